What follows belongs to an exercise in optimizing a design on an open flow for small area; a production flow would make more cautious choices.
The RTL was checked by simulation tests, not by an equivalence proof against the original design.
The runs stand in the order in which they began. Some may have run side by side, so a run need not build on the results above it, and the first need not be the original design.
Not every run is shown, and edits may drop behaviour that the tests do not exercise.
The clock port is modelled as an ideal driver; clocking choices that lean on that would not hold on a real chip.
Power and IR drop assume default switching activity.

[design.v]
module uart_fifo #(
    parameter WIDTH = 32,            
    parameter DEPTH = 4,             
    parameter AWIDTH = $clog2(DEPTH)
) (
    input                       rst,
    input                       clk,
    input                       push,
    input                       pop,
    input [WIDTH-1:0]           din,
    output logic [WIDTH-1:0]    dout,
    output                      full,
    output                      empty,
    output [AWIDTH:0]           entry
);
    reg [WIDTH-1:0]     mem[2**AWIDTH-1:0];      
    reg [AWIDTH:0]      rdptr;
    reg [AWIDTH:0]      wtptr;
    logic               ren;
    logic               wen;
    logic [AWIDTH:0]    wrptr_minus_rdptr;
    always @(posedge clk) begin
        if (rst) begin
            rdptr <= 'b0;
            wtptr <= 'b0;
        end
        else begin
            if (ren) begin
                rdptr <= rdptr + 1'b1;
            end
            if (wen) begin
                wtptr <= wtptr + 1'b1;
            end
        end
    end
    assign wen = ~full & push;
    assign ren = ~empty & pop;
    assign wrptr_minus_rdptr = wtptr - rdptr;
    assign full  = wrptr_minus_rdptr == DEPTH;
    assign empty = wrptr_minus_rdptr == 0;
    assign entry = wrptr_minus_rdptr;
    always @(posedge clk) begin
        if (wen)
        begin
            mem[wtptr[AWIDTH-1:0]] <= din;
        end
    end
    always @* begin
        dout = mem[rdptr[AWIDTH-1:0]];
    end
endmodule
module uart_baud #(
    parameter SAMPLE = 1
) (
    input           clk,
    input           rst,
    input [15:0]    cfg_div,
    input           baud_clear,
    output reg      baud_tick,
    output reg      baud_sample
);
    reg [15:0]      baud_cnt;
    logic           baud_cnt_fire;
    logic [15:0]    div;
    assign baud_cnt_fire = baud_cnt == 0;
    assign div = cfg_div + 1'b1;
    always @(posedge clk) begin
        if (rst) baud_cnt <= 0;
        else begin
            if (baud_cnt_fire || baud_clear) baud_cnt <= div;
            else baud_cnt <= baud_cnt - 1'b1;
        end
    end
    always @(posedge clk) begin
        if (rst) baud_tick <= 0;
        else baud_tick <= baud_cnt_fire;
    end
    generate
        if (SAMPLE) begin: sample_logic
            reg [11:0]  sample_cnt;
            logic       sample_cnt_fire;
            assign sample_cnt_fire = sample_cnt == 0;
            always @(posedge clk) begin
                if (rst) sample_cnt <= 0;
                else begin
                    if (sample_cnt_fire || baud_clear) sample_cnt <= div[15:4];
                    else sample_cnt <= sample_cnt - 1'b1;
                end
            end
            always @(posedge clk) begin
                if (rst) baud_sample <= 0;
                else baud_sample <= sample_cnt_fire;
            end
        end
        else begin: no_sample_logic
            always baud_sample = 0;
        end
    endgenerate
endmodule
module uart_rx (
    input           clk,
    input           rst,
    input [15:0]    cfg_div,
    input           cfg_rxen,
    input           cfg_nstop,
    output reg       rx_valid,
    output reg [7:0] rx_data,
    input           uart_rxd
);
    logic           baud_tick;
    logic           baud_sample;
    logic           cycle_cnt_fire;
    logic           cycle_cnt_cmpl;
    logic           sample_cnt_fire;
    logic           uart_rxd_synced;
    reg [1:0]       uart_rxd_sync;
    reg             baud_clear;
    reg [2:0]       cycle_cnt;
    reg [3:0]       sample_cnt;
    localparam IDLE  = 0;
    localparam START = 1;
    localparam DATA  = 2;
    localparam STOP  = 3;
    reg [1:0]       state;
    logic [1:0]     state_next;
    assign cycle_cnt_fire = (cycle_cnt == 0);
    assign cycle_cnt_cmpl = cycle_cnt_fire & baud_tick;
    assign sample_cnt_fire = (sample_cnt == 0);
    always @(posedge clk) begin
        if (rst) uart_rxd_sync <= 2'b11;
        else begin
            uart_rxd_sync[0] <= uart_rxd;
            uart_rxd_sync[1] <= uart_rxd_sync[0];
        end
    end
    assign uart_rxd_synced = uart_rxd_sync[1];
    always @(*) begin
        state_next = state;
        case(state)
            IDLE:  if (!uart_rxd_synced & cfg_rxen) state_next = START;
            START: if (sample_cnt_fire) state_next = DATA;  
            DATA:  if (cycle_cnt_cmpl) state_next = STOP;
            STOP:  if (cycle_cnt_cmpl) state_next = IDLE;
        endcase
    end
    always @(posedge clk) begin
        if (rst) state <= IDLE;
        else state <= state_next;
    end
    always @(posedge clk) begin
        baud_clear <= 1'b0;
        rx_valid <= 1'b0;
        if (baud_sample) sample_cnt <= sample_cnt - 1'b1;
        if (baud_tick) cycle_cnt <= cycle_cnt - 1'b1;
        case(state)
            IDLE: begin
                baud_clear <= 1'b1;
                sample_cnt <= 7;
            end
            START: begin
                if (sample_cnt_fire) baud_clear <= 1'b1;
                cycle_cnt <= 7;
            end
            DATA: begin
                if (baud_tick) rx_data <= {uart_rxd_synced, rx_data[7:1]};
                if (cycle_cnt_cmpl) cycle_cnt <= {2'b0, cfg_nstop};
            end
            STOP: begin
                rx_valid <= cycle_cnt_cmpl;
            end
        endcase
    end
    uart_baud u_uart_baud(
        .clk            (clk),
        .rst            (rst),
        .cfg_div        (cfg_div),
        .baud_clear     (baud_clear),
        .baud_tick      (baud_tick),
        .baud_sample    (baud_sample)
    );
endmodule
module uart_tx (
    input           clk,
    input           rst,
    input [15:0]    cfg_div,
    input           cfg_txen,
    input           cfg_nstop,
    input           tx_valid,
    input [7:0]     tx_data,
    output reg      tx_ready,
    output reg      uart_txd
);
    logic           req;
    logic           baud_tick;
    logic           cycle_cnt_cmpl;
    logic           cycle_cnt_fire;
    reg             baud_clear;
    reg [7:0]       buffer;
    reg [2:0]       cycle_cnt;
    localparam IDLE  = 0;
    localparam START = 1;
    localparam DATA  = 2;
    localparam STOP  = 3;
    reg [1:0]       state;
    logic [1:0]     state_next;
    assign          req = tx_valid & tx_ready & cfg_txen;
    assign          cycle_cnt_fire = (cycle_cnt == 0);
    assign          cycle_cnt_cmpl = cycle_cnt_fire & baud_tick;
    always @(*) begin
        state_next = state;
        case(state)
            IDLE:  if (req) state_next = START;
            START: if (baud_tick) state_next = DATA;
            DATA:  if (cycle_cnt_cmpl) state_next = STOP;
            STOP:  if (cycle_cnt_cmpl) state_next = IDLE;
        endcase
    end
    always @(posedge clk) begin
        if (rst) state <= IDLE;
        else state <= state_next;
    end
    always @(posedge clk) begin
        baud_clear <= 1'b0;
        tx_ready <= 1'b0;
        if (baud_tick) cycle_cnt <= cycle_cnt - 1'b1;
        case(state)
            IDLE: begin
                buffer <= tx_data;
                tx_ready <= ~req;
                uart_txd <= 1'b1;
                baud_clear <= 1'b1;
            end
            START: begin
                uart_txd <= 1'b0;
                cycle_cnt <= 7;
            end
            DATA: begin
                uart_txd <= buffer[0];
                if (baud_tick) buffer <= (buffer >> 1);
                if (cycle_cnt_cmpl) cycle_cnt <= {2'b0, cfg_nstop};
            end
            STOP: begin
                uart_txd <= 1'b1;
            end
        endcase
    end
    uart_baud u_uart_baud(
        .clk            (clk),
        .rst            (rst),
        .cfg_div        (cfg_div),
        .baud_clear     (baud_clear),
        .baud_tick      (baud_tick),
        .baud_sample    ()
    );
endmodule
module avalon_uart (
    input               clk,
    input               rst,
    input               avn_read,
    input               avn_write,
    input [4:0]         avn_address,
    input [31:0]        avn_writedata,
    output reg [31:0]   avn_readdata,
    output              avn_waitrequest,
    output              int_txwm,
    output              int_rxwm,
    output              uart_txd,
    input               uart_rxd
);
    logic [15:0]    cfg_div;
    logic           cfg_txen;
    logic           cfg_rxen;
    logic           cfg_nstop;
    logic           tx_valid;
    logic [7:0]     tx_data;
    logic           tx_ready;
    logic           rx_valid;
    logic [7:0]     rx_data;
    logic           txfifo_push;
    logic           txfifo_pop;
    logic [7:0]     txfifo_din;
    logic [7:0]     txfifo_dout;
    logic           txfifo_full;
    logic           txfifo_empty;
    logic [3:0]     txfifo_entry;
    logic           rxfifo_push;
    logic           rxfifo_pop;
    logic [7:0]     rxfifo_din;
    logic [7:0]     rxfifo_dout;
    logic           rxfifo_full;
    logic           rxfifo_empty;
    logic [3:0]     rxfifo_entry;
    logic           txwm;
    logic           rxwm;
    reg             txdata_valid;
    logic [31:0]    txdata;
    reg             txdata_full;
    reg [7:0]       txdata_data;
    logic           txdata_write;
    assign txdata = {txdata_full, 23'b0, txdata_data};
    logic [31:0]    rxdata;
    logic           rxdata_empty;
    logic [7:0]     rxdata_data;
    logic           rxdata_read;
    assign rxdata = {rxdata_empty, 23'b0, rxdata_data};
    logic [31:0]    txctrl;
    reg [2:0]       txctrl_txcnt;
    reg             txctrl_nstop;    
    reg             txctrl_txen;
    logic           txctrl_write;
    assign txctrl = {13'b0, txctrl_txcnt, 14'b0, txctrl_nstop, txctrl_txen};
    logic [31:0]    rxctrl;
    reg [2:0]       rxctrl_rxcnt;
    reg             rxctrl_rxen;
    logic           rxctrl_write;
    assign rxctrl = {13'b0, rxctrl_rxcnt, 15'b0, rxctrl_rxen};
    logic [31:0]    ie;
    reg             ie_rxwm;
    reg             ie_txwm;
    logic           ie_write;
    assign ie = {30'b0, ie_rxwm, ie_txwm};
    logic [31:0]    ip;
    reg             ip_rxwm;
    reg             ip_txwm;
    assign ip = {30'b0, ip_rxwm, ip_txwm};
    logic [31:0]    div;
    reg [15:0]      div_div;     
    logic           div_write;
    assign div = {16'b0, div_div};
    always @(posedge clk) begin
        case(avn_address)
        5'h00: avn_readdata <= txdata;
        5'h04: avn_readdata <= rxdata;
        5'h08: avn_readdata <= txctrl;
        5'h0C: avn_readdata <= rxctrl;
        5'h10: avn_readdata <= ie;
        5'h14: avn_readdata <= ip;
        5'h18: avn_readdata <= div;
        default: avn_readdata <= txdata;
        endcase
    end
    always @* begin
        txdata_write = 1'b0;
        txctrl_write = 1'b0;
        rxctrl_write = 1'b0;
        ie_write = 1'b0;
        div_write = 1'b0;
        /*verilator lint_off CASEINCOMPLETE*/
        case(avn_address)
        /*verilator lint_on CASEINCOMPLETE*/
        5'h00: txdata_write = avn_write;
        5'h08: txctrl_write = avn_write;
        5'h0C: rxctrl_write = avn_write;
        5'h10: ie_write = avn_write;
        5'h18: div_write = avn_write;
        endcase
    end
    always @(posedge clk) begin
        if (rst) begin
            txdata_data <= 8'b0;
            txctrl_txcnt <= 3'b0;
            txctrl_nstop <= 1'b0;
            txctrl_txen <= 1'b0;
            rxctrl_rxcnt <= 3'b0;
            rxctrl_rxen <= 1'b0;
            ie_rxwm <= 1'b0;
            ie_txwm <= 1'b0;
            div_div <= 16'b0;
        end
        else begin
        if (txdata_write) begin
            txdata_data <= avn_writedata[7:0];
        end
        if (txctrl_write) begin
            txctrl_txcnt <= avn_writedata[18:16];
            txctrl_nstop <= avn_writedata[1];
            txctrl_txen <= avn_writedata[0];
        end
        if (rxctrl_write) begin
            rxctrl_rxcnt <= avn_writedata[18:16];
            rxctrl_rxen <= avn_writedata[0];
        end
        if (ie_write) begin
            ie_rxwm <= avn_writedata[1];
            ie_txwm <= avn_writedata[0];
        end
        if (div_write) begin
            div_div <= avn_writedata[15:0];
        end
        end
    end
    always @(posedge clk) begin
        txdata_full <= txfifo_full;
        ip_rxwm <= rxwm;
        ip_txwm <= txwm;
    end
    assign avn_waitrequest = 1'b0;
    assign rxdata_empty = rxfifo_empty;
    assign rxdata_data = rxfifo_dout;
    assign int_txwm = ip_txwm;
    assign int_rxwm = ip_rxwm;
    assign rxdata_read = (avn_address == 5'h04) & avn_read;
    assign cfg_div   = div_div;
    assign cfg_txen  = txctrl_txen;
    assign cfg_rxen  = rxctrl_rxen;
    assign cfg_nstop = txctrl_nstop;
    always @(posedge clk) begin
        if (rst) txdata_valid <= 1'b0;
        else txdata_valid <= txdata_write;
    end
    assign txfifo_push  = txdata_valid & ~txfifo_full;
    assign txfifo_pop   = ~txfifo_empty & tx_ready;
    assign txfifo_din   = txdata_data;
    assign tx_valid     = txfifo_pop;
    assign tx_data      = txfifo_dout;
    assign txwm         = (txfifo_entry < {1'b0, txctrl_txcnt}) & ie_txwm;
    assign rxfifo_push  = rx_valid & ~rxfifo_full;
    assign rxfifo_pop   = rxdata_read;
    assign rxfifo_din   = rx_data;
    assign rxwm         = (rxfifo_entry > {1'b0, rxctrl_rxcnt}) & ie_rxwm;
    uart_tx u_uart_tx(.*);
    uart_rx u_uart_rx(.*);
    uart_fifo #( .WIDTH (8), .DEPTH (8))
    u_tx_fifo (
        .rst    (rst),
        .clk    (clk),
        .push   (txfifo_push),
        .pop    (txfifo_pop),
        .din    (txfifo_din),
        .dout   (txfifo_dout),
        .full   (txfifo_full),
        .empty  (txfifo_empty),
        .entry  (txfifo_entry)
    );
    uart_fifo #( .WIDTH (8), .DEPTH (8))
    u_rx_fifo (
        .rst    (rst),
        .clk    (clk),
        .push   (rxfifo_push),
        .pop    (rxfifo_pop),
        .din    (rxfifo_din),
        .dout   (rxfifo_dout),
        .full   (rxfifo_full),
        .empty  (rxfifo_empty),
        .entry  (rxfifo_entry)
    );
endmodule
[config.mk]
export PLATFORM = sky130hd
export DESIGN_NAME = avalon_uart
export DESIGN_NICKNAME = avalon_uart
export VERILOG_FILES = /design/flow/design.v
export SDC_FILE = /design/flow/constraint.sdc
export NUM_CORES = 4
export LEC_CHECK = 0
export CAP_MARGIN = 20
export CORE_MARGIN = 2
export CORE_UTILIZATION = 40
export SLEW_MARGIN = 20
[run.sh]
#!/bin/bash
# synth_recipe.tcl (not shown) runs the flow's synth.tcl, then flattens the netlist and writes it again
# the make line also repeats each setting of config.mk as NAME=value (left out here)
make -C /OpenROAD-flow-scripts/flow DESIGN_CONFIG=/design/flow/config.mk WORK_HOME=/design/flow/orfs CLKGATE_MAP_FILE= SYNTH_SCRIPT=/design/flow/synth_recipe.tcl finish
[constraint.sdc]
create_clock -name core_clock -period 5.0 [get_ports {clk}]
set_input_delay 1.0000 -clock core_clock [delete_from_list [all_inputs] [get_ports {clk}]]
set_output_delay 1.0000 -clock core_clock [all_outputs]
set_load 0.01 [all_outputs]
==> results of run 1 <==
registers in the layout, indices dropped and copies added (netlist names), 12 cells and up, named ones only:
name and cells:
u_uart_tx.u_uart_baud.baud_cnt 16, div_div 16, avn_readdata 20, u_tx_fifo.mem 64, u_uart_rx.u_uart_baud.baud_cnt 16, u_rx_fifo.mem 64
u_uart_rx.u_uart_baud.sample_logic.sample_cnt 12
worst paths after layout:
check	from	to	slack, ns
setup / recovery	u_rx_fifo.wtptr[0]	u_rx_fifo.mem[5][7]	1.75
hold / removal	u_uart_rx.uart_rxd_sync[0]	u_uart_rx.uart_rxd_sync[1]	0.42
setup reg to reg	u_rx_fifo.wtptr[0]	u_rx_fifo.mem[5][7]	1.75
hold reg to reg	u_uart_rx.uart_rxd_sync[0]	u_uart_rx.uart_rxd_sync[1]	0.42
where the power goes:
group	switching (uW)	internal (uW)	total (uW)
registers	139	2670	2810
clock network	966	1600	2570
logic	617	499	1120
cells by family after synthesis:
kind of cell	after synthesis
flip-flops	293
adder cells (fa/ha/maj)	37
AND/OR/NAND/NOR	325
multiplexers	75
XOR/XNOR	63
other	1
AO/OA/AOI/OAI	161
buffers and inverters	101
through the flow:
step | power (uW) | utilization (%) | cells
floorplan | 3750 | - | 1068
detailed placement | 3980 | 43.2 | 1473
CTS | 6560 | 46.9 | 1531
global route | 6820 | 46.9 | 1531
finish | 6500 | 46.9 | 1531
global placement | 3960 | 43.2 | 1473
area by class of cell:
class,instances,area (um2)
Timing Repair Buffer,64,606
Clock buffer,33,783
Multi-Input combinational cell,674,5040
Fill cell,2831,16700
Sequential cell,293,7310
Tap cell,402,503
Inverter,40,150
Clock inverter,25,372
worst reg2reg max path, stage by stage, from the launching register on:
cell     delay [ns]
dfxtp_1        0.41
inv_1          0.15
ha_1           0.19
inv_1          0.06
fa_1           0.37
xor2_1         0.26
or3b_1         0.26
o31a_1         0.26
nand2_1        0.14
nor3b_2        0.78
metal layers:
layer	GRT usage, %	up-vias	routed length, um
li1	-	3922	-
met1	23.0	3948	12800
met2	27.5	132	12700
met3	2.18	40	843
met4	3.94	0	525
met5	0	-	0
cell usage after synthesis, drive strengths merged (26+ instances only):
library cell | count | area, um2
nor2 | 101 | 379
xor2 | 26 | 228
ha | 35 | 438
clkbuf | 32 | 121
a21oi | 39 | 195
a211oi | 40 | 350
nand3 | 36 | 180
xnor2 | 37 | 324
inv | 40 | 150
mux4 | 32 | 721
buf | 29 | 191
dfxtp | 149 | 2980
o21ai | 34 | 170
mux2i | 40 | 400
edfxtp | 144 | 4320
nand2 | 69 | 259
==> impl_metrics.py, run 1 <==
metrics = {
    "status": {
        "outcome": "finished clean",
    },
    "place": {
        "place_area_mm2": 0.0136,
        "place_ws_ns": 1.08,
        "hpwl_um": 18100,
        "port_buffers": 51,
        "gp_congestion": 0.774,
    },
    "grt": {
        "track_usage_pct": 16.5,
        "first_global_vias": 7895,
        "grt_antenna_before_repair": 0,
        "grt_max_degree": 66,
        "gr-total-overflow": 0,
        "grt_pass1_wl_um": 43400,
    },
    "floorplan": {
        "die_w_um": 182,
        "core_mm2": 0.0315,
        "dieArea_mm2": 0.0333,
        "fp.dieH_um": 182,
        "initial_core_util_pct": 40.5,
        "io_pins": 78,
        "fp-row-count": 65,
    },
    "worst_setup_path": {
        "setup.worst_path.class": "register to register",
        "cp.required_ns": 5.19,
        "reg2reg_depth": 9,
        "cp-end-kind": "register",
        "crit_buf_inv": 2,
        "worst-path-stages": 9,
        "crit_top_cell": "inv_1",
        "slowest_delay_ns": 0.78,
        "start_kind": "register",
        "cp_slowest_cell": "nor3b_2",
        "worstPathMaxFanout": 8,
        "path_cells": "inv_1 > ha_1 > inv_1 > fa_1 > xor2_1 > or3b_1 > o31a_1 > nand2_1 > nor3b_2",
        "crit_arrival_ns": 3.43,
        "crit_family": "simple AND/OR/NAND/NOR gates",
    },
    "sta": {
        "finalWorstSetupSlack_ns": 1.75,
        "fin_skew_ns": 0.0135,
        "tns_ns": 0,
        "slew_violations": 0,
        "final-hold-violation-count": 0,
        "rsz0062_at_grt": "false",
        "relSlewSlack_pct": 32.0,
        "finalCritPeriodShare_pct": 64.9,
        "fin_crit_ns": 3.25,
        "setup_viol": 0,
        "hold_ws_ns": 0.418,
        "fmax_ghz": 0.308,
        "tightest_slew_ns": 1.02,
    },
    "power": {
        "p_leak_uw": 0.00501,
        "p_per_area_mw_per_mm2": 440,
        "ir_drop_uv": 268,
    },
    "flow_run": {
        "cap_violations": 0,
    },
    "yosys": {
        "ys.flop_type": "dfxtp_1",
        "ys_warn_count": 5,
        "synth_compound_area_share_pct": 9.21,
        "synth_top_family_by_area": "simple AND/OR/NAND/NOR gates",
        "synth.distinct_cells": 70,
        "async_flop_share_pct": 0,
        "ys_ff_latch": 293,
        "synth_edf_count": 144,
        "yosys.area_share.simple_pct": 12.6,
        "synth-adder-area-share_pct": 3.75,
        "avgSynthCellArea_um2": 12.1,
        "syn-cell-area_mm2": 0.0127,
        "synthXorXnorAreaFrac_pct": 4.33,
        "synthMuxAreaShare_pct": 9.07,
        "yosysSeqAreaShare_pct": 57.4,
        "synthCells": 1056,
    },
    "final_layout": {
        "stdcell_area_mm2": 0.0148,
        "final_cell_mix": "dfxtp_1 (148), edfxtp_1 (144), nor2_1 (101)",
        "final_nets": 1183,
        "diodes": 0,
        "area_growth_syn_to_layout_pct": 15.9,
        "layout_commonest_cell": "dfxtp_1",
        "final_layout_size_suffix_gt1_share_pct": 12.3,
    },
    "clock_tree": {
        "cts_hold_buf": 0,
        "ctsResizeCount": 0,
        "max-clock-path-buffers": 3,
        "clk_pin_slew_ns": 0.06,
        "cts_num_sinks": 293,
        "postCtsSetupBuffers": 0,
        "cts_buffers": 31,
        "cts_tree": "done",
        "htree_levels": 1,
        "worstSkewPairLatency_ns": 0.56,
        "cts_root_buf": "clkbuf_16",
    },
    "detailed_routing": {
        "antenna_left": 0,
        "drtIter0Drc": 510,
        "vias": 8042,
        "post_drt_wl_per_cell_um": 17.6,
        "routed_wirelength_um": 26900,
        "vias_per_cell": 5.25,
        "drcViolationCount": 0,
        "first_pass_iters": 5,
    },
    "hold_path": {
        "hold_class": "register to register",
        "holdPathStages": 1,
    },
}
==> inputs of run 2 (changes only) <==
--- a/config.mk
+++ b/config.mk
@@ -8,4 +8,5 @@
 export CAP_MARGIN = 20
 export CORE_MARGIN = 2
-export CORE_UTILIZATION = 40
+export CORE_UTILIZATION = 60
+export CTS_BUF_LIST = sky130_fd_sc_hd__clkbuf_2 sky130_fd_sc_hd__clkbuf_4
 export SLEW_MARGIN = 20
==> impl_metrics.py, run 2 <==
metrics = {
    "clock_tree": {
        "cts_num_sinks": 293,
        "max-clock-path-buffers": 3,
        "clk_pin_slew_ns": 0.06,
        "cts_buffers": 75,
        "cts_hold_buf": 0,
        "ctsResizeCount": 0,
        "cts_root_buf": "clkbuf_4",
        "htree_levels": 3,
        "cts_tree": "done",
        "worstSkewPairLatency_ns": 0.70,
        "postCtsSetupBuffers": 0,
    },
    "worst_setup_path": {
        "path_cells": "inv_1 > ha_1 > inv_1 > fa_1 > or3b_1 > o311ai_1 > a21oi_1 > o221a_2",
        "r2r-end": "u_uart_tx.state[0]",
        "start_kind": "register",
        "reg2reg_depth": 8,
        "cp_slowest_cell": "o311ai_1",
        "cp.required_ns": 5.56,
        "crit_arrival_ns": 3.70,
        "slowest_delay_ns": 0.61,
        "ff2ff_setup_slack_ns": 1.86,
        "worstPathMaxFanout": 8,
        "rr_startpoint": "u_tx_fifo.wtptr[0]",
        "crit_top_cell": "inv_1",
        "setup.worst_path.class": "register to register",
        "cp-end-kind": "register",
    },
    "grt": {
        "grt_pass1_wl_um": 42900,
        "grt_max_degree": 68,
        "first_global_vias": 8243,
        "track_usage_pct": 25.0,
        "grt_antenna_before_repair": 2,
        "gr-total-overflow": 0,
    },
    "power": {
        "p_per_area_mw_per_mm2": 422,
        "p_leak_uw": 0.00509,
        "ir_drop_uv": 302,
    },
    "yosys": {
        "avgSynthCellArea_um2": 12.1,
        "synth_edf_count": 144,
        "ys_warn_count": 5,
        "async_flop_share_pct": 0,
        "synthTopCellsByArea": "edfxtp_1 (34%), dfxtp_1 (23%), mux4_2 (5.7%)",
        "yosysSeqAreaShare_pct": 57.4,
        "synth_top_cell_by_area": "edfxtp_1",
        "ys_ff_latch": 293,
        "synth.distinct_cells": 70,
        "yosys.area.top_type_share_pct": 34.0,
        "synthCells": 1056,
        "synth.most_common_cell": "dfxtp_1",
        "synth_common_cells": "dfxtp_1 (149), edfxtp_1 (144), nor2_1 (101)",
        "syn-cell-area_mm2": 0.0127,
        "ys.flop_type": "dfxtp_1",
    },
    "place": {
        "gp_congestion": 0.813,
        "place_ws_ns": 1.52,
        "hpwl_um": 17900,
        "port_buffers": 51,
    },
    "status": {
        "outcome": "finished clean",
    },
    "sta": {
        "rsz0062_at_grt": "false",
        "setup_viol": 0,
        "tns_ns": 0,
        "fmax_ghz": 0.319,
        "finalWorstSetupSlack_ns": 1.86,
        "relSlewSlack_pct": 29.9,
        "fin_crit_ns": 3.14,
        "slew_violations": 0,
        "final-hold-violation-count": 0,
        "tightest_slew_ns": 1.05,
        "finalCritPeriodShare_pct": 62.7,
        "fin_skew_ns": 0.0506,
    },
    "detailed_routing": {
        "vias": 8342,
        "drcViolationCount": 0,
        "wl_met3_um": 1450,
        "top_layer": "met5",
        "first_pass_iters": 5,
        "wl_met1_um": 12300,
        "dr_wl_met2_um": 12800,
        "routed_wirelength_um": 27200,
        "drtIter0Drc": 526,
        "vias_per_cell": 5.63,
        "antenna_left": 0,
        "post_drt_wl_per_cell_um": 18.3,
    },
    "final_layout": {
        "final_nets": 1228,
        "layout_commonest_cell": "dfxtp_1",
        "final_cell_mix": "dfxtp_1 (148), edfxtp_1 (144), clkbuf_4 (123)",
        "final_layout_size_suffix_gt1_share_pct": 18.0,
        "area_growth_syn_to_layout_pct": 14.0,
        "fill_cells": 1619,
    },
    "hold_path": {
        "holdPathStages": 1,
        "hold_path_end": "u_uart_rx.uart_rxd_sync[1]",
        "hold_class": "register to register",
        "worstHoldStart": "u_uart_rx.uart_rxd_sync[0]",
    },
    "floorplan": {
        "fp.dieH_um": 150,
        "die_w_um": 150,
        "fp-row-count": 53,
        "core_mm2": 0.0210,
        "dieArea_mm2": 0.0224,
        "initial_core_util_pct": 60.8,
        "io_pins": 78,
    },
    "flow_run": {
        "cap_violations": 0,
    },
}
-- run 2: cell counts after synthesis --
No cell type changed its count.
-- run 2: kinds of logic (layout without fill, tap and decap cells) --
group           count (synthesis)  count (layout)  synth area share, %
simple gates                  325             325                 12.6
flops                         293             293                 57.4
compound gates                161             161                 9.21
buf+inv                       101             239                 3.64
mux                            75              75                 9.07
xor+xnor                       63              63                 4.33
fa+ha+maj                      37              37                 3.75
other cells                     1              14               0.0294
-- run 2: power by group --
| group | internal (uW) | leakage [uW] | switching, uW |
|---|---|---|---|
| Sequential | 2670 | 0.00249 | 171 |
| Clock | 1260 | 0.000630 | 945 |
| Combinational | 496 | 0.00197 | 584 |
-- run 2: worst max-delay path by stage --
stage                       startpoint  slack, ns                  end  cells past startpoint
floorplan           u_rx_fifo.wtptr[0]       1.94  u_rx_fifo.mem[4][0]                      9
global placement        avn_address[2]       1.51   u_rx_fifo.rdptr[3]                      6
detailed placement      avn_address[2]       1.52   u_rx_fifo.rdptr[3]                      6
CTS                 u_rx_fifo.wtptr[0]       1.85  u_rx_fifo.mem[3][1]                      9
global route        u_tx_fifo.wtptr[0]       1.64   u_uart_tx.state[0]                      8
finish              u_tx_fifo.wtptr[0]       1.86   u_uart_tx.state[0]                      8
-- run 2: per-stage QoR --
| step | power, uW | cells | hold slack (ns) | area, um2 | utilization, % |
|---|---|---|---|---|---|
| 6_report | 6130 | 1482 | 0.418 | 14500 | 69.3 |
| 5_1_grt | 6460 | 1482 | 0.444 | 14500 | 69.3 |
| 4_1_cts | 6180 | 1481 | 0.429 | 14500 | 69.3 |
| 3_5_place_dp | 3970 | 1347 | 0.409 | 13500 | 64.2 |
| 3_3_place_gp | 3950 | 1347 | 0.405 | 13500 | 64.2 |
| 2_1_floorplan | 3750 | 1068 | 0.389 | 12800 | - |
-- run 2: layer usage --
metal,up-vias,GRT usage (%)
met5,-,0
met4,2,10.3
met3,56,5.09
met2,235,39.4
met1,3996,34.3
li1,4053,-
-- run 2: cell type report --
type | count | area, um2 | share of cell area [%]
diodes | 1 | 2.50 | 0.0172
clock buffers | 123 | 923 | 6.36
repair buffers | 65 | 613 | 4.22
flip-flops and latches | 293 | 7310 | 50.3
clock inverters | 11 | 130 | 0.896
inverters | 40 | 150 | 1.03
multi-input cells | 674 | 5050 | 34.8
well taps | 275 | 344 | 2.37
-- run 2: critical path, delay by kind of cell (launching register included) --
kind | cells | cell delay (ns)
AOI/OAI and AO/OA | 3 | 1.12
adders and majority gates | 2 | 0.68
and+or+nand+nor | 1 | 0.52
DFF | 1 | 0.49
buffers and inverters | 2 | 0.24
==> inputs of run 3 (changes only) <==
==> design.v (replaced) <==
module uart_fifo #(
    parameter HEAD_AT_COUNT = 0      
) (
    input               rst,
    input               clk,
    input               push,
    input               pop,
    input [7:0]         din,
    output [7:0]        dout,
    output              full,
    output              empty,
    output [3:0]        entry
);
    reg [7:0]   mem [7:0];
    reg [3:0]   count;
    logic       wen;
    logic       ren;
    logic [2:0] ridx;
    assign full  = count[3];
    assign empty = (count == 4'd0);
    assign entry = count;
    assign wen = ~full & push;
    assign ren = ~empty & pop;
    always @(posedge clk) begin
        if (rst) count <= 4'd0;
        else if (wen & ~ren) count <= count + 1'b1;
        else if (ren & ~wen) count <= count - 1'b1;
    end
    integer i;
    always @(posedge clk) begin
        if (wen) begin
            mem[0] <= din;
            for (i = 1; i < 8; i = i + 1) mem[i] <= mem[i-1];
        end
    end
    assign ridx = HEAD_AT_COUNT ? count[2:0] : count[2:0] - 1'b1;
    assign dout = mem[ridx];
endmodule
module uart_baud #(
    parameter SAMPLE = 1
) (
    input           clk,
    input [15:0]    cfg_div,
    input           baud_clear,
    output reg      baud_tick,
    output reg      baud_sample
);
    reg [15:0]      baud_cnt;
    logic           baud_cnt_fire;
    assign baud_cnt_fire = &baud_cnt;
    always @(posedge clk) begin
        if (baud_cnt_fire || baud_clear) baud_cnt <= cfg_div;
        else baud_cnt <= baud_cnt - 1'b1;
        baud_tick <= baud_cnt_fire;
    end
    generate
        if (SAMPLE) begin: sample_logic
            reg [11:0]  sample_cnt;
            reg         sample_ext;
            logic       sample_cnt_fire;
            logic       sample_load;
            assign sample_cnt_fire = sample_ext ? (&sample_cnt) : (sample_cnt == 12'd0);
            assign sample_load = sample_cnt_fire || baud_clear;
            always @(posedge clk) begin
                if (sample_load) sample_cnt <= cfg_div[15:4];
                else if (!sample_ext) sample_cnt <= sample_cnt - 1'b1;
                sample_ext <= sample_load & (&cfg_div[3:0]);
                baud_sample <= sample_cnt_fire;
            end
        end
        else begin: no_sample_logic
            always @* baud_sample = 1'b0;
        end
    endgenerate
endmodule
module uart_rx (
    input           clk,
    input           rst,
    input [15:0]    cfg_div,
    input           cfg_rxen,
    input           cfg_nstop,
    output reg       rx_valid,
    output reg [7:0] rx_data,
    input           uart_rxd
);
    logic           baud_tick;
    logic           baud_sample;
    logic           cnt_zero;
    logic           cycle_cnt_cmpl;
    logic           uart_rxd_synced;
    reg [1:0]       uart_rxd_sync;
    reg             baud_clear;
    reg [2:0]       cnt;
    localparam IDLE  = 0;
    localparam START = 1;
    localparam DATA  = 2;
    localparam STOP  = 3;
    reg [1:0]       state;
    logic [1:0]     state_next;
    assign cnt_zero = (cnt == 3'd0);
    assign cycle_cnt_cmpl = cnt_zero & baud_tick;
    always @(posedge clk) begin
        if (rst) uart_rxd_sync <= 2'b11;
        else begin
            uart_rxd_sync[0] <= uart_rxd;
            uart_rxd_sync[1] <= uart_rxd_sync[0];
        end
    end
    assign uart_rxd_synced = uart_rxd_sync[1];
    always @(*) begin
        state_next = state;
        case(state)
            IDLE:  if (!uart_rxd_synced & cfg_rxen) state_next = START;
            START: if (cnt_zero) state_next = DATA;
            DATA:  if (cycle_cnt_cmpl) state_next = STOP;
            STOP:  if (cycle_cnt_cmpl) state_next = IDLE;
        endcase
    end
    always @(posedge clk) begin
        if (rst) state <= IDLE;
        else state <= state_next;
    end
    always @(posedge clk) begin
        baud_clear <= (state == IDLE) | ((state == START) & cnt_zero);
        rx_valid <= (state == STOP) & cycle_cnt_cmpl;
        case(state)
            IDLE: begin
                cnt <= 3'd7;
            end
            START: begin
                if (cnt_zero) cnt <= 3'd7;
                else if (baud_sample) cnt <= cnt - 1'b1;
            end
            DATA: begin
                if (baud_tick) rx_data <= {uart_rxd_synced, rx_data[7:1]};
                if (cycle_cnt_cmpl) cnt <= {2'b0, cfg_nstop};
                else if (baud_tick) cnt <= cnt - 1'b1;
            end
            STOP: begin
                if (baud_tick) cnt <= cnt - 1'b1;
            end
        endcase
    end
    uart_baud #(.SAMPLE(1)) u_uart_baud(
        .clk            (clk),
        .cfg_div        (cfg_div),
        .baud_clear     (baud_clear),
        .baud_tick      (baud_tick),
        .baud_sample    (baud_sample)
    );
endmodule
module uart_tx (
    input           clk,
    input           rst,
    input [15:0]    cfg_div,
    input           cfg_txen,
    input           cfg_nstop,
    input           fifo_empty,
    input [7:0]     fifo_head,
    output          fifo_pop,
    output reg      uart_txd
);
    logic           req;
    logic           baud_tick;
    logic           cycle_cnt_cmpl;
    reg             tx_ready;
    reg             baud_clear;
    reg [7:0]       buffer;
    reg [2:0]       cycle_cnt;
    localparam IDLE  = 0;
    localparam START = 1;
    localparam DATA  = 2;
    localparam STOP  = 3;
    reg [1:0]       state;
    logic [1:0]     state_next;
    assign fifo_pop = ~fifo_empty & tx_ready;
    assign req = fifo_pop & cfg_txen;
    assign cycle_cnt_cmpl = (cycle_cnt == 3'd0) & baud_tick;
    always @(*) begin
        state_next = state;
        case(state)
            IDLE:  if (req) state_next = START;
            START: if (baud_tick) state_next = DATA;
            DATA:  if (cycle_cnt_cmpl) state_next = STOP;
            STOP:  if (cycle_cnt_cmpl) state_next = IDLE;
        endcase
    end
    always @(posedge clk) begin
        if (rst) state <= IDLE;
        else state <= state_next;
    end
    always @(posedge clk) begin
        baud_clear <= (state == IDLE);
        tx_ready <= (state == IDLE) & ~req;
        if (baud_tick) cycle_cnt <= cycle_cnt - 1'b1;
        case(state)
            IDLE: begin
                buffer <= fifo_head;
                uart_txd <= 1'b1;
            end
            START: begin
                uart_txd <= 1'b0;
                cycle_cnt <= 3'd7;
            end
            DATA: begin
                uart_txd <= buffer[0];
                if (baud_tick) buffer <= (buffer >> 1);
                if (cycle_cnt_cmpl) cycle_cnt <= {2'b0, cfg_nstop};
            end
            STOP: begin
                uart_txd <= 1'b1;
            end
        endcase
    end
    uart_baud #(.SAMPLE(0)) u_uart_baud(
        .clk            (clk),
        .cfg_div        (cfg_div),
        .baud_clear     (baud_clear),
        .baud_tick      (baud_tick),
        .baud_sample    ()
    );
endmodule
module avalon_uart (
    input               clk,
    input               rst,
    input               avn_read,
    input               avn_write,
    input [4:0]         avn_address,
    input [31:0]        avn_writedata,
    output reg [31:0]   avn_readdata,
    output              avn_waitrequest,
    output              int_txwm,
    output              int_rxwm,
    output              uart_txd,
    input               uart_rxd
);
    logic           rx_valid;
    logic [7:0]     rx_data;
    logic           txfifo_push;
    logic           txfifo_pop;
    logic [7:0]     txfifo_dout;
    logic           txfifo_full;
    logic           txfifo_empty;
    logic [3:0]     txfifo_entry;
    logic           rxfifo_pop;
    logic [7:0]     rxfifo_dout;
    logic           rxfifo_full;
    logic           rxfifo_empty;
    logic [3:0]     rxfifo_entry;
    reg             txdata_valid;
    reg             txdata_full;
    reg [7:0]       txdata_data;
    reg [2:0]       txctrl_txcnt;
    reg             txctrl_nstop;
    reg             txctrl_txen;
    reg [2:0]       rxctrl_rxcnt;
    reg             rxctrl_rxen;
    reg             ie_rxwm;
    reg             ie_txwm;
    reg             ip_rxwm;
    reg             ip_txwm;
    reg [15:0]      div_div;
    reg [2:0]       rd_sel;
    reg             rd_flag;
    reg [1:0]       rd_ip;
    logic           addr_ok;
    logic           txdata_write;
    logic           txctrl_write;
    logic           rxctrl_write;
    logic           ie_write;
    logic           div_write;
    assign addr_ok = (avn_address[1:0] == 2'b00) & (avn_address[4:2] != 3'd7);
    assign txdata_write = avn_write & (avn_address == 5'h00);
    assign txctrl_write = avn_write & (avn_address == 5'h08);
    assign rxctrl_write = avn_write & (avn_address == 5'h0C);
    assign ie_write     = avn_write & (avn_address == 5'h10);
    assign div_write    = avn_write & (avn_address == 5'h18);
    always @(posedge clk) begin
        if (rst) begin
            txdata_data <= 8'b0;
            txctrl_txcnt <= 3'b0;
            txctrl_nstop <= 1'b0;
            txctrl_txen <= 1'b0;
            rxctrl_rxcnt <= 3'b0;
            rxctrl_rxen <= 1'b0;
            ie_rxwm <= 1'b0;
            ie_txwm <= 1'b0;
            div_div <= 16'b0;
        end
        else begin
        if (txdata_write) begin
            txdata_data <= avn_writedata[7:0];
        end
        if (txctrl_write) begin
            txctrl_txcnt <= avn_writedata[18:16];
            txctrl_nstop <= avn_writedata[1];
            txctrl_txen <= avn_writedata[0];
        end
        if (rxctrl_write) begin
            rxctrl_rxcnt <= avn_writedata[18:16];
            rxctrl_rxen <= avn_writedata[0];
        end
        if (ie_write) begin
            ie_rxwm <= avn_writedata[1];
            ie_txwm <= avn_writedata[0];
        end
        if (div_write) begin
            div_div <= avn_writedata[15:0];
        end
        end
    end
    always @(posedge clk) begin
        txdata_full <= txfifo_full;
        ip_rxwm <= (rxfifo_entry > {1'b0, rxctrl_rxcnt}) & ie_rxwm;
        ip_txwm <= (txfifo_entry < {1'b0, txctrl_txcnt}) & ie_txwm;
    end
    always @(posedge clk) begin
        if (rst) txdata_valid <= 1'b0;
        else txdata_valid <= txdata_write;
    end
    always @(posedge clk) begin
        rd_sel  <= addr_ok ? avn_address[4:2] : 3'd0;
        rd_flag <= (avn_address == 5'h04) ? rxfifo_empty :
                   (addr_ok & (avn_address[4:2] != 3'd0)) ? 1'b0 : txdata_full;
        rd_ip   <= {ip_rxwm, ip_txwm};
    end
    always @* begin
        avn_readdata = 32'b0;
        avn_readdata[31] = rd_flag;
        case (rd_sel)
        3'd0: avn_readdata[7:0] = txdata_data;
        3'd1: avn_readdata[7:0] = rxfifo_dout;
        3'd2: begin
            avn_readdata[18:16] = txctrl_txcnt;
            avn_readdata[1:0] = {txctrl_nstop, txctrl_txen};
        end
        3'd3: begin
            avn_readdata[18:16] = rxctrl_rxcnt;
            avn_readdata[0] = rxctrl_rxen;
        end
        3'd4: avn_readdata[1:0] = {ie_rxwm, ie_txwm};
        3'd5: avn_readdata[1:0] = rd_ip;
        default: avn_readdata[15:0] = div_div;
        endcase
    end
    assign avn_waitrequest = 1'b0;
    assign int_txwm = ip_txwm;
    assign int_rxwm = ip_rxwm;
    assign txfifo_push = txdata_valid;
    assign rxfifo_pop  = (avn_address == 5'h04) & avn_read;
    uart_tx u_uart_tx (
        .clk        (clk),
        .rst        (rst),
        .cfg_div    (div_div),
        .cfg_txen   (txctrl_txen),
        .cfg_nstop  (txctrl_nstop),
        .fifo_empty (txfifo_empty),
        .fifo_head  (txfifo_dout),
        .fifo_pop   (txfifo_pop),
        .uart_txd   (uart_txd)
    );
    uart_rx u_uart_rx (
        .clk        (clk),
        .rst        (rst),
        .cfg_div    (div_div),
        .cfg_rxen   (rxctrl_rxen),
        .cfg_nstop  (txctrl_nstop),
        .rx_valid   (rx_valid),
        .rx_data    (rx_data),
        .uart_rxd   (uart_rxd)
    );
    uart_fifo #(.HEAD_AT_COUNT(0)) u_tx_fifo (
        .rst    (rst),
        .clk    (clk),
        .push   (txfifo_push),
        .pop    (txfifo_pop),
        .din    (txdata_data),
        .dout   (txfifo_dout),
        .full   (txfifo_full),
        .empty  (txfifo_empty),
        .entry  (txfifo_entry)
    );
    uart_fifo #(.HEAD_AT_COUNT(1)) u_rx_fifo (
        .rst    (rst),
        .clk    (clk),
        .push   (rx_valid),
        .pop    (rxfifo_pop),
        .din    (rx_data),
        .dout   (rxfifo_dout),
        .full   (rxfifo_full),
        .empty  (rxfifo_empty),
        .entry  (rxfifo_entry)
    );
endmodule
--- a/config.mk
+++ b/config.mk
@@ -8,5 +8,4 @@
 export CAP_MARGIN = 20
 export CORE_MARGIN = 2
-export CORE_UTILIZATION = 60
-export CTS_BUF_LIST = sky130_fd_sc_hd__clkbuf_2 sky130_fd_sc_hd__clkbuf_4
+export CORE_UTILIZATION = 40
 export SLEW_MARGIN = 20
==> impl_metrics.py, run 3 <==
metrics = {
    "status": {
        "outcome": "finished clean",
    },
    "yosys": {
        "syn-cell-area_mm2": 0.0114,
        "synth.most_common_cell": "edfxtp_1",
        "synth-adder-area-share_pct": 3.65,
        "synthXorXnorAreaFrac_pct": 3.23,
        "ys.flop_type": "edfxtp_1",
        "synth_common_cells": "edfxtp_1 (159), dfxtp_1 (103), nor2_1 (97)",
        "synthTopCellsByArea": "edfxtp_1 (42%), dfxtp_1 (18%), mux2i_1 (5.2%)",
        "yosys.area.top_type_share_pct": 41.9,
        "ys_warn_count": 9,
        "synth_compound_area_share_pct": 10.0,
        "yosys.area_share.simple_pct": 11.7,
        "synthCells": 967,
        "synth_edf_count": 159,
        "ys_ff_latch": 262,
        "yosysSeqAreaShare_pct": 60.0,
        "async_flop_share_pct": 0,
        "synth_top_family_by_area": "simple AND/OR/NAND/NOR gates",
        "avgSynthCellArea_um2": 11.8,
        "synthMuxAreaShare_pct": 7.66,
        "synth.distinct_cells": 68,
        "synth_top_cell_by_area": "edfxtp_1",
    },
    "clock_tree": {
        "cts_num_sinks": 262,
        "max-clock-path-buffers": 3,
        "cts_root_buf": "clkbuf_16",
        "cts_tree": "done",
        "clk_pin_slew_ns": 0.06,
        "htree_levels": 1,
        "ctsResizeCount": 0,
        "cts_hold_buf": 0,
        "postCtsSetupBuffers": 0,
        "cts_buffers": 29,
        "worstSkewPairLatency_ns": 0.55,
    },
    "worst_setup_path": {
        "reg2reg_depth": 10,
        "worstPathMaxFanout": 21,
        "cp-end-kind": "output port",
        "cp.required_ns": 4.00,
        "rr_startpoint": "u_rx_fifo.count[0]",
        "start_kind": "register",
        "crit_start": "u_rx_fifo.count[0]",
        "crit_arrival_ns": 2.98,
        "setup.worst_path.class": "register to output port",
        "r2r-end": "u_rx_fifo.count[3]",
        "ff2ff_setup_slack_ns": 1.95,
    },
    "grt": {
        "grt_antenna_before_repair": 0,
        "grt_max_degree": 66,
        "grt_pass1_wl_um": 38800,
        "track_usage_pct": 16.0,
        "first_global_vias": 6981,
        "gr-total-overflow": 0,
    },
    "detailed_routing": {
        "top_layer": "met4",
        "wl_met3_um": 919,
        "routed_wirelength_um": 24000,
        "post_drt_wl_per_cell_um": 17.0,
        "drtIter0Drc": 437,
        "vias_per_cell": 5.08,
        "drcViolationCount": 0,
        "vias": 7177,
        "antenna_left": 0,
        "first_pass_iters": 6,
        "wl_met1_um": 11800,
        "dr_wl_met2_um": 10600,
    },
    "place": {
        "port_buffers": 51,
        "hpwl_um": 15900,
        "place_ws_ns": 1.48,
        "gp_congestion": 0.823,
    },
    "sta": {
        "fin_skew_ns": 0.0130,
        "slew_violations": 0,
        "fmax_ghz": 0.251,
        "tightest_slew_ns": 0.995,
        "rsz0062_at_grt": "false",
        "relSlewSlack_pct": 33.7,
        "finalCritPeriodShare_pct": 79.6,
        "setup_viol": 0,
        "fin_crit_ns": 3.98,
        "finalWorstSetupSlack_ns": 1.02,
        "tns_ns": 0,
        "final-hold-violation-count": 0,
        "hold_ws_ns": 0.401,
    },
    "final_layout": {
        "final_nets": 1086,
        "final_layout_size_suffix_gt1_share_pct": 8.79,
        "area_growth_syn_to_layout_pct": 15.3,
        "layout_commonest_cell": "edfxtp_1",
        "diodes": 0,
        "final_cell_mix": "edfxtp_1 (159), dfxtp_1 (103), nor2_1 (97)",
    },
    "floorplan": {
        "core_mm2": 0.0279,
        "io_pins": 78,
        "initial_core_util_pct": 40.8,
        "die_w_um": 173,
        "fp-row-count": 61,
        "dieArea_mm2": 0.0298,
        "fp.dieH_um": 173,
    },
    "power": {
        "p_leak_uw": 0.00470,
        "ir_drop_uv": 263,
        "p_per_area_mw_per_mm2": 493,
        "power_uw": 6480,
    },
    "flow_run": {
        "cap_violations": 0,
    },
    "hold_path": {
        "holdPathStages": 0,
        "hold_class": "register to register",
        "hold_path_end": "rd_ip[1]",
        "worstHoldStart": "ip_rxwm",
    },
}
-- run 3: changes by cell type after synthesis, moves of 10 or more --
cell / delta
xor2_1: -10
o21ai_1: +18
mux4_2: -23
a211oi_1: -22
mux2i_1: +19
edfxtp_1: +15
xnor2_1: -11
dfxtp_1: -46
nand3_1: -27
o21ai_0: +18
-- run 3: worst max-delay path by stage --
stage / to / slack [ns] / cells after the start
2_1_floorplan: u_rx_fifo.count[3] / 1.29 / 9
3_3_place_gp: u_rx_fifo.count[3] / 1.49 / 11
3_5_place_dp: u_rx_fifo.count[3] / 1.48 / 11
4_1_cts: avn_readdata[1] / 0.94 / 6
5_1_grt: avn_readdata[1] / 0.79 / 6
6_report: avn_readdata[1] / 1.02 / 6
-- run 3: final cells by class --
| type | instances | area, um2 |
|---|---|---|
| Multi-Input combinational cell | 625 | 4190 |
| Timing Repair Buffer | 60 | 573 |
| Clock buffer | 45 | 856 |
| Tap cell | 378 | 473 |
| Inverter | 34 | 128 |
| Fill cell | 2588 | 14800 |
| Sequential cell | 262 | 6840 |
| Clock inverter | 9 | 77.6 |
-- run 3: critical path: stages, from the launching register on --
cell and delay (ns):
dfxtp_1 0.86, inv_1 0.26, nor3_1 0.24, a221oi_1 0.07, o21ai_0 0.26, o21a_1 0.19
clkdlybuf4s50_1 0.55
-- run 3: cell families (layout without fill, tap and decap cells) --
group | count (synthesis) | in the layout
other cells | 1 | 13
mux | 75 | 75
fa+ha+maj | 32 | 32
simple gates | 278 | 278
buf+inv | 92 | 148
flops | 262 | 262
compound gates | 185 | 185
xor+xnor | 42 | 42
-- run 3: report_power, final --
group | leakage, uW | internal [uW] | total (uW) | switching, uW
combinational | 0.00191 | 827 | 1770 | 944
sequential | 0.00233 | 2490 | 2640 | 155
clock | 0.000465 | 1220 | 2070 | 842
-- run 3: stage by stage --
step                      util (%)  cell area, um2  instances
after floorplan                  -           11400        979
after global placement        43.7           12200       1359
after detailed placement      43.7           12200       1359
after CTS                     47.0           13100       1413
after global routing          47.0           13100       1413
final                         47.0           13100       1413
-- run 3: per-layer routing --
metal	vias up	GRT usage (%)
met4	0	4.91
met1	3441	23.1
met2	116	24.8
li1	3576	-
met3	44	2.51
met5	-	0
==> inputs of run 4 (changes only) <==
==> flow/run.sh (new file) <==
#!/bin/bash
# Standard ORFS layout, with clock tree synthesis told not to add dummy
# loads and to build clusters of clkbuf_8.
set -euo pipefail
export CTS_ARGS="-sink_clustering_enable -repair_clock_nets -dont_use_dummy_load -buf_list sky130_fd_sc_hd__clkbuf_8 -sink_clustering_size 16 -sink_clustering_max_diameter 60"
bash standard.sh > standard.log 2>&1
==> standard.sh (new file) <==
#!/bin/bash
# synth_recipe.tcl (not shown) runs the flow's synth.tcl, then flattens the netlist and writes it again
# the make line also repeats each setting of config.mk as NAME=value (left out here)
make -C /OpenROAD-flow-scripts/flow DESIGN_CONFIG=/design/flow/config.mk WORK_HOME=/design/flow/orfs CLKGATE_MAP_FILE= SYNTH_SCRIPT=/design/flow/synth_recipe.tcl "${@:-finish}"
removed: run.sh
==> impl_metrics.py, run 4 <==
metrics = {
    "grt": {
        "grt_pass1_wl_um": 38400,
        "grt_max_degree": 66,
        "track_usage_pct": 15.8,
        "gr-total-overflow": 0,
        "grt_antenna_before_repair": 0,
        "first_global_vias": 6953,
    },
    "detailed_routing": {
        "vias": 7086,
        "vias_per_cell": 5.12,
        "drcViolationCount": 0,
        "post_drt_wl_per_cell_um": 17.2,
        "antenna_left": 0,
        "routed_wirelength_um": 23800,
        "drtIter0Drc": 397,
        "first_pass_iters": 5,
    },
    "final_layout": {
        "fill_cells": 2658,
        "final_layout_size_suffix_gt1_share_pct": 7.15,
        "final_cell_mix": "edfxtp_1 (159), dfxtp_1 (103), nor2_1 (97)",
        "final_nets": 1083,
        "area_growth_syn_to_layout_pct": 10.3,
        "diodes": 0,
        "layout_commonest_cell": "edfxtp_1",
        "stdcell_area_mm2": 0.0126,
    },
    "floorplan": {
        "fp-row-count": 61,
        "dieArea_mm2": 0.0298,
        "die_w_um": 173,
        "core_mm2": 0.0279,
        "fp.dieH_um": 173,
        "io_pins": 78,
        "initial_core_util_pct": 40.8,
    },
    "sta": {
        "slew_violations": 0,
        "final-hold-violation-count": 0,
        "relSlewSlack_pct": 35.5,
        "finalCritPeriodShare_pct": 80.0,
        "fin_crit_ns": 4.00,
        "setup_viol": 0,
        "tightest_slew_ns": 0.968,
        "rsz0062_at_grt": "false",
        "fin_skew_ns": 0.0752,
        "fmax_ghz": 0.250,
        "tns_ns": 0,
    },
    "status": {
        "outcome": "finished clean",
    },
    "yosys": {
        "ys_warn_count": 9,
        "synth_edf_count": 159,
        "synth_common_cells": "edfxtp_1 (159), dfxtp_1 (103), nor2_1 (97)",
        "synth.most_common_cell": "edfxtp_1",
        "synth.distinct_cells": 68,
        "syn-cell-area_mm2": 0.0114,
        "async_flop_share_pct": 0,
        "avgSynthCellArea_um2": 11.8,
        "yosysSeqAreaShare_pct": 60.0,
        "synthCells": 967,
        "synth_top_cell_by_area": "edfxtp_1",
        "synthTopCellsByArea": "edfxtp_1 (42%), dfxtp_1 (18%), mux2i_1 (5.2%)",
        "ys_ff_latch": 262,
        "ys.flop_type": "edfxtp_1",
        "yosys.area.top_type_share_pct": 41.9,
    },
    "worst_setup_path": {
        "cp-end-kind": "output port",
        "start_kind": "register",
        "setup.worst_path.class": "register to output port",
        "crit_arrival_ns": 3.00,
        "worstPathMaxFanout": 21,
        "cp.required_ns": 4.00,
    },
    "power": {
        "p_leak_uw": 0.00442,
        "ir_drop_uv": 222,
        "p_per_area_mw_per_mm2": 441,
    },
    "hold_path": {
        "hold_class": "register to register",
    },
    "clock_tree": {
        "postCtsSetupBuffers": 0,
        "cts_tree": "done",
        "clk_pin_slew_ns": 0.10,
        "worstSkewPairLatency_ns": 0.59,
        "cts_num_sinks": 262,
        "ctsResizeCount": 0,
        "max-clock-path-buffers": 3,
        "cts_hold_buf": 0,
        "cts_buffers": 26,
        "htree_levels": 1,
        "cts_root_buf": "clkbuf_8",
    },
    "place": {
        "gp_congestion": 0.823,
        "hpwl_um": 15900,
        "port_buffers": 51,
        "place_area_mm2": 0.0122,
    },
    "flow_run": {
        "cap_violations": 0,
    },
}
[run 4: cell type report]
| type | instances | area [um2] | share of cell area, % |
|---|---|---|---|
| clock buffer | 26 | 358 | 2.85 |
| multi-input combinational | 625 | 4190 | 33.4 |
| timing repair buffer | 60 | 573 | 4.56 |
| sequential | 262 | 6840 | 54.4 |
| inverter | 34 | 128 | 1.02 |
| tap | 378 | 473 | 3.77 |
[run 4: critical path, cell delays in order, from the launching register on]
cell	delay [ns]
dfxtp_1	0.86
inv_1	0.26
nor3_1	0.24
a221oi_1	0.07
o21ai_0	0.26
o21a_1	0.19
clkdlybuf4s50_1	0.55
[run 4: power by group]
| part | switching [uW] | internal (uW) | leakage, uW |
|---|---|---|---|
| registers | 154 | 2480 | 0.00233 |
| logic | 941 | 827 | 0.00191 |
| clock network | 675 | 462 | 0.000187 |
[run 4: cell families (layout without fill, tap and decap cells)]
family | count (synthesis) | count (layout) | share of synthesized area [%]
and+or+nand+nor | 278 | 278 | 11.7
muxes | 75 | 75 | 7.66
other | 1 | 13 | 0.0329
buffers and inverters | 92 | 120 | 3.70
adders and majority gates | 32 | 32 | 3.65
xor gates and xnor gates | 42 | 42 | 3.23
AOI/OAI and AO/OA | 185 | 185 | 10.0
DFF | 262 | 262 | 60.0
[run 4: stage by stage]
| step | total power, uW | setup slack, ns | instances | util [%] | hold WS, ns |
|---|---|---|---|---|---|
| 5_1_grt | 5920 | 0.744 | 1385 | 45.0 | 0.375 |
| 6_report | 5540 | 0.998 | 1385 | 45.0 | 0.374 |
| 3_3_place_gp | 4450 | 1.49 | 1359 | 43.7 | 0.393 |
| 2_1_floorplan | 4120 | 1.29 | 979 | - | 0.382 |
| 4_1_cts | 5610 | 0.889 | 1385 | 45.0 | 0.369 |
| 3_5_place_dp | 4450 | 1.48 | 1359 | 43.7 | 0.389 |
[run 4: final timing paths]
check                     startpoint                 end  slack [ns]  cells past startpoint
setup reg to reg  u_rx_fifo.count[0]  u_rx_fifo.count[3]        1.94                     10
hold / removal               ip_rxwm            rd_ip[1]        0.37                      0
hold reg to reg              ip_rxwm            rd_ip[1]        0.37                      0
setup / recovery  u_rx_fifo.count[0]     avn_readdata[1]         1.0                      6
[run 4: layer usage]
metal,GRT usage (%),share of wire (%),up-vias
met5,0,0,-
met4,4.41,2.7,0
met3,2.48,3.8,39
met2,24.7,44,113
met1,23.0,49,3396
li1,-,-,3538
==> inputs of run 5 (changes only) <==
==> flow/run.sh (replaced) <==
#!/bin/bash
# Standard ORFS layout, with clock tree synthesis told not to add dummy
# loads and to build clusters of clkbuf_8, and ports buffered with buf_1.
set -euo pipefail
export CTS_ARGS="-sink_clustering_enable -repair_clock_nets -dont_use_dummy_load -buf_list sky130_fd_sc_hd__clkbuf_8 -sink_clustering_size 16 -sink_clustering_max_diameter 60"
export BUFFER_PORTS_ARGS="-buffer_cell sky130_fd_sc_hd__buf_1"
bash standard.sh > standard.log 2>&1
==> impl_metrics.py, run 5 <==
metrics = {
    "worst_setup_path": {
        "path_cells": "buf_4 > nand2b_1 > a2bb2oi_1 > a221oi_1 > o21ai_0 > o21a_1 > buf_1",
        "crit_arrival_ns": 2.79,
        "crit_family": "compound AO/OA/AOI/OAI gates",
        "cp_slowest_cell": "dfxtp_1",
        "crit_buf_inv": 2,
        "start_kind": "register",
        "crit_start": "u_rx_fifo.count[1]",
        "rr_startpoint": "u_rx_fifo.count[0]",
        "cp.required_ns": 4.00,
        "cp-end-kind": "output port",
        "setup.worst_path.class": "register to output port",
        "slowest_delay_ns": 0.62,
        "ff2ff_setup_slack_ns": 1.94,
        "worstPathMaxFanout": 13,
    },
    "power": {
        "ir_drop_uv": 286,
        "p_per_area_mw_per_mm2": 449,
        "switching_share_pct": 32.3,
        "clockPowerShare_pct": 20.0,
        "p_seq_share_pct": 48.0,
        "comb_power_share_pct": 32.0,
        "p_int_uw": 3720,
        "p_switching_uw": 1770,
        "p_leak_uw": 0.00429,
    },
    "clock_tree": {
        "postCtsSetupBuffers": 0,
        "cts_buffers": 24,
        "cts_tree": "done",
        "max-clock-path-buffers": 3,
        "htree_levels": 1,
        "cts_root_buf": "clkbuf_8",
        "clk_pin_slew_ns": 0.09,
        "cts_num_sinks": 262,
        "worstSkewPairLatency_ns": 0.56,
        "ctsResizeCount": 0,
        "cts_hold_buf": 0,
    },
    "yosys": {
        "async_flop_share_pct": 0,
        "synthCells": 967,
        "synthTopCellsByArea": "edfxtp_1 (42%), dfxtp_1 (18%), mux2i_1 (5.2%)",
        "ys.flop_type": "edfxtp_1",
        "avgSynthCellArea_um2": 11.8,
        "synth_common_cells": "edfxtp_1 (159), dfxtp_1 (103), nor2_1 (97)",
        "synth.most_common_cell": "edfxtp_1",
        "yosys.area.top_type_share_pct": 41.9,
        "ys_warn_count": 9,
        "synth_edf_count": 159,
        "syn-cell-area_mm2": 0.0114,
        "synth.distinct_cells": 68,
        "synth_top_cell_by_area": "edfxtp_1",
        "yosysSeqAreaShare_pct": 60.0,
        "ys_ff_latch": 262,
    },
    "final_layout": {
        "final_nets": 1082,
        "final_layout_size_suffix_gt1_share_pct": 7.06,
        "final_cell_mix": "edfxtp_1 (159), dfxtp_1 (103), nor2_1 (97)",
        "diodes": 0,
        "layout_commonest_cell": "edfxtp_1",
        "fill_cells": 2690,
        "final_cells": 1384,
        "area_growth_syn_to_layout_pct": 7.35,
    },
    "sta": {
        "finalWorstSetupSlack_ns": 1.21,
        "relSlewSlack_pct": 34.8,
        "fin_skew_ns": 0.0428,
        "fin_crit_ns": 3.79,
        "rsz0062_at_grt": "false",
        "final-hold-violation-count": 0,
        "setup_viol": 0,
        "slew_violations": 0,
        "hold_ws_ns": 0.387,
        "tightest_slew_ns": 0.978,
        "fmax_ghz": 0.264,
        "tns_ns": 0,
        "finalCritPeriodShare_pct": 75.8,
    },
    "place": {
        "gp_congestion": 0.800,
        "port_buffers": 51,
        "dp.cells": 1360,
        "hpwl_um": 16000,
        "place_ws_ns": 1.73,
    },
    "grt": {
        "grt_max_degree": 66,
        "track_usage_pct": 15.8,
        "grt_pass1_wl_um": 38400,
        "first_global_vias": 6955,
        "grt_antenna_before_repair": 0,
        "gr-total-overflow": 0,
    },
    "floorplan": {
        "fp-row-count": 61,
        "dieArea_mm2": 0.0298,
        "core_mm2": 0.0279,
        "die_w_um": 173,
        "fp.dieH_um": 173,
        "io_pins": 78,
        "initial_core_util_pct": 40.8,
    },
    "flow_run": {
        "cap_violations": 0,
    },
    "detailed_routing": {
        "routed_wirelength_um": 23800,
        "drtIter0Drc": 518,
        "first_pass_iters": 5,
        "antenna_left": 0,
        "drcViolationCount": 0,
        "post_drt_wl_per_cell_um": 17.2,
        "vias": 7174,
        "vias_per_cell": 5.18,
    },
    "status": {
        "outcome": "finished clean",
    },
    "hold_path": {
        "worstHoldStart": "ip_rxwm",
        "hold_class": "register to register",
    },
}
==> run 5: layout make-up <==
class | count | area [um2] | share of cell area [%]
inverter | 34 | 128 | 1.04
timing repair buffer | 61 | 268 | 2.19
tap | 378 | 473 | 3.87
multi-input combinational | 625 | 4190 | 34.3
sequential | 262 | 6840 | 55.9
clock buffer | 24 | 330 | 2.70
==> run 5: kinds of logic after synthesis <==
logic type / synth area share [%]
other: 0.0329
muxes: 7.66
adders and majority gates: 3.65
DFF: 60.0
AOI/OAI and AO/OA: 10.0
buffers and inverters: 3.70
and+or+nand+nor: 11.7
xor gates and xnor gates: 3.23
==> run 5: power by group through the flow <==
stage	Combinational, uW	Sequential [uW]	Clock, uW
2_1_floorplan	1470	2650	0
3_3_place_gp	1740	2680	0
3_5_place_dp	1760	2680	0
4_1_cts	1770	2630	1140
5_1_grt	1990	2660	1220
6_report	1760	2630	1100
==> run 5: layer usage <==
layer | wire [um] | vias to the layer above | GRT usage (%)
met1 | 11700 | 3470 | 22.9
met4 | 497 | 0 | 3.92
li1 | - | 3546 | -
met3 | 858 | 35 | 2.13
met2 | 10700 | 123 | 25.2
met5 | 0 | - | 0
==> run 5: metrics by stage <==
stage / instance area [um2] / utilization (%) / power [uW]
floorplan: 11400 / - / 4120
global route: 12200 / 43.8 / 5870
finish: 12200 / 43.8 / 5490
global placement: 11900 / 42.6 / 4420
detailed placement: 11900 / 42.6 / 4440
CTS: 12200 / 43.8 / 5550
==> run 5: worst paths after layout <==
path	to	depth (start not counted)
hold reg to reg	rd_ip[1]	0
setup / recovery	avn_readdata[1]	7
setup reg to reg	u_rx_fifo.count[3]	10
hold / removal	rd_ip[1]	0
==> inputs of run 6 (changes only) <==
==> flow/run.sh (replaced) <==
#!/bin/bash
# The standard ORFS layout with three changes:
# - ABC maps the logic for area (flow/abc_area_map.script: dch + amap)
#   instead of ORFS's speed script; registers are mapped before ABC, so
#   they are the standard synthesis's.
# - clock tree synthesis adds no dummy loads and builds clusters of
#   clkbuf_8.
# - ports are buffered with buf_1.
set -euo pipefail
here=$(pwd)
rm -rf "$here/scripts"
cp -r "$FLOW_HOME/scripts" "$here/scripts"
cp "$here/flow/abc_area_map.script" "$here/scripts/abc_area_map.script"
sed -i 's#/abc_speed.script#/abc_area_map.script#' "$here/scripts/synth_preamble.tcl"
grep -q abc_area_map.script "$here/scripts/synth_preamble.tcl"
export SCRIPTS_DIR="$here/scripts"
export CTS_ARGS="-sink_clustering_enable -repair_clock_nets -dont_use_dummy_load -buf_list sky130_fd_sc_hd__clkbuf_8 -sink_clustering_size 16 -sink_clustering_max_diameter 60"
export BUFFER_PORTS_ARGS="-buffer_cell sky130_fd_sc_hd__buf_1"
bash standard.sh > standard.log 2>&1
==> flow/abc_area_map.script (new file) <==
strash
dch -f
amap
topo
==> impl_metrics.py, run 6 <==
metrics = {
    "floorplan": {
        "dieArea_mm2": 0.0280,
        "core_mm2": 0.0261,
        "fp-row-count": 59,
        "initial_core_util_pct": 40.8,
        "fp.dieH_um": 167,
        "die_w_um": 167,
        "io_pins": 78,
    },
    "detailed_routing": {
        "vias": 7274,
        "routed_wirelength_um": 23100,
        "antenna_left": 0,
        "vias_per_cell": 5.34,
        "drcViolationCount": 0,
        "first_pass_iters": 16,
        "post_drt_wl_per_cell_um": 17.0,
        "drtIter0Drc": 736,
    },
    "final_layout": {
        "final_layout_size_suffix_gt1_share_pct": 4.19,
        "final_nets": 1102,
        "area_growth_syn_to_layout_pct": 9.44,
        "regArea_mm2": 0.00684,
        "diodes": 0,
        "final_cell_mix": "edfxtp_1 (159), clkinv_1 (103), dfxtp_1 (103)",
        "layout_commonest_cell": "edfxtp_1",
        "multiInputGateArea_mm2": 0.00342,
        "fill_cells": 2482,
        "stdcell_area_mm2": 0.0117,
    },
    "clock_tree": {
        "htree_levels": 1,
        "worstSkewPairLatency_ns": 0.55,
        "ctsResizeCount": 0,
        "cts_hold_buf": 0,
        "cts_buffers": 24,
        "clk_pin_slew_ns": 0.09,
        "cts_root_buf": "clkbuf_8",
        "max-clock-path-buffers": 3,
        "cts_tree": "done",
        "postCtsSetupBuffers": 0,
        "cts_num_sinks": 262,
    },
    "worst_setup_path": {
        "slowest_delay_ns": 0.84,
        "setup.worst_path.class": "register to output port",
        "rr_startpoint": "u_rx_fifo.count[1]",
        "reg2reg_depth": 12,
        "crit_arrival_ns": 3.24,
        "r2r-end": "u_rx_fifo.count[3]",
        "cp.required_ns": 4.00,
        "cp-end-kind": "output port",
        "ff2ff_setup_slack_ns": 1.75,
        "cp_slowest_cell": "nor3_1",
        "start_kind": "register",
        "path_cells": "clkinv_1 > nor3_1 > a222oi_1 > a41oi_1 > a21oi_1 > o211ai_1 > buf_1",
        "worstPathMaxFanout": 8,
    },
    "yosys": {
        "ys_warn_count": 9,
        "synthMuxAreaShare_pct": 0,
        "yosysSeqAreaShare_pct": 64.1,
        "async_flop_share_pct": 0,
        "yosys.area.top_type_share_pct": 44.7,
        "synth_top_family_by_area": "compound AO/OA/AOI/OAI gates",
        "synthTopCellsByArea": "edfxtp_1 (45%), dfxtp_1 (19%), a21oi_1 (4.1%)",
        "yosys.area_share.simple_pct": 9.75,
        "synth_edf_count": 159,
        "synth_common_cells": "edfxtp_1 (159), clkinv_1 (103), dfxtp_1 (103)",
        "ys.flop_type": "edfxtp_1",
        "synth_top_cell_by_area": "edfxtp_1",
        "synth-adder-area-share_pct": 3.89,
        "synthXorXnorAreaFrac_pct": 0.0821,
        "avgSynthCellArea_um2": 11.4,
        "syn-cell-area_mm2": 0.0107,
        "synth.distinct_cells": 44,
        "synth_compound_area_share_pct": 17.6,
        "ys_ff_latch": 262,
        "synthCells": 939,
        "synth.most_common_cell": "edfxtp_1",
    },
    "sta": {
        "fin_crit_ns": 4.24,
        "fmax_ghz": 0.236,
        "setup_viol": 0,
        "tns_ns": 0,
        "slew_violations": 0,
        "relSlewSlack_pct": 27.6,
        "final-hold-violation-count": 0,
        "fin_skew_ns": 0.0357,
        "hold_ws_ns": 0.381,
        "finalCritPeriodShare_pct": 84.8,
        "rsz0062_at_grt": "false",
        "tightest_slew_ns": 1.08,
    },
    "grt": {
        "first_global_vias": 6802,
        "gr-total-overflow": 0,
        "grt_max_degree": 66,
        "grt_pass1_wl_um": 36700,
        "grt_antenna_before_repair": 0,
        "track_usage_pct": 16.3,
    },
    "place": {
        "port_buffers": 51,
        "hpwl_um": 16100,
        "gp_congestion": 0.793,
        "place_area_mm2": 0.0113,
    },
    "flow_run": {
        "cap_violations": 0,
    },
    "power": {
        "p_leak_uw": 0.00382,
        "p_per_area_mw_per_mm2": 478,
        "ir_drop_uv": 247,
        "power_uw": 5580,
    },
    "status": {
        "outcome": "finished clean",
    },
    "hold_path": {
        "hold_path_end": "rd_ip[0]",
        "hold_class": "register to register",
        "worstHoldStart": "ip_txwm",
        "holdPathStages": 0,
    },
}
==> run 6: cell types whose count changed in the layout (fill, tap and decap cells not counted), sizes merged, moves of 12 or more <==
cell / previous run / this run
clkinv: 0 / 103
mux2i: 59 / 0
a21oi: 41 / 87
inv: 34 / 0
o22ai: 5 / 35
nand2: 76 / 48
a22oi: 11 / 38
xnor2: 26 / 0
nor3: 18 / 41
xor2: 16 / 1
and3: 14 / 1
a222oi: 0 / 12
==> run 6: how the worst max path moves through the flow <==
stage | startpoint | end | slack (ns) | depth (start not counted)
2_1_floorplan | u_tx_fifo.count[3] | u_tx_fifo.count[3] | 1.25 | 10
3_3_place_gp | u_rx_fifo.count[0] | avn_readdata[0] | 1.33 | 7
3_5_place_dp | u_rx_fifo.count[0] | avn_readdata[0] | 1.35 | 7
4_1_cts | u_rx_fifo.count[0] | avn_readdata[0] | 0.75 | 7
5_1_grt | u_rx_fifo.count[0] | avn_readdata[0] | 0.50 | 7
6_report | u_rx_fifo.count[0] | avn_readdata[0] | 0.76 | 7
==> run 6: cell families after synthesis <==
kind of cell | count (synthesis)
other | 1
AND/OR/NAND/NOR | 231
buffers and inverters | 117
flip-flops | 262
XOR/XNOR | 1
AO/OA/AOI/OAI | 295
adder cells (fa/ha/maj) | 32
==> run 6: routing by layer <==
metal / GRT usage, % / vias up / share of wire (%)
li1: - / 3672 / -
met1: 22.9 / 3401 / 47
met2: 27.0 / 165 / 47
met3: 2.72 / 36 / 4.8
met4: 3.29 / 0 / 1.9
met5: 0 / - / 0
==> run 6: final cells by class <==
type,count,area share (%)
multi-input cells,572,29.2
inverters,103,3.31
well taps,335,3.59
flip-flops and latches,262,58.5
clock buffers,24,2.83
repair buffers,65,2.50
==> run 6: critical path, delay by kind of cell, from the launching register on <==
| family | cells | cell delay (ns) |
|---|---|---|
| simple gates | 1 | 0.84 |
| buf+inv | 2 | 0.48 |
| compound gates | 4 | 0.88 |
| flops | 1 | 0.51 |
==> run 6: through the flow <==
stage	setup WS [ns]	util [%]	instances
floorplan	1.25	-	951
global placement	1.33	43.3	1335
detailed placement	1.35	43.4	1335
CTS	0.746	44.6	1359
global route	0.504	44.7	1361
finish	0.759	44.7	1361
==> run 6: where the power goes <==
group          total (uW)  leakage [uW]  internal (uW)  switching [uW]
clock                1090      0.000173            429             664
combinational        1660       0.00134            637            1030
sequential           2830       0.00231           2600             223
total                5580       0.00382           3670            1910
==> inputs of run 7 (changes only) <==
--- a/design.v
+++ b/design.v
@@ -80,5 +80,5 @@
     input           cfg_rxen,
     input           cfg_nstop,
-    output reg       rx_valid,
+    output logic     rx_valid,
     output reg [7:0] rx_data,
     input           uart_rxd
@@ -108,4 +108,5 @@
     end
     assign uart_rxd_synced = uart_rxd_sync[1];
+    assign rx_valid = (state == IDLE) & ~baud_clear;
     always @(*) begin
         state_next = state;
@@ -123,5 +124,4 @@
     always @(posedge clk) begin
         baud_clear <= (state == IDLE) | ((state == START) & cnt_zero);
-        rx_valid <= (state == STOP) & cycle_cnt_cmpl;
         case(state)
             IDLE: begin
@@ -164,5 +164,5 @@
     logic           baud_tick;
     logic           cycle_cnt_cmpl;
-    reg             tx_ready;
+    logic           tx_ready;
     reg             baud_clear;
     reg [7:0]       buffer;
@@ -174,4 +174,5 @@
     reg [1:0]       state;
     logic [1:0]     state_next;
+    assign tx_ready = (state == IDLE) & baud_clear;
     assign fifo_pop = ~fifo_empty & tx_ready;
     assign req = fifo_pop & cfg_txen;
@@ -192,5 +193,4 @@
     always @(posedge clk) begin
         baud_clear <= (state == IDLE);
-        tx_ready <= (state == IDLE) & ~req;
         if (baud_tick) cycle_cnt <= cycle_cnt - 1'b1;
         case(state)
@@ -204,6 +204,5 @@
             end
             DATA: begin
-                uart_txd <= buffer[0];
-                if (baud_tick) buffer <= (buffer >> 1);
+                uart_txd <= buffer[~cycle_cnt];
                 if (cycle_cnt_cmpl) cycle_cnt <= {2'b0, cfg_nstop};
             end
@@ -263,5 +262,4 @@
     reg [2:0]       rd_sel;
     reg             rd_flag;
-    reg [1:0]       rd_ip;
     logic           addr_ok;
     logic           txdata_write;
@@ -316,19 +314,27 @@
     end
     always @(posedge clk) begin
-        if (rst) txdata_valid <= 1'b0;
-        else txdata_valid <= txdata_write;
+        txdata_valid <= txdata_write;
     end
     always @(posedge clk) begin
-        rd_sel  <= addr_ok ? avn_address[4:2] : 3'd0;
-        rd_flag <= (avn_address == 5'h04) ? rxfifo_empty :
-                   (addr_ok & (avn_address[4:2] != 3'd0)) ? 1'b0 : txdata_full;
-        rd_ip   <= {ip_rxwm, ip_txwm};
+        if (addr_ok & (avn_address[4:2] == 3'd5)) begin
+            rd_sel  <= {1'b1, ip_rxwm, 1'b1};
+            rd_flag <= ip_txwm;
+        end
+        else begin
+            rd_sel  <= addr_ok ? avn_address[4:2] : 3'd0;
+            rd_flag <= (avn_address == 5'h04) ? rxfifo_empty : txdata_full;
+        end
     end
     always @* begin
         avn_readdata = 32'b0;
-        avn_readdata[31] = rd_flag;
         case (rd_sel)
-        3'd0: avn_readdata[7:0] = txdata_data;
-        3'd1: avn_readdata[7:0] = rxfifo_dout;
+        3'd0: begin
+            avn_readdata[31] = rd_flag;
+            avn_readdata[7:0] = txdata_data;
+        end
+        3'd1: begin
+            avn_readdata[31] = rd_flag;
+            avn_readdata[7:0] = rxfifo_dout;
+        end
         3'd2: begin
             avn_readdata[18:16] = txctrl_txcnt;
@@ -340,6 +346,6 @@
         end
         3'd4: avn_readdata[1:0] = {ie_rxwm, ie_txwm};
-        3'd5: avn_readdata[1:0] = rd_ip;
-        default: avn_readdata[15:0] = div_div;
+        3'd6: avn_readdata[15:0] = div_div;
+        default: avn_readdata[1:0] = {rd_sel[1], rd_flag};
         endcase
     end
--- a/flow/run.sh
+++ b/flow/run.sh
@@ -1,5 +1,5 @@
 #!/bin/bash
 # The standard ORFS layout with three changes:
-# - ABC maps the logic for area (flow/abc_area_map.script: dch + amap)
+# - ABC maps the logic for area (flow/abc_area_map.script: dc2, dch, amap)
 #   instead of ORFS's speed script; registers are mapped before ABC, so
 #   they are the standard synthesis's.
==> flow/abc_area_map.script (replaced) <==
strash
dc2
dch -f
amap -F 4 -A 8
topo
==> impl_metrics.py, run 7 <==
metrics = {
    "clock_tree": {
        "cts_tree": "done",
        "postCtsSetupBuffers": 0,
        "htree_levels": 1,
        "max-clock-path-buffers": 3,
        "ctsResizeCount": 0,
        "cts_hold_buf": 0,
        "worstSkewPairLatency_ns": 0.55,
        "clk_pin_slew_ns": 0.09,
        "cts_root_buf": "clkbuf_8",
        "cts_num_sinks": 258,
        "cts_buffers": 23,
    },
    "yosys": {
        "yosys.area.top_type_share_pct": 45.2,
        "synthMuxAreaShare_pct": 0,
        "ys_ff_latch": 258,
        "synth_compound_area_share_pct": 17.5,
        "synth_edf_count": 159,
        "ys_warn_count": 9,
        "async_flop_share_pct": 0,
        "synthTopCellsByArea": "edfxtp_1 (45%), dfxtp_1 (19%), clkinv_1 (4.4%)",
        "yosysSeqAreaShare_pct": 63.9,
        "ys.flop_type": "edfxtp_1",
        "synth_common_cells": "edfxtp_1 (159), clkinv_1 (124), dfxtp_1 (99)",
        "syn-cell-area_mm2": 0.0106,
        "yosys.area_share.simple_pct": 9.07,
        "synth_top_family_by_area": "compound AO/OA/AOI/OAI gates",
        "synth.most_common_cell": "edfxtp_1",
        "synth-adder-area-share_pct": 4.17,
        "synthCells": 922,
        "synthXorXnorAreaFrac_pct": 0,
        "avgSynthCellArea_um2": 11.5,
        "synth.distinct_cells": 36,
        "synth_top_cell_by_area": "edfxtp_1",
    },
    "grt": {
        "first_global_vias": 7197,
        "track_usage_pct": 17.2,
        "gr-total-overflow": 0,
        "grt_max_degree": 65,
        "grt_antenna_before_repair": 1,
        "grt_pass1_wl_um": 38500,
    },
    "final_layout": {
        "area_growth_syn_to_layout_pct": 9.80,
        "final_layout_size_suffix_gt1_share_pct": 4.34,
        "stdcell_area_mm2": 0.0116,
        "final_core_util_pct": 44.7,
        "final_nets": 1091,
        "final_cell_mix": "edfxtp_1 (159), clkinv_1 (124), dfxtp_1 (99)",
        "layout_commonest_cell": "edfxtp_1",
        "fill_cells": 2407,
    },
    "worst_setup_path": {
        "ff2ff_setup_slack_ns": 1.42,
        "setup.worst_path.class": "register to output port",
        "start_kind": "register",
        "cp-end-kind": "output port",
        "crit_arrival_ns": 3.38,
        "worstPathMaxFanout": 12,
        "cp.required_ns": 4.00,
    },
    "detailed_routing": {
        "drcViolationCount": 0,
        "first_pass_iters": 6,
        "antenna_left": 0,
        "vias_per_cell": 5.50,
        "routed_wirelength_um": 24000,
        "vias": 7424,
        "drtIter0Drc": 690,
        "post_drt_wl_per_cell_um": 17.8,
    },
    "sta": {
        "tns_ns": 0,
        "final-hold-violation-count": 0,
        "rsz0062_at_grt": "false",
        "fin_crit_ns": 4.38,
        "tightest_slew_ns": 1.04,
        "fin_skew_ns": 0.0663,
        "setup_viol": 0,
        "fmax_ghz": 0.229,
        "finalCritPeriodShare_pct": 87.5,
        "slew_violations": 0,
        "relSlewSlack_pct": 30.9,
    },
    "hold_path": {
        "hold_class": "register to register",
    },
    "power": {
        "ir_drop_uv": 286,
        "p_leak_uw": 0.00379,
        "p_per_area_mw_per_mm2": 543,
    },
    "flow_run": {
        "cap_violations": 0,
    },
    "floorplan": {
        "initial_core_util_pct": 40.7,
        "io_pins": 78,
        "dieArea_mm2": 0.0277,
        "die_w_um": 167,
        "fp-row-count": 59,
        "core_mm2": 0.0260,
        "fp.dieH_um": 167,
    },
    "place": {
        "hpwl_um": 16800,
        "gp_congestion": 0.801,
        "port_buffers": 51,
        "place_area_mm2": 0.0113,
    },
    "status": {
        "outcome": "finished clean",
    },
}
==> run 7: logic make-up after synthesis <==
family	count (synthesis)
AND/OR/NAND/NOR	210
other	1
flip-flops	258
AO/OA/AOI/OAI	282
adder cells (fa/ha/maj)	34
buffers and inverters	137
==> run 7: area by class of cell <==
type	instances	area, um2	share of cell area, %
tap	335	419	3.61
inverter	124	465	4.01
antenna	1	2.50	0.0216
clock buffer	23	317	2.73
multi-input combinational	539	3320	28.6
sequential	258	6760	58.2
timing repair buffer	69	327	2.81
==> run 7: report_power, final <==
| group | switching, uW | leakage [uW] | internal, uW |
|---|---|---|---|
| Clock | 640 | 0.000165 | 411 |
| Combinational | 1320 | 0.00132 | 797 |
| Sequential | 328 | 0.00230 | 2800 |
==> run 7: per-layer routing <==
layer,track usage [%],wire [um],up-vias
li1,-,-,3656
met1,24.6,11400,3572
met2,27.5,10900,161
met3,2.64,1100,35
met4,4.46,527,0
met5,0,0,-
==> run 7: critical path: stages, from the launching register on <==
cell and delay (ns):
dfxtp_1 0.45, clkinv_1 0.14, nor3_1 0.78, clkinv_1 0.65
o22ai_1 0.33, a221oi_1 0.12, o221ai_1 0.16, buf_1 0.18
==> run 7: worst paths after layout <==
path,start,endpoint,depth (start not counted)
setup / recovery,rd_sel[1],avn_readdata[1],7
setup reg to reg,u_rx_fifo.count[1],u_rx_fifo.count[3],16
hold reg to reg,u_uart_rx.uart_rxd_sync[0],u_uart_rx.uart_rxd_sync[1],1
hold / removal,u_uart_rx.uart_rxd_sync[0],u_uart_rx.uart_rxd_sync[1],1
==> run 7: metrics by stage <==
step           hold slack [ns]  total power (uW)  setup slack (ns)  instances
3_3_place_gp             0.393              5240              1.34       1325
6_report                 0.420              6300             0.624       1349
4_1_cts                  0.423              6350             0.658       1348
5_1_grt                  0.438              6800             0.458       1348
2_1_floorplan            0.391              4700            0.0379        934
3_5_place_dp             0.400              5300              1.28       1325
==> inputs of run 8 (changes only) <==
--- a/config.mk
+++ b/config.mk
@@ -9,3 +9,4 @@
 export CORE_MARGIN = 2
 export CORE_UTILIZATION = 40
+export GPL_TIMING_DRIVEN = 0
 export SLEW_MARGIN = 20
==> impl_metrics.py, run 8 <==
metrics = {
    "yosys": {
        "synth_edf_count": 159,
        "ys.flop_type": "edfxtp_1",
        "synthCells": 922,
        "syn-cell-area_mm2": 0.0106,
        "async_flop_share_pct": 0,
        "synth.distinct_cells": 36,
        "ys_warn_count": 9,
        "yosysSeqAreaShare_pct": 63.9,
        "ys_ff_latch": 258,
        "synth.most_common_cell": "edfxtp_1",
        "synth_common_cells": "edfxtp_1 (159), clkinv_1 (124), dfxtp_1 (99)",
        "synth_top_cell_by_area": "edfxtp_1",
        "yosys.area.top_type_share_pct": 45.2,
        "avgSynthCellArea_um2": 11.5,
        "synthTopCellsByArea": "edfxtp_1 (45%), dfxtp_1 (19%), clkinv_1 (4.4%)",
    },
    "clock_tree": {
        "worstSkewPairLatency_ns": 0.56,
        "max-clock-path-buffers": 3,
        "cts_root_buf": "clkbuf_8",
        "clk_pin_slew_ns": 0.08,
        "cts_hold_buf": 0,
        "cts_num_sinks": 258,
        "htree_levels": 1,
        "cts_tree": "done",
        "cts_buffers": 24,
    },
    "floorplan": {
        "die_w_um": 167,
        "initial_core_util_pct": 40.7,
        "fp.dieH_um": 167,
        "fp-row-count": 59,
        "dieArea_mm2": 0.0277,
        "io_pins": 78,
        "core_mm2": 0.0260,
    },
    "grt": {
        "track_usage_pct": 16.9,
        "grt_antenna_before_repair": 1,
        "gr-total-overflow": 0,
        "grt_max_degree": 33,
        "first_global_vias": 6931,
        "grt_pass1_wl_um": 37700,
    },
    "sta": {
        "rsz0062_at_grt": "false",
        "fin_crit_ns": 4.71,
        "fmax_ghz": 0.212,
        "tightest_slew_ns": 1.13,
        "hold_ws_ns": 0.423,
        "finalWorstSetupSlack_ns": 0.291,
        "final-hold-violation-count": 0,
        "relSlewSlack_pct": 24.0,
        "slew_violations": 0,
        "fin_skew_ns": 0.0590,
        "setup_viol": 0,
        "finalCritPeriodShare_pct": 94.2,
    },
    "worst_setup_path": {
        "setup.worst_path.class": "register to output port",
        "crit_arrival_ns": 3.71,
        "cp-end-kind": "output port",
        "start_kind": "register",
        "worstPathMaxFanout": 10,
        "cp.required_ns": 4.00,
        "reg2reg_depth": 15,
    },
    "detailed_routing": {
        "routed_wirelength_um": 23900,
        "vias_per_cell": 5.46,
        "drtIter0Drc": 567,
        "drcViolationCount": 0,
        "post_drt_wl_per_cell_um": 17.6,
        "vias": 7388,
        "first_pass_iters": 5,
        "antenna_left": 0,
    },
    "power": {
        "p_per_area_mw_per_mm2": 540,
        "ir_drop_uv": 262,
        "power_uw": 6350,
        "p_leak_uw": 0.00384,
    },
    "final_layout": {
        "area_growth_syn_to_layout_pct": 11.2,
        "final_cells": 1352,
        "stdcell_area_mm2": 0.0118,
        "final_cell_mix": "edfxtp_1 (159), clkinv_1 (124), dfxtp_1 (99)",
        "final_layout_size_suffix_gt1_share_pct": 5.71,
        "layout_commonest_cell": "edfxtp_1",
        "final_nets": 1094,
    },
    "place": {
        "port_buffers": 51,
        "place_ws_ns": 0.634,
        "place_area_mm2": 0.0114,
        "gp_congestion": 0.819,
        "hpwl_um": 16700,
        "dp.cells": 1326,
    },
    "status": {
        "outcome": "finished clean",
    },
    "flow_run": {
        "cap_violations": 0,
    },
    "hold_path": {
        "holdPathStages": 1,
        "hold_class": "register to register",
    },
}
## run 8: report_power, final
group | internal (uW) | switching (uW)
Sequential | 2800 | 337
Clock | 428 | 650
Combinational | 808 | 1320
## run 8: cell families (layout without fill, tap and decap cells)
group	Yosys count	in the layout	share of synthesized area (%)
compound gates	282	282	17.5
fa+ha+maj	34	34	4.17
buf+inv	137	219	5.33
flops	258	258	63.9
other cells	1	14	0.0355
simple gates	210	210	9.07
## run 8: metal layers
layer | up-vias | GRT usage (%) | share of wire, %
li1 | 3671 | - | -
met3 | 25 | 2.90 | 5.1
met5 | - | 0 | 0
met1 | 3511 | 24.3 | 47
met2 | 181 | 27.2 | 46
met4 | 0 | 3.64 | 1.8
## run 8: through the flow
stage / TNS (ns) / utilization [%]
final: 0 / 45.2
after global routing: 0 / 45.2
after CTS: 0 / 45.1
after detailed placement: 0 / 43.9
after global placement: -3.07 / 43.2
after floorplan: 0 / -
## run 8: repair_timing
item / 4_1_cts / 5_1_grt
resized for setup: 0 / 1
setup endpoints to repair: 0 / 4
endpoints found under the hold margin: 0 / 0
setup buffers: 0 / 0
## run 8: area by class of cell
type,count,area [um2]
inverters,124,465
clock buffers,24,330
well taps,335,419
repair buffers,58,312
fillers,2476,14200
flip-flops and latches,258,6760
diodes,1,2.50
multi-input cells,539,3370
plain buffers,13,97.6
## run 8: worst max-delay path: stages, from the launching register on
cell and delay [ns]:
dfxtp_1 0.42, nor2_1 0.58, clkinv_1 0.22, nor2_2 0.45, clkinv_1 0.44, nor2_1 0.18
nor2_1 0.08, a222oi_1 0.50, clkinv_1 0.13, buf_1 0.16
## run 8: path summary, 6_finish.rpt
| check | slack, ns | startpoint | endpoint |
|---|---|---|---|
| min reg2reg | 0.42 | u_uart_rx.uart_rxd_sync[0] | u_uart_rx.uart_rxd_sync[1] |
| max | 0.29 | u_rx_fifo.count[1] | avn_readdata[7] |
| min | 0.42 | u_uart_rx.uart_rxd_sync[0] | u_uart_rx.uart_rxd_sync[1] |
| max reg2reg | 1.01 | u_rx_fifo.count[1] | u_rx_fifo.count[3] |
==> inputs of run 9 (changes only) <==
--- a/config.mk
+++ b/config.mk
@@ -6,7 +6,6 @@
 export NUM_CORES = 4
 export LEC_CHECK = 0
-export CAP_MARGIN = 20
+export CAP_MARGIN = 0
 export CORE_MARGIN = 2
 export CORE_UTILIZATION = 40
-export GPL_TIMING_DRIVEN = 0
-export SLEW_MARGIN = 20
+export SLEW_MARGIN = 0
==> impl_metrics.py, run 9 <==
metrics = {
    "yosys": {
        "avgSynthCellArea_um2": 11.5,
        "ys_warn_count": 9,
        "async_flop_share_pct": 0,
        "ys_ff_latch": 258,
        "synth-adder-area-share_pct": 4.17,
        "ys.flop_type": "edfxtp_1",
        "synthXorXnorAreaFrac_pct": 0,
        "synthCells": 922,
        "syn-cell-area_mm2": 0.0106,
        "yosys.area_share.simple_pct": 9.07,
        "synth_compound_area_share_pct": 17.5,
        "synth_top_family_by_area": "compound AO/OA/AOI/OAI gates",
        "synthTopCellsByArea": "edfxtp_1 (45%), dfxtp_1 (19%), clkinv_1 (4.4%)",
        "synth_edf_count": 159,
        "yosysSeqAreaShare_pct": 63.9,
        "synth.most_common_cell": "edfxtp_1",
        "synth.distinct_cells": 36,
        "synth_common_cells": "edfxtp_1 (159), clkinv_1 (124), dfxtp_1 (99)",
        "yosys.area.top_type_share_pct": 45.2,
        "synth_top_cell_by_area": "edfxtp_1",
        "synthMuxAreaShare_pct": 0,
    },
    "clock_tree": {
        "max-clock-path-buffers": 3,
        "cts_tree": "done",
        "ctsResizeCount": 0,
        "worstSkewPairLatency_ns": 0.56,
        "cts_hold_buf": 0,
        "htree_levels": 1,
        "cts_buffers": 23,
        "cts_num_sinks": 258,
        "postCtsSetupBuffers": 0,
        "cts_root_buf": "clkbuf_8",
        "clk_pin_slew_ns": 0.09,
    },
    "place": {
        "port_buffers": 51,
        "hpwl_um": 16800,
        "gp_congestion": 0.801,
        "place_area_mm2": 0.0113,
    },
    "sta": {
        "fin_crit_ns": 4.36,
        "finalCritPeriodShare_pct": 87.3,
        "relSlewSlack_pct": 21.3,
        "tns_ns": 0,
        "rsz0062_at_grt": "false",
        "tightest_slew_ns": 1.17,
        "setup_viol": 0,
        "slew_violations": 0,
        "fin_skew_ns": 0.0440,
        "final-hold-violation-count": 0,
        "fmax_ghz": 0.229,
    },
    "detailed_routing": {
        "drtIter0Drc": 728,
        "antenna_left": 0,
        "drcViolationCount": 0,
        "routed_wirelength_um": 24100,
        "vias": 7503,
        "first_pass_iters": 8,
        "post_drt_wl_per_cell_um": 17.9,
        "vias_per_cell": 5.56,
    },
    "hold_path": {
        "hold_class": "register to register",
        "worstHoldStart": "u_uart_rx.uart_rxd_sync[0]",
    },
    "worst_setup_path": {
        "cp-end-kind": "output port",
        "path_cells": "clkinv_1 > nor3_1 > clkinv_1 > o22ai_1 > a221oi_1 > o221ai_1 > buf_1",
        "start_kind": "register",
        "crit_start": "rd_sel[1]",
        "crit_family": "buffers and inverters",
        "cp_slowest_cell": "nor3_1",
        "rr_startpoint": "u_rx_fifo.count[1]",
        "slowest_delay_ns": 0.79,
        "worstPathMaxFanout": 12,
        "setup.worst_path.class": "register to output port",
        "crit_buf_inv": 3,
        "cp.required_ns": 4.00,
        "crit_top_cell": "clkinv_1",
        "crit_arrival_ns": 3.36,
    },
    "final_layout": {
        "stdcell_area_mm2": 0.0116,
        "final_nets": 1091,
        "final_layout_size_suffix_gt1_share_pct": 4.24,
        "final_cell_mix": "edfxtp_1 (159), clkinv_1 (124), dfxtp_1 (99)",
        "area_growth_syn_to_layout_pct": 9.75,
        "layout_commonest_cell": "edfxtp_1",
        "fill_cells": 2401,
        "regArea_mm2": 0.00676,
        "multiInputGateArea_mm2": 0.00332,
    },
    "floorplan": {
        "die_w_um": 167,
        "core_mm2": 0.0260,
        "initial_core_util_pct": 40.7,
        "io_pins": 78,
        "dieArea_mm2": 0.0277,
        "fp-row-count": 59,
        "fp.dieH_um": 167,
    },
    "grt": {
        "grt_pass1_wl_um": 38500,
        "track_usage_pct": 17.2,
        "gr-total-overflow": 0,
        "grt_antenna_before_repair": 1,
        "first_global_vias": 7072,
        "grt_max_degree": 65,
    },
    "power": {
        "p_switching_uw": 2290,
        "p_int_uw": 4010,
        "clockPowerShare_pct": 16.8,
        "p_seq_share_pct": 49.7,
        "switching_share_pct": 36.4,
        "p_leak_uw": 0.00379,
        "ir_drop_uv": 272,
        "p_per_area_mw_per_mm2": 543,
        "comb_power_share_pct": 33.5,
    },
    "status": {
        "outcome": "finished clean",
    },
    "flow_run": {
        "cap_violations": 0,
    },
}
run 9: cell types whose count changed in the layout (fill, tap and decap cells not counted), sizes merged:
cell,delta
buf,-2
clkbuf,-1
run 9: kinds of logic after synthesis:
family	Yosys count
AOI/OAI and AO/OA	282
and+or+nand+nor	210
DFF	258
buffers and inverters	137
other	1
adders and majority gates	34
run 9: metrics by stage:
step / total power [uW] / setup slack, ns / util (%) / std cells / hold WS, ns
2_1_floorplan: 4700 / 0.0379 / - / 934 / 0.391
3_3_place_gp: 5240 / 1.34 / 43.4 / 1325 / 0.393
3_5_place_dp: 5290 / 1.29 / 43.4 / 1325 / 0.400
4_1_cts: 6350 / 0.677 / 44.6 / 1348 / 0.422
5_1_grt: 6800 / 0.443 / 44.6 / 1348 / 0.438
6_report: 6300 / 0.636 / 44.7 / 1349 / 0.419
run 9: path summary, 6_finish.rpt:
| check | to | slack [ns] | cells past startpoint |
|---|---|---|---|
| max | avn_readdata[1] | 0.64 | 7 |
| min | u_uart_rx.uart_rxd_sync[1] | 0.42 | 1 |
| max reg2reg | u_rx_fifo.count[3] | 1.42 | 16 |
| min reg2reg | u_uart_rx.uart_rxd_sync[1] | 0.42 | 1 |
run 9: layout make-up:
| cell class | count | share of cell area (%) |
|---|---|---|
| well taps | 335 | 3.61 |
| multi-input cells | 539 | 28.6 |
| flip-flops and latches | 258 | 58.2 |
| repair buffers | 69 | 2.81 |
| clock buffers | 23 | 2.73 |
| diodes | 1 | 0.0216 |
| inverters | 124 | 4.01 |
run 9: routing by layer:
metal / vias to the layer above / track usage [%] / part of all wire (%)
met5: - / 0 / 0
met2: 202 / 27.4 / 45
met1: 3606 / 24.8 / 47
met3: 28 / 2.88 / 6.3
li1: 3667 / - / -
met4: 0 / 3.97 / 1.8
run 9: power groups by stage:
stage	sequential [uW]	combinational, uW	clock, uW
floorplan	3080	1620	0
global placement	3160	2080	0
detailed placement	3170	2120	0
CTS	3130	2120	1100
global route	3190	2440	1170
finish	3130	2110	1060
==> inputs of run 10 (changes only) <==
--- a/flow/run.sh
+++ b/flow/run.sh
@@ -1,9 +1,11 @@
 #!/bin/bash
-# The standard ORFS layout with three changes:
-# - ABC maps the logic for area (flow/abc_area_map.script: dc2, dch, amap)
+# The standard ORFS layout with four changes:
+# - no hard adder cells before ABC (ADDER_MAP_FILE empty), so ABC maps
+#   the counters and comparators with the rest of the logic;
+# - ABC maps the logic for area (flow/abc_area_map.script: dch, amap)
 #   instead of ORFS's speed script; registers are mapped before ABC, so
-#   they are the standard synthesis's.
+#   they are the standard synthesis's;
 # - clock tree synthesis adds no dummy loads and builds clusters of
-#   clkbuf_8.
+#   clkbuf_8;
 # - ports are buffered with buf_1.
 set -euo pipefail
@@ -15,4 +17,5 @@
 grep -q abc_area_map.script "$here/scripts/synth_preamble.tcl"
 export SCRIPTS_DIR="$here/scripts"
+export ADDER_MAP_FILE=
 export CTS_ARGS="-sink_clustering_enable -repair_clock_nets -dont_use_dummy_load -buf_list sky130_fd_sc_hd__clkbuf_8 -sink_clustering_size 16 -sink_clustering_max_diameter 60"
 export BUFFER_PORTS_ARGS="-buffer_cell sky130_fd_sc_hd__buf_1"
==> flow/abc_area_map.script (replaced) <==
strash
dch -f
amap -F 4 -A 8
topo
--- a/config.mk
+++ b/config.mk
@@ -6,6 +6,6 @@
 export NUM_CORES = 4
 export LEC_CHECK = 0
-export CAP_MARGIN = 0
+export CAP_MARGIN = 20
 export CORE_MARGIN = 2
 export CORE_UTILIZATION = 40
-export SLEW_MARGIN = 0
+export SLEW_MARGIN = 20
==> impl_metrics.py, run 10 <==
metrics = {
    "yosys": {
        "synth_edf_count": 159,
        "synth_compound_area_share_pct": 18.0,
        "synthMuxAreaShare_pct": 0,
        "synth-adder-area-share_pct": 0,
        "synth_common_cells": "edfxtp_1 (159), dfxtp_1 (99), clkinv_1 (95)",
        "synth_top_family_by_area": "compound AO/OA/AOI/OAI gates",
        "async_flop_share_pct": 0,
        "avgSynthCellArea_um2": 11.7,
        "ys_warn_count": 9,
        "yosys.area_share.simple_pct": 9.53,
        "synth_top_cell_by_area": "edfxtp_1",
        "ys_ff_latch": 258,
        "synth.distinct_cells": 35,
        "yosysSeqAreaShare_pct": 67.9,
        "synthTopCellsByArea": "edfxtp_1 (48%), dfxtp_1 (20%), clkinv_1 (3.6%)",
        "synth.most_common_cell": "edfxtp_1",
        "yosys.area.top_type_share_pct": 48.0,
        "ys.flop_type": "edfxtp_1",
        "synthCells": 849,
        "synthXorXnorAreaFrac_pct": 0,
        "syn-cell-area_mm2": 0.00995,
    },
    "sta": {
        "tns_ns": 0,
        "slew_violations": 0,
        "tightest_slew_ns": 1.08,
        "fmax_ghz": 0.249,
        "finalCritPeriodShare_pct": 80.3,
        "final-hold-violation-count": 0,
        "fin_skew_ns": 0.0831,
        "relSlewSlack_pct": 27.5,
        "fin_crit_ns": 4.01,
        "rsz0062_at_grt": "false",
        "setup_viol": 0,
    },
    "flow_run": {
        "cap_violations": 0,
    },
    "hold_path": {
        "hold_path_end": "txdata_full",
        "holdPathStages": 0,
        "hold_class": "register to register",
        "worstHoldStart": "u_tx_fifo.count[3]",
    },
    "worst_setup_path": {
        "reg2reg_depth": 24,
        "ff2ff_setup_slack_ns": 1.12,
        "r2r-end": "u_uart_tx.u_uart_baud.baud_cnt[15]",
        "cp.required_ns": 4.00,
        "start_kind": "register",
        "crit_arrival_ns": 3.01,
        "cp-end-kind": "output port",
        "worstPathMaxFanout": 9,
        "rr_startpoint": "u_uart_tx.u_uart_baud.baud_cnt[0]",
        "setup.worst_path.class": "register to output port",
    },
    "clock_tree": {
        "cts_num_sinks": 258,
        "worstSkewPairLatency_ns": 0.57,
        "cts_root_buf": "clkbuf_8",
        "postCtsSetupBuffers": 0,
        "clk_pin_slew_ns": 0.09,
        "cts_tree": "done",
        "ctsResizeCount": 0,
        "cts_hold_buf": 0,
        "htree_levels": 1,
        "max-clock-path-buffers": 3,
        "cts_buffers": 22,
    },
    "place": {
        "port_buffers": 51,
        "place_area_mm2": 0.0106,
        "gp_congestion": 0.859,
        "hpwl_um": 15100,
    },
    "detailed_routing": {
        "drcViolationCount": 0,
        "first_pass_iters": 7,
        "vias_per_cell": 5.42,
        "post_drt_wl_per_cell_um": 17.7,
        "drtIter0Drc": 709,
        "vias": 6839,
        "routed_wirelength_um": 22300,
        "antenna_left": 0,
    },
    "grt": {
        "gr-total-overflow": 0,
        "track_usage_pct": 16.9,
        "grt_pass1_wl_um": 35100,
        "grt_max_degree": 67,
        "grt_antenna_before_repair": 0,
        "first_global_vias": 6344,
    },
    "status": {
        "outcome": "finished clean",
    },
    "floorplan": {
        "fp.dieH_um": 162,
        "die_w_um": 162,
        "dieArea_mm2": 0.0262,
        "core_mm2": 0.0244,
        "io_pins": 78,
        "initial_core_util_pct": 40.8,
        "fp-row-count": 57,
    },
    "final_layout": {
        "final_layout_size_suffix_gt1_share_pct": 4.48,
        "stdcell_area_mm2": 0.0109,
        "final_nets": 982,
        "final_cell_mix": "edfxtp_1 (159), dfxtp_1 (99), clkinv_1 (94)",
        "layout_commonest_cell": "edfxtp_1",
        "area_growth_syn_to_layout_pct": 9.93,
        "diodes": 0,
    },
    "power": {
        "p_leak_uw": 0.00352,
        "p_per_area_mw_per_mm2": 513,
        "ir_drop_uv": 281,
    },
}
[run 10: cell count changes after synthesis, moves of 5 or more]
cell,change
nor3_1,-11
nand3_1,-5
a22o_1,+5
nand2_1,+27
o22ai_1,-21
ha_1,-32
a32oi_1,+8
a21oi_1,-5
o21a_1,-8
or2_0,+7
clkinv_1,-29
[run 10: critical path, stage by stage, from the launching register on]
cell and delay (ns):
dfxtp_1 0.37, clkinv_1 0.18, nor3_1 0.08, buf_4 0.18, a22o_1 0.23, a221oi_1 0.31
nand3_1 0.26, a222oi_1 0.56, clkinv_1 0.13, buf_1 0.15
[run 10: layout make-up]
cell class              count  area (um2)
repair buffers             68         317
flip-flops and latches    258        6760
clock buffers              22         303
well taps                 324         405
multi-input cells         495        2810
fillers                  2294       13400
inverters                  95         357
[run 10: worst max-delay path by stage]
stage          slack, ns  cells after the start                                  to                               from
2_1_floorplan       0.48                     10                  u_rx_fifo.count[2]                 u_uart_rx.state[1]
3_3_place_gp        1.21                     24  u_uart_tx.u_uart_baud.baud_cnt[15]  u_uart_tx.u_uart_baud.baud_cnt[1]
3_5_place_dp        1.18                     24  u_uart_tx.u_uart_baud.baud_cnt[15]  u_uart_tx.u_uart_baud.baud_cnt[1]
4_1_cts             0.76                      7                     avn_readdata[0]                 u_rx_fifo.count[0]
5_1_grt             0.39                     24  u_uart_tx.u_uart_baud.baud_cnt[15]  u_uart_tx.u_uart_baud.baud_cnt[0]
6_report            0.99                      9                     avn_readdata[3]                 u_rx_fifo.count[0]
[run 10: cells by family after synthesis]
family,Yosys count
DFF,258
AOI/OAI and AO/OA,267
buffers and inverters,108
and+or+nand+nor,215
other,1
[run 10: metrics by stage]
stage | total power (uW) | cells | setup slack, ns | utilization (%) | hold slack [ns]
CTS | 5640 | 1261 | 0.758 | 44.8 | 0.367
floorplan | 4120 | 861 | 0.478 | - | 0.338
global placement | 4580 | 1239 | 1.21 | 43.6 | 0.357
detailed placement | 4610 | 1239 | 1.18 | 43.6 | 0.352
finish | 5610 | 1262 | 0.987 | 44.9 | 0.363
global route | 6000 | 1262 | 0.387 | 44.9 | 0.380
[run 10: layer usage]
metal | share of wire [%] | global-route usage, % | vias up
met4 | 2.3 | 4.34 | 0
met5 | 0 | 0 | -
met3 | 5.9 | 2.37 | 28
met1 | 46 | 24.5 | 3210
met2 | 45 | 27.0 | 197
li1 | - | - | 3404
[run 10: power by group]
group	switching [uW]	internal [uW]	total [uW]
Sequential	240	2700	2940
Combinational	1070	560	1630
Clock	644	394	1040
Total	1960	3650	5610
==> inputs of run 11 (changes only) <==
--- a/design.v
+++ b/design.v
@@ -48,7 +48,9 @@
     reg [15:0]      baud_cnt;
     logic           baud_cnt_fire;
-    assign baud_cnt_fire = &baud_cnt;
+    logic [15:0]    div;
+    assign div = cfg_div + 1'b1;
+    assign baud_cnt_fire = baud_cnt == 16'd0;
     always @(posedge clk) begin
-        if (baud_cnt_fire || baud_clear) baud_cnt <= cfg_div;
+        if (baud_cnt_fire || baud_clear) baud_cnt <= div;
         else baud_cnt <= baud_cnt - 1'b1;
         baud_tick <= baud_cnt_fire;
@@ -57,13 +59,9 @@
         if (SAMPLE) begin: sample_logic
             reg [11:0]  sample_cnt;
-            reg         sample_ext;
             logic       sample_cnt_fire;
-            logic       sample_load;
-            assign sample_cnt_fire = sample_ext ? (&sample_cnt) : (sample_cnt == 12'd0);
-            assign sample_load = sample_cnt_fire || baud_clear;
+            assign sample_cnt_fire = sample_cnt == 12'd0;
             always @(posedge clk) begin
-                if (sample_load) sample_cnt <= cfg_div[15:4];
-                else if (!sample_ext) sample_cnt <= sample_cnt - 1'b1;
-                sample_ext <= sample_load & (&cfg_div[3:0]);
+                if (sample_cnt_fire || baud_clear) sample_cnt <= div[15:4];
+                else sample_cnt <= sample_cnt - 1'b1;
                 baud_sample <= sample_cnt_fire;
             end
--- a/flow/run.sh
+++ b/flow/run.sh
@@ -3,5 +3,5 @@
 # - no hard adder cells before ABC (ADDER_MAP_FILE empty), so ABC maps
 #   the counters and comparators with the rest of the logic;
-# - ABC maps the logic for area (flow/abc_area_map.script: dch, amap)
+# - ABC maps the logic for area (flow/abc_area_map.script: dc2, dch, amap)
 #   instead of ORFS's speed script; registers are mapped before ABC, so
 #   they are the standard synthesis's;
==> flow/abc_area_map.script (replaced) <==
strash
dc2
dch -f
amap -F 4 -A 8
topo
==> impl_metrics.py, run 11 <==
metrics = {
    "worst_setup_path": {
        "cp_slowest_cell": "dfxtp_1",
        "crit_arrival_ns": 4.62,
        "cp.required_ns": 5.41,
        "slowest_delay_ns": 0.33,
        "start_kind": "register",
        "cp-end-kind": "register",
        "setup.worst_path.class": "register to register",
        "worstPathMaxFanout": 14,
    },
    "clock_tree": {
        "htree_levels": 1,
        "cts_hold_buf": 0,
        "clk_pin_slew_ns": 0.10,
        "max-clock-path-buffers": 3,
        "cts_num_sinks": 257,
        "cts_tree": "done",
        "cts_root_buf": "clkbuf_8",
        "cts_buffers": 20,
        "worstSkewPairLatency_ns": 0.54,
    },
    "yosys": {
        "yosys.area.top_type_share_pct": 44.7,
        "ys_warn_count": 9,
        "synth_common_cells": "edfxtp_1 (147), nor2_1 (117), clkinv_1 (112)",
        "avgSynthCellArea_um2": 11.2,
        "async_flop_share_pct": 0,
        "ys_ff_latch": 257,
        "synth_edf_count": 147,
        "synthCells": 878,
        "syn-cell-area_mm2": 0.00987,
        "ys.flop_type": "edfxtp_1",
        "synth.most_common_cell": "edfxtp_1",
        "yosysSeqAreaShare_pct": 67.1,
        "synth.distinct_cells": 34,
        "synthTopCellsByArea": "edfxtp_1 (45%), dfxtp_1 (22%), nor2_1 (4.5%)",
        "synth_top_cell_by_area": "edfxtp_1",
    },
    "place": {
        "place_area_mm2": 0.0106,
        "port_buffers": 51,
        "gp_congestion": 0.866,
        "hpwl_um": 15100,
        "place_ws_ns": 0.622,
    },
    "sta": {
        "tns_ns": 0,
        "relSlewSlack_pct": 47.0,
        "setup_viol": 0,
        "fin_skew_ns": 0.0581,
        "fin_crit_ns": 4.21,
        "tightest_slew_ns": 0.795,
        "slew_violations": 0,
        "fmax_ghz": 0.237,
        "finalCritPeriodShare_pct": 84.3,
        "finalWorstSetupSlack_ns": 0.787,
        "final-hold-violation-count": 0,
        "rsz0062_at_grt": "false",
    },
    "floorplan": {
        "dieArea_mm2": 0.0259,
        "initial_core_util_pct": 40.7,
        "fp-row-count": 57,
        "io_pins": 78,
        "fp.dieH_um": 161,
        "core_mm2": 0.0242,
        "die_w_um": 161,
    },
    "final_layout": {
        "final_layout_size_suffix_gt1_share_pct": 4.95,
        "layout_commonest_cell": "edfxtp_1",
        "final_nets": 1014,
        "stdcell_area_mm2": 0.0109,
        "diodes": 0,
        "final_cell_mix": "edfxtp_1 (147), nor2_1 (116), dfxtp_1 (110)",
        "area_growth_syn_to_layout_pct": 10.3,
    },
    "detailed_routing": {
        "first_pass_iters": 6,
        "drtIter0Drc": 548,
        "post_drt_wl_per_cell_um": 17.0,
        "antenna_left": 0,
        "drcViolationCount": 0,
        "vias_per_cell": 5.42,
        "routed_wirelength_um": 21900,
        "vias": 7014,
    },
    "grt": {
        "grt_max_degree": 66,
        "gr-total-overflow": 0,
        "first_global_vias": 6497,
        "grt_pass1_wl_um": 34700,
        "track_usage_pct": 16.7,
        "grt_antenna_before_repair": 0,
    },
    "power": {
        "ir_drop_uv": 162,
        "p_leak_uw": 0.00343,
        "p_per_area_mw_per_mm2": 369,
    },
    "hold_path": {
        "hold_class": "register to register",
    },
    "status": {
        "outcome": "finished clean",
    },
    "flow_run": {
        "cap_violations": 0,
    },
}
==> run 11: cell families after synthesis <==
kind of cell | share of synthesized area, %
compound gates | 18.9
buf+inv | 5.25
flops | 67.1
other cells | 0.0380
simple gates | 8.75
==> run 11: metrics by stage <==
| stage | hold slack, ns | util (%) | power (uW) | instances |
|---|---|---|---|---|
| after floorplan | 0.365 | - | 2900 | 890 |
| after global placement | 0.395 | 43.6 | 3070 | 1273 |
| after detailed placement | 0.407 | 43.6 | 3080 | 1273 |
| after CTS | 0.424 | 44.8 | 4050 | 1293 |
| after global routing | 0.444 | 44.9 | 4230 | 1294 |
| final | 0.423 | 44.9 | 4010 | 1294 |
==> run 11: per-layer routing <==
layer	share of wire, %	global-route usage [%]
met5	0	0
met4	2.8	5.44
met3	4.5	2.08
met2	45	26.6
met1	47	23.9
==> run 11: worst max-delay path, delay by kind of cell, from the launching register on <==
family / cells / cell delay, ns
DFF: 1 / 0.33
AOI/OAI and AO/OA: 1 / 0.13
and+or+nand+nor: 15 / 2.10
buffers and inverters: 14 / 1.50
==> run 11: layout make-up <==
| type | count | area [um2] |
|---|---|---|
| fillers | 2316 | 13400 |
| flip-flops and latches | 257 | 6620 |
| multi-input cells | 508 | 2800 |
| inverters | 112 | 424 |
| well taps | 324 | 405 |
| repair buffers | 72 | 349 |
| clock buffers | 20 | 275 |
| repair inverters | 1 | 7.51 |
==> run 11: what timing repair did <==
item	CTS	global route
gates resized for setup	0	6
endpoints found under the setup margin	0	16
setup buffers	0	0
==> run 11: worst paths after layout <==
check	from	cells after the start	to	slack, ns
min	u_uart_rx.uart_rxd_sync[0]	1	u_uart_rx.uart_rxd_sync[1]	0.42
min reg2reg	u_uart_rx.uart_rxd_sync[0]	1	u_uart_rx.uart_rxd_sync[1]	0.42
max	u_uart_tx.u_uart_baud.baud_cnt[0]	30	u_uart_tx.u_uart_baud.baud_cnt[3]	0.79
max reg2reg	u_uart_tx.u_uart_baud.baud_cnt[0]	30	u_uart_tx.u_uart_baud.baud_cnt[3]	0.79
==> run 11: power by group <==
group | switching [uW] | internal [uW]
Clock | 623 | 360
Sequential | 83.4 | 2350
Combinational | 382 | 213
==> inputs of run 12 (changes only) <==
--- a/flow/run.sh
+++ b/flow/run.sh
@@ -18,4 +18,5 @@
 export SCRIPTS_DIR="$here/scripts"
 export ADDER_MAP_FILE=
+export SKIP_REPAIR_TIE_FANOUT=1
 export CTS_ARGS="-sink_clustering_enable -repair_clock_nets -dont_use_dummy_load -buf_list sky130_fd_sc_hd__clkbuf_8 -sink_clustering_size 16 -sink_clustering_max_diameter 60"
 export BUFFER_PORTS_ARGS="-buffer_cell sky130_fd_sc_hd__buf_1"
==> impl_metrics.py, run 12 <==
metrics = {
    "yosys": {
        "synth_top_cell_by_area": "edfxtp_1",
        "synthCells": 878,
        "synth.distinct_cells": 34,
        "synth_edf_count": 147,
        "synthTopCellsByArea": "edfxtp_1 (45%), dfxtp_1 (22%), nor2_1 (4.5%)",
        "yosys.area.top_type_share_pct": 44.7,
        "yosysSeqAreaShare_pct": 67.1,
        "ys_warn_count": 9,
        "syn-cell-area_mm2": 0.00987,
        "ys.flop_type": "edfxtp_1",
        "ys_ff_latch": 257,
        "async_flop_share_pct": 0,
        "synth.most_common_cell": "edfxtp_1",
        "synth_common_cells": "edfxtp_1 (147), nor2_1 (117), clkinv_1 (112)",
        "avgSynthCellArea_um2": 11.2,
    },
    "worst_setup_path": {
        "rr_startpoint": "u_uart_tx.u_uart_baud.baud_cnt[0]",
        "worstPathMaxFanout": 16,
        "cp.required_ns": 5.42,
        "ff2ff_setup_slack_ns": 0.79,
        "reg2reg_depth": 31,
        "cp_slowest_cell": "dfxtp_1",
        "start_kind": "register",
        "slowest_delay_ns": 0.33,
        "crit_top_cell": "clkinv_1",
        "cp-end-kind": "register",
        "crit_start": "u_uart_tx.u_uart_baud.baud_cnt[0]",
        "r2r-end": "u_uart_tx.u_uart_baud.baud_cnt[14]",
        "crit_arrival_ns": 4.63,
        "setup.worst_path.class": "register to register",
    },
    "final_layout": {
        "layout_commonest_cell": "edfxtp_1",
        "final_nets": 1004,
        "final_layout_size_suffix_gt1_share_pct": 5.63,
        "diodes": 0,
        "area_growth_syn_to_layout_pct": 10.1,
        "final_cell_mix": "edfxtp_1 (147), nor2_1 (113), dfxtp_1 (110)",
        "final_cells": 1284,
    },
    "sta": {
        "final-hold-violation-count": 0,
        "relSlewSlack_pct": 44.7,
        "fin_crit_ns": 4.21,
        "setup_viol": 0,
        "tightest_slew_ns": 0.826,
        "hold_ws_ns": 0.420,
        "fmax_ghz": 0.238,
        "tns_ns": 0,
        "rsz0062_at_grt": "false",
        "slew_violations": 0,
        "finalCritPeriodShare_pct": 84.2,
        "fin_skew_ns": 0.0525,
    },
    "detailed_routing": {
        "drcViolationCount": 0,
        "drtIter0Drc": 690,
        "vias_per_cell": 5.37,
        "antenna_left": 0,
        "vias": 6893,
        "first_pass_iters": 6,
        "post_drt_wl_per_cell_um": 16.9,
        "routed_wirelength_um": 21700,
    },
    "place": {
        "hpwl_um": 14900,
        "gp_congestion": 0.860,
        "port_buffers": 51,
        "dp.cells": 1261,
    },
    "grt": {
        "grt_antenna_before_repair": 0,
        "grt_max_degree": 66,
        "grt_pass1_wl_um": 34200,
        "track_usage_pct": 16.4,
        "first_global_vias": 6444,
        "gr-total-overflow": 0,
    },
    "flow_run": {
        "cap_violations": 0,
    },
    "floorplan": {
        "fp.dieH_um": 161,
        "initial_core_util_pct": 40.7,
        "dieArea_mm2": 0.0259,
        "fp-row-count": 57,
        "die_w_um": 161,
        "core_mm2": 0.0242,
        "io_pins": 78,
    },
    "clock_tree": {
        "htree_levels": 1,
        "clk_pin_slew_ns": 0.10,
        "worstSkewPairLatency_ns": 0.54,
        "cts_buffers": 21,
        "cts_tree": "done",
        "cts_hold_buf": 0,
        "max-clock-path-buffers": 3,
        "cts_num_sinks": 257,
        "cts_root_buf": "clkbuf_8",
    },
    "power": {
        "ir_drop_uv": 178,
        "p_per_area_mw_per_mm2": 372,
        "p_leak_uw": 0.00341,
    },
    "status": {
        "outcome": "finished clean",
    },
    "hold_path": {
        "worstHoldStart": "u_uart_rx.uart_rxd_sync[0]",
        "hold_path_end": "u_uart_rx.uart_rxd_sync[1]",
        "hold_class": "register to register",
        "holdPathStages": 1,
    },
}
run 12: per-stage QoR:
| stage | cell area [um2] | utilization [%] | setup slack, ns | total power [uW] |
|---|---|---|---|---|
| detailed placement | 10500 | 43.4 | 0.704 | 3070 |
| global placement | 10500 | 43.4 | 0.757 | 3070 |
| finish | 10900 | 44.8 | 0.790 | 4040 |
| floorplan | 9870 | - | 0.265 | 2900 |
| CTS | 10800 | 44.6 | 0.675 | 4080 |
| global route | 10900 | 44.8 | 0.0115 | 4270 |
run 12: worst max-delay path by stage:
stage | end | slack [ns]
2_1_floorplan | u_rx_fifo.count[3] | 0.27
3_3_place_gp | u_uart_rx.u_uart_baud.baud_cnt[8] | 0.76
3_5_place_dp | u_uart_rx.u_uart_baud.baud_cnt[8] | 0.70
4_1_cts | u_uart_rx.u_uart_baud.baud_cnt[1] | 0.67
5_1_grt | u_uart_tx.u_uart_baud.baud_cnt[14] | 0.01
6_report | u_uart_tx.u_uart_baud.baud_cnt[14] | 0.79
run 12: layout make-up:
cell class / count / area (um2)
well taps: 324 / 405
fillers: 2295 / 13400
repair buffers: 72 / 349
flip-flops and latches: 257 / 6620
repair inverters: 2 / 10.0
clock buffers: 21 / 289
multi-input cells: 496 / 2760
inverters: 112 / 428
run 12: kinds of logic after synthesis:
family,synth area share (%)
compound gates,18.9
other cells,0.0380
flops,67.1
buf+inv,5.25
simple gates,8.75
run 12: layer usage:
layer | GRT usage [%] | wire (um) | vias to the layer above
met5 | 0 | 0 | -
met4 | 3.86 | 367 | 0
met3 | 3.16 | 1100 | 25
met2 | 26.1 | 9960 | 178
met1 | 23.3 | 10300 | 3243
li1 | - | - | 3447
run 12: critical path: cells and delay by family, from the launching register on:
family          cells  cell delay, ns
flops               1            0.33
simple gates       16            2.16
compound gates      1            0.05
buf+inv            14            1.52
run 12: timing repair:
item,4_1_cts,5_1_grt
gates resized for setup,0,8
buffers inserted,0,0
endpoints found under the setup margin,0,30
run 12: power breakdown:
group          total, uW  switching (uW)  internal (uW)  leakage (uW)
clock               1000             625            377      0.000151
combinational        604             387            217       0.00103
sequential          2440            84.2           2350       0.00222
==> inputs of run 13 (changes only) <==
--- a/flow/run.sh
+++ b/flow/run.sh
@@ -18,5 +18,5 @@
 export SCRIPTS_DIR="$here/scripts"
 export ADDER_MAP_FILE=
-export SKIP_REPAIR_TIE_FANOUT=1
+export REMOVE_ABC_BUFFERS=1
 export CTS_ARGS="-sink_clustering_enable -repair_clock_nets -dont_use_dummy_load -buf_list sky130_fd_sc_hd__clkbuf_8 -sink_clustering_size 16 -sink_clustering_max_diameter 60"
 export BUFFER_PORTS_ARGS="-buffer_cell sky130_fd_sc_hd__buf_1"
--- a/config.mk
+++ b/config.mk
@@ -9,3 +9,4 @@
 export CORE_MARGIN = 2
 export CORE_UTILIZATION = 40
+export GPL_TIMING_DRIVEN = 0
 export SLEW_MARGIN = 20
==> impl_metrics.py, run 13 <==
metrics = {
    "status": {
        "outcome": "finished clean",
    },
    "yosys": {
        "yosys.area.top_type_share_pct": 44.7,
        "synth_edf_count": 147,
        "synthMuxAreaShare_pct": 0,
        "async_flop_share_pct": 0,
        "synth_top_family_by_area": "compound AO/OA/AOI/OAI gates",
        "ys_ff_latch": 257,
        "synth.most_common_cell": "edfxtp_1",
        "avgSynthCellArea_um2": 11.2,
        "ys_warn_count": 9,
        "synth_compound_area_share_pct": 18.9,
        "synthXorXnorAreaFrac_pct": 0,
        "synth-adder-area-share_pct": 0,
        "yosys.area_share.simple_pct": 8.75,
        "syn-cell-area_mm2": 0.00987,
        "ys.flop_type": "edfxtp_1",
        "synthCells": 878,
        "yosysSeqAreaShare_pct": 67.1,
        "synth.distinct_cells": 34,
        "synth_top_cell_by_area": "edfxtp_1",
        "synth_common_cells": "edfxtp_1 (147), nor2_1 (117), clkinv_1 (112)",
        "synthTopCellsByArea": "edfxtp_1 (45%), dfxtp_1 (22%), nor2_1 (4.5%)",
    },
    "grt": {
        "track_usage_pct": 16.9,
        "first_global_vias": 6555,
        "grt_pass1_wl_um": 35100,
        "grt_max_degree": 35,
        "grt_antenna_before_repair": 0,
        "gr-total-overflow": 0,
    },
    "worst_setup_path": {
        "worstPathMaxFanout": 10,
        "crit_arrival_ns": 3.65,
        "rr_startpoint": "u_uart_tx.u_uart_baud.baud_cnt[0]",
        "crit_start": "u_rx_fifo.count[1]",
        "cp-end-kind": "output port",
        "cp.required_ns": 4.00,
        "setup.worst_path.class": "register to output port",
        "start_kind": "register",
    },
    "place": {
        "gp_congestion": 0.874,
        "port_buffers": 51,
        "hpwl_um": 15500,
        "place_ws_ns": 0.342,
        "place_area_mm2": 0.0106,
        "dp.cells": 1261,
    },
    "clock_tree": {
        "cts_hold_buf": 0,
        "cts_root_buf": "clkbuf_8",
        "cts_tree": "done",
        "cts_buffers": 22,
        "htree_levels": 1,
        "cts_num_sinks": 257,
        "worstSkewPairLatency_ns": 0.55,
        "clk_pin_slew_ns": 0.10,
        "max-clock-path-buffers": 3,
    },
    "sta": {
        "fmax_ghz": 0.215,
        "fin_crit_ns": 4.65,
        "final-hold-violation-count": 0,
        "slew_violations": 0,
        "setup_viol": 0,
        "tns_ns": 0,
        "finalCritPeriodShare_pct": 93.0,
        "relSlewSlack_pct": 36.0,
        "fin_skew_ns": 0.0712,
        "tightest_slew_ns": 0.957,
        "finalWorstSetupSlack_ns": 0.351,
    },
    "final_layout": {
        "diodes": 0,
        "final_nets": 1005,
        "final_core_util_pct": 45.0,
        "fill_cells": 2304,
        "final_layout_size_suffix_gt1_share_pct": 5.52,
        "area_growth_syn_to_layout_pct": 10.6,
        "final_cells": 1285,
        "layout_commonest_cell": "edfxtp_1",
        "final_cell_mix": "edfxtp_1 (147), nor2_1 (114), dfxtp_1 (110)",
        "stdcell_area_mm2": 0.0109,
    },
    "detailed_routing": {
        "antenna_left": 0,
        "first_pass_iters": 5,
        "drtIter0Drc": 566,
        "vias": 6959,
        "post_drt_wl_per_cell_um": 17.3,
        "vias_per_cell": 5.42,
        "routed_wirelength_um": 22200,
        "drcViolationCount": 0,
    },
    "power": {
        "ir_drop_uv": 230,
        "p_leak_uw": 0.00340,
        "p_per_area_mw_per_mm2": 373,
    },
    "hold_path": {
        "hold_class": "register to register",
        "worstHoldStart": "u_rx_fifo.mem[2][5]",
    },
    "floorplan": {
        "core_mm2": 0.0242,
        "die_w_um": 161,
        "io_pins": 78,
        "fp-row-count": 57,
        "fp.dieH_um": 161,
        "initial_core_util_pct": 40.7,
        "dieArea_mm2": 0.0259,
    },
    "flow_run": {
        "cap_violations": 0,
    },
}
## run 13: final timing paths
check	end	slack [ns]	depth (start not counted)
setup / recovery	avn_readdata[3]	0.35	7
setup reg to reg	u_uart_tx.u_uart_baud.baud_cnt[2]	0.60	30
hold / removal	u_rx_fifo.mem[3][5]	0.40	0
hold reg to reg	u_rx_fifo.mem[3][5]	0.40	0
## run 13: area by class of cell
cell class	instances	area [um2]	share of cell area, %
flip-flops and latches	257	6620	60.6
multi-input cells	508	2870	26.3
inverters	112	429	3.93
well taps	324	405	3.71
clock buffers	22	303	2.77
repair buffers	60	280	2.57
repair inverters	2	12.5	0.115
## run 13: where the power goes
part           leakage (uW)  internal [uW]  total (uW)  switching [uW]
clock network      0.000158            394        1030             632
logic               0.00102            202         599             397
registers           0.00222           2350        2440            89.4
## run 13: critical path, cell delays in order, from the launching register on
cell,delay (ns)
dfxtp_1,0.41
nor2_1,0.60
clkinv_1,0.22
nor2_2,0.45
clkinv_1,0.43
o21ai_0,0.58
o221ai_1,0.28
buf_1,0.18
## run 13: what timing repair did
action | CTS | global route
resized for setup | 0 | 9
setup endpoints to repair | 0 | 32
endpoints found under the hold margin | 0 | 0
setup buffers | 0 | 0
## run 13: kinds of logic after synthesis
group,after synthesis
and+or+nand+nor,208
AOI/OAI and AO/OA,287
buffers and inverters,125
other,1
DFF,257
## run 13: through the flow
step	total power [uW]	hold slack [ns]
after CTS	4100	0.405
final	4070	0.399
after floorplan	2890	0.365
after global routing	4270	0.411
after global placement	3050	0.396
after detailed placement	3080	0.403
## run 13: per-layer routing
metal | global-route usage [%] | routed length (um)
met1 | 23.7 | 10300
met2 | 27.7 | 10200
met3 | 2.36 | 1210
met4 | 4.83 | 475
met5 | 0 | 0
==> inputs of run 14 (changes only) <==
--- a/flow/run.sh
+++ b/flow/run.sh
@@ -18,5 +18,4 @@
 export SCRIPTS_DIR="$here/scripts"
 export ADDER_MAP_FILE=
-export REMOVE_ABC_BUFFERS=1
 export CTS_ARGS="-sink_clustering_enable -repair_clock_nets -dont_use_dummy_load -buf_list sky130_fd_sc_hd__clkbuf_8 -sink_clustering_size 16 -sink_clustering_max_diameter 60"
 export BUFFER_PORTS_ARGS="-buffer_cell sky130_fd_sc_hd__buf_1"
--- a/config.mk
+++ b/config.mk
@@ -8,5 +8,5 @@
 export CAP_MARGIN = 20
 export CORE_MARGIN = 2
-export CORE_UTILIZATION = 40
-export GPL_TIMING_DRIVEN = 0
+export CORE_UTILIZATION = 65
+export PLACE_DENSITY = 0.75
 export SLEW_MARGIN = 20
==> impl_metrics.py, run 14 <==
metrics = {
    "status": {
        "outcome": "finished clean",
    },
    "worst_setup_path": {
        "setup.worst_path.class": "register to register",
        "start_kind": "register",
        "slowest_delay_ns": 0.34,
        "cp.required_ns": 5.42,
        "reg2reg_depth": 30,
        "cp-end-kind": "register",
        "crit_arrival_ns": 4.74,
        "cp_slowest_cell": "dfxtp_1",
        "worstPathMaxFanout": 16,
        "crit_top_cell": "nor2_1",
    },
    "final_layout": {
        "final_cell_mix": "edfxtp_1 (147), nor2_1 (112), dfxtp_1 (110)",
        "final_layout_size_suffix_gt1_share_pct": 5.47,
        "fill_cells": 1053,
        "layout_commonest_cell": "edfxtp_1",
        "final_nets": 1013,
        "diodes": 0,
        "area_growth_syn_to_layout_pct": 8.70,
    },
    "clock_tree": {
        "cts_num_sinks": 257,
        "cts_buffers": 20,
        "max-clock-path-buffers": 3,
        "htree_levels": 1,
        "clk_pin_slew_ns": 0.10,
        "worstSkewPairLatency_ns": 0.55,
        "postCtsSetupBuffers": 0,
        "cts_tree": "done",
        "cts_root_buf": "clkbuf_8",
    },
    "yosys": {
        "synth_compound_area_share_pct": 18.9,
        "yosys.area_share.simple_pct": 8.75,
        "synthCells": 878,
        "synthMuxAreaShare_pct": 0,
        "synth_top_cell_by_area": "edfxtp_1",
        "synth.most_common_cell": "edfxtp_1",
        "avgSynthCellArea_um2": 11.2,
        "ys_warn_count": 9,
        "async_flop_share_pct": 0,
        "yosys.area.top_type_share_pct": 44.7,
        "synth_common_cells": "edfxtp_1 (147), nor2_1 (117), clkinv_1 (112)",
        "ys_ff_latch": 257,
        "yosysSeqAreaShare_pct": 67.1,
        "syn-cell-area_mm2": 0.00987,
        "synthXorXnorAreaFrac_pct": 0,
        "ys.flop_type": "edfxtp_1",
        "synth_edf_count": 147,
        "synth-adder-area-share_pct": 0,
        "synth.distinct_cells": 34,
        "synthTopCellsByArea": "edfxtp_1 (45%), dfxtp_1 (22%), nor2_1 (4.5%)",
        "synth_top_family_by_area": "compound AO/OA/AOI/OAI gates",
    },
    "grt": {
        "grtUsageMet1_pct": 37.6,
        "grt_use_met2_pct": 43.5,
        "first_global_vias": 6799,
        "grt_antenna_before_repair": 0,
        "met3_usage_pct": 4.86,
        "grt_pass1_wl_um": 34300,
        "grt_max_degree": 66,
        "grt-busiest-layer": "met2",
        "track_usage_pct": 26.7,
        "gr-total-overflow": 0,
    },
    "sta": {
        "hold_ws_ns": 0.403,
        "tightest_slew_ns": 0.815,
        "rsz0062_at_grt": "false",
        "slew_violations": 0,
        "tns_ns": 0,
        "fin_skew_ns": 0.0554,
        "fin_crit_ns": 4.32,
        "fmax_ghz": 0.232,
        "finalCritPeriodShare_pct": 86.3,
        "setup_viol": 0,
        "final-hold-violation-count": 0,
        "relSlewSlack_pct": 45.3,
    },
    "floorplan": {
        "die_w_um": 127,
        "fp-row-count": 45,
        "core_mm2": 0.0150,
        "dieArea_mm2": 0.0162,
        "io_pins": 78,
        "initial_core_util_pct": 65.6,
        "fp.dieH_um": 127,
    },
    "power": {
        "p_leak_uw": 0.00342,
        "ir_drop_uv": 227,
        "p_per_area_mw_per_mm2": 377,
    },
    "detailed_routing": {
        "vias": 7266,
        "vias_per_cell": 6.28,
        "routed_wirelength_um": 22000,
        "antenna_left": 0,
        "post_drt_wl_per_cell_um": 19.1,
        "first_pass_iters": 9,
        "drcViolationCount": 0,
        "drtIter0Drc": 760,
    },
    "place": {
        "hpwl_um": 15100,
        "gp_congestion": 0.853,
        "port_buffers": 51,
    },
    "hold_path": {
        "hold_class": "register to register",
        "holdPathStages": 0,
    },
    "flow_run": {
        "cap_violations": 0,
    },
}
==> run 14: cell counts after synthesis <==
Identical to the previous run, type by type.
==> run 14: critical path: cells and delay by family (launching register included) <==
family                 cells  cell delay (ns)
flip-flops                 1             0.34
AND/OR/NAND/NOR           15             2.14
AO/OA/AOI/OAI              1             0.17
buffers and inverters     14             1.54
==> run 14: final timing paths <==
kind,start,end,slack [ns]
hold / removal,u_uart_rx.rx_data[1],u_rx_fifo.mem[0][1],0.40
setup / recovery,u_uart_tx.u_uart_baud.baud_cnt[0],u_uart_tx.u_uart_baud.baud_cnt[6],0.68
setup reg to reg,u_uart_tx.u_uart_baud.baud_cnt[0],u_uart_tx.u_uart_baud.baud_cnt[6],0.68
hold reg to reg,u_uart_rx.rx_data[1],u_rx_fifo.mem[0][1],0.40
==> run 14: cells by family (layout without fill, tap and decap cells) <==
logic type             Yosys count  count (layout)
flip-flops                     257             257
AND/OR/NAND/NOR                208             208
other                            1              13
buffers and inverters          125             204
AO/OA/AOI/OAI                  287             287
==> run 14: power breakdown <==
| part | internal [uW] | total [uW] | switching [uW] |
|---|---|---|---|
| Sequential | 2350 | 2440 | 87.6 |
| Clock | 360 | 974 | 614 |
| Combinational | 217 | 633 | 416 |
==> run 14: layout make-up <==
cell class                 count  area [um2]  area share, %
clock buffer                  20         275           2.57
tap                          188         235           2.19
inverter                     112         428           3.99
sequential                   257        6620           61.7
timing repair buffer          70         338           3.15
multi-input combinational    508        2820           26.3
timing repair inverter         2        15.0          0.140
==> run 14: repair_timing <==
action / in CTS / in global routing
endpoints found under the setup margin: 0 / 32
resized for setup: 0 / 14
hold buffers: 0 / 0
hold endpoints to repair: 0 / 0
==> run 14: per-layer routing <==
metal	routed length, um	vias up
li1	-	3446
met1	9280	3447
met2	10400	328
met3	1890	45
met4	498	0
met5	0	-
==> run 14: per-stage QoR <==
stage / total power [uW] / utilization [%] / setup slack (ns) / area, um2 / cells
after global placement: 3050 / 69.1 / 0.667 / 10400 / 1135
after floorplan: 2900 / - / 0.265 / 9920 / 890
after global routing: 4220 / 71.3 / 0.0107 / 10700 / 1157
after detailed placement: 3090 / 69.1 / 0.552 / 10400 / 1135
after CTS: 4040 / 71.0 / 0.482 / 10700 / 1155
final: 4050 / 71.3 / 0.684 / 10700 / 1157
==> inputs of run 15 (changes only) <==
--- a/config.mk
+++ b/config.mk
@@ -8,5 +8,5 @@
 export CAP_MARGIN = 20
 export CORE_MARGIN = 2
-export CORE_UTILIZATION = 65
-export PLACE_DENSITY = 0.75
+export CORE_UTILIZATION = 75
+export PLACE_DENSITY = 0.85
 export SLEW_MARGIN = 20
==> impl_metrics.py, run 15 <==
metrics = {
    "yosys": {
        "synth_top_cell_by_area": "edfxtp_1",
        "synth_compound_area_share_pct": 18.9,
        "synth_common_cells": "edfxtp_1 (147), nor2_1 (117), clkinv_1 (112)",
        "synthCells": 878,
        "yosys.area_share.simple_pct": 8.75,
        "synth.distinct_cells": 34,
        "ys_ff_latch": 257,
        "syn-cell-area_mm2": 0.00987,
        "synth-adder-area-share_pct": 0,
        "yosysSeqAreaShare_pct": 67.1,
        "synthXorXnorAreaFrac_pct": 0,
        "synth_edf_count": 147,
        "ys.flop_type": "edfxtp_1",
        "async_flop_share_pct": 0,
        "synth_top_family_by_area": "compound AO/OA/AOI/OAI gates",
        "synthTopCellsByArea": "edfxtp_1 (45%), dfxtp_1 (22%), nor2_1 (4.5%)",
        "synthMuxAreaShare_pct": 0,
        "yosys.area.top_type_share_pct": 44.7,
        "avgSynthCellArea_um2": 11.2,
        "ys_warn_count": 9,
        "synth.most_common_cell": "edfxtp_1",
    },
    "worst_setup_path": {
        "setup.worst_path.class": "register to register",
        "crit_top_cell": "clkinv_1",
        "crit_arrival_ns": 4.71,
        "slowest_delay_ns": 0.33,
        "cp-endpoint": "u_uart_rx.u_uart_baud.baud_cnt[10]",
        "start_kind": "register",
        "cp_slowest_cell": "dfxtp_1",
        "ff2ff_setup_slack_ns": 0.66,
        "r2r-end": "u_uart_rx.u_uart_baud.baud_cnt[10]",
        "cp.required_ns": 5.37,
        "worstPathMaxFanout": 7,
        "cp-end-kind": "register",
        "rr_startpoint": "u_uart_rx.u_uart_baud.baud_cnt[0]",
        "crit_start": "u_uart_rx.u_uart_baud.baud_cnt[0]",
        "reg2reg_depth": 30,
    },
    "sta": {
        "fin_crit_ns": 4.34,
        "relSlewSlack_pct": 46.3,
        "fmax_ghz": 0.231,
        "hold_ws_ns": 0.390,
        "tns_ns": 0,
        "slew_violations": 0,
        "rsz0062_at_grt": "false",
        "finalCritPeriodShare_pct": 86.7,
        "final-hold-violation-count": 0,
        "finalWorstSetupSlack_ns": 0.665,
        "tightest_slew_ns": 0.802,
        "fin_skew_ns": 0.0661,
        "setup_viol": 0,
    },
    "floorplan": {
        "die_w_um": 119,
        "fp.dieH_um": 119,
        "dieArea_mm2": 0.0141,
        "core_mm2": 0.0127,
        "fp-row-count": 41,
        "initial_core_util_pct": 77.6,
        "io_pins": 78,
    },
    "clock_tree": {
        "cts_tree": "done",
        "clk_pin_slew_ns": 0.10,
        "cts_root_buf": "clkbuf_8",
        "worstSkewPairLatency_ns": 0.54,
        "cts_buffers": 20,
        "htree_levels": 1,
        "cts_hold_buf": 0,
        "max-clock-path-buffers": 3,
        "cts_num_sinks": 257,
    },
    "power": {
        "p_seq_share_pct": 60.3,
        "p_switching_uw": 1130,
        "switching_share_pct": 27.8,
        "p_per_area_mw_per_mm2": 379,
        "clockPowerShare_pct": 24.0,
        "p_int_uw": 2920,
        "comb_power_share_pct": 15.7,
        "ir_drop_uv": 270,
        "p_leak_uw": 0.00341,
        "power_uw": 4050,
    },
    "place": {
        "port_buffers": 51,
        "gp_congestion": 0.925,
        "hpwl_um": 15400,
        "place_ws_ns": 0.600,
    },
    "detailed_routing": {
        "drcViolationCount": 0,
        "drtIter0Drc": 1145,
        "post_drt_wl_per_cell_um": 19.8,
        "antenna_left": 0,
        "first_pass_iters": 8,
        "vias_per_cell": 6.57,
        "vias": 7472,
        "routed_wirelength_um": 22600,
    },
    "grt": {
        "first_global_vias": 7136,
        "grt_max_degree": 67,
        "grt_antenna_before_repair": 0,
        "gr-total-overflow": 0,
        "grt_pass1_wl_um": 36100,
        "track_usage_pct": 32.2,
    },
    "flow_run": {
        "cap_violations": 0,
    },
    "final_layout": {
        "final_nets": 1010,
        "area_growth_syn_to_layout_pct": 8.28,
        "final_cell_mix": "edfxtp_1 (147), nor2_1 (114), dfxtp_1 (110)",
        "final_core_util_pct": 84.0,
        "final_layout_size_suffix_gt1_share_pct": 5.28,
        "diodes": 0,
        "layout_commonest_cell": "edfxtp_1",
    },
    "hold_path": {
        "hold_class": "register to register",
        "worstHoldStart": "u_uart_rx.rx_data[3]",
    },
    "status": {
        "outcome": "finished clean",
    },
}
[run 15: cell counts after synthesis]
No cell type changed its count.
[run 15: final cells by class]
type	count	area, um2
multi-input cells	508	2830
clock buffers	20	275
repair inverters	2	10.0
repair buffers	67	312
well taps	172	215
flip-flops and latches	257	6620
inverters	112	428
fillers	714	2040
[run 15: cell families (layout without fill, tap and decap cells)]
family                 count (synthesis)  count (layout)
AOI/OAI and AO/OA                    287             287
buffers and inverters                125             201
DFF                                  257             257
other                                  1              13
and+or+nand+nor                      208             208
[run 15: stage by stage]
stage,cells,area (um2)
6_report,1138,10700
5_1_grt,1138,10700
4_1_cts,1136,10600
3_5_place_dp,1116,10400
2_1_floorplan,890,9920
3_3_place_gp,1116,10400
[run 15: power groups by stage]
stage                     combinational [uW]  sequential, uW  clock, uW
after floorplan                          443            2460          0
after global placement                   566            2470          0
after detailed placement                 605            2480          0
after CTS                                614            2440        971
after global routing                     708            2450       1050
final                                    636            2440        973
[run 15: routing by layer]
layer	part of all wire [%]	vias to the layer above	global-route usage (%)
li1	-	3450	-
met1	39	3442	45.1
met2	48	493	52.6
met3	9.3	87	3.47
met4	3.7	0	12.6
met5	0	-	0
[run 15: what timing repair did]
item	in CTS	in global routing
resized for setup	0	9
setup endpoints to repair	0	32
buffers inserted	0	0
[run 15: worst min-delay path by stage]
stage / cells after the start / endpoint / slack (ns)
after floorplan: 0 / txdata_full / 0.36
after global placement: 0 / u_rx_fifo.mem[0][0] / 0.40
after detailed placement: 0 / u_rx_fifo.mem[0][0] / 0.41
after CTS: 0 / u_uart_rx.rx_data[2] / 0.39
after global routing: 0 / u_rx_fifo.mem[0][3] / 0.40
final: 0 / u_rx_fifo.mem[0][3] / 0.39
[run 15: critical path, delay by kind of cell, from the launching register on]
family | cells | cell delay, ns
buf+inv | 14 | 1.61
compound gates | 1 | 0.13
flops | 1 | 0.33
simple gates | 15 | 2.11
==> inputs of run 16 (changes only) <==
==> flow/run.sh (replaced) <==
#!/bin/bash
# The standard ORFS layout with these changes:
# - no hard adder cells before ABC (ADDER_MAP_FILE empty), so ABC maps
#   the counters and comparators with the rest of the logic;
# - ABC maps the logic for area (flow/abc_area_map.script: fraig, dc2,
#   dch, amap) instead of ORFS's speed script; registers are mapped
#   before ABC, so they are the standard synthesis's;
# - clock tree synthesis adds no dummy loads and builds clusters of
#   clkbuf_8, then flow/clock_buffer_sizing.tcl downsizes clock buffers
#   that have slew to spare;
# - ports are buffered with buf_1.
# Each ORFS step keeps its own log under orfs/logs; standard.log has
# make's output.
set -euo pipefail
here=$(pwd)
rm -rf "$here/scripts"
cp -r "$FLOW_HOME/scripts" "$here/scripts"
cp "$here/flow/abc_area_map.script" "$here/scripts/abc_area_map.script"
sed -i 's#/abc_speed.script#/abc_area_map.script#' "$here/scripts/synth_preamble.tcl"
grep -q abc_area_map.script "$here/scripts/synth_preamble.tcl"
sed -i "s#^log_cmd clock_tree_synthesis {\*}\$cts_args\$#&\nsource $here/flow/clock_buffer_sizing.tcl#" "$here/scripts/cts.tcl"
grep -q clock_buffer_sizing.tcl "$here/scripts/cts.tcl"
export SCRIPTS_DIR="$here/scripts"
export ADDER_MAP_FILE=
export CTS_ARGS="-sink_clustering_enable -repair_clock_nets -dont_use_dummy_load -buf_list sky130_fd_sc_hd__clkbuf_8 -sink_clustering_size 16 -sink_clustering_max_diameter 60"
export CLK_BUF_MAX_SLEW=0.100
export BUFFER_PORTS_ARGS="-buffer_cell sky130_fd_sc_hd__buf_1"
bash standard.sh > standard.log 2>&1
==> flow/abc_area_map.script (replaced) <==
strash
&get -n
&fraig -x
&put
dc2
dch -f
amap -F 4 -A 8
topo
==> flow/clock_buffer_sizing.tcl (new file) <==
# Sourced by cts.tcl right after clock_tree_synthesis: give each clock
# buffer the smallest clkbuf size whose loads still see at most
# CLK_BUF_MAX_SLEW ns of slew (placement parasitics), leaf buffers first.
set_propagated_clock [all_clocks]
estimate_parasitics -placement

proc clk_worst_load_slew {net} {
  set w 0
  foreach p [get_pins -of_objects $net -filter "direction == input"] {
    set s [get_property $p slew_max]
    if {$s > $w} { set w $s }
  }
  return $w
}

proc downsize_clock_buffers {target} {
  set sizes {sky130_fd_sc_hd__clkbuf_1 sky130_fd_sc_hd__clkbuf_2 sky130_fd_sc_hd__clkbuf_4
             sky130_fd_sc_hd__clkbuf_8 sky130_fd_sc_hd__clkbuf_16}
  set leaves {}
  set upper {}
  foreach inst [get_cells *] {
    if {[lsearch $sizes [get_property $inst ref_name]] < 0} { continue }
    set out [get_nets -of_objects [get_pins -of_objects $inst -filter "direction == output"]]
    set drives_buf 0
    foreach p [get_pins -of_objects $out -filter "direction == input"] {
      if {[lsearch $sizes [get_property [get_cells -of_objects $p] ref_name]] >= 0} { set drives_buf 1 }
    }
    if {$drives_buf} { lappend upper $inst } else { lappend leaves $inst }
  }
  set n 0
  foreach inst [concat $leaves $upper] {
    set m [get_property $inst ref_name]
    set i [lsearch $sizes $m]
    set out [get_nets -of_objects [get_pins -of_objects $inst -filter "direction == output"]]
    set in [get_nets -of_objects [get_pins -of_objects $inst -filter "direction == input"]]
    for {set j 0} {$j < $i} {incr j} {
      replace_cell $inst [lindex $sizes $j]
      if {[clk_worst_load_slew $out] <= $target && [clk_worst_load_slew $in] <= $target} {
        incr n
        break
      }
      replace_cell $inst $m
    }
  }
  puts "clock_buffer_sizing: downsized $n clock buffers"
}

downsize_clock_buffers $::env(CLK_BUF_MAX_SLEW)
--- a/config.mk
+++ b/config.mk
@@ -8,5 +8,4 @@
 export CAP_MARGIN = 20
 export CORE_MARGIN = 2
-export CORE_UTILIZATION = 75
-export PLACE_DENSITY = 0.85
+export CORE_UTILIZATION = 40
 export SLEW_MARGIN = 20
==> impl_metrics.py, run 16 <==
metrics = {
    "worst_setup_path": {
        "slowest_delay_ns": 0.34,
        "crit_arrival_ns": 4.67,
        "setup.worst_path.class": "register to register",
        "cp.required_ns": 5.44,
        "worstPathMaxFanout": 14,
        "cp-end-kind": "register",
        "cp_slowest_cell": "dfxtp_1",
        "start_kind": "register",
    },
    "yosys": {
        "synth.distinct_cells": 38,
        "synth_top_cell_by_area": "edfxtp_1",
        "syn-cell-area_mm2": 0.00980,
        "synth_common_cells": "edfxtp_1 (147), dfxtp_1 (110), clkinv_1 (100), nor2_1 (100), a21oi_1 (75)",
        "ys_ff_latch": 257,
        "avgSynthCellArea_um2": 11.5,
        "yosys.area.top_type_share_pct": 45.0,
        "synth.most_common_cell": "edfxtp_1",
        "yosysSeqAreaShare_pct": 67.5,
        "synthTopCellsByArea": "edfxtp_1 (45%), dfxtp_1 (22%), a21oi_1 (3.8%)",
        "ys.flop_type": "edfxtp_1",
        "ys_warn_count": 9,
        "async_flop_share_pct": 0,
        "synth_edf_count": 147,
        "synthCells": 853,
    },
    "detailed_routing": {
        "vias_per_cell": 5.33,
        "first_pass_iters": 5,
        "drtIter0Drc": 679,
        "vias": 6788,
        "routed_wirelength_um": 21500,
        "drcViolationCount": 0,
        "post_drt_wl_per_cell_um": 16.9,
        "antenna_left": 0,
    },
    "grt": {
        "gr-total-overflow": 0,
        "grtUsageMet1_pct": 23.8,
        "grt-busiest-layer": "met2",
        "grt_max_degree": 67,
        "met3_usage_pct": 2.45,
        "grt_pass1_wl_um": 33800,
        "grt_antenna_before_repair": 1,
        "track_usage_pct": 16.4,
        "first_global_vias": 6186,
        "grt_use_met2_pct": 25.8,
    },
    "sta": {
        "slew_violations": 0,
        "setup_viol": 0,
        "rsz0062_at_grt": "false",
        "fmax_ghz": 0.236,
        "relSlewSlack_pct": 27.7,
        "fin_skew_ns": 0.0617,
        "fin_crit_ns": 4.23,
        "finalWorstSetupSlack_ns": 0.766,
        "tightest_slew_ns": 1.08,
        "tns_ns": 0,
        "final-hold-violation-count": 0,
        "finalCritPeriodShare_pct": 84.7,
    },
    "power": {
        "p_per_area_mw_per_mm2": 453,
        "ir_drop_uv": 234,
        "p_leak_uw": 0.00347,
    },
    "clock_tree": {
        "cts_tree": "done",
        "ctsResizeCount": 0,
        "clk_pin_slew_ns": 0.10,
        "worstSkewPairLatency_ns": 0.59,
        "cts_num_sinks": 257,
        "postCtsSetupBuffers": 0,
        "cts_buffers": 24,
        "cts_hold_buf": 0,
    },
    "floorplan": {
        "dieArea_mm2": 0.0258,
        "fp-row-count": 57,
        "fp.dieH_um": 161,
        "core_mm2": 0.0242,
        "die_w_um": 161,
        "initial_core_util_pct": 40.5,
        "io_pins": 78,
    },
    "final_layout": {
        "final_cell_mix": "edfxtp_1 (147), dfxtp_1 (110), nor2_1 (100)",
        "final_cells": 1273,
        "layout_commonest_cell": "edfxtp_1",
        "final_nets": 992,
        "final_layout_size_suffix_gt1_share_pct": 5.06,
        "fill_cells": 2255,
        "multiInputGateArea_mm2": 0.00278,
        "regArea_mm2": 0.00662,
        "area_growth_syn_to_layout_pct": 10.5,
    },
    "place": {
        "place_ws_ns": 0.743,
        "dp.cells": 1248,
        "gp_congestion": 0.815,
        "port_buffers": 51,
        "hpwl_um": 14600,
    },
    "hold_path": {
        "hold_class": "register to register",
    },
    "status": {
        "outcome": "finished clean",
    },
    "flow_run": {
        "cap_violations": 0,
    },
}
run 16: final cells by class:
class / count / area share, %
Antenna cell: 1 / 0.0231
Clock buffer: 24 / 2.88
Inverter: 100 / 3.46
Multi-Input combinational cell: 495 / 25.6
Sequential cell: 257 / 61.1
Tap cell: 324 / 3.74
Timing Repair Buffer: 72 / 3.20
run 16: per-layer routing:
metal  vias up  routed length, um
met2       193               9530
met1      3169              10300
met5         -                  0
met3        32               1190
met4         0                483
li1       3394                  -
run 16: cells by family (layout without fill, tap and decap cells):
| family | Yosys count | in the layout | synth area share, % |
|---|---|---|---|
| DFF | 257 | 257 | 67.5 |
| xor gates and xnor gates | 1 | 1 | 0.0894 |
| and+or+nand+nor | 199 | 199 | 8.78 |
| AOI/OAI and AO/OA | 282 | 282 | 18.8 |
| other | 1 | 14 | 0.0383 |
| buffers and inverters | 113 | 196 | 4.83 |
run 16: metrics by stage:
step	cell area (um2)	utilization (%)	hold slack [ns]	power, uW
after floorplan	9860	-	0.362	3540
after CTS	10800	44.8	0.407	4960
after global routing	10800	44.8	0.419	5210
final	10800	44.8	0.410	4910
after detailed placement	10500	43.5	0.382	3920
after global placement	10500	43.5	0.387	3890
run 16: critical path: cells and delay by family (launching register included):
kind / cells / cell delay (ns)
AND/OR/NAND/NOR: 15 / 2.08
buffers and inverters: 14 / 1.53
flip-flops: 1 / 0.34
AO/OA/AOI/OAI: 1 / 0.13
run 16: final timing paths:
path                                     start                           endpoint  slack [ns]  cells past startpoint
max reg2reg  u_uart_rx.u_uart_baud.baud_cnt[0]  u_uart_rx.u_uart_baud.baud_cnt[3]        0.77                     30
min                         u_tx_fifo.count[3]                        txdata_full        0.41                      0
max          u_uart_rx.u_uart_baud.baud_cnt[0]  u_uart_rx.u_uart_baud.baud_cnt[3]        0.77                     30
min reg2reg                 u_tx_fifo.count[3]                        txdata_full        0.41                      0
run 16: power breakdown:
group | internal [uW] | leakage (uW) | switching [uW]
logic | 414 | 0.00107 | 766
clock network | 403 | 0.000165 | 642
registers | 2520 | 0.00223 | 160
==> inputs of run 17 (changes only) <==
--- a/flow/run.sh
+++ b/flow/run.sh
@@ -24,5 +24,5 @@
 export ADDER_MAP_FILE=
 export CTS_ARGS="-sink_clustering_enable -repair_clock_nets -dont_use_dummy_load -buf_list sky130_fd_sc_hd__clkbuf_8 -sink_clustering_size 16 -sink_clustering_max_diameter 60"
-export CLK_BUF_MAX_SLEW=0.100
+export CLK_BUF_MAX_SLEW=0.0
 export BUFFER_PORTS_ARGS="-buffer_cell sky130_fd_sc_hd__buf_1"
 bash standard.sh > standard.log 2>&1
==> impl_metrics.py, run 17 <==
metrics = {
    "worst_setup_path": {
        "crit_family": "simple AND/OR/NAND/NOR gates",
        "start_kind": "register",
        "setup.worst_path.class": "register to register",
        "worstPathMaxFanout": 14,
        "cp-end-kind": "register",
        "crit_arrival_ns": 4.64,
        "crit_buf_inv": 14,
        "cp.required_ns": 5.41,
        "ff2ff_setup_slack_ns": 0.77,
        "slowest_delay_ns": 0.34,
        "cp_slowest_cell": "dfxtp_1",
    },
    "clock_tree": {
        "postCtsSetupBuffers": 0,
        "ctsResizeCount": 0,
        "worstSkewPairLatency_ns": 0.56,
        "cts_num_sinks": 257,
        "cts_buffers": 24,
        "cts_tree": "done",
        "clk_pin_slew_ns": 0.10,
        "cts_hold_buf": 0,
    },
    "sta": {
        "slew_violations": 0,
        "relSlewSlack_pct": 25.0,
        "rsz0062_at_grt": "false",
        "setup_viol": 0,
        "fin_skew_ns": 0.0621,
        "tns_ns": 0,
        "fin_crit_ns": 4.23,
        "finalCritPeriodShare_pct": 84.6,
        "tightest_slew_ns": 1.12,
        "finalWorstSetupSlack_ns": 0.770,
        "final-hold-violation-count": 0,
        "fmax_ghz": 0.236,
    },
    "status": {
        "outcome": "finished clean",
    },
    "yosys": {
        "ys.flop_type": "edfxtp_1",
        "synthCells": 853,
        "yosysSeqAreaShare_pct": 67.5,
        "avgSynthCellArea_um2": 11.5,
        "async_flop_share_pct": 0,
        "yosys.area.top_type_share_pct": 45.0,
        "synth.distinct_cells": 38,
        "synth_top_cell_by_area": "edfxtp_1",
        "synth.most_common_cell": "edfxtp_1",
        "ys_warn_count": 9,
        "synth_edf_count": 147,
        "ys_ff_latch": 257,
        "synthTopCellsByArea": "edfxtp_1 (45%), dfxtp_1 (22%), a21oi_1 (3.8%)",
        "synth_common_cells": "edfxtp_1 (147), dfxtp_1 (110), clkinv_1 (100), nor2_1 (100), a21oi_1 (75)",
        "syn-cell-area_mm2": 0.00980,
    },
    "power": {
        "p_leak_uw": 0.00347,
        "switching_share_pct": 31.8,
        "comb_power_share_pct": 23.9,
        "p_int_uw": 3370,
        "p_switching_uw": 1570,
        "clockPowerShare_pct": 21.7,
        "power_uw": 4940,
        "ir_drop_uv": 234,
        "p_seq_share_pct": 54.4,
        "p_per_area_mw_per_mm2": 455,
    },
    "detailed_routing": {
        "drtIter0Drc": 601,
        "drcViolationCount": 0,
        "wl_met1_um": 10300,
        "top_layer": "met4",
        "antenna_left": 0,
        "first_pass_iters": 7,
        "vias_per_cell": 5.34,
        "routed_wirelength_um": 21500,
        "vias": 6790,
        "post_drt_wl_per_cell_um": 16.9,
        "dr_wl_met2_um": 9520,
        "wl_met3_um": 1130,
    },
    "final_layout": {
        "multiInputGateArea_mm2": 0.00278,
        "final_layout_size_suffix_gt1_share_pct": 5.06,
        "final_core_util_pct": 44.9,
        "regArea_mm2": 0.00662,
        "layout_commonest_cell": "edfxtp_1",
        "diodes": 0,
        "final_nets": 992,
        "area_growth_syn_to_layout_pct": 10.7,
        "final_cell_mix": "edfxtp_1 (147), dfxtp_1 (110), nor2_1 (100)",
        "fill_cells": 2255,
    },
    "floorplan": {
        "initial_core_util_pct": 40.5,
        "fp-row-count": 57,
        "core_mm2": 0.0242,
        "dieArea_mm2": 0.0258,
        "fp.dieH_um": 161,
        "die_w_um": 161,
        "io_pins": 78,
    },
    "place": {
        "gp_congestion": 0.815,
        "port_buffers": 51,
        "place_ws_ns": 0.743,
        "hpwl_um": 14600,
    },
    "grt": {
        "first_global_vias": 6175,
        "grt_max_degree": 67,
        "grt_pass1_wl_um": 33800,
        "gr-total-overflow": 0,
        "grt_antenna_before_repair": 0,
        "track_usage_pct": 16.4,
    },
    "hold_path": {
        "hold_class": "register to register",
    },
    "flow_run": {
        "cap_violations": 0,
    },
}
## run 17: cell counts after synthesis
Identical to the previous run, type by type.
## run 17: layer usage
| metal | vias to the layer above | GRT usage (%) |
|---|---|---|
| met3 | 33 | 2.45 |
| met5 | - | 0 |
| met4 | 0 | 4.67 |
| met2 | 188 | 25.8 |
| li1 | 3385 | - |
| met1 | 3184 | 23.8 |
## run 17: cells by family after synthesis
| family | after synthesis | synth area share (%) |
|---|---|---|
| xor+xnor | 1 | 0.0894 |
| other cells | 1 | 0.0383 |
| compound gates | 282 | 18.8 |
| buf+inv | 113 | 4.83 |
| simple gates | 199 | 8.78 |
| flops | 257 | 67.5 |
## run 17: worst register-to-register path, delay by kind of cell, from the launching register on
| kind | cells | cell delay, ns |
|---|---|---|
| simple gates | 15 | 2.07 |
| buf+inv | 14 | 1.53 |
| flops | 1 | 0.34 |
| compound gates | 1 | 0.14 |
## run 17: final cells by class
cell class	count	area share, %
Multi-Input combinational cell	495	25.6
Sequential cell	257	61.0
Timing Repair Buffer	72	3.19
Clock buffer	24	3.04
Tap cell	324	3.74
Inverter	100	3.46
## run 17: path summary, 6_finish.rpt
kind / start / to / depth (start not counted)
setup / recovery: u_uart_rx.u_uart_baud.baud_cnt[0] / u_uart_rx.u_uart_baud.baud_cnt[3] / 30
hold / removal: u_tx_fifo.count[3] / txdata_full / 0
setup reg to reg: u_uart_rx.u_uart_baud.baud_cnt[0] / u_uart_rx.u_uart_baud.baud_cnt[3] / 30
hold reg to reg: u_tx_fifo.count[3] / txdata_full / 0
## run 17: power by group through the flow
stage / combinational (uW) / sequential [uW] / clock, uW
finish: 1180 / 2690 / 1070
global route: 1340 / 2720 / 1190
CTS: 1190 / 2680 / 1110
detailed placement: 1190 / 2730 / 0
global placement: 1170 / 2720 / 0
floorplan: 863 / 2680 / 0
## run 17: through the flow
stage                     area (um2)  instances  hold slack, ns
final                          10900       1272           0.408
after global routing           10900       1272           0.419
after CTS                      10800       1272           0.407
after detailed placement       10500       1248           0.382
after global placement         10500       1247           0.387
after floorplan                 9860        865           0.362
==> inputs of run 18 (changes only) <==
--- a/design.v
+++ b/design.v
@@ -46,22 +46,28 @@
     output reg      baud_sample
 );
-    reg [15:0]      baud_cnt;
+    localparam [15:0] MASK16 = 16'hAAAA;
+    localparam [11:0] MASK12 = 12'hAAA;
+    reg [15:0]      baud_cnt_q;
+    logic [15:0]    baud_cnt;
     logic           baud_cnt_fire;
     logic [15:0]    div;
+    assign baud_cnt = baud_cnt_q ^ MASK16;
     assign div = cfg_div + 1'b1;
     assign baud_cnt_fire = baud_cnt == 16'd0;
     always @(posedge clk) begin
-        if (baud_cnt_fire || baud_clear) baud_cnt <= div;
-        else baud_cnt <= baud_cnt - 1'b1;
+        if (baud_cnt_fire || baud_clear) baud_cnt_q <= div ^ MASK16;
+        else baud_cnt_q <= (baud_cnt - 1'b1) ^ MASK16;
         baud_tick <= baud_cnt_fire;
     end
     generate
         if (SAMPLE) begin: sample_logic
-            reg [11:0]  sample_cnt;
+            reg [11:0]  sample_cnt_q;
+            logic [11:0] sample_cnt;
             logic       sample_cnt_fire;
+            assign sample_cnt = sample_cnt_q ^ MASK12;
             assign sample_cnt_fire = sample_cnt == 12'd0;
             always @(posedge clk) begin
-                if (sample_cnt_fire || baud_clear) sample_cnt <= div[15:4];
-                else sample_cnt <= sample_cnt - 1'b1;
+                if (sample_cnt_fire || baud_clear) sample_cnt_q <= div[15:4] ^ MASK12;
+                else sample_cnt_q <= (sample_cnt - 1'b1) ^ MASK12;
                 baud_sample <= sample_cnt_fire;
             end
@@ -257,5 +263,6 @@
     reg             ip_rxwm;
     reg             ip_txwm;
-    reg [15:0]      div_div;
+    reg [15:0]      div_q;           
+    logic [15:0]    div_div;
     reg [2:0]       rd_sel;
     reg             rd_flag;
@@ -266,4 +273,6 @@
     logic           ie_write;
     logic           div_write;
+    localparam [15:0] DIV_MASK = 16'hFFFF;
+    assign div_div = div_q ^ DIV_MASK;
     assign addr_ok = (avn_address[1:0] == 2'b00) & (avn_address[4:2] != 3'd7);
     assign txdata_write = avn_write & (avn_address == 5'h00);
@@ -282,5 +291,5 @@
             ie_rxwm <= 1'b0;
             ie_txwm <= 1'b0;
-            div_div <= 16'b0;
+            div_q <= DIV_MASK;
         end
         else begin
@@ -302,5 +311,5 @@
         end
         if (div_write) begin
-            div_div <= avn_writedata[15:0];
+            div_q <= avn_writedata[15:0] ^ DIV_MASK;
         end
         end
--- a/flow/run.sh
+++ b/flow/run.sh
@@ -24,5 +24,5 @@
 export ADDER_MAP_FILE=
 export CTS_ARGS="-sink_clustering_enable -repair_clock_nets -dont_use_dummy_load -buf_list sky130_fd_sc_hd__clkbuf_8 -sink_clustering_size 16 -sink_clustering_max_diameter 60"
-export CLK_BUF_MAX_SLEW=0.0
+export CLK_BUF_MAX_SLEW=0.100
 export BUFFER_PORTS_ARGS="-buffer_cell sky130_fd_sc_hd__buf_1"
 bash standard.sh > standard.log 2>&1
==> impl_metrics.py, run 18 <==
metrics = {
    "final_layout": {
        "layout_commonest_cell": "edfxtp_1",
        "area_growth_syn_to_layout_pct": 10.4,
        "final_layout_size_suffix_gt1_share_pct": 5.26,
        "final_nets": 957,
        "final_cell_mix": "edfxtp_1 (147), dfxtp_1 (110), nor2_1 (88)",
        "fill_cells": 2313,
        "multiInputGateArea_mm2": 0.00278,
        "regArea_mm2": 0.00662,
    },
    "worst_setup_path": {
        "cp_slowest_cell": "a221oi_1",
        "crit_start": "u_rx_fifo.count[0]",
        "setup.worst_path.class": "register to output port",
        "worstPathMaxFanout": 10,
        "cp-endpoint": "avn_readdata[1]",
        "cp-end-kind": "output port",
        "crit_arrival_ns": 2.71,
        "slowest_delay_ns": 0.44,
        "rr_startpoint": "div_q[0]",
        "cp.required_ns": 4.00,
        "path_cells": "clkinv_1 > nor3_1 > buf_4 > a222oi_1 > nand2_1 > a221oi_1 > o221ai_1 > buf_1",
        "reg2reg_depth": 24,
        "start_kind": "register",
        "r2r-end": "u_uart_rx.u_uart_baud.sample_logic.sample_cnt_q[11]",
        "ff2ff_setup_slack_ns": 1.37,
    },
    "grt": {
        "track_usage_pct": 17.2,
        "grt_pass1_wl_um": 35100,
        "grtUsageMet1_pct": 25.4,
        "grt_antenna_before_repair": 2,
        "met3_usage_pct": 3.04,
        "grt_max_degree": 66,
        "grt_use_met2_pct": 26.4,
        "grt-busiest-layer": "met2",
        "first_global_vias": 6455,
        "gr-total-overflow": 0,
    },
    "floorplan": {
        "core_mm2": 0.0241,
        "initial_core_util_pct": 40.5,
        "fp-row-count": 57,
        "dieArea_mm2": 0.0256,
        "io_pins": 78,
        "die_w_um": 160,
        "fp.dieH_um": 160,
    },
    "sta": {
        "tns_ns": 0,
        "rsz0062_at_grt": "false",
        "slew_violations": 0,
        "final-hold-violation-count": 0,
        "fin_skew_ns": 0.0724,
        "fmax_ghz": 0.269,
        "tightest_slew_ns": 1.09,
        "finalCritPeriodShare_pct": 74.3,
        "relSlewSlack_pct": 27.1,
        "setup_viol": 0,
        "fin_crit_ns": 3.71,
    },
    "yosys": {
        "synth_common_cells": "edfxtp_1 (147), dfxtp_1 (110), nor2_1 (89)",
        "synthTopCellsByArea": "edfxtp_1 (45%), dfxtp_1 (23%), a22oi_1 (3.6%)",
        "ys.flop_type": "edfxtp_1",
        "ys_warn_count": 9,
        "syn-cell-area_mm2": 0.00975,
        "synthCells": 820,
        "avgSynthCellArea_um2": 11.9,
        "synth_top_cell_by_area": "edfxtp_1",
        "yosys.area.top_type_share_pct": 45.3,
        "yosysSeqAreaShare_pct": 67.8,
        "synth_edf_count": 147,
        "async_flop_share_pct": 0,
        "synth.most_common_cell": "edfxtp_1",
        "ys_ff_latch": 257,
        "synth.distinct_cells": 35,
    },
    "clock_tree": {
        "postCtsSetupBuffers": 0,
        "cts_num_sinks": 257,
        "cts_buffers": 22,
        "worstSkewPairLatency_ns": 0.58,
        "cts_tree": "done",
        "cts_hold_buf": 0,
        "clk_pin_slew_ns": 0.09,
        "ctsResizeCount": 0,
    },
    "detailed_routing": {
        "first_pass_iters": 7,
        "post_drt_wl_per_cell_um": 17.7,
        "vias_per_cell": 5.52,
        "drcViolationCount": 0,
        "drtIter0Drc": 701,
        "vias": 6835,
        "routed_wirelength_um": 22000,
        "antenna_left": 0,
    },
    "hold_path": {
        "hold_class": "register to register",
        "holdPathStages": 1,
    },
    "power": {
        "p_leak_uw": 0.00343,
        "p_per_area_mw_per_mm2": 435,
        "power_uw": 4680,
        "ir_drop_uv": 308,
    },
    "flow_run": {
        "cap_violations": 0,
    },
    "place": {
        "gp_congestion": 0.829,
        "port_buffers": 51,
        "hpwl_um": 15200,
    },
    "status": {
        "outcome": "finished clean",
    },
}
[run 18: routing by layer]
layer  vias to the layer above  part of all wire, %
li1                       3333                    -
met1                      3254                   47
met2                       221                   45
met3                        27                  6.7
met4                         0                  1.9
met5                         -                    0
[run 18: cells by family after synthesis]
kind of cell	Yosys count	synth area share (%)
AO/OA/AOI/OAI	263	19.0
XOR/XNOR	1	0.0898
buffers and inverters	100	4.35
flip-flops	257	67.8
other	1	0.0385
AND/OR/NAND/NOR	198	8.63
[run 18: power breakdown]
part	total (uW)	internal (uW)	switching, uW
clock	997	369	627
combinational	1040	366	678
sequential	2640	2500	142
[run 18: cell type report]
type | instances | area share [%]
flip-flops and latches | 257 | 61.5
well taps | 324 | 3.77
diodes | 2 | 0.0465
repair buffers | 72 | 3.22
multi-input cells | 475 | 25.8
inverters | 87 | 3.03
clock buffers | 22 | 2.64
[run 18: how the worst min path moves through the flow]
| stage | start | to | slack [ns] |
|---|---|---|---|
| 2_1_floorplan | u_tx_fifo.count[3] | txdata_full | 0.36 |
| 3_3_place_gp | u_uart_rx.uart_rxd_sync[0] | u_uart_rx.uart_rxd_sync[1] | 0.39 |
| 3_5_place_dp | u_uart_rx.uart_rxd_sync[0] | u_uart_rx.uart_rxd_sync[1] | 0.40 |
| 4_1_cts | u_uart_rx.uart_rxd_sync[0] | u_uart_rx.uart_rxd_sync[1] | 0.42 |
| 5_1_grt | u_rx_fifo.mem[6][2] | u_rx_fifo.mem[7][2] | 0.46 |
| 6_report | u_uart_rx.uart_rxd_sync[0] | u_uart_rx.uart_rxd_sync[1] | 0.42 |
[run 18: critical path, delay by kind of cell (launching register included)]
family          cells  cell delay (ns)
simple gates        2             0.17
buf+inv             3             0.54
compound gates      3             1.05
flops               1             0.42
[run 18: stage by stage]
step	util [%]	cell area (um2)	hold slack (ns)	cells	setup WS (ns)
after floorplan	-	9800	0.362	832	0.306
after global placement	43.4	10500	0.395	1214	1.13
after detailed placement	43.4	10500	0.397	1214	1.11
after CTS	44.6	10700	0.421	1236	1.06
after global routing	44.7	10800	0.456	1239	0.851
final	44.7	10800	0.418	1239	1.29
==> inputs of run 19 (changes only) <==
--- a/flow/run.sh
+++ b/flow/run.sh
@@ -23,4 +23,5 @@
 export SCRIPTS_DIR="$here/scripts"
 export ADDER_MAP_FILE=
+export GPL_KEEP_OVERFLOW=0
 export CTS_ARGS="-sink_clustering_enable -repair_clock_nets -dont_use_dummy_load -buf_list sky130_fd_sc_hd__clkbuf_8 -sink_clustering_size 16 -sink_clustering_max_diameter 60"
 export CLK_BUF_MAX_SLEW=0.100
==> impl_metrics.py, run 19 <==
metrics = {
    "status": {
        "outcome": "finished clean",
    },
    "yosys": {
        "synthCells": 820,
        "avgSynthCellArea_um2": 11.9,
        "synth.distinct_cells": 35,
        "ys.flop_type": "edfxtp_1",
        "yosys.area.top_type_share_pct": 45.3,
        "syn-cell-area_mm2": 0.00975,
        "ys_warn_count": 9,
        "synth_top_cell_by_area": "edfxtp_1",
        "ys_ff_latch": 257,
        "async_flop_share_pct": 0,
        "synthTopCellsByArea": "edfxtp_1 (45%), dfxtp_1 (23%), a22oi_1 (3.6%)",
        "yosysSeqAreaShare_pct": 67.8,
        "synth.most_common_cell": "edfxtp_1",
        "synth_edf_count": 147,
        "synth_common_cells": "edfxtp_1 (147), dfxtp_1 (110), nor2_1 (89)",
    },
    "clock_tree": {
        "cts_num_sinks": 257,
        "worstSkewPairLatency_ns": 0.58,
        "clk_pin_slew_ns": 0.10,
        "cts_hold_buf": 0,
        "cts_tree": "done",
        "postCtsSetupBuffers": 0,
        "cts_buffers": 22,
        "ctsResizeCount": 0,
    },
    "power": {
        "p_int_uw": 3210,
        "power_uw": 4670,
        "p_switching_uw": 1460,
        "p_leak_uw": 0.00338,
        "switching_share_pct": 31.3,
        "p_per_area_mw_per_mm2": 434,
        "comb_power_share_pct": 22.3,
        "ir_drop_uv": 239,
        "clockPowerShare_pct": 21.2,
        "p_seq_share_pct": 56.5,
    },
    "sta": {
        "rsz0062_at_grt": "false",
        "finalCritPeriodShare_pct": 84.2,
        "fin_skew_ns": 0.0487,
        "tightest_slew_ns": 1.09,
        "setup_viol": 0,
        "relSlewSlack_pct": 27.0,
        "fmax_ghz": 0.238,
        "finalWorstSetupSlack_ns": 0.792,
        "final-hold-violation-count": 0,
        "fin_crit_ns": 4.21,
        "slew_violations": 0,
    },
    "worst_setup_path": {
        "crit_arrival_ns": 3.21,
        "start_kind": "register",
        "setup.worst_path.class": "register to output port",
        "worstPathMaxFanout": 9,
        "cp.required_ns": 4.00,
        "cp-end-kind": "output port",
        "ff2ff_setup_slack_ns": 1.38,
    },
    "floorplan": {
        "io_pins": 78,
        "core_mm2": 0.0241,
        "initial_core_util_pct": 40.5,
        "fp-row-count": 57,
        "die_w_um": 160,
        "dieArea_mm2": 0.0256,
        "fp.dieH_um": 160,
    },
    "flow_run": {
        "cap_violations": 0,
    },
    "detailed_routing": {
        "post_drt_wl_per_cell_um": 18.0,
        "vias_per_cell": 5.60,
        "routed_wirelength_um": 22000,
        "drtIter0Drc": 706,
        "first_pass_iters": 7,
        "drcViolationCount": 0,
        "antenna_left": 0,
        "vias": 6858,
    },
    "final_layout": {
        "final_core_util_pct": 44.7,
        "final_nets": 943,
        "final_cell_mix": "edfxtp_1 (147), dfxtp_1 (110), nor2_1 (88)",
        "area_growth_syn_to_layout_pct": 10.5,
        "stdcell_area_mm2": 0.0108,
        "final_cells": 1224,
        "final_layout_size_suffix_gt1_share_pct": 5.45,
        "layout_commonest_cell": "edfxtp_1",
        "fill_cells": 2277,
    },
    "place": {
        "hpwl_um": 15400,
        "gp_congestion": 0.825,
        "port_buffers": 51,
        "dp.cells": 1201,
        "place_ws_ns": 1.10,
        "place_area_mm2": 0.0105,
    },
    "grt": {
        "grt_max_degree": 46,
        "track_usage_pct": 17.0,
        "first_global_vias": 6399,
        "gr-total-overflow": 0,
        "grt_pass1_wl_um": 34700,
        "grt_antenna_before_repair": 1,
    },
    "hold_path": {
        "hold_class": "register to register",
    },
}
-- run 19: cell counts after synthesis --
No cell type changed its count.
-- run 19: layer usage --
metal  part of all wire (%)  wire (um)  vias up  global-route usage (%)
met5                      0          0        -                       0
li1                       -          -     3301                       -
met3                    5.7       1250       28                    2.26
met1                     48      10600     3337                    25.2
met2                     45       9860      192                    26.5
met4                    1.7        370        0                    4.22
-- run 19: worst max-delay path, cell delays in order, from the launching register on --
cell and delay (ns):
dfxtp_1 0.59, clkinv_1 0.35, nor3_2 0.70, a222oi_1 0.24, nand2_1 0.12, a221oi_1 0.08, o221ai_1 0.36, buf_1 0.20
-- run 19: path summary, 6_finish.rpt --
kind / start / endpoint / depth (start not counted)
worst max-delay path: u_rx_fifo.count[1] / avn_readdata[1] / 7
worst min-delay path: u_uart_rx.uart_rxd_sync[0] / u_uart_rx.uart_rxd_sync[1] / 1
worst max register to register: div_q[0] / u_uart_rx.u_uart_baud.baud_cnt_q[15] / 24
worst min register to register: u_uart_rx.uart_rxd_sync[0] / u_uart_rx.uart_rxd_sync[1] / 1
-- run 19: kinds of logic after synthesis --
logic type             count (synthesis)  synth area share (%)
XOR/XNOR                               1                0.0898
other                                  1                0.0385
buffers and inverters                100                  4.35
AO/OA/AOI/OAI                        263                  19.0
AND/OR/NAND/NOR                      198                  8.63
flip-flops                           257                  67.8
-- run 19: layout make-up --
| class | instances | area [um2] | area share [%] |
|---|---|---|---|
| Antenna cell | 1 | 2.50 | 0.0232 |
| Multi-Input combinational cell | 475 | 2850 | 26.5 |
| Tap cell | 324 | 405 | 3.76 |
| Clock buffer | 22 | 275 | 2.56 |
| Timing Repair Buffer | 58 | 295 | 2.74 |
| Inverter | 87 | 328 | 3.04 |
| Sequential cell | 257 | 6620 | 61.4 |
-- run 19: power groups by stage --
stage          clock network (uW)  registers [uW]  logic, uW
6_report                      990            2640       1040
5_1_grt                      1100            2670       1170
4_1_cts                      1030            2640       1040
3_3_place_gp                    0            2680        978
2_1_floorplan                   0            2640        741
3_5_place_dp                    0            2680       1040
-- run 19: through the flow --
| stage | hold slack, ns | TNS, ns |
|---|---|---|
| global route | 0.445 | 0 |
| global placement | 0.394 | -4.20 |
| detailed placement | 0.399 | 0 |
| floorplan | 0.362 | 0 |
| CTS | 0.431 | 0 |
| finish | 0.427 | 0 |
==> inputs of run 20 (changes only) <==
--- a/flow/run.sh
+++ b/flow/run.sh
@@ -4,6 +4,7 @@
 #   the counters and comparators with the rest of the logic;
 # - ABC maps the logic for area (flow/abc_area_map.script: fraig, dc2,
-#   dch, amap) instead of ORFS's speed script; registers are mapped
-#   before ABC, so they are the standard synthesis's;
+#   dch, amap) instead of ORFS's speed script, without the weak _0 cells
+#   that have a _1 twin of the same area; registers are mapped before
+#   ABC, so they are the standard synthesis's;
 # - clock tree synthesis adds no dummy loads and builds clusters of
 #   clkbuf_8, then flow/clock_buffer_sizing.tcl downsizes clock buffers
@@ -19,9 +20,13 @@
 sed -i 's#/abc_speed.script#/abc_area_map.script#' "$here/scripts/synth_preamble.tcl"
 grep -q abc_area_map.script "$here/scripts/synth_preamble.tcl"
+# ABC also leaves out the _0 drive variants that have a _1 variant of the
+# same area, so that equal-area choices take the stronger cell
+sed -i 's#{\*}\$lib_dont_use_args -constr#{*}$lib_dont_use_args {*}$::env(ABC_EXTRA_DONT_USE) -constr#' "$here/scripts/synth_preamble.tcl"
+grep -q ABC_EXTRA_DONT_USE "$here/scripts/synth_preamble.tcl"
 sed -i "s#^log_cmd clock_tree_synthesis {\*}\$cts_args\$#&\nsource $here/flow/clock_buffer_sizing.tcl#" "$here/scripts/cts.tcl"
 grep -q clock_buffer_sizing.tcl "$here/scripts/cts.tcl"
 export SCRIPTS_DIR="$here/scripts"
 export ADDER_MAP_FILE=
-export GPL_KEEP_OVERFLOW=0
+export ABC_EXTRA_DONT_USE="-dont_use sky130_fd_sc_hd__o21ai_0 -dont_use sky130_fd_sc_hd__a21boi_0 -dont_use sky130_fd_sc_hd__and2_0 -dont_use sky130_fd_sc_hd__o311ai_0 -dont_use sky130_fd_sc_hd__or2_0"
 export CTS_ARGS="-sink_clustering_enable -repair_clock_nets -dont_use_dummy_load -buf_list sky130_fd_sc_hd__clkbuf_8 -sink_clustering_size 16 -sink_clustering_max_diameter 60"
 export CLK_BUF_MAX_SLEW=0.100
==> impl_metrics.py, run 20 <==
metrics = {
    "detailed_routing": {
        "drcViolationCount": 0,
        "antenna_left": 0,
        "routed_wirelength_um": 22100,
        "drtIter0Drc": 649,
        "post_drt_wl_per_cell_um": 17.9,
        "first_pass_iters": 9,
        "vias_per_cell": 5.53,
        "vias": 6835,
    },
    "final_layout": {
        "final_cell_mix": "edfxtp_1 (147), dfxtp_1 (110), nor2_1 (89)",
        "fill_cells": 2318,
        "regArea_mm2": 0.00662,
        "layout_commonest_cell": "edfxtp_1",
        "final_nets": 956,
        "stdcell_area_mm2": 0.0108,
        "area_growth_syn_to_layout_pct": 10.4,
        "final_layout_size_suffix_gt1_share_pct": 5.26,
        "multiInputGateArea_mm2": 0.00279,
    },
    "clock_tree": {
        "cts_num_sinks": 257,
        "ctsResizeCount": 0,
        "worstSkewPairLatency_ns": 0.60,
        "cts_buffers": 23,
        "clk_pin_slew_ns": 0.10,
        "cts_hold_buf": 0,
        "cts_tree": "done",
        "postCtsSetupBuffers": 0,
    },
    "grt": {
        "first_global_vias": 6258,
        "track_usage_pct": 17.0,
        "gr-total-overflow": 0,
        "grt_pass1_wl_um": 34600,
        "grt_max_degree": 66,
        "grt_antenna_before_repair": 1,
    },
    "yosys": {
        "yosys.area.top_type_share_pct": 45.3,
        "synth_common_cells": "edfxtp_1 (147), dfxtp_1 (110), nor2_1 (89)",
        "synth.most_common_cell": "edfxtp_1",
        "yosysSeqAreaShare_pct": 67.8,
        "ys.flop_type": "edfxtp_1",
        "synth_edf_count": 147,
        "ys_warn_count": 9,
        "synth_top_cell_by_area": "edfxtp_1",
        "synthCells": 820,
        "avgSynthCellArea_um2": 11.9,
        "async_flop_share_pct": 0,
        "synth.distinct_cells": 35,
        "ys_ff_latch": 257,
        "synthTopCellsByArea": "edfxtp_1 (45%), dfxtp_1 (23%), a22oi_1 (3.6%)",
        "syn-cell-area_mm2": 0.00975,
    },
    "worst_setup_path": {
        "cp.required_ns": 4.00,
        "cp-end-kind": "output port",
        "setup.worst_path.class": "register to output port",
        "worstPathMaxFanout": 9,
        "start_kind": "register",
        "crit_arrival_ns": 2.75,
    },
    "place": {
        "gp_congestion": 0.816,
        "port_buffers": 51,
        "place_area_mm2": 0.0105,
        "hpwl_um": 15100,
    },
    "sta": {
        "tns_ns": 0,
        "tightest_slew_ns": 1.06,
        "fmax_ghz": 0.266,
        "setup_viol": 0,
        "rsz0062_at_grt": "false",
        "final-hold-violation-count": 0,
        "fin_crit_ns": 3.75,
        "slew_violations": 0,
        "finalCritPeriodShare_pct": 75.1,
        "fin_skew_ns": 0.0801,
        "relSlewSlack_pct": 28.7,
    },
    "power": {
        "p_per_area_mw_per_mm2": 438,
        "p_leak_uw": 0.00343,
        "ir_drop_uv": 265,
    },
    "floorplan": {
        "die_w_um": 160,
        "fp.dieH_um": 160,
        "initial_core_util_pct": 40.5,
        "io_pins": 78,
        "fp-row-count": 57,
        "dieArea_mm2": 0.0256,
        "core_mm2": 0.0241,
    },
    "status": {
        "outcome": "finished clean",
    },
    "hold_path": {
        "hold_class": "register to register",
    },
    "flow_run": {
        "cap_violations": 0,
    },
}
## run 20: critical path: stages, from the launching register on
cell,delay (ns)
dfxtp_1,0.40
clkinv_1,0.17
nor3_1,0.07
buf_4,0.19
a222oi_1,0.34
nand2_1,0.10
a221oi_1,0.43
o221ai_1,0.28
buf_1,0.19
## run 20: final timing paths
kind                                                          to  cells past startpoint  slack [ns]           startpoint
max                                              avn_readdata[1]                      8        1.25   u_rx_fifo.count[1]
min                                          u_rx_fifo.mem[4][0]                      0        0.40  u_rx_fifo.mem[3][0]
max reg2reg  u_uart_rx.u_uart_baud.sample_logic.sample_cnt_q[11]                     24        1.35             div_q[0]
min reg2reg                                  u_rx_fifo.mem[4][0]                      0        0.40  u_rx_fifo.mem[3][0]
## run 20: final cells by class
| class | instances | share of cell area [%] |
|---|---|---|
| antenna | 1 | 0.0232 |
| clock buffer | 23 | 2.76 |
| inverter | 87 | 3.03 |
| multi-input combinational | 475 | 25.9 |
| sequential | 257 | 61.4 |
| tap | 324 | 3.76 |
| timing repair buffer | 70 | 3.10 |
## run 20: routing by layer
layer	up-vias	global-route usage (%)	wire length, um
met2	226	25.7	9700
li1	3325	-	-
met3	24	2.96	1500
met4	0	3.03	340
met5	-	0	0
met1	3260	25.9	10600
## run 20: through the flow
stage / power, uW / cells / setup slack [ns] / hold WS, ns / utilization (%)
floorplan: 3400 / 832 / 0.251 / 0.368 / -
global placement: 3720 / 1213 / 1.42 / 0.386 / 43.4
detailed placement: 3730 / 1213 / 1.39 / 0.393 / 43.4
CTS: 4750 / 1236 / 1.20 / 0.404 / 44.6
global route: 4990 / 1237 / 0.742 / 0.411 / 44.7
finish: 4720 / 1237 / 1.25 / 0.400 / 44.7
## run 20: kinds of logic after synthesis
group / after synthesis / synth area share (%)
compound gates: 263 / 19.0
xor+xnor: 1 / 0.0898
buf+inv: 100 / 4.35
flops: 257 / 67.8
other cells: 1 / 0.0385
simple gates: 198 / 8.63
## run 20: power by group
group / internal [uW] / switching [uW]
combinational: 369 / 686
clock: 386 / 642
sequential: 2500 / 141
==> inputs of run 21 (changes only) <==
--- a/flow/run.sh
+++ b/flow/run.sh
@@ -10,5 +10,7 @@
 #   clkbuf_8, then flow/clock_buffer_sizing.tcl downsizes clock buffers
 #   that have slew to spare;
-# - ports are buffered with buf_1.
+# - ports are buffered with buf_1, and flow/pre_gpl_repair.tcl repairs
+#   slew and capacitance right after that, before timing-driven global
+#   placement;
 # Each ORFS step keeps its own log under orfs/logs; standard.log has
 # make's output.
@@ -24,4 +26,7 @@
 sed -i 's#{\*}\$lib_dont_use_args -constr#{*}$lib_dont_use_args {*}$::env(ABC_EXTRA_DONT_USE) -constr#' "$here/scripts/synth_preamble.tcl"
 grep -q ABC_EXTRA_DONT_USE "$here/scripts/synth_preamble.tcl"
+awk -v f="$here/flow/pre_gpl_repair.tcl" '{print} /^    buffer_ports /{print "    source " f}' "$here/scripts/global_place.tcl" > "$here/scripts/global_place.tcl.new"
+mv "$here/scripts/global_place.tcl.new" "$here/scripts/global_place.tcl"
+grep -q pre_gpl_repair.tcl "$here/scripts/global_place.tcl"
 sed -i "s#^log_cmd clock_tree_synthesis {\*}\$cts_args\$#&\nsource $here/flow/clock_buffer_sizing.tcl#" "$here/scripts/cts.tcl"
 grep -q clock_buffer_sizing.tcl "$here/scripts/cts.tcl"
==> flow/pre_gpl_repair.tcl (new file) <==
# Sourced by global_place.tcl after port buffering: repair max slew and
# capacitance on the initial placement (the FIFO write enables drive 64
# flip-flops each), so that timing-driven global placement does not see
# those slow nets as timing violations and rebuffer elsewhere.
estimate_parasitics -placement
repair_design -verbose
==> impl_metrics.py, run 21 <==
metrics = {
    "worst_setup_path": {
        "worstPathMaxFanout": 9,
        "rr_startpoint": "div_q[0]",
        "cp.required_ns": 4.00,
        "start_kind": "register",
        "setup.worst_path.class": "register to output port",
        "crit_arrival_ns": 2.73,
        "cp-end-kind": "output port",
        "ff2ff_setup_slack_ns": 1.41,
        "r2r-end": "u_uart_rx.u_uart_baud.baud_cnt_q[15]",
        "reg2reg_depth": 24,
    },
    "clock_tree": {
        "ctsResizeCount": 0,
        "postCtsSetupBuffers": 0,
        "cts_hold_buf": 0,
        "worstSkewPairLatency_ns": 0.57,
        "cts_tree": "done",
        "cts_buffers": 22,
        "cts_num_sinks": 257,
        "clk_pin_slew_ns": 0.10,
    },
    "yosys": {
        "synth_top_cell_by_area": "edfxtp_1",
        "yosysSeqAreaShare_pct": 67.8,
        "synth.distinct_cells": 35,
        "async_flop_share_pct": 0,
        "ys.flop_type": "edfxtp_1",
        "synth_common_cells": "edfxtp_1 (147), dfxtp_1 (110), nor2_1 (89)",
        "synth.most_common_cell": "edfxtp_1",
        "synthCells": 820,
        "synthTopCellsByArea": "edfxtp_1 (45%), dfxtp_1 (23%), a22oi_1 (3.6%)",
        "syn-cell-area_mm2": 0.00975,
        "ys_ff_latch": 257,
        "avgSynthCellArea_um2": 11.9,
        "synth_edf_count": 147,
        "yosys.area.top_type_share_pct": 45.3,
        "ys_warn_count": 9,
    },
    "place": {
        "hpwl_um": 15100,
        "port_buffers": 51,
        "gp_congestion": 0.834,
    },
    "power": {
        "comb_power_share_pct": 22.6,
        "p_leak_uw": 0.00343,
        "p_per_area_mw_per_mm2": 435,
        "clockPowerShare_pct": 21.1,
        "p_seq_share_pct": 56.3,
        "ir_drop_uv": 254,
        "switching_share_pct": 31.0,
        "p_switching_uw": 1450,
        "p_int_uw": 3230,
    },
    "hold_path": {
        "worstHoldStart": "u_uart_rx.uart_rxd_sync[0]",
        "hold_class": "register to register",
        "holdPathStages": 1,
        "hold_path_end": "u_uart_rx.uart_rxd_sync[1]",
    },
    "detailed_routing": {
        "vias_per_cell": 5.50,
        "routed_wirelength_um": 21900,
        "post_drt_wl_per_cell_um": 17.6,
        "drcViolationCount": 0,
        "drtIter0Drc": 546,
        "first_pass_iters": 5,
        "antenna_left": 0,
        "vias": 6825,
    },
    "sta": {
        "tightest_slew_ns": 0.982,
        "tns_ns": 0,
        "rsz0062_at_grt": "false",
        "final-hold-violation-count": 0,
        "relSlewSlack_pct": 34.0,
        "setup_viol": 0,
        "fin_skew_ns": 0.0989,
        "finalCritPeriodShare_pct": 74.5,
        "fin_crit_ns": 3.73,
        "fmax_ghz": 0.268,
        "slew_violations": 0,
    },
    "final_layout": {
        "layout_commonest_cell": "edfxtp_1",
        "final_cell_mix": "edfxtp_1 (147), dfxtp_1 (110), nor2_1 (89)",
        "regArea_mm2": 0.00662,
        "fill_cells": 2271,
        "multiInputGateArea_mm2": 0.00278,
        "final_nets": 959,
        "final_layout_size_suffix_gt1_share_pct": 5.25,
        "area_growth_syn_to_layout_pct": 10.4,
        "final_core_util_pct": 44.7,
    },
    "grt": {
        "grt_max_degree": 66,
        "gr-total-overflow": 0,
        "grt_antenna_before_repair": 2,
        "first_global_vias": 6272,
        "track_usage_pct": 16.8,
        "grt_pass1_wl_um": 34200,
    },
    "floorplan": {
        "core_mm2": 0.0241,
        "die_w_um": 160,
        "fp.dieH_um": 160,
        "fp-row-count": 57,
        "dieArea_mm2": 0.0256,
        "io_pins": 78,
        "initial_core_util_pct": 40.5,
    },
    "flow_run": {
        "cap_violations": 0,
    },
    "status": {
        "outcome": "finished clean",
    },
}
run 21: power by group through the flow:
stage          clock (uW)  combinational [uW]  sequential (uW)
2_1_floorplan           0                 757             2640
3_3_place_gp            0                1050             2680
3_5_place_dp            0                1060             2680
4_1_cts              1030                1070             2640
5_1_grt              1090                1190             2660
6_report              986                1060             2640
run 21: metrics by stage:
step           instances  power (uW)  hold slack, ns  worst slack, ns  instance area (um2)
6_report            1241        4680           0.414             1.27                10800
4_1_cts             1238        4730           0.404             1.24                10800
3_3_place_gp        1216        3720           0.388             1.46                10500
2_1_floorplan        832        3400           0.368            0.251                 9800
3_5_place_dp        1216        3750           0.392             1.40                10500
5_1_grt             1240        4950           0.431            0.809                10800
run 21: logic make-up (layout without fill, tap and decap cells):
group	Yosys count	count (layout)	synth area share, %
AOI/OAI and AO/OA	263	263	19.0
DFF	257	257	67.8
and+or+nand+nor	198	198	8.63
buffers and inverters	100	183	4.35
other	1	15	0.0385
xor gates and xnor gates	1	1	0.0898
run 21: worst max path at each step:
stage / start / end / slack, ns / cells after the start
after floorplan: u_uart_rx.state[0] / u_rx_fifo.count[2] / 0.25 / 9
after global placement: div_q[0] / u_uart_rx.u_uart_baud.sample_logic.sample_cnt_q[11] / 1.46 / 24
after detailed placement: div_q[0] / u_uart_tx.u_uart_baud.baud_cnt_q[15] / 1.40 / 24
after CTS: u_rx_fifo.count[1] / avn_readdata[1] / 1.24 / 8
after global routing: div_q[0] / u_uart_tx.u_uart_baud.baud_cnt_q[15] / 0.81 / 24
final: u_rx_fifo.count[1] / avn_readdata[1] / 1.27 / 8
run 21: layout make-up:
type	count	area share (%)
clock buffer	22	2.55
antenna	2	0.0465
sequential	257	61.5
multi-input combinational	475	25.8
inverter	87	3.03
tap	324	3.77
timing repair buffer	74	3.36
run 21: critical path, cell delays in order, from the launching register on:
cell and delay, ns:
dfxtp_1 0.41, clkinv_1 0.17, nor3_1 0.07, buf_4 0.19
a222oi_1 0.36, nand2_1 0.10, a221oi_1 0.40, o221ai_1 0.28
buf_1 0.19
run 21: routing by layer:
| metal | share of wire [%] | wire, um | up-vias | global-route usage, % |
|---|---|---|---|---|
| li1 | - | - | 3327 | - |
| met3 | 6.8 | 1500 | 25 | 3.32 |
| met4 | 1.8 | 396 | 0 | 4.18 |
| met5 | 0 | 0 | - | 0 |
| met1 | 47 | 10300 | 3262 | 24.1 |
| met2 | 44 | 9740 | 211 | 26.3 |
==> inputs of run 22 (changes only) <==
--- a/flow/run.sh
+++ b/flow/run.sh
@@ -33,4 +33,5 @@
 export SCRIPTS_DIR="$here/scripts"
 export ADDER_MAP_FILE=
+export GPL_KEEP_OVERFLOW=0
 export ABC_EXTRA_DONT_USE="-dont_use sky130_fd_sc_hd__o21ai_0 -dont_use sky130_fd_sc_hd__a21boi_0 -dont_use sky130_fd_sc_hd__and2_0 -dont_use sky130_fd_sc_hd__o311ai_0 -dont_use sky130_fd_sc_hd__or2_0"
 export CTS_ARGS="-sink_clustering_enable -repair_clock_nets -dont_use_dummy_load -buf_list sky130_fd_sc_hd__clkbuf_8 -sink_clustering_size 16 -sink_clustering_max_diameter 60"
==> impl_metrics.py, run 22 <==
metrics = {
    "status": {
        "outcome": "finished clean",
    },
    "sta": {
        "tightest_slew_ns": 1.14,
        "fin_crit_ns": 4.17,
        "finalCritPeriodShare_pct": 83.4,
        "fmax_ghz": 0.240,
        "final-hold-violation-count": 0,
        "setup_viol": 0,
        "rsz0062_at_grt": "false",
        "slew_violations": 0,
        "fin_skew_ns": 0.0843,
        "relSlewSlack_pct": 23.2,
        "tns_ns": 0,
        "finalWorstSetupSlack_ns": 0.831,
    },
    "detailed_routing": {
        "vias": 6779,
        "vias_per_cell": 5.52,
        "routed_wirelength_um": 22000,
        "antenna_left": 0,
        "drtIter0Drc": 750,
        "post_drt_wl_per_cell_um": 17.9,
        "first_pass_iters": 7,
        "drcViolationCount": 0,
    },
    "worst_setup_path": {
        "ff2ff_setup_slack_ns": 1.25,
        "reg2reg_depth": 18,
        "cp-end-kind": "output port",
        "cp.required_ns": 4.00,
        "crit_start": "u_rx_fifo.count[0]",
        "r2r-end": "u_uart_rx.u_uart_baud.baud_cnt_q[15]",
        "start_kind": "register",
        "crit_arrival_ns": 3.17,
        "setup.worst_path.class": "register to output port",
        "cp-endpoint": "avn_readdata[1]",
        "worstPathMaxFanout": 10,
        "rr_startpoint": "u_uart_rx.u_uart_baud.baud_cnt_q[0]",
    },
    "yosys": {
        "ys_warn_count": 9,
        "synthTopCellsByArea": "edfxtp_1 (45%), dfxtp_1 (23%), a22oi_1 (3.6%)",
        "synth.distinct_cells": 35,
        "syn-cell-area_mm2": 0.00975,
        "synth_edf_count": 147,
        "ys_ff_latch": 257,
        "yosys.area.top_type_share_pct": 45.3,
        "ys.flop_type": "edfxtp_1",
        "synth_common_cells": "edfxtp_1 (147), dfxtp_1 (110), nor2_1 (89)",
        "async_flop_share_pct": 0,
        "synth_top_cell_by_area": "edfxtp_1",
        "synth.most_common_cell": "edfxtp_1",
        "avgSynthCellArea_um2": 11.9,
        "yosysSeqAreaShare_pct": 67.8,
        "synthCells": 820,
    },
    "place": {
        "place_ws_ns": 0.941,
        "port_buffers": 51,
        "gp_congestion": 0.796,
        "hpwl_um": 15100,
    },
    "clock_tree": {
        "cts_tree": "done",
        "clk_pin_slew_ns": 0.10,
        "cts_buffers": 23,
        "worstSkewPairLatency_ns": 0.59,
        "ctsResizeCount": 0,
        "postCtsSetupBuffers": 0,
        "cts_num_sinks": 257,
        "cts_hold_buf": 0,
    },
    "final_layout": {
        "fill_cells": 2310,
        "layout_commonest_cell": "edfxtp_1",
        "multiInputGateArea_mm2": 0.00283,
        "final_nets": 946,
        "final_core_util_pct": 44.8,
        "final_cell_mix": "edfxtp_1 (147), dfxtp_1 (110), nor2_1 (88)",
        "regArea_mm2": 0.00662,
        "final_layout_size_suffix_gt1_share_pct": 5.32,
        "area_growth_syn_to_layout_pct": 10.8,
    },
    "flow_run": {
        "cap_violations": 0,
    },
    "floorplan": {
        "core_mm2": 0.0241,
        "fp.dieH_um": 160,
        "fp-row-count": 57,
        "die_w_um": 160,
        "initial_core_util_pct": 40.5,
        "io_pins": 78,
        "dieArea_mm2": 0.0256,
    },
    "grt": {
        "track_usage_pct": 17.0,
        "grt_antenna_before_repair": 1,
        "gr-total-overflow": 0,
        "grt_max_degree": 43,
        "grt_pass1_wl_um": 34800,
        "first_global_vias": 6271,
    },
    "power": {
        "p_per_area_mw_per_mm2": 438,
        "ir_drop_uv": 200,
        "p_leak_uw": 0.00340,
    },
    "hold_path": {
        "hold_class": "register to register",
        "worstHoldStart": "u_uart_rx.rx_data[2]",
    },
}
run 22: cell type report:
class | count | share of cell area (%)
flip-flops and latches | 257 | 61.2
multi-input cells | 475 | 26.2
well taps | 324 | 3.75
repair buffers | 60 | 3.11
inverters | 87 | 3.02
clock buffers | 23 | 2.67
diodes | 1 | 0.0232
run 22: metrics by stage:
| step | hold slack [ns] | instances | power (uW) | area, um2 |
|---|---|---|---|---|
| CTS | 0.421 | 1224 | 4750 | 10800 |
| detailed placement | 0.403 | 1201 | 3740 | 10500 |
| global placement | 0.387 | 1200 | 3720 | 10400 |
| global route | 0.435 | 1227 | 5010 | 10800 |
| floorplan | 0.368 | 832 | 3400 | 9800 |
| finish | 0.415 | 1227 | 4730 | 10800 |
run 22: critical path: stages (launching register included):
cell and delay [ns]:
dfxtp_1 0.57, clkinv_1 0.32, nor3_2 0.71, a222oi_1 0.24, nand2_1 0.10, a221oi_1 0.07
o221ai_1 0.39, buf_1 0.20
run 22: worst min path at each step:
| stage | depth (start not counted) | slack, ns | endpoint |
|---|---|---|---|
| finish | 0 | 0.42 | u_rx_fifo.mem[0][2] |
| global route | 0 | 0.44 | u_tx_fifo.mem[5][0] |
| CTS | 0 | 0.42 | u_tx_fifo.mem[5][0] |
| detailed placement | 1 | 0.40 | u_uart_rx.uart_rxd_sync[1] |
| global placement | 1 | 0.39 | u_uart_rx.uart_rxd_sync[1] |
| floorplan | 0 | 0.37 | txdata_full |
run 22: logic make-up (layout without fill, tap and decap cells):
kind of cell	count (synthesis)	after routing	synth area share, %
AO/OA/AOI/OAI	263	263	19.0
XOR/XNOR	1	1	0.0898
buffers and inverters	100	170	4.35
flip-flops	257	257	67.8
other	1	14	0.0385
AND/OR/NAND/NOR	198	198	8.63
run 22: power by group:
group | switching [uW] | internal (uW) | total [uW]
Combinational | 691 | 381 | 1070
Sequential | 146 | 2490 | 2640
Clock | 644 | 374 | 1020
Total | 1480 | 3250 | 4730
run 22: per-layer routing:
layer,vias up,share of wire [%],global-route usage [%]
met3,23,7.2,3.09
met5,-,0,0
met4,0,1.5,3.77
li1,3317,-,-
met2,227,44,26.2
met1,3212,47,25.1
==> inputs of run 23 (changes only) <==
==> flow/run.sh (replaced) <==
#!/bin/bash
# The standard ORFS layout with these changes:
# - no hard adder cells before ABC (ADDER_MAP_FILE empty), so ABC maps
#   the counters and comparators with the rest of the logic;
# - ABC maps the logic for area (flow/abc_area_map.script: fraig, dc2,
#   dch, amap) instead of ORFS's speed script; registers are mapped
#   before ABC, so they are the standard synthesis's;
# - clock tree synthesis adds no dummy loads and builds clusters of
#   clkbuf_8, then flow/clock_buffer_sizing.tcl downsizes clock buffers
#   that have slew to spare;
# - ports are buffered with buf_1.
# Each ORFS step keeps its own log under orfs/logs; standard.log has
# make's output.
set -euo pipefail
here=$(pwd)
rm -rf "$here/scripts"
cp -r "$FLOW_HOME/scripts" "$here/scripts"
cp "$here/flow/abc_area_map.script" "$here/scripts/abc_area_map.script"
sed -i 's#/abc_speed.script#/abc_area_map.script#' "$here/scripts/synth_preamble.tcl"
grep -q abc_area_map.script "$here/scripts/synth_preamble.tcl"
sed -i "s#^log_cmd clock_tree_synthesis {\*}\$cts_args\$#&\nsource $here/flow/clock_buffer_sizing.tcl#" "$here/scripts/cts.tcl"
grep -q clock_buffer_sizing.tcl "$here/scripts/cts.tcl"
export SCRIPTS_DIR="$here/scripts"
export ADDER_MAP_FILE=
export GLOBAL_PLACEMENT_ARGS="-timing_driven_net_reweight_overflow 60"
export CTS_ARGS="-sink_clustering_enable -repair_clock_nets -dont_use_dummy_load -buf_list sky130_fd_sc_hd__clkbuf_8 -sink_clustering_size 16 -sink_clustering_max_diameter 60"
export CLK_BUF_MAX_SLEW=0.100
export BUFFER_PORTS_ARGS="-buffer_cell sky130_fd_sc_hd__buf_1"
bash standard.sh > standard.log 2>&1
removed: flow/pre_gpl_repair.tcl
==> impl_metrics.py, run 23 <==
metrics = {
    "status": {
        "outcome": "finished clean",
    },
    "power": {
        "power_uw": 4690,
        "ir_drop_uv": 244,
        "p_leak_uw": 0.00338,
        "p_per_area_mw_per_mm2": 435,
    },
    "worst_setup_path": {
        "setup.worst_path.class": "register to output port",
        "crit_arrival_ns": 3.16,
        "cp_slowest_cell": "nor3_2",
        "slowest_delay_ns": 0.71,
        "cp-end-kind": "output port",
        "start_kind": "register",
        "cp.required_ns": 4.00,
        "path_cells": "clkinv_1 > nor3_2 > a222oi_1 > nand2_1 > a221oi_1 > o221ai_1 > buf_1",
        "worstPathMaxFanout": 9,
    },
    "final_layout": {
        "regArea_mm2": 0.00662,
        "final_layout_size_suffix_gt1_share_pct": 5.44,
        "area_growth_syn_to_layout_pct": 10.6,
        "layout_commonest_cell": "edfxtp_1",
        "stdcell_area_mm2": 0.0108,
        "final_cell_mix": "edfxtp_1 (147), dfxtp_1 (110), nor2_1 (88)",
        "multiInputGateArea_mm2": 0.00285,
        "final_nets": 944,
        "fill_cells": 2302,
    },
    "yosys": {
        "synth_compound_area_share_pct": 19.0,
        "synth-adder-area-share_pct": 0,
        "ys_ff_latch": 257,
        "async_flop_share_pct": 0,
        "synthXorXnorAreaFrac_pct": 0.0898,
        "yosys.area_share.simple_pct": 8.63,
        "synth_common_cells": "edfxtp_1 (147), dfxtp_1 (110), nor2_1 (89)",
        "synth.most_common_cell": "edfxtp_1",
        "synth.distinct_cells": 35,
        "syn-cell-area_mm2": 0.00975,
        "synth_edf_count": 147,
        "yosysSeqAreaShare_pct": 67.8,
        "synthCells": 820,
        "ys_warn_count": 9,
        "avgSynthCellArea_um2": 11.9,
        "synth_top_family_by_area": "compound AO/OA/AOI/OAI gates",
        "ys.flop_type": "edfxtp_1",
        "synthTopCellsByArea": "edfxtp_1 (45%), dfxtp_1 (23%), a22oi_1 (3.6%)",
        "synth_top_cell_by_area": "edfxtp_1",
        "yosys.area.top_type_share_pct": 45.3,
        "synthMuxAreaShare_pct": 0,
    },
    "place": {
        "port_buffers": 51,
        "place_ws_ns": 1.03,
        "hpwl_um": 15400,
        "place_area_mm2": 0.0105,
        "gp_congestion": 0.843,
    },
    "detailed_routing": {
        "drcViolationCount": 0,
        "antenna_left": 0,
        "drtIter0Drc": 665,
        "first_pass_iters": 5,
        "vias_per_cell": 5.58,
        "post_drt_wl_per_cell_um": 18.0,
        "routed_wirelength_um": 22000,
        "vias": 6846,
    },
    "flow_run": {
        "cap_violations": 0,
    },
    "sta": {
        "setup_viol": 0,
        "fin_crit_ns": 4.16,
        "relSlewSlack_pct": 31.3,
        "fin_skew_ns": 0.106,
        "rsz0062_at_grt": "false",
        "finalWorstSetupSlack_ns": 0.836,
        "final-hold-violation-count": 0,
        "slew_violations": 0,
        "finalCritPeriodShare_pct": 83.3,
        "fmax_ghz": 0.240,
        "tightest_slew_ns": 1.02,
    },
    "hold_path": {
        "hold_class": "register to register",
    },
    "grt": {
        "grt_max_degree": 37,
        "gr-total-overflow": 0,
        "grt_pass1_wl_um": 34500,
        "grt_antenna_before_repair": 2,
        "track_usage_pct": 16.9,
        "first_global_vias": 6299,
    },
    "clock_tree": {
        "postCtsSetupBuffers": 0,
        "cts_hold_buf": 0,
        "cts_buffers": 22,
        "cts_tree": "done",
        "clk_pin_slew_ns": 0.10,
        "cts_num_sinks": 257,
        "worstSkewPairLatency_ns": 0.58,
        "ctsResizeCount": 0,
    },
    "floorplan": {
        "core_mm2": 0.0241,
        "fp-row-count": 57,
        "io_pins": 78,
        "dieArea_mm2": 0.0256,
        "die_w_um": 160,
        "fp.dieH_um": 160,
        "initial_core_util_pct": 40.5,
    },
}
-- run 23: changes by cell type in the layout (fill, tap and decap cells not counted), moves of 4 or more --
cell	change
o21ai_0	+51
o21ai_1	-51
nor3_1	-4
nor3_2	+4
-- run 23: final cells by class --
cell class	count	share of cell area (%)
multi-input cells	475	26.4
inverters	87	3.04
flip-flops and latches	257	61.3
clock buffers	22	2.66
diodes	2	0.0464
repair buffers	59	2.74
well taps	324	3.76
-- run 23: power by group --
part / switching (uW) / leakage (uW) / internal, uW / total [uW]
sequential: 148 / 0.00223 / 2490 / 2640
clock: 634 / 0.000150 / 372 / 1010
combinational: 687 / 0.00100 / 361 / 1050
total: 1470 / 0.00338 / 3230 / 4690
-- run 23: worst max-delay path: cells and delay by family (launching register included) --
| family | cells | cell delay, ns |
|---|---|---|
| AND/OR/NAND/NOR | 2 | 0.83 |
| AO/OA/AOI/OAI | 3 | 0.67 |
| flip-flops | 1 | 0.57 |
| buffers and inverters | 2 | 0.54 |
-- run 23: path summary, 6_finish.rpt --
path	from	to	slack, ns	cells past startpoint
setup reg to reg	div_q[0]	u_uart_rx.u_uart_baud.baud_cnt_q[15]	1.20	24
hold / removal	u_tx_fifo.count[3]	txdata_full	0.32	0
hold reg to reg	u_tx_fifo.count[3]	txdata_full	0.32	0
setup / recovery	u_rx_fifo.count[1]	avn_readdata[1]	0.84	7
-- run 23: kinds of logic (layout without fill, tap and decap cells) --
kind of cell / count (synthesis) / after routing
AOI/OAI and AO/OA: 263 / 263
DFF: 257 / 257
and+or+nand+nor: 198 / 198
buffers and inverters: 100 / 168
other: 1 / 15
xor gates and xnor gates: 1 / 1
-- run 23: per-stage QoR --
| stage | cells | setup TNS (ns) | util [%] | hold WS [ns] |
|---|---|---|---|---|
| 6_report | 1226 | 0 | 44.7 | 0.319 |
| 5_1_grt | 1226 | 0 | 44.7 | 0.337 |
| 4_1_cts | 1224 | 0 | 44.6 | 0.314 |
| 3_5_place_dp | 1202 | 0 | 43.4 | 0.400 |
| 3_3_place_gp | 1194 | -4.09 | 42.7 | 0.395 |
| 2_1_floorplan | 832 | 0 | - | 0.362 |
-- run 23: per-layer routing --
layer	GRT usage [%]	up-vias	share of wire [%]
met2	25.8	222	44
met3	2.44	37	6.2
li1	-	3305	-
met4	4.83	0	2.1
met1	25.3	3282	48
met5	0	-	0
==> inputs of run 24 (changes only) <==
--- a/flow/run.sh
+++ b/flow/run.sh
@@ -23,6 +23,5 @@
 export SCRIPTS_DIR="$here/scripts"
 export ADDER_MAP_FILE=
-export GLOBAL_PLACEMENT_ARGS="-timing_driven_net_reweight_overflow 60"
-export CTS_ARGS="-sink_clustering_enable -repair_clock_nets -dont_use_dummy_load -buf_list sky130_fd_sc_hd__clkbuf_8 -sink_clustering_size 16 -sink_clustering_max_diameter 60"
+export CTS_ARGS="-sink_clustering_enable -repair_clock_nets -dont_use_dummy_load -buf_list sky130_fd_sc_hd__clkbuf_8 -sink_clustering_size 16 -sink_clustering_max_diameter 70"
 export CLK_BUF_MAX_SLEW=0.100
 export BUFFER_PORTS_ARGS="-buffer_cell sky130_fd_sc_hd__buf_1"
==> impl_metrics.py, run 24 <==
metrics = {
    "clock_tree": {
        "cts_hold_buf": 0,
        "cts_num_sinks": 257,
        "cts_tree": "done",
        "cts_buffers": 20,
        "worstSkewPairLatency_ns": 0.57,
        "clk_pin_slew_ns": 0.09,
        "ctsResizeCount": 0,
        "postCtsSetupBuffers": 0,
    },
    "power": {
        "p_per_area_mw_per_mm2": 434,
        "ir_drop_uv": 310,
        "p_leak_uw": 0.00342,
    },
    "sta": {
        "rsz0062_at_grt": "false",
        "setup_viol": 0,
        "fin_skew_ns": 0.0314,
        "relSlewSlack_pct": 25.0,
        "finalCritPeriodShare_pct": 73.8,
        "tns_ns": 0,
        "fin_crit_ns": 3.69,
        "slew_violations": 0,
        "final-hold-violation-count": 0,
        "tightest_slew_ns": 1.12,
        "fmax_ghz": 0.271,
    },
    "worst_setup_path": {
        "crit_arrival_ns": 2.69,
        "cp-end-kind": "output port",
        "reg2reg_depth": 24,
        "rr_startpoint": "div_q[0]",
        "start_kind": "register",
        "ff2ff_setup_slack_ns": 1.36,
        "worstPathMaxFanout": 10,
        "setup.worst_path.class": "register to output port",
        "r2r-end": "u_uart_rx.u_uart_baud.sample_logic.sample_cnt_q[11]",
        "cp.required_ns": 4.00,
    },
    "yosys": {
        "synth_top_cell_by_area": "edfxtp_1",
        "ys_ff_latch": 257,
        "avgSynthCellArea_um2": 11.9,
        "synth.distinct_cells": 35,
        "syn-cell-area_mm2": 0.00975,
        "ys.flop_type": "edfxtp_1",
        "synth_common_cells": "edfxtp_1 (147), dfxtp_1 (110), nor2_1 (89)",
        "synthCells": 820,
        "synth.most_common_cell": "edfxtp_1",
        "yosysSeqAreaShare_pct": 67.8,
        "synth_edf_count": 147,
        "synthTopCellsByArea": "edfxtp_1 (45%), dfxtp_1 (23%), a22oi_1 (3.6%)",
        "async_flop_share_pct": 0,
        "ys_warn_count": 9,
        "yosys.area.top_type_share_pct": 45.3,
    },
    "hold_path": {
        "worstHoldStart": "u_uart_rx.uart_rxd_sync[0]",
        "hold_class": "register to register",
        "holdPathStages": 1,
        "hold_path_end": "u_uart_rx.uart_rxd_sync[1]",
    },
    "detailed_routing": {
        "wl_met1_um": 10400,
        "first_pass_iters": 5,
        "routed_wirelength_um": 22100,
        "drtIter0Drc": 677,
        "vias": 6826,
        "vias_per_cell": 5.52,
        "top_layer": "met5",
        "wl_met3_um": 1390,
        "dr_wl_met2_um": 9840,
        "drcViolationCount": 0,
        "antenna_left": 0,
        "post_drt_wl_per_cell_um": 17.9,
    },
    "place": {
        "port_buffers": 51,
        "gp_congestion": 0.829,
        "place_area_mm2": 0.0105,
        "hpwl_um": 15200,
    },
    "final_layout": {
        "layout_commonest_cell": "edfxtp_1",
        "stdcell_area_mm2": 0.0107,
        "final_cell_mix": "edfxtp_1 (147), dfxtp_1 (110), nor2_1 (88)",
        "area_growth_syn_to_layout_pct": 10.1,
        "final_nets": 955,
        "final_layout_size_suffix_gt1_share_pct": 4.94,
    },
    "grt": {
        "gr-total-overflow": 0,
        "first_global_vias": 6434,
        "track_usage_pct": 17.2,
        "grt_max_degree": 66,
        "grt_antenna_before_repair": 3,
        "grt_pass1_wl_um": 35100,
    },
    "floorplan": {
        "fp-row-count": 57,
        "dieArea_mm2": 0.0256,
        "io_pins": 78,
        "die_w_um": 160,
        "fp.dieH_um": 160,
        "initial_core_util_pct": 40.5,
        "core_mm2": 0.0241,
    },
    "flow_run": {
        "cap_violations": 0,
    },
    "status": {
        "outcome": "finished clean",
    },
}
-- run 24: cell count changes in the layout (fill, tap and decap cells not counted), moves of 2 or more --
| cell | previous run | this run |
|---|---|---|
| nor3_2 | 16 | 1 |
| buf_4 | 2 | 20 |
| buf_6 | 2 | 0 |
| buf_8 | 3 | 0 |
| clkbuf_8 | 20 | 18 |
| nor3_1 | 15 | 30 |
-- run 24: cells by family after synthesis --
family                    after synthesis  synth area share (%)
AOI/OAI and AO/OA                     263                  19.0
DFF                                   257                  67.8
and+or+nand+nor                       198                  8.63
buffers and inverters                 100                  4.35
xor gates and xnor gates                1                0.0898
other                                   1                0.0385
-- run 24: final cells by class --
cell class,count,area (um2)
Clock buffer,20,263
Multi-Input combinational cell,475,2780
Sequential cell,257,6620
Inverter,87,327
Tap cell,324,405
Antenna cell,2,5.00
Fill cell,2317,13400
Timing Repair Buffer,72,347
-- run 24: layer usage --
metal	up-vias	track usage (%)
li1	3318	-
met1	3279	25.3
met2	196	26.6
met3	31	3.09
met4	2	3.93
met5	-	0
-- run 24: worst max-delay path by stage --
stage,from,depth (start not counted),end
finish,u_rx_fifo.count[0],8,avn_readdata[1]
global route,div_q[0],24,u_uart_rx.u_uart_baud.baud_cnt_q[15]
CTS,u_uart_tx.u_uart_baud.baud_cnt_q[0],18,u_uart_tx.u_uart_baud.baud_cnt_q[15]
detailed placement,u_uart_tx.u_uart_baud.baud_cnt_q[0],18,u_uart_tx.u_uart_baud.baud_cnt_q[15]
global placement,u_uart_tx.u_uart_baud.baud_cnt_q[0],18,u_uart_tx.u_uart_baud.baud_cnt_q[15]
floorplan,u_uart_rx.state[0],9,u_rx_fifo.count[2]
-- run 24: through the flow --
stage / util [%] / instances / total power (uW) / setup WS (ns) / hold slack (ns)
after floorplan: - / 832 / 3380 / 0.306 / 0.362
after global placement: 43.4 / 1214 / 3710 / 1.13 / 0.395
after detailed placement: 43.4 / 1214 / 3730 / 1.11 / 0.397
after CTS: 44.5 / 1234 / 4700 / 1.09 / 0.417
after global routing: 44.5 / 1237 / 4940 / 0.857 / 0.454
final: 44.5 / 1237 / 4660 / 1.31 / 0.414
-- run 24: worst max-delay path, cell delays in order (launching register included) --
cell and delay, ns:
dfxtp_1 0.42, clkinv_1 0.17, nor3_1 0.07, buf_4 0.19
a222oi_1 0.35, nand2_1 0.10, a221oi_1 0.40, o221ai_1 0.25
buf_1 0.19
-- run 24: where the power goes --
group / switching (uW) / internal [uW] / total (uW)
Sequential: 141 / 2500 / 2640
Clock: 634 / 344 / 978
Combinational: 676 / 365 / 1040
==> inputs of run 25 (changes only) <==
--- a/flow/run.sh
+++ b/flow/run.sh
@@ -23,5 +23,5 @@
 export SCRIPTS_DIR="$here/scripts"
 export ADDER_MAP_FILE=
-export CTS_ARGS="-sink_clustering_enable -repair_clock_nets -dont_use_dummy_load -buf_list sky130_fd_sc_hd__clkbuf_8 -sink_clustering_size 16 -sink_clustering_max_diameter 70"
+export CTS_ARGS="-sink_clustering_enable -repair_clock_nets -dont_use_dummy_load -buf_list sky130_fd_sc_hd__clkbuf_8 -sink_clustering_size 18 -sink_clustering_max_diameter 70"
 export CLK_BUF_MAX_SLEW=0.100
 export BUFFER_PORTS_ARGS="-buffer_cell sky130_fd_sc_hd__buf_1"
==> impl_metrics.py, run 25 <==
metrics = {
    "grt": {
        "grt_pass1_wl_um": 35100,
        "grt_max_degree": 66,
        "first_global_vias": 6394,
        "gr-total-overflow": 0,
        "track_usage_pct": 17.2,
        "grt_antenna_before_repair": 2,
    },
    "floorplan": {
        "fp-row-count": 57,
        "fp.dieH_um": 160,
        "initial_core_util_pct": 40.5,
        "die_w_um": 160,
        "core_mm2": 0.0241,
        "dieArea_mm2": 0.0256,
        "io_pins": 78,
    },
    "clock_tree": {
        "cts_tree": "done",
        "cts_num_sinks": 257,
        "worstSkewPairLatency_ns": 0.56,
        "ctsResizeCount": 0,
        "cts_buffers": 18,
        "clk_pin_slew_ns": 0.09,
        "cts_hold_buf": 0,
        "postCtsSetupBuffers": 0,
    },
    "detailed_routing": {
        "routed_wirelength_um": 22100,
        "vias": 6803,
        "vias_per_cell": 5.51,
        "post_drt_wl_per_cell_um": 17.9,
        "first_pass_iters": 7,
        "drcViolationCount": 0,
        "drtIter0Drc": 674,
        "antenna_left": 0,
    },
    "power": {
        "ir_drop_uv": 248,
        "p_seq_share_pct": 57.0,
        "switching_share_pct": 31.2,
        "p_switching_uw": 1440,
        "comb_power_share_pct": 22.5,
        "p_leak_uw": 0.00340,
        "p_int_uw": 3180,
        "clockPowerShare_pct": 20.4,
        "p_per_area_mw_per_mm2": 431,
    },
    "sta": {
        "finalCritPeriodShare_pct": 73.6,
        "final-hold-violation-count": 0,
        "tns_ns": 0,
        "tightest_slew_ns": 1.06,
        "relSlewSlack_pct": 28.7,
        "rsz0062_at_grt": "false",
        "fin_skew_ns": 0.0523,
        "setup_viol": 0,
        "fmax_ghz": 0.272,
        "fin_crit_ns": 3.68,
        "slew_violations": 0,
    },
    "place": {
        "port_buffers": 51,
        "hpwl_um": 15200,
        "gp_congestion": 0.829,
    },
    "worst_setup_path": {
        "crit_arrival_ns": 2.68,
        "rr_startpoint": "div_q[0]",
        "setup.worst_path.class": "register to output port",
        "cp-end-kind": "output port",
        "crit_buf_inv": 3,
        "cp.required_ns": 4.00,
        "path_cells": "clkinv_1 > nor3_1 > buf_4 > a222oi_1 > nand2_1 > a221oi_1 > o221ai_1 > buf_1",
        "cp_slowest_cell": "dfxtp_1",
        "crit_start": "u_rx_fifo.count[0]",
        "crit_family": "compound AO/OA/AOI/OAI gates",
        "slowest_delay_ns": 0.42,
        "worstPathMaxFanout": 10,
        "start_kind": "register",
    },
    "yosys": {
        "yosysSeqAreaShare_pct": 67.8,
        "synthTopCellsByArea": "edfxtp_1 (45%), dfxtp_1 (23%), a22oi_1 (3.6%)",
        "synthCells": 820,
        "synth.distinct_cells": 35,
        "synth_edf_count": 147,
        "synth_top_cell_by_area": "edfxtp_1",
        "avgSynthCellArea_um2": 11.9,
        "synth_common_cells": "edfxtp_1 (147), dfxtp_1 (110), nor2_1 (89)",
        "syn-cell-area_mm2": 0.00975,
        "ys.flop_type": "edfxtp_1",
        "ys_warn_count": 9,
        "yosys.area.top_type_share_pct": 45.3,
        "async_flop_share_pct": 0,
        "synth.most_common_cell": "edfxtp_1",
        "ys_ff_latch": 257,
    },
    "final_layout": {
        "layout_commonest_cell": "edfxtp_1",
        "final_layout_size_suffix_gt1_share_pct": 4.73,
        "area_growth_syn_to_layout_pct": 9.89,
        "final_cell_mix": "edfxtp_1 (147), dfxtp_1 (110), nor2_1 (88)",
        "final_core_util_pct": 44.5,
        "final_nets": 953,
    },
    "hold_path": {
        "hold_class": "register to register",
        "worstHoldStart": "u_uart_rx.uart_rxd_sync[0]",
    },
    "status": {
        "outcome": "finished clean",
    },
    "flow_run": {
        "cap_violations": 0,
    },
}
run 25: cell counts after synthesis:
Identical to the previous run, type by type.
run 25: power groups by stage:
stage | clock [uW] | sequential (uW) | combinational [uW]
final | 945 | 2640 | 1040
after global routing | 1060 | 2660 | 1180
after CTS | 986 | 2640 | 1040
after detailed placement | 0 | 2680 | 1040
after global placement | 0 | 2680 | 1030
after floorplan | 0 | 2640 | 741
run 25: path summary, 6_finish.rpt:
path / end / slack [ns] / cells past startpoint
max: avn_readdata[1] / 1.32 / 8
min: u_uart_rx.uart_rxd_sync[1] / 0.41 / 1
max reg2reg: u_uart_rx.u_uart_baud.sample_logic.sample_cnt_q[11] / 1.39 / 24
min reg2reg: u_uart_rx.uart_rxd_sync[1] / 0.41 / 1
run 25: kinds of logic after synthesis:
| group | share of synthesized area, % |
|---|---|
| AOI/OAI and AO/OA | 19.0 |
| DFF | 67.8 |
| and+or+nand+nor | 8.63 |
| buffers and inverters | 4.35 |
| xor gates and xnor gates | 0.0898 |
| other | 0.0385 |
run 25: layout make-up:
| class | count | area, um2 |
|---|---|---|
| flip-flops and latches | 257 | 6620 |
| fillers | 2326 | 13400 |
| multi-input cells | 475 | 2780 |
| well taps | 324 | 405 |
| diodes | 2 | 5.00 |
| repair buffers | 72 | 347 |
| clock buffers | 18 | 241 |
| inverters | 87 | 327 |
run 25: routing by layer:
metal	share of wire (%)	GRT usage [%]
met1	47	25.3
met2	45	26.6
met3	6.4	3.09
met4	1.4	3.85
met5	0	0
run 25: metrics by stage:
step           area (um2)  setup WS, ns  hold slack [ns]  total power (uW)  std cells
2_1_floorplan        9800         0.306            0.362              3380        832
3_3_place_gp        10500          1.13            0.395              3710       1214
3_5_place_dp        10500          1.11            0.397              3730       1214
4_1_cts             10700          1.10            0.414              4670       1232
5_1_grt             10700         0.837            0.448              4900       1235
6_report            10700          1.32            0.413              4620       1235
run 25: worst register-to-register path, delay by kind of cell, from the launching register on:
family / cells / cell delay, ns
buf+inv: 8 / 0.79
flops: 1 / 0.35
compound gates: 2 / 0.57
simple gates: 14 / 1.85
==> inputs of run 26 (changes only) <==
--- a/flow/run.sh
+++ b/flow/run.sh
@@ -23,5 +23,5 @@
 export SCRIPTS_DIR="$here/scripts"
 export ADDER_MAP_FILE=
-export CTS_ARGS="-sink_clustering_enable -repair_clock_nets -dont_use_dummy_load -buf_list sky130_fd_sc_hd__clkbuf_8 -sink_clustering_size 18 -sink_clustering_max_diameter 70"
+export CTS_ARGS="-sink_clustering_enable -repair_clock_nets -dont_use_dummy_load -buf_list sky130_fd_sc_hd__clkbuf_8 -sink_clustering_size 16 -sink_clustering_max_diameter 80"
 export CLK_BUF_MAX_SLEW=0.100
 export BUFFER_PORTS_ARGS="-buffer_cell sky130_fd_sc_hd__buf_1"
==> impl_metrics.py, run 26 <==
metrics = {
    "grt": {
        "grt_antenna_before_repair": 2,
        "gr-total-overflow": 0,
        "grt_pass1_wl_um": 35000,
        "first_global_vias": 6438,
        "track_usage_pct": 17.1,
        "grt_max_degree": 66,
    },
    "yosys": {
        "ys.flop_type": "edfxtp_1",
        "ys_warn_count": 9,
        "ys_ff_latch": 257,
        "synthTopCellsByArea": "edfxtp_1 (45%), dfxtp_1 (23%), a22oi_1 (3.6%)",
        "synth_top_cell_by_area": "edfxtp_1",
        "yosysSeqAreaShare_pct": 67.8,
        "syn-cell-area_mm2": 0.00975,
        "synth.most_common_cell": "edfxtp_1",
        "synth_common_cells": "edfxtp_1 (147), dfxtp_1 (110), nor2_1 (89)",
        "async_flop_share_pct": 0,
        "synth_edf_count": 147,
        "avgSynthCellArea_um2": 11.9,
        "yosys.area.top_type_share_pct": 45.3,
        "synthCells": 820,
        "synth.distinct_cells": 35,
    },
    "sta": {
        "finalWorstSetupSlack_ns": 1.30,
        "finalCritPeriodShare_pct": 74.1,
        "rsz0062_at_grt": "false",
        "setup_viol": 0,
        "final-hold-violation-count": 0,
        "fin_skew_ns": 0.0747,
        "relSlewSlack_pct": 28.8,
        "fmax_ghz": 0.270,
        "slew_violations": 0,
        "tightest_slew_ns": 1.06,
        "tns_ns": 0,
        "fin_crit_ns": 3.70,
    },
    "floorplan": {
        "initial_core_util_pct": 40.5,
        "die_w_um": 160,
        "io_pins": 78,
        "dieArea_mm2": 0.0256,
        "fp.dieH_um": 160,
        "fp-row-count": 57,
        "core_mm2": 0.0241,
    },
    "clock_tree": {
        "cts_num_sinks": 257,
        "postCtsSetupBuffers": 0,
        "cts_buffers": 20,
        "cts_hold_buf": 0,
        "clk_pin_slew_ns": 0.09,
        "worstSkewPairLatency_ns": 0.55,
        "cts_tree": "done",
        "ctsResizeCount": 0,
    },
    "worst_setup_path": {
        "start_kind": "register",
        "cp.required_ns": 4.00,
        "setup.worst_path.class": "register to output port",
        "worstPathMaxFanout": 10,
        "crit_arrival_ns": 2.70,
        "cp-end-kind": "output port",
    },
    "place": {
        "hpwl_um": 15200,
        "port_buffers": 51,
        "place_ws_ns": 1.11,
        "dp.cells": 1214,
        "place_area_mm2": 0.0105,
        "gp_congestion": 0.829,
    },
    "detailed_routing": {
        "vias": 6803,
        "first_pass_iters": 5,
        "routed_wirelength_um": 22000,
        "vias_per_cell": 5.50,
        "post_drt_wl_per_cell_um": 17.8,
        "antenna_left": 0,
        "drtIter0Drc": 705,
        "drcViolationCount": 0,
    },
    "final_layout": {
        "stdcell_area_mm2": 0.0107,
        "final_cells": 1237,
        "layout_commonest_cell": "edfxtp_1",
        "area_growth_syn_to_layout_pct": 10.1,
        "final_nets": 955,
        "final_layout_size_suffix_gt1_share_pct": 4.83,
        "final_cell_mix": "edfxtp_1 (147), dfxtp_1 (110), nor2_1 (88)",
        "final_core_util_pct": 44.5,
        "fill_cells": 2317,
    },
    "power": {
        "p_leak_uw": 0.00341,
        "ir_drop_uv": 186,
        "p_per_area_mw_per_mm2": 433,
    },
    "status": {
        "outcome": "finished clean",
    },
    "flow_run": {
        "cap_violations": 0,
    },
    "hold_path": {
        "hold_class": "register to register",
    },
}
==> run 26: cell type report <==
cell class              instances  area, um2  share of cell area, %
multi-input cells             475       2780                   25.9
flip-flops and latches        257       6620                   61.6
well taps                     324        405                   3.78
inverters                      87        327                   3.04
clock buffers                  20        259                   2.41
repair buffers                 72        347                   3.23
diodes                          2       5.00                 0.0466
==> run 26: routing by layer <==
layer	global-route usage (%)	vias up	share of wire (%)
met5	0	-	0
met3	2.68	31	5.9
met2	26.5	206	45
met1	25.2	3242	47
li1	-	3324	-
met4	4.30	0	2.1
==> run 26: worst max-delay path: stages, from the launching register on <==
cell and delay (ns):
dfxtp_1 0.43, clkinv_1 0.17, nor3_1 0.07, buf_4 0.19, a222oi_1 0.35, nand2_1 0.10, a221oi_1 0.40, o221ai_1 0.25
buf_1 0.19
==> run 26: per-stage QoR <==
stage	total power (uW)	hold slack [ns]
floorplan	3380	0.362
global placement	3710	0.395
detailed placement	3730	0.397
CTS	4690	0.385
global route	4920	0.412
finish	4650	0.402
==> run 26: power breakdown <==
group	switching [uW]	internal, uW	total [uW]
Combinational	675	365	1040
Sequential	142	2500	2640
Clock	632	338	971
Total	1450	3200	4650
==> run 26: final timing paths <==
path,startpoint,end,slack (ns),depth (start not counted)
worst min-delay path,u_rx_fifo.mem[0][6],u_rx_fifo.mem[1][6],0.40,0
worst max register to register,div_q[0],u_uart_rx.u_uart_baud.sample_logic.sample_cnt_q[11],1.37,24
worst max-delay path,u_rx_fifo.count[0],avn_readdata[1],1.30,8
worst min register to register,u_rx_fifo.mem[0][6],u_rx_fifo.mem[1][6],0.40,0
==> run 26: kinds of logic after synthesis <==
group / synth area share, %
other: 0.0385
AOI/OAI and AO/OA: 19.0
buffers and inverters: 4.35
DFF: 67.8
xor gates and xnor gates: 0.0898
and+or+nand+nor: 8.63

-- afterwards: timing with drivers on the ports --
The flow's constraints put no driver on any port. The routed layouts listed below were extracted and timed again, unchanged, in two steps. Step 1 (the two cells are an assumption about what drives the block):
set clk [get_ports {clk}]
set_driving_cell -lib_cell sky130_fd_sc_hd__clkbuf_16 $clk
set_driving_cell -lib_cell sky130_fd_sc_hd__buf_2 [delete_from_list [all_inputs] $clk]
Step 2 also shifts input and output timing later by t, the mid clock arrival at the registers, as if the neighbouring blocks saw the same clock. Three values: no drivers, after step 1, after step 2; two values: the first two.
run	shift t [ns]	setup WS [ns]	hold WS [ns]	pins driven straight from the clock port
run 1	0.609	1.754 / 1.754 / 1.454	0.418 / 0.418 / 0.418	1
run 2	0.722	1.864 / 1.864 / 1.469	0.418 / 0.418 / 0.418	1
run 3	0.591	1.020 / 0.968 / 1.405	0.401 / 0.401 / 0.401	1
run 4	0.588	0.998 / 0.950 / 1.432	0.374 / 0.374 / 0.374	1
run 5	0.573	1.210 / 1.163 / 1.736	0.387 / 0.387 / 0.387	1
run 6	0.580	0.759 / 0.713 / 1.293	0.381 / 0.381 / 0.381	1
run 7	0.566	0.624 / 0.581 / 1.147	0.420 / 0.420 / 0.420	1
run 8	0.570	0.291 / 0.247 / 0.817	0.423 / 0.423 / 0.423	1
run 9	0.568	0.636 / 0.593 / 1.161	0.419 / 0.419 / 0.419	1
run 10	0.569	0.987 / 0.943 / 1.123	0.363 / 0.363 / 0.363	1
run 11	0.549	0.787 / 0.787 / 0.787	0.423 / 0.423 / 0.423	1
run 12	0.559	0.790 / 0.790 / 0.790	0.420 / 0.420 / 0.420	1
run 13	0.555	0.351 / 0.312 / 0.602	0.399 / 0.399 / 0.399	1
run 14	0.561	0.684 / 0.684 / 0.684	0.403 / 0.403 / 0.403	1
run 15	0.541	0.665 / 0.665 / 0.665	0.390 / 0.390 / 0.390	1
run 16	0.592	0.766 / 0.766 / 0.766	0.410 / 0.410 / 0.410	1
run 17	0.566	0.770 / 0.770 / 0.770	0.408 / 0.408 / 0.408	1
run 18	0.587	1.286 / 1.246 / 1.373	0.418 / 0.418 / 0.418	1
run 19	0.599	0.792 / 0.749 / 1.348	0.427 / 0.427 / 0.427	1
run 20	0.598	1.245 / 1.203 / 1.354	0.400 / 0.400 / 0.400	1
run 21	0.565	1.273 / 1.230 / 1.410	0.414 / 0.414 / 0.414	1
run 22	0.599	0.831 / 0.790 / 1.247	0.415 / 0.415 / 0.415	1
run 23	0.573	0.836 / 0.794 / 1.203	0.319 / 0.319 / 0.319	1
run 24	0.595	1.308 / 1.266 / 1.356	0.414 / 0.414 / 0.414	1
run 25	0.583	1.319 / 1.275 / 1.393	0.413 / 0.413 / 0.413	1
run 26	0.565	1.295 / 1.253 / 1.365	0.402 / 0.402 / 0.402	1
After both steps setup and hold are still met in every run listed. The setup slack of run 2, which loses most, moves by 0.000 ns with the drivers and by -0.395 ns with both steps.
